This design comes from an exercise in tuning for small area on the open sky130 flow, not from production work. RTL that was checked went through simulation tests only; none was proved equivalent to the original. Runs are listed by start time; runs that overlapped did not see each other's results, and the first one shown may already differ from the original design. Some runs may be left out. An edit can pass the tests and still lose a function that they never use. Only the layout flow was run in run 10; the RTL was not checked for function there.

File: config.mk
export PLATFORM = sky130hd
export DESIGN_NAME = fft16_top
export DESIGN_NICKNAME = fft16_top
export VERILOG_FILES = /design/flow/design.v
export SDC_FILE = /design/flow/constraint.sdc
export NUM_CORES = 4
export LEC_CHECK = 0
export CAP_MARGIN = 20
export CORE_MARGIN = 2
export CORE_UTILIZATION = 40
export SLEW_MARGIN = 20
File: constraint.sdc
create_clock -name core_clock -period 10.0 [get_ports {clk}]
set_input_delay 2.0000 -clock core_clock [delete_from_list [all_inputs] [get_ports {clk}]]
set_output_delay 2.0000 -clock core_clock [all_outputs]
set_load 0.01 [all_outputs]
File: design.v
`timescale 1ns / 1ps
module fft16_top(
    input clk,
    input rst,
    input [15:0] data_in,
    input [3:0] write_addr,
    input we,
    input [3:0] read_addr,
    input re,
    output [15:0] data_r,
    output [15:0] data_i
    );
    function [15:0] tr17; input [16:0] s; tr17 = {s[16], s[14:0]}; endfunction
    function [15:0] tr18; input [17:0] s; tr18 = {s[17], s[14:0]}; endfunction
    function [15:0] addsub;
        input [15:0] a, b; input sub;
        reg [16:0] s;
        begin
            s = {a[15], a} + ({b[15], b} ^ {17{sub}}) + {16'd0, sub};
            addsub = tr17(s);
        end
    endfunction
    function [15:0] add3;
        input [15:0] a, o1, o2; input c0, c1;
        reg [17:0] s;
        begin
            s = {{2{a[15]}}, a} + {{2{o1[15]}}, o1} + {{2{o2[15]}}, o2} + {17'd0, c0} + {17'd0, c1};
            add3 = tr18(s);
        end
    endfunction
    function [15:0] f180;
        input [15:0] v;
        reg [21:0] e, p;
        begin
            e = {{6{v[15]}}, v};
            p = (e << 5) + (e << 3) + (e << 2) + e;
            f180 = p[21:6];
        end
    endfunction
    reg [15:0] x [0:15];
    genvar g;
    generate for (g = 0; g < 16; g = g + 1) begin : smem
        always @(posedge clk)
            if (we && write_addr == g) x[g] <= data_in;
    end endgenerate
    wire k0 = read_addr[0], k1 = read_addr[1], k2 = read_addr[2];
    wire [15:0] A [0:7];
    generate for (g = 0; g < 8; g = g + 1) begin : st1
        assign A[g] = addsub(x[g], x[g+8], k0);
    end endgenerate
    wire [15:0] B [0:3];
    generate for (g = 0; g < 4; g = g + 1) begin : st2
        assign B[g] = addsub(A[g], A[g+4], k1);
    end endgenerate
    wire [15:0] Cr [0:1];
    wire [15:0] Ci [0:1];
    generate for (g = 0; g < 2; g = g + 1) begin : st3
        wire [15:0] a0 = A[g], a4 = A[g+4], a2 = A[g+2], a6 = A[g+6];
        wire min6 = (a6 == 16'h8000) & ~k1;
        wire min4 = (a4 == 16'h8000) & ~k1;
        wire [15:0] fb = f180(a2);
        wire [15:0] f6 = min6 ? 16'd0 : f180(a6);
        wire nb = |a2[5:0], n6 = |a6[5:0];
        reg [15:0] pr, o1, o2, pi, o3, o4;
        reg c1, c2, c3, c4;
        always @* begin
            if (!k0) begin
                pr = B[g];
                o1 = k1 ? 16'd0 : (B[g+2] ^ {16{k2}}); c1 = ~k1 & k2;
                o2 = 16'd0; c2 = 1'b0;
                pi = 16'd0;
                o3 = k1 ? (B[g+2] ^ {16{~k2}}) : 16'd0; c3 = k1 & ~k2;
                o4 = 16'd0; c4 = 1'b0;
            end else begin
                pr = a0;
                o1 = fb ^ {16{k1 ^ k2}};  c1 = k1 ? (k2 ? nb : ~nb) : k2;
                o2 = f6 ^ {16{~(k1 ^ k2)}}; c2 = k1 ? (k2 ? ~n6 : n6) : ~k2;
                pi = k1 ? a4 : (min4 ? 16'd0 : ~a4);
                o3 = f6 ^ {16{~k2}};  c3 = k2 ? n6 : ~n6;
                o4 = fb ^ {16{~k2}};  c4 = k2 ? nb : ~nb;
            end
        end
        wire ci_extra = k0 & ~k1 & ~min4;
        assign Cr[g] = add3(pr, o1, o2, c1, c2);
        wire [17:0] si = {{2{pi[15]}}, pi} + {{2{o3[15]}}, o3} + {{2{o4[15]}}, o4}
                       + {17'd0, c3} + {17'd0, c4} + {17'd0, ci_extra};
        assign Ci[g] = tr18(si);
    end endgenerate
    reg [15:0] ar4, ai4, br4, bi4;
    reg [3:0]  k4;
    always @(posedge clk)
        if (re) begin
            ar4 <= Cr[0]; ai4 <= Ci[0]; br4 <= Cr[1]; bi4 <= Ci[1];
            k4 <= read_addr;
        end
    function [47:0] prods;    
        input [15:0] v;
        reg [22:0] e, p45, p59, p49;
        begin
            e = {{7{v[15]}}, v};
            p45 = (e << 5) + (e << 3) + (e << 2) + e;
            p59 = (e << 6) - (e << 2) - e;
            p49 = (e << 5) + (e << 4) + e;
            prods = {p49[22:7], p59[21:6], p45[21:6]};
        end
    endfunction
    wire [47:0] pr_ = prods(br4), pi_ = prods(bi4);
    wire [15:0] h180r = pr_[15:0], h236r = pr_[31:16], h98r = pr_[47:32];
    wire [15:0] h180i = pi_[15:0], h236i = pi_[31:16], h98i = pi_[47:32];
    wire n6r = |br4[5:0], n7r = |br4[6:0], n6i = |bi4[5:0], n7i = |bi4[6:0];
    function [16:0] hsel;    
        input [2:0] cls; input [15:0] v, h180, h236, h98; input n6, n7;
        case (cls)
        3'd1: hsel = {1'b0, v};
        3'd2: hsel = {n6, h180};
        3'd3: hsel = {n6, h236};
        3'd4: hsel = {n7, h98};
        default: hsel = 17'd0;
        endcase
    endfunction
    reg [2:0] cr, ci;    
    reg swr, swi;        
    always @* begin
        case (k4[2:0])
        3'd0: begin cr = 1; ci = 0; swr = 0; swi = 0; end
        3'd1: begin cr = 3; ci = 4; swr = 0; swi = 1; end
        3'd2: begin cr = 2; ci = 2; swr = 0; swi = 1; end
        3'd3: begin cr = 4; ci = 3; swr = 0; swi = 1; end
        3'd4: begin cr = 0; ci = 1; swr = 0; swi = 1; end
        3'd5: begin cr = 4; ci = 3; swr = 1; swi = 1; end
        3'd6: begin cr = 2; ci = 2; swr = 1; swi = 1; end
        default: begin cr = 3; ci = 4; swr = 1; swi = 1; end
        endcase
    end
    wire q4 = k4[3];
    wire [16:0] t1 = hsel(cr, br4, h180r, h236r, h98r, n6r, n7r);   
    wire [16:0] t2 = hsel(ci, bi4, h180i, h236i, h98i, n6i, n7i);   
    wire [16:0] t3 = hsel(cr, bi4, h180i, h236i, h98i, n6i, n7i);   
    wire [16:0] t4 = hsel(ci, br4, h180r, h236r, h98r, n6r, n7r);   
    wire s1 = swr ^ q4, s2 = swi ^ ~q4, s3 = swr ^ q4, s4 = swi ^ q4;
    wire [15:0] o1 = t1[15:0] ^ {16{s1}}, o2 = t2[15:0] ^ {16{s2}};
    wire [15:0] o3 = t3[15:0] ^ {16{s3}}, o4 = t4[15:0] ^ {16{s4}};
    wire c1 = s1 ^ (swr & t1[16]), c2 = s2 ^ (swi & t2[16]);
    wire c3 = s3 ^ (swr & t3[16]), c4 = s4 ^ (swi & t4[16]);
    assign data_r = add3(ar4, o1, o2, c1, c2);
    assign data_i = add3(ai4, o3, o4, c3, c4);
endmodule
File: run.sh
#!/bin/bash
# synth_recipe.tcl (not shown) runs the flow's synth.tcl, then flattens the netlist and writes it again
# the make line also repeats each setting of config.mk as NAME=value (left out here)
make -C /OpenROAD-flow-scripts/flow DESIGN_CONFIG=/design/flow/config.mk WORK_HOME=/design/flow/orfs CLKGATE_MAP_FILE= SYNTH_SCRIPT=/design/flow/synth_recipe.tcl finish
==> summary.txt, run 1 <==
status -> complete, no violations
arrival time worst endpoint -> 7.62 ns
CP required -> 8.00 ns
crit path time final -> 9.62 ns
Area contributors post-synth -> edfxtp_1, ha_1, fa_1
# hold bufs at CTS -> 0
CP Capture Type -> output pin
warnings from Yosys -> 2
Worst Setup Start Kind -> flip-flop
worst-path cell chain -> inv_1 -> fa_1 -> ha_1 -> a21o_1 -> a2111oi_0 -> a211oi_1 -> a31o_2 -> a21o_1 -> xor2_1 -> mux2i_1 -> mux2i_1 -> a21oi_1 -> xor2_1 -> fa_1 -> ha_1 -> or4_1 -> nand2b_1 -> o211a_1 -> o21ai_0 -> a22o_1 -> clkdlybuf4s50_1
layout cells sized above 1 -> 0.0942
vias in the first global route -> 32.9k
final setup vio count -> 0
fillcell total -> 10.2k
GRT Overall Usage -> 0.216
CTS tree -> done
most common cell in the netlist -> ha_1
Post-synth top cells -> ha_1, inv_1, xnor2_1
# port buffers -> 58
share of the synthesized area in the top cell type -> 0.225
Synth Register Bits -> 324
clk_skew -> 0.0173 ns
1st-pass router iterations -> 6
IO Pins -> 60
Die Width -> 333 um
DRT Wirelength -> 121000 um
vias -> 33.9k
syn_area_per_cell -> 9.53 um2
min-delay worst type -> flip-flop to flip-flop
Mapped Cells -> 4541
Post-synth EDFFs -> 324
largest net degree at the start of global routing -> 73
critical path class -> flip-flop to output pin
RSZ-0062 raised after global routing -> false
Mapped Area -> 43300 um2
post-synthesis sequential area ratio -> 0.225
Crit Path Max Fanout -> 7
max_cap viols -> 0
prevailing post-synth register cell -> edfxtp_1
drt via density -> 5.41
# DRC -> 0
f_max -> 0.104 GHz
fin. max-slew vios -> 0
actual slew at the worst max-slew pin -> 1.10 ns
Fin. Hold Viols -> 0
die area -> 111000 um2
Clock Tree Root -> clkbuf_16
CTS Buf Count -> 39
CTS Sinks -> 324
initial antenna violation count -> 0
core area -> 107000 um2
GPL Wtd Cong -> 0.949
effective utilization at floorplan -> 0.404
first-pass GRT wire length -> 189000 um
chip height -> 333 um
1st-iter DRT viols -> 2535
Worst-Skew Late Latency -> 0.59 ns
nets -> 5713
fin worst setup slack -> 0.382 ns
fraction of registers with async set/reset -> 0
final worst-path cycle share -> 0.962
# diodes -> 0
H-tree depth -> 2
area delta synth->final -> 13.1%
post-synth net total -> 5422
Max clock buf depth -> 3
Slew HR -> 0.263
WL per Instance -> 19.3 um
DP HPWL -> 97800 um
Final ANT Viol Nets -> 0
fin util -> 0.457
clock slew at reported path FFs -> 0.06 ns
Placement Rows -> 120
worst slack, placed -> -0.0389 ns
leading area contributor after synthesis -> edfxtp_1
grt ovf -> 0
Cell variety after synth -> 95
max incr delay on CP -> 0.66 ns
Slowest cell on crit path -> edfxtp_1
## critical path: cells and delay by family (launching register included)
family	cells	cell delay, ns
AO/OA/AOI/OAI	9	2.48
XOR/XNOR	2	0.60
adder cells (fa/ha/maj)	4	1.48
buffers and inverters	2	0.72
flip-flops	1	0.66
multiplexers	2	0.33
AND/OR/NAND/NOR	2	0.76
## per-stage QoR
stage,hold slack [ns],instance area (um2),TNS (ns),instances
after floorplan,1.10,43300,0,4541
after global placement,1.31,47400,0,6165
after detailed placement,1.30,47400,-0.0617,6165
after CTS,1.33,48700,0,6239
after global routing,1.38,49000,0,6264
final,1.32,49000,0,6264
## metal layers
metal,wire [um],GRT usage,share of wire
met1,57400,0.309,0.47
met2,54800,0.354,0.45
met3,5600,0.0184,0.046
met4,3260,0.0529,0.027
met5,0,0,0
## area by class of cell
cell class / count / area, um2 / area share
multi-input cells: 3697 / 31700 / 0.648
clock inverters: 29 / 360 / 0.00736
repair buffers: 367 / 2910 / 0.0594
flip-flops and latches: 324 / 9730 / 0.199
inverters: 403 / 1510 / 0.0309
clock buffers: 41 / 983 / 0.0201
well taps: 1403 / 1760 / 0.0359
## what timing repair did
| item | 4_1_cts | 5_1_grt |
|---|---|---|
| endpoints found under the setup margin | 1 | 10 |
| endpoints found under the hold margin | 0 | 0 |
| resized for setup | 0 | 5 |
| pin swaps | 0 | 0 |
| buffers inserted | 4 | 25 |
## cell usage in the layout, fill, tap and decap left out, types with 22 or more instances in the layout
master and instances:
fa_1 318, or3_1 34, o21a_1 58, clkdlybuf4s50_1 52, o211ai_1 40, a21o_1 84, ha_1 534, mux2i_1 25
inv_1 401, buf_4 308, o21ai_0 226, a21oi_1 244, nand3_1 66, a31oi_1 35, xnor2_1 395, xor2_1 311
nor3_1 98, edfxtp_1 324, a221oi_1 40, clkbuf_16 39, o21bai_1 48, nor2_1 348, o221ai_1 22, a211oi_1 25
and3_1 32, o22ai_1 23, nand2_1 272, nand2b_1 46, nor2b_1 48
## registers in the layout (all words and copies together), names as in the netlist
signal,cells
bi4,16
k4,4
ai4,16
ar4,16
br4,16
x,256
## worst paths after layout
path | startpoint | endpoint | slack, ns | cells after the start
max | bi4[6] | data_i[15] | 0.38 | 21
min | x[0][0] | ar4[0] | 1.32 | 4
max reg2reg | x[10][0] | ai4[15] | 1.80 | 35
min reg2reg | x[0][0] | ar4[0] | 1.32 | 4
## cells by family (layout without fill, tap and decap cells)
group | count (synthesis) | in the layout | share of synthesized area
xor gates and xnor gates | 711 | 711 | 0.144
AOI/OAI and AO/OA | 1028 | 1028 | 0.157
muxes | 39 | 39 | 0.00977
buffers and inverters | 520 | 840 | 0.0453
DFF | 324 | 324 | 0.225
and+or+nand+nor | 1065 | 1065 | 0.117
adders and majority gates | 854 | 854 | 0.302
Power of run 1 is not shown: default switching activity piles up to over one toggle a cycle in this logic, so the estimate is an artifact.
==> run 2: changes to the inputs <==
--- a/config.mk
+++ b/config.mk
@@ -5,6 +5,7 @@
 export SDC_FILE = /design/flow/constraint.sdc
 export NUM_CORES = 4
 export LEC_CHECK = 0
+export ABC_AREA = 1
 export CAP_MARGIN = 20
 export CORE_MARGIN = 2
 export CORE_UTILIZATION = 40
==> summary.txt, run 2 <==
clk_skew -> 0.0183 ns (+0.00104 ns)
Crit path top cell by count -> o21ai_0
Synth Register Bits -> 324 (unchanged)
Mapped Area -> 48400 um2 (+12%)
Fin. Hold Viols -> 0 (unchanged)
commonest non-fill, non-tap cell in the layout -> nand2_1
most frequent cells in the layout -> nand2_1, inv_1, ha_1, nand3_1, a21oi_1
actual slew at the worst max-slew pin -> 1.12 ns (+0.0163 ns)
crit path time final -> 9.31 ns (-0.307 ns)
first-pass GRT wire length -> 233000 um (+23%)
IO Pins -> 60 (unchanged)
min-delay worst type -> flip-flop to flip-flop
number of flip-flops in the largest register -> 256 (unchanged)
Final ANT Viol Nets -> 0 (unchanged)
setup TNS -> 0 ns (unchanged)
CTS tree -> done
Die Width -> 352 um (+5.7%)
core area -> 120000 um2 (+12%)
Cell variety after synth -> 63 (-34%)
worst slack, placed -> 0.525 ns (+0.564 ns)
prevailing post-synth register cell -> edfxtp_1
post_cts resized -> 0 (unchanged)
Worst-Skew Late Latency -> 0.60 ns (about the same)
postcts setup bufs -> 0 (-4)
max incr delay on CP -> 0.84 ns (+0.18 ns)
CP required -> 8.00 ns (about the same)
effective utilization at floorplan -> 0.404 (about the same)
RSZ-0062 raised after global routing -> false
warnings from Yosys -> 2 (unchanged)
share of the synthesized area in the top cell type -> 0.201 (-0.0239)
worst-path cell chain -> fa_1 -> fa_1 -> ha_1 -> a21oi_1 -> a21boi_0 -> o21ai_0 -> o21ai_0 -> o21ai_0 -> nor3_1 -> nand2_1 -> nand2_1 -> nand2_1 -> fa_1 -> inv_1 -> ha_1 -> a21oi_1 -> o21ai_0 -> nand2_1 -> o211ai_1 -> a31oi_1 -> o21ai_0 -> xor2_1 -> clkdlybuf4s50_1
Buffers & Inverters on Critical Path -> 2 (unchanged)
f_max -> 0.107 GHz (+3.3%)
Post-synth EDFFs -> 324 (unchanged)
chip height -> 352 um (+5.7%)
Crit Path Max Fanout -> 10 (+3)
Clock Tree Root -> clkbuf_16
initial antenna violation count -> 3 (+3)
vias -> 43.0k (+27%)
clock slew at reported path FFs -> 0.06 ns (about the same)
DP HPWL -> 122000 um (+25%)
arrival time worst endpoint -> 7.31 ns (-0.31 ns)
CP Capture Type -> output pin
CTS Buf Count -> 38 (-2.6%)
DRT Wirelength -> 149000 um (+23%)
final setup vio count -> 0 (unchanged)
# port buffers -> 58 (unchanged)
critical path class -> flip-flop to output pin
GRT Overall Usage -> 0.236 (+0.0200)
vias in the first global route -> 41.0k (+25%)
worst hold slack -> 1.33 ns (+0.0111 ns)
fin. max-slew vios -> 0 (unchanged)
die area -> 124000 um2 (+12%)
Post-synth top cells -> nand2_1, inv_1, ha_1
GPL Wtd Cong -> 0.984 (+3.7%)
Mapped Cells -> 6433 (+42%)
status -> complete, no violations
Worst Setup Start Kind -> flip-flop
layout cells sized above 1 -> 0.0407 (-0.0535)
final worst-path cycle share -> 0.931 (-0.0307)
Slew HR -> 0.252 (-0.0109)
largest net degree at the start of global routing -> 82 (+12%)
fraction of registers with async set/reset -> 0 (unchanged)
Placement Rows -> 127 (+5.8%)
post-synth net total -> 7314 (+35%)
leading area contributor after synthesis -> edfxtp_1
post-synthesis sequential area ratio -> 0.201 (-0.0239)
1st-pass router iterations -> 7 (+1)
1st-iter DRT viols -> 3326 (+31%)
# hold bufs at CTS -> 0 (unchanged)
Slowest cell on crit path -> edfxtp_1
CTS Sinks -> 324 (unchanged)
WL per Instance -> 18.3 um (-5.3%)
largest register by flop count -> x
drt via density -> 5.30 (-2.1%)
Area contributors post-synth -> edfxtp_1, ha_1, fa_1
nets -> 7364 (+29%)
Max clock buf depth -> 3 (unchanged)
most common cell in the netlist -> nand2_1
H-tree depth -> 2 (unchanged)
critical path's top delay family -> compound AO/OA/AOI/OAI gates
area delta synth->final -> 8.23%
max_cap viols -> 0 (unchanged)
grt ovf -> 0 (unchanged)
syn_area_per_cell -> 7.53 um2 (-21%)
# DRC -> 0 (unchanged)
fin worst setup slack -> 0.689 ns (+0.307 ns)
==> run 2: path summary, 6_finish.rpt <==
kind	from	to	slack, ns	cells after the start
worst min register to register	x[0][0]	ar4[0]	1.33	4
worst max-delay path	bi4[5]	data_r[11]	0.69	23
worst max register to register	x[11][0]	bi4[11]	2.30	30
worst min-delay path	x[0][0]	ar4[0]	1.33	4
==> run 2: metal layers <==
layer	wire, um	up-vias	track usage
li1	-	21500	-
met1	69300	20300	0.328
met2	67800	1077	0.392
met3	7020	205	0.0212
met4	4530	0	0.0656
met5	0	-	0
==> run 2: layout make-up <==
type,count,area (um2)
diodes,3,7.51
clock buffers,48,988
repair buffers,136,1170
multi-input cells,5154,35000
clock inverters,21,349
fillers,12200,67600
inverters,829,3110
flip-flops and latches,324,9730
well taps,1612,2020
==> run 2: worst register-to-register path, delay by kind of cell (launching register included) <==
family | cells | cell delay [ns]
compound gates | 8 | 1.59
xor+xnor | 3 | 0.84
fa+ha+maj | 7 | 2.98
buf+inv | 3 | 0.34
flops | 1 | 0.42
simple gates | 9 | 1.28
==> run 2: logic make-up (layout without fill, tap and decap cells) <==
family,after synthesis,count (layout),synth area share
AND/OR/NAND/NOR,2768,2768,0.246
XOR/XNOR,484,484,0.0877
buffers and inverters,955,1034,0.0758
AO/OA/AOI/OAI,1049,1049,0.120
flip-flops,324,324,0.201
other,0,3,0
adder cells (fa/ha/maj),853,853,0.270
==> run 2: through the flow <==
step            util  std cells  instance area [um2]
4_1_cts        0.437       8124                52400
6_report       0.437       8127                52400
5_1_grt        0.437       8124                52400
3_3_place_gp   0.426       8055                51100
3_5_place_dp   0.426       8055                51100
2_1_floorplan      -       6433                48400
Power of run 2 is left out for the same reason.
==> run 3: changes to the inputs <==
==> design.v (replaced) <==
`timescale 1ns / 1ps
module fft16_top(
    input clk,
    input rst,
    input [15:0] data_in,
    input [3:0] write_addr,
    input we,
    input [3:0] read_addr,
    input re,
    output [15:0] data_r,
    output [15:0] data_i
    );
    function [15:0] tr17; input [16:0] s; tr17 = {s[16], s[14:0]}; endfunction
    function [15:0] tr18; input [17:0] s; tr18 = {s[17], s[14:0]}; endfunction
    function [15:0] addsub;
        input [15:0] a, b; input sub;
        reg [16:0] s;
        begin
            s = {a[15], a} + ({b[15], b} ^ {17{sub}}) + {16'd0, sub};
            addsub = tr17(s);
        end
    endfunction
    function [15:0] add3;
        input [15:0] a, o1, o2; input c0, c1;
        reg [17:0] s;
        begin
            s = {{2{a[15]}}, a} + {{2{o1[15]}}, o1} + {{2{o2[15]}}, o2} + {17'd0, c0} + {17'd0, c1};
            add3 = tr18(s);
        end
    endfunction
    reg [15:0] x [0:15];
    genvar g;
    generate for (g = 0; g < 16; g = g + 1) begin : smem
        always @(posedge clk)
            if (we && write_addr == g) x[g] <= data_in;
    end endgenerate
    wire k0 = read_addr[0], k1 = read_addr[1], k2 = read_addr[2];
    wire [15:0] A [0:7];
    generate for (g = 0; g < 8; g = g + 1) begin : st1
        assign A[g] = addsub(x[g], x[g+8], k0);
    end endgenerate
    wire [15:0] Cr [0:1];
    wire [15:0] Ci [0:1];
    generate for (g = 0; g < 2; g = g + 1) begin : st3
        wire [15:0] a0 = A[g], a4 = A[g+4], a2 = A[g+2], a6 = A[g+6];
        wire min6 = (a6 == 16'h8000) & k0 & ~k1;
        wire min4 = (a4 == 16'h8000) & k0 & ~k1;
        wire [22:0] xs, xc, ys, yc;
        wire [22:0] xsum, ysum;
        wire [22:0] xss, xcc, yss, ycc;
        csa4x45 ux(a2, xss, xcc);
        csa4x45 uy(a6, yss, ycc);
        assign xs = k0 ? xss : {a2[15], a2, 6'b111111};
        assign xc = k0 ? xcc : {{a6[15], a6} ^ {17{k1}}, 5'b0, k1};
        assign ys = k0 ? yss : {a0[15], a0, 6'b111111};
        assign yc = k0 ? ycc : {{a4[15], a4} ^ {17{k1}}, 5'b0, k1};
        assign xsum = xs + xc;
        assign ysum = ys + yc;
        wire [15:0] xo = {k0 ? xsum[21] : xsum[22], xsum[20:6]};
        wire [15:0] yo = {k0 ? ysum[21] : ysum[22], ysum[20:6]} & {16{~min6}};
        wire nb = |a2[5:0], n6 = |a6[5:0] & ~min6;
        reg [15:0] pr, o1, o2, pi, o3, o4;
        reg c1, c2, c3, c4;
        always @* begin
            if (!k0) begin
                pr = yo;
                o1 = k1 ? 16'd0 : (xo ^ {16{k2}}); c1 = ~k1 & k2;
                o2 = 16'd0; c2 = 1'b0;
                pi = 16'd0;
                o3 = 16'd0; c3 = 1'b0;
                o4 = k1 ? (xo ^ {16{~k2}}) : 16'd0; c4 = k1 & ~k2;
            end else begin
                pr = a0;
                o1 = xo ^ {16{k1 ^ k2}};  c1 = k1 ? (k2 ? nb : ~nb) : k2;
                o2 = yo ^ {16{~(k1 ^ k2)}}; c2 = k1 ? (k2 ? ~n6 : n6) : ~k2;
                pi = k1 ? a4 : (min4 ? 16'd0 : ~a4);
                o3 = yo ^ {16{~k2}};  c3 = k2 ? n6 : ~n6;
                o4 = xo ^ {16{~k2}};  c4 = k2 ? nb : ~nb;
            end
        end
        wire ci_extra = k0 & ~k1 & ~min4;
        assign Cr[g] = add3(pr, o1, o2, c1, c2);
        wire [17:0] si = {{2{pi[15]}}, pi} + {{2{o3[15]}}, o3} + {{2{o4[15]}}, o4}
                       + {17'd0, c3} + {17'd0, c4} + {17'd0, ci_extra};
        assign Ci[g] = tr18(si);
    end endgenerate
    reg [15:0] ar4, ai4, br4, bi4;
    reg [3:0]  k4;
    always @(posedge clk)
        if (re) begin
            ar4 <= Cr[0]; ai4 <= Ci[0]; br4 <= Cr[1]; bi4 <= Ci[1];
            k4 <= read_addr;
        end
    wire odd4 = k4[0];
    wire [24:0] uar_s, uar_c, ubr_s, ubr_c, uai_s, uai_c, ubi_s, ubi_c;
    prodA pa_r(br4, odd4, uar_s, uar_c);
    prodA pa_i(bi4, odd4, uai_s, uai_c);
    prodB pb_r(br4, ubr_s, ubr_c);
    prodB pb_i(bi4, ubi_s, ubi_c);
    wire [24:0] uar = uar_s + uar_c, uai = uai_s + uai_c;
    wire [24:0] ubr = ubr_s + ubr_c, ubi = ubi_s + ubi_c;
    wire [15:0] har = uar[23:8], hai = uai[23:8], hbr = ubr[23:8], hbi = ubi[23:8];
    wire n6r = |br4[5:0], n7r = |br4[6:0], n6i = |bi4[5:0], n7i = |bi4[6:0];
    function [16:0] hsel;    
        input [1:0] cls; input [15:0] v, ha, hb; input n6, n7;
        case (cls)
        2'd1: hsel = {1'b0, v};
        2'd2: hsel = {n6, ha};
        2'd3: hsel = {n7, hb};
        default: hsel = 17'd0;
        endcase
    endfunction
    reg [1:0] cr, ci;    
    reg swr, swi;        
    always @* begin
        case (k4[2:0])
        3'd0: begin cr = 1; ci = 0; swr = 0; swi = 0; end
        3'd1: begin cr = 2; ci = 3; swr = 0; swi = 1; end
        3'd2: begin cr = 2; ci = 2; swr = 0; swi = 1; end
        3'd3: begin cr = 3; ci = 2; swr = 0; swi = 1; end
        3'd4: begin cr = 0; ci = 1; swr = 0; swi = 1; end
        3'd5: begin cr = 3; ci = 2; swr = 1; swi = 1; end
        3'd6: begin cr = 2; ci = 2; swr = 1; swi = 1; end
        default: begin cr = 2; ci = 3; swr = 1; swi = 1; end
        endcase
    end
    wire q4 = k4[3];
    wire [16:0] t1 = hsel(cr, br4, har, hbr, n6r, n7r);   
    wire [16:0] t2 = hsel(ci, bi4, hai, hbi, n6i, n7i);   
    wire [16:0] t3 = hsel(cr, bi4, hai, hbi, n6i, n7i);   
    wire [16:0] t4 = hsel(ci, br4, har, hbr, n6r, n7r);   
    wire s1 = swr ^ q4, s2 = swi ^ ~q4, s3 = swr ^ q4, s4 = swi ^ q4;
    wire [15:0] o1 = t1[15:0] ^ {16{s1}}, o2 = t2[15:0] ^ {16{s2}};
    wire [15:0] o3 = t3[15:0] ^ {16{s3}}, o4 = t4[15:0] ^ {16{s4}};
    wire c1 = s1 ^ (swr & t1[16]), c2 = s2 ^ (swi & t2[16]);
    wire c3 = s3 ^ (swr & t3[16]), c4 = s4 ^ (swi & t4[16]);
    assign data_r = add3(ar4, o1, o2, c1, c2);
    assign data_i = add3(ai4, o3, o4, c3, c4);
endmodule
module csa32 #(parameter W = 25) (input [W-1:0] x, y, z, output [W-1:0] s, c);
    assign s = x ^ y ^ z;
    assign c = {(x[W-2:0] & y[W-2:0]) | (z[W-2:0] & (x[W-2:0] | y[W-2:0])), 1'b0};
endmodule
module csa4x45 (input [15:0] v, output [22:0] s, output [22:0] c);
    wire [22:0] e = {{7{v[15]}}, v};
    wire [22:0] s1, c1;
    csa32 #(23) l1 (e << 5, e << 3, e << 2, s1, c1);
    csa32 #(23) l2 (s1, c1, e, s, c);
endmodule
module prodA (input [15:0] v, input odd, output [24:0] s, output [24:0] c);
    wire [24:0] e = {{9{v[15]}}, v};
    wire [24:0] ne = ~e;
    wire [24:0] r1 = {e[16:0], odd ? 8'd20 : 8'd80};
    wire [24:0] r3 = odd ? (ne << 2) : (e << 2);
    wire [24:0] r4 = odd ? 25'd0 : (ne << 6);
    wire [24:0] s1, c1;
    csa32 #(25) l1 (r1, ne << 4, r3, s1, c1);
    csa32 #(25) l2 (s1, c1, r4, s, c);
endmodule
module prodB (input [15:0] v, output [24:0] s, output [24:0] c);
    wire [24:0] e = {{9{v[15]}}, v};
    wire [24:0] ne = ~e;
    csa32 #(25) l1 ({e[17:0], 7'd32}, ne << 5, e << 1, s, c);
endmodule
--- a/config.mk
+++ b/config.mk
@@ -5,7 +5,6 @@
 export SDC_FILE = /design/flow/constraint.sdc
 export NUM_CORES = 4
 export LEC_CHECK = 0
-export ABC_AREA = 1
 export CAP_MARGIN = 20
 export CORE_MARGIN = 2
 export CORE_UTILIZATION = 40
==> summary.txt, run 3 <==
status -> complete, no violations
Hold Path End -> br4[0]
most common cell in the netlist -> ha_1
critical register-to-register path startpoint -> x[11][1]
initial antenna violation count -> 0 (-3)
DRT Wirelength -> 116000 um (-22%)
clock slew at reported path FFs -> 0.06 ns (about the same)
final setup vio count -> 0 (unchanged)
worst hold path depth -> 4 (unchanged)
RSZ-0062 raised after global routing -> true
chip height -> 331 um (-6.0%)
max_cap viols -> 0 (unchanged)
Fin. Hold Viols -> 0 (unchanged)
cell count of the worst reg-to-reg path -> 31 (+3.3%)
reg2reg setup slack -> 1.79 ns (-0.51 ns)
Mapped Area -> 42700 um2 (-12%)
fin. max-slew vios -> 0 (unchanged)
share of the synthesized area in the top cell type -> 0.228 (+0.0267)
CP Capture Type -> output pin
actual slew at the worst max-slew pin -> 1.10 ns (-0.0221 ns)
flip-flop and latch area -> 9730 um2 (unchanged)
core area -> 106000 um2 (-12%)
largest net degree at the start of global routing -> 97 (+18%)
post-synth net total -> 5398 (-26%)
layout cells sized above 1 -> 0.0927 (+0.0520)
WL per Instance -> 18.8 um (+2.6%)
syn_area_per_cell -> 9.30 um2 (+24%)
area of the multi-input gates -> 31200 um2 (-11%)
drt via density -> 5.38 (+1.6%)
# port buffers -> 58 (unchanged)
GPL Wtd Cong -> 0.923 (-6.2%)
IO Pins -> 60 (unchanged)
fin worst setup slack -> 0.341 ns (-0.348 ns)
# hold bufs at CTS -> 0 (unchanged)
Cell variety after synth -> 98 (+56%)
Post-synth EDFFs -> 324 (unchanged)
# DRC -> 0 (unchanged)
vias in the first global route -> 32.4k (-21%)
DP Cell Count -> 6112 (-24%)
final worst-path cycle share -> 0.966 (+0.0348)
clk_skew -> 0.0245 ns (+0.00614 ns)
grt ovf -> 0 (unchanged)
fillcell total -> 10.2k (-17%)
Clock Tree Root -> clkbuf_16
1st-iter DRT viols -> 2228 (-33%)
Slew HR -> 0.264 (+0.0118)
effective utilization at floorplan -> 0.404 (+0.000699)
die area -> 110000 um2 (-12%)
f_max -> 0.104 GHz (-3.6%)
commonest non-fill, non-tap cell in the layout -> ha_1
H-tree depth -> 2 (unchanged)
CTS Sinks -> 324 (unchanged)
Final ANT Viol Nets -> 0 (unchanged)
RR Endpoint -> bi4[15]
GRT Overall Usage -> 0.211 (-0.0256)
worst slack, placed -> -0.0851 ns (-0.610 ns)
number of flip-flops in the largest register -> 256 (unchanged)
nets -> 5573 (-24%)
CTS tree -> done
Final Non-Filler Cells -> 6190 (-24%)
max incr delay on CP -> 0.58 ns (-0.26 ns)
first-pass GRT wire length -> 182000 um (-22%)
Max clock buf depth -> 3 (unchanged)
fraction of registers with async set/reset -> 0 (unchanged)
Placement Rows -> 119 (-6.3%)
Crit Path Max Fanout -> 6 (-4)
area delta synth->final -> 12.2%
Worst Setup Start Kind -> flip-flop
Worst-Skew Late Latency -> 0.59 ns (about the same)
min-delay worst type -> flip-flop to flip-flop
CTS Buf Count -> 40 (+5.3%)
1st-pass router iterations -> 5 (-2)
Post-synth top cells -> ha_1, xnor2_1, inv_1
Slowest cell on crit path -> clkdlybuf4s50_1
largest register by flop count -> x
hold_sp -> x[1][0]
Area contributors post-synth -> edfxtp_1, ha_1, fa_1
prevailing post-synth register cell -> edfxtp_1
vias -> 33.3k (-23%)
# diodes -> 0 (-3)
Synth Register Bits -> 324 (unchanged)
critical path class -> flip-flop to output pin
leading area contributor after synthesis -> edfxtp_1
DP HPWL -> 93100 um (-23%)
arrival time worst endpoint -> 7.66 ns (+0.35 ns)
crit path time final -> 9.66 ns (+0.348 ns)
CP required -> 8.00 ns (about the same)
Die Width -> 331 um (-6.0%)
warnings from Yosys -> 2 (unchanged)
post-synthesis sequential area ratio -> 0.228 (+0.0267)
most frequent cells in the layout -> ha_1, xnor2_1, inv_1, nor2_1, edfxtp_1
Mapped Cells -> 4596 (-29%)
-- run 3: changes by cell type after synthesis, sizes merged, moves of 111 or more --
cell and delta:
a21oi -209, xor2 -111, xnor2 +326, inv -435, nand2 -1247, nand3 -430
-- run 3: worst max path at each step --
stage | cells past startpoint | start | endpoint | slack (ns)
floorplan | 34 | read_addr[0] | bi4[15] | -0.06
global placement | 31 | read_addr[0] | ai4[15] | -0.05
detailed placement | 33 | read_addr[0] | ai4[15] | -0.09
CTS | 30 | k4[0] | data_r[14] | 0.01
global route | 27 | k4[0] | data_i[11] | -0.05
finish | 27 | k4[0] | data_r[11] | 0.34
-- run 3: critical path: cells and delay by family (launching register included) --
kind | cells | cell delay, ns
xor+xnor | 3 | 0.93
simple gates | 4 | 0.54
flops | 1 | 0.44
buf+inv | 6 | 1.22
fa+ha+maj | 6 | 2.33
mux | 1 | 0.14
compound gates | 7 | 1.48
-- run 3: repair_timing --
action,in CTS,in global routing
pin swaps,1,8
endpoints found under the setup margin,12,14
gates resized for setup,13,35
cloned,0,0
setup buffers,1,7
-- run 3: cell type report --
| class | count | share of cell area |
|---|---|---|
| clock buffers | 45 | 0.0217 |
| multi-input cells | 3717 | 0.651 |
| repair buffers | 293 | 0.0507 |
| inverters | 395 | 0.0310 |
| flip-flops and latches | 324 | 0.203 |
| well taps | 1391 | 0.0363 |
| clock inverters | 25 | 0.00639 |
-- run 3: stage by stage --
step	utilization	hold slack (ns)	area [um2]	setup TNS, ns
detailed placement	0.438	1.37	46300	-0.0855
global placement	0.438	1.39	46300	-0.0520
finish	0.454	1.37	48000	0
global route	0.454	1.45	48000	-0.0618
floorplan	-	1.02	42800	-0.0622
CTS	0.451	1.40	47700	0
-- run 3: kinds of logic after synthesis --
family	Yosys count	share of synthesized area
simple gates	1078	0.115
compound gates	1056	0.161
fa+ha+maj	781	0.276
xor+xnor	704	0.146
buf+inv	555	0.0491
flops	324	0.228
mux	98	0.0241
-- run 3: per-layer routing --
metal | vias to the layer above | wire length [um] | track usage
met5 | - | 0 | 0
li1 | 16400 | - | -
met2 | 710 | 53000 | 0.348
met3 | 134 | 4670 | 0.0165
met1 | 16000 | 55700 | 0.299
met4 | 0 | 2800 | 0.0509
Power of run 3 is left out for the same reason.
==> run 4: changes to the inputs <==
--- a/config.mk
+++ b/config.mk
@@ -7,5 +7,6 @@
 export LEC_CHECK = 0
 export CAP_MARGIN = 20
 export CORE_MARGIN = 2
-export CORE_UTILIZATION = 40
+export CORE_UTILIZATION = 60
+export CTS_BUF_LIST = sky130_fd_sc_hd__clkbuf_4 sky130_fd_sc_hd__clkbuf_8
 export SLEW_MARGIN = 20
==> summary.txt, run 4 <==
status -> complete, no violations
CTS tree -> done
prevailing post-synth register cell -> edfxtp_1
area delta synth->final -> 11.2%
1st-iter DRT viols -> 2250 (+0.99%)
min-delay worst type -> flip-flop to flip-flop
critical path class -> flip-flop to output pin
clock slew at reported path FFs -> 0.07 ns (about the same)
DP Cell Count -> 5687 (-7.0%)
# port buffers -> 58 (unchanged)
grt met3 use -> 0.0241 (+0.00761)
share of the synthesized area in the top cell type -> 0.228 (unchanged)
hold_sp -> x[1][0]
Mapped Area -> 42700 um2 (unchanged)
syn_area_per_cell -> 9.30 um2 (unchanged)
layout cells sized above 1 -> 0.109 (+0.0161)
fraction of registers with async set/reset -> 0 (unchanged)
fillcell total -> 5789 (-43%)
DRT Wirelength -> 116000 um (-0.26%)
Crit Path Max Fanout -> 20 (+14)
nets -> 5614 (+0.74%)
largest net degree at the start of global routing -> 88 (-9.3%)
Post-synth top cells -> ha_1, xnor2_1, inv_1
met1 Use GR -> 0.420 (+0.121)
number of flip-flops in the largest register -> 256 (unchanged)
CP Capture Type -> output pin
Worst-Skew Late Latency -> 0.67 ns (+0.08 ns)
chip height -> 271 um (-18%)
arrival time worst endpoint -> 7.74 ns (+0.08 ns)
post-synthesis sequential area ratio -> 0.228 (unchanged)
final setup vio count -> 0 (unchanged)
Hold Path End -> br4[0]
leading area contributor after synthesis -> edfxtp_1
final worst-path cycle share -> 0.974 (+0.00813)
clk_skew -> 0.0518 ns (+0.0274 ns)
fin. max-slew vios -> 0 (unchanged)
# DRC -> 0 (unchanged)
H-tree depth -> 2 (unchanged)
first-pass GRT wire length -> 180000 um (-0.88%)
Slew HR -> 0.307 (+0.0432)
Final ANT Viol Nets -> 0 (unchanged)
initial antenna violation count -> 1 (+1)
grt ovf -> 0 (unchanged)
max_cap viols -> 0 (unchanged)
Slowest cell on crit path -> clkdlybuf4s50_1
Synth Register Bits -> 324 (unchanged)
Cell variety after synth -> 98 (unchanged)
effective utilization at floorplan -> 0.608 (+0.204)
IO Pins -> 60 (unchanged)
Final Non-Filler Cells -> 5794 (-6.4%)
most frequent cells in the layout -> ha_1, xnor2_1, inv_1, nor2_1, edfxtp_1
vias -> 33.7k (+1.2%)
post-synth net total -> 5398 (unchanged)
most common cell in the netlist -> ha_1
crit path time final -> 9.74 ns (+0.0813 ns)
worst hold slack -> 1.25 ns (-0.114 ns)
Post-synth EDFFs -> 324 (unchanged)
critical path's top delay family -> adder cells
vias in the first global route -> 32.5k (+0.13%)
CTS Sinks -> 324 (unchanged)
Mapped Cells -> 4596 (unchanged)
actual slew at the worst max-slew pin -> 1.03 ns (-0.0677 ns)
Fin. Hold Viols -> 0 (unchanged)
CTS Buf Count -> 52 (+30%)
DP HPWL -> 92300 um (-0.91%)
Buffers & Inverters on Critical Path -> 8 (+2)
commonest non-fill, non-tap cell in the layout -> ha_1
largest register by flop count -> x
GRT Overall Usage -> 0.313 (+0.103)
# hold bufs at CTS -> 0 (unchanged)
reg2reg setup slack -> 1.74 ns (-0.05 ns)
cell count of the worst reg-to-reg path -> 33 (+6.5%)
most used routing layer -> met2
Area contributors post-synth -> edfxtp_1, ha_1, fa_1
worst hold path depth -> 4 (unchanged)
Worst Setup Start Kind -> flip-flop
Placement Rows -> 97 (-18%)
RR Endpoint -> bi4[14]
Max clock buf depth -> 3 (unchanged)
max incr delay on CP -> 0.57 ns (about the same)
critical register-to-register path startpoint -> x[15][0]
f_max -> 0.103 GHz (-0.83%)
Die Width -> 271 um (-18%)
met2 global-route usage -> 0.522 (+0.173)
CP required -> 8.00 ns (about the same)
core area -> 70300 um2 (-34%)
Crit path top cell by count -> fa_1
die area -> 73400 um2 (-33%)
Clock Tree Root -> clkbuf_8
WL per Instance -> 20.0 um (+6.6%)
GPL Wtd Cong -> 0.989 (+7.2%)
warnings from Yosys -> 2 (unchanged)
1st-pass router iterations -> 5 (unchanged)
drt via density -> 5.82 (+8.2%)
-- run 4: cell counts after synthesis --
No cell type changed its count.
-- run 4: timing repair --
action	in CTS	in global routing
gates resized for setup	34	56
pin swaps	4	14
buffers inserted	1	9
gates cloned	0	1
setup endpoints to repair	10	18
-- run 4: logic make-up after synthesis --
kind of cell    count (synthesis)  share of synthesized area
xor+xnor                      704                      0.146
mux                            98                     0.0241
simple gates                 1078                      0.115
fa+ha+maj                     781                      0.276
compound gates               1056                      0.161
buf+inv                       555                     0.0491
flops                         324                      0.228
-- run 4: worst max path at each step --
stage	start	end	slack, ns	depth (start not counted)
after global routing	k4[0]	data_i[15]	-0.05	25
after floorplan	read_addr[0]	bi4[15]	-0.06	34
final	k4[0]	data_i[10]	0.26	31
after global placement	read_addr[0]	ai4[15]	-0.25	33
after detailed placement	read_addr[0]	ai4[15]	-0.33	33
after CTS	k4[0]	data_r[14]	0.003	27
-- run 4: through the flow --
step	instance area (um2)	setup WS [ns]	util	setup TNS (ns)
finish	47500	0.260	0.677	0
global route	47500	-0.0546	0.677	-0.0704
CTS	47200	0.00258	0.671	0
detailed placement	45900	-0.325	0.653	-0.638
global placement	45900	-0.254	0.653	-0.280
floorplan	42800	-0.0622	-	-0.0622
-- run 4: layout make-up --
cell class | instances | area (um2) | share of cell area
Multi-Input combinational cell | 3717 | 31400 | 0.661
Sequential cell | 324 | 9730 | 0.205
Timing Repair Buffer | 322 | 2630 | 0.0552
Inverter | 395 | 1490 | 0.0313
Tap cell | 940 | 1180 | 0.0247
Clock buffer | 67 | 828 | 0.0174
Clock inverter | 28 | 272 | 0.00571
Antenna cell | 1 | 2.50 | 0.0000526
-- run 4: worst min-delay path, delay by kind of cell (launching register included) --
family,cells,cell delay [ns]
XOR/XNOR,1,0.16
AO/OA/AOI/OAI,1,0.22
flip-flops,1,0.36
adder cells (fa/ha/maj),2,0.39
-- run 4: layer usage --
metal / wire length [um] / vias to the layer above
met3: 5250 / 208
met5: 0 / -
met1: 51300 / 16100
met2: 53500 / 915
met4: 5770 / 0
li1: - / 16500
Power of run 4 is left out for the same reason.
==> run 5: changes to the inputs <==
--- a/config.mk
+++ b/config.mk
@@ -7,6 +7,7 @@
 export LEC_CHECK = 0
 export CAP_MARGIN = 20
 export CORE_MARGIN = 2
-export CORE_UTILIZATION = 60
-export CTS_BUF_LIST = sky130_fd_sc_hd__clkbuf_4 sky130_fd_sc_hd__clkbuf_8
+export CORE_UTILIZATION = 40
+export GPL_ROUTABILITY_DRIVEN = 0
+export GPL_TIMING_DRIVEN = 0
 export SLEW_MARGIN = 20
==> summary.txt, run 5 <==
status -> finished with violations
failed layout checks -> negative setup slack
RR Endpoint -> ai4[15]
min-delay worst type -> flip-flop to flip-flop
drt via density -> 5.66 (-2.8%)
reg2reg setup slack -> 2.01 ns (+0.27 ns)
most common cell in the netlist -> ha_1
worst hold path depth -> 4 (unchanged)
Synth Register Bits -> 324 (unchanged)
max_cap viols -> 0 (unchanged)
met1 Use GR -> 0.323 (-0.0970)
Buffers & Inverters on Critical Path -> 6 (-2)
largest net degree at the start of global routing -> 62 (-30%)
RSZ-0062 raised after global routing -> true
initial antenna violation count -> 0 (-1)
arrival time worst endpoint -> 8.07 ns (+0.33 ns)
Post-synth EDFFs -> 324 (unchanged)
Slew HR -> 0.198 (-0.109)
IO Pins -> 60 (unchanged)
chip height -> 331 um (+22%)
prevailing post-synth register cell -> edfxtp_1
CP Capture Type -> output pin
Die Width -> 331 um (+22%)
Synth Area in XOR/XNOR -> 0.146 (unchanged)
Crit path depth -> 28 (-9.7%)
commonest non-fill, non-tap cell in the layout -> ha_1
simple-gate share of the synthesized area -> 0.115 (unchanged)
DRT Wirelength -> 139000 um (+20%)
effective utilization at floorplan -> 0.404 (-0.204)
fillcell total -> 10.1k (+74%)
clk_skew -> 0.0335 ns (-0.0183 ns)
cell count of the worst reg-to-reg path -> 29 (-12%)
cell area after layout -> 49100 um2 (+3.3%)
Final ANT Viol Nets -> 0 (unchanged)
most frequent cells in the layout -> ha_1, inv_1, xnor2_1, nor2_1, edfxtp_1
Compound-Gate Fraction of Synth Area -> 0.161 (unchanged)
post-synth net total -> 5398 (unchanged)
max incr delay on CP -> 0.59 ns (+0.02 ns)
# hold bufs at CTS -> 0 (unchanged)
Area contributors post-synth -> edfxtp_1, ha_1, fa_1
DP HPWL -> 111000 um (+20%)
Mapped Area -> 42700 um2 (unchanged)
Clock Tree Root -> clkbuf_16
nets -> 5591 (-0.41%)
warnings from Yosys -> 2 (unchanged)
largest register by flop count -> x
GRT Overall Usage -> 0.249 (-0.0639)
CP Capture Point -> data_i[12]
Crit Path Max Fanout -> 21 (+5.0%)
Post-synth top cells -> ha_1, xnor2_1, inv_1
placed cell area -> 45400 um2 (-1.1%)
core area -> 106000 um2 (+50%)
fin worst setup slack -> -0.0658 ns (-0.326 ns)
Synth Area in Adders -> 0.276 (unchanged)
Placement Rows -> 119 (+23%)
critical register-to-register path startpoint -> x[14][0]
layout cells sized above 1 -> 0.110 (+0.000859)
Mapped Cells -> 4596 (unchanged)
crit path time final -> 10.07 ns (+0.326 ns)
actual slew at the worst max-slew pin -> 1.20 ns (+0.174 ns)
1st-iter DRT viols -> 3085 (+37%)
share of the synthesized area in the top cell type -> 0.228 (unchanged)
syn_area_per_cell -> 9.30 um2 (unchanged)
# diodes -> 0 (-1)
critical path's top delay family -> adder cells
Fin. Hold Viols -> 0 (unchanged)
# port buffers -> 58 (unchanged)
most used routing layer -> met2
die area -> 110000 um2 (+49%)
met2 global-route usage -> 0.410 (-0.112)
f_max -> 0.0993 GHz (-3.2%)
CTS Buf Count -> 35 (-33%)
Crit. Startpoint -> k4[0]
mux contribution to synthesized area -> 0.0241 (unchanged)
# DRC -> 0 (unchanged)
final worst-path cycle share -> 1.01 (+0.0326)
largest family of logic cells by synthesized area -> adder cells
number of flip-flops in the largest register -> 256 (unchanged)
area delta synth->final -> 14.9%
final setup vio count -> 1 (+1)
critical path class -> flip-flop to output pin
clock slew at reported path FFs -> 0.06 ns (about the same)
Slowest cell on crit path -> clkdlybuf4s50_1
WL per Instance -> 22.4 um (+12%)
fin. max-slew vios -> 0 (unchanged)
first-pass GRT wire length -> 207000 um (+15%)
post-synthesis sequential area ratio -> 0.228 (unchanged)
Cell variety after synth -> 98 (unchanged)
vias -> 35.1k (+4.1%)
Worst Setup Start Kind -> flip-flop
1st-pass router iterations -> 8 (+3)
fraction of registers with async set/reset -> 0 (unchanged)
grt ovf -> 0 (unchanged)
H-tree depth -> 2 (unchanged)
grt met3 use -> 0.0311 (+0.00694)
CTS Sinks -> 324 (unchanged)
Worst-Skew Late Latency -> 0.59 ns (-0.08 ns)
CTS tree -> done
CP required -> 8.00 ns (about the same)
vias in the first global route -> 34.0k (+4.7%)
Max clock buf depth -> 3 (unchanged)
leading area contributor after synthesis -> edfxtp_1
[run 5: final cells by class]
cell class                 instances  area [um2]  share of cell area
multi-input combinational       3717       32700               0.666
sequential                       324        9730               0.198
tap                             1391        1740              0.0354
inverter                         395        1500              0.0305
timing repair buffer             160        1460              0.0297
clock buffer                      38         908              0.0185
buffer                           156         816              0.0166
clock inverter                    25         239             0.00487
[run 5: how the worst min path moves through the flow]
stage | to | slack (ns) | startpoint
after floorplan | br4[0] | 1.02 | x[1][0]
after global placement | br4[0] | 1.27 | x[1][0]
after detailed placement | br4[0] | 1.29 | x[1][0]
after CTS | br4[0] | 1.29 | x[1][0]
after global routing | br4[0] | 1.38 | x[1][0]
final | br4[0] | 1.33 | x[1][0]
[run 5: timing repair]
item | in CTS | in global routing
pin swaps | 34 | 75
resized for setup | 200 | 216
setup buffers | 33 | 51
endpoints found under the setup margin | 91 | 43
[run 5: per-layer routing]
metal	part of all wire	wire length, um	up-vias
met4	0.060	8270	0
met1	0.42	58000	16900
met2	0.45	63000	1405
met3	0.068	9440	357
li1	-	-	16500
met5	0	0	-
[run 5: metrics by stage]
stage | setup TNS [ns] | hold WS, ns | utilization | worst slack, ns | cells
after floorplan | -0.0622 | 1.02 | - | -0.0622 | 4596
after global placement | -196.92 | 1.27 | 0.427 | -3.64 | 6045
after detailed placement | -178.75 | 1.29 | 0.429 | -3.75 | 6062
after CTS | -0.261 | 1.29 | 0.451 | -0.0901 | 6154
after global routing | -0.549 | 1.38 | 0.465 | -0.195 | 6206
final | -0.0658 | 1.33 | 0.465 | -0.0658 | 6206
[run 5: cell families after synthesis]
| kind of cell | after synthesis |
|---|---|
| AO/OA/AOI/OAI | 1056 |
| multiplexers | 98 |
| buffers and inverters | 555 |
| adder cells (fa/ha/maj) | 781 |
| XOR/XNOR | 704 |
| flip-flops | 324 |
| AND/OR/NAND/NOR | 1078 |
[run 5: tightest hold or removal path: cells and delay by family (launching register included)]
family                     cells  cell delay (ns)
adders and majority gates      2             0.43
xor gates and xnor gates       1             0.17
AOI/OAI and AO/OA              1             0.25
DFF                            1             0.35
Power of run 5 is left out for the same reason.
==> run 6: changes to the inputs <==
==> config.mk (replaced) <==
export PLATFORM = sky130hd
export DESIGN_NAME = fft16_top
export DESIGN_NICKNAME = fft16_top
export VERILOG_FILES = /design/flow/design.v
export SDC_FILE = /design/flow/constraint.sdc
export NUM_CORES = 4
export LEC_CHECK = 0
export CAP_MARGIN = 5
export CORE_MARGIN = 2
export CORE_UTILIZATION = 40
export SLEW_MARGIN = 5
==> summary.txt, run 6 <==
reg2reg setup slack -> 1.79 ns (-0.22 ns)
Die Width -> 331 um (unchanged)
GPL Wtd Cong -> 0.923
area delta synth->final -> 12.2%
grt ovf -> 0 (unchanged)
max_cap viols -> 0 (unchanged)
core area -> 106000 um2 (unchanged)
worst slack, placed -> -0.0851 ns (+3.67 ns)
CTS Sinks -> 324 (unchanged)
first-pass GRT wire length -> 182000 um (-12%)
fin worst setup slack -> 0.341 ns (+0.407 ns)
Cell variety after synth -> 98 (unchanged)
Final ANT Viol Nets -> 0 (unchanged)
CTS tree -> done
CTS Buf Count -> 40 (+14%)
Fin. Hold Viols -> 0 (unchanged)
vias in the first global route -> 32.4k (-4.6%)
clk_skew -> 0.0245 ns (-0.00902 ns)
syn_area_per_cell -> 9.30 um2 (unchanged)
# DRC -> 0 (unchanged)
cell count of the worst reg-to-reg path -> 31 (+6.9%)
DRT Wirelength -> 116000 um (-16%)
Crit Path Max Fanout -> 6 (-71%)
most common cell in the netlist -> ha_1
# diodes -> 0 (unchanged)
1st-pass router iterations -> 5 (-3)
IO Pins -> 60 (unchanged)
final setup vio count -> 0 (-1)
max incr delay on CP -> 0.58 ns (about the same)
final worst-path cycle share -> 0.966 (-0.0407)
Slowest cell on crit path -> clkdlybuf4s50_1
Post-synth EDFFs -> 324 (unchanged)
largest register by flop count -> x
warnings from Yosys -> 2 (unchanged)
min-delay worst type -> flip-flop to flip-flop
Post-synth top cells -> ha_1, xnor2_1, inv_1
arrival time worst endpoint -> 7.66 ns (-0.41 ns)
RSZ-0062 raised after global routing -> true
Placement Rows -> 119 (unchanged)
placed cell area -> 46300 um2 (+2.0%)
fillcell total -> 10.2k (+0.88%)
fin. max-slew vios -> 0 (unchanged)
Worst-Skew Late Latency -> 0.59 ns (about the same)
# port buffers -> 58 (unchanged)
cell area after layout -> 48000 um2 (-2.3%)
post-synth net total -> 5398 (unchanged)
prevailing post-synth register cell -> edfxtp_1
leading area contributor after synthesis -> edfxtp_1
area of the multi-input gates -> 31200 um2 (-4.6%)
number of flip-flops in the largest register -> 256 (unchanged)
drt via density -> 5.38 (-4.9%)
critical register-to-register path startpoint -> x[11][1]
Mapped Area -> 42700 um2 (unchanged)
post-synthesis sequential area ratio -> 0.228 (unchanged)
Mapped Cells -> 4596 (unchanged)
layout cells sized above 1 -> 0.0927 (-0.0169)
Synth Register Bits -> 324 (unchanged)
actual slew at the worst max-slew pin -> 1.10 ns (-0.106 ns)
status -> complete, no violations
chip height -> 331 um (unchanged)
die area -> 110000 um2 (unchanged)
largest net degree at the start of global routing -> 97 (+56%)
most frequent cells in the layout -> ha_1, xnor2_1, inv_1, nor2_1, edfxtp_1
initial antenna violation count -> 0 (unchanged)
f_max -> 0.104 GHz (+4.2%)
share of the synthesized area in the top cell type -> 0.228 (unchanged)
CP required -> 8.00 ns (about the same)
vias -> 33.3k (-5.2%)
Worst Setup Start Kind -> flip-flop
CP Capture Point -> data_r[11]
fraction of registers with async set/reset -> 0 (unchanged)
commonest non-fill, non-tap cell in the layout -> ha_1
flip-flop and latch area -> 9730 um2 (unchanged)
Max clock buf depth -> 3 (unchanged)
critical path class -> flip-flop to output pin
Clock Tree Root -> clkbuf_16
GRT Overall Usage -> 0.211 (-0.0386)
H-tree depth -> 2 (unchanged)
Slew HR -> 0.264 (+0.0656)
Final Non-Filler Cells -> 6190 (-0.26%)
DP HPWL -> 93100 um (-16%)
effective utilization at floorplan -> 0.404 (unchanged)
RR Endpoint -> bi4[15]
Area contributors post-synth -> edfxtp_1, ha_1, fa_1
DP Cell Count -> 6112 (+0.82%)
crit path time final -> 9.66 ns (-0.407 ns)
nets -> 5573 (-0.32%)
WL per Instance -> 18.8 um (-16%)
Crit. Startpoint -> k4[0]
CP Capture Type -> output pin
1st-iter DRT viols -> 2228 (-28%)
clock slew at reported path FFs -> 0.06 ns (about the same)
-- run 6: timing repair --
action / CTS / global route
endpoints found under the hold margin: 0 / 0
pin swaps: 1 / 8
buffers inserted: 1 / 7
resized for setup: 13 / 35
setup endpoints to repair: 12 / 14
hold buffers: 0 / 0
-- run 6: through the flow --
stage	TNS [ns]	utilization	hold WS, ns
6_report	0	0.454	1.37
5_1_grt	-0.0618	0.454	1.45
3_5_place_dp	-0.0855	0.438	1.37
3_3_place_gp	-0.0520	0.438	1.39
2_1_floorplan	-0.0622	-	1.02
4_1_cts	0	0.451	1.40
-- run 6: final cells by class --
class / count / area share
Clock buffer: 45 / 0.0217
Multi-Input combinational cell: 3717 / 0.651
Timing Repair Buffer: 293 / 0.0507
Tap cell: 1391 / 0.0363
Inverter: 395 / 0.0310
Sequential cell: 324 / 0.203
Clock inverter: 25 / 0.00639
-- run 6: cell families (layout without fill, tap and decap cells) --
kind of cell             count (synthesis)  in the layout  share of synthesized area
AO/OA/AOI/OAI                         1056           1056                      0.161
XOR/XNOR                               704            704                      0.146
adder cells (fa/ha/maj)                781            781                      0.276
buffers and inverters                  555            758                     0.0491
flip-flops                             324            324                      0.228
multiplexers                            98             98                     0.0241
AND/OR/NAND/NOR                       1078           1078                      0.115
-- run 6: critical path, delay by kind of cell, from the launching register on --
| family | cells | cell delay, ns |
|---|---|---|
| adders and majority gates | 6 | 2.33 |
| AOI/OAI and AO/OA | 7 | 1.48 |
| buffers and inverters | 6 | 1.22 |
| xor gates and xnor gates | 3 | 0.93 |
| and+or+nand+nor | 4 | 0.54 |
| DFF | 1 | 0.44 |
| muxes | 1 | 0.14 |
-- run 6: routing by layer --
layer	share of wire	global-route usage	vias to the layer above
li1	-	-	16400
met1	0.48	0.299	16000
met2	0.46	0.348	710
met3	0.040	0.0165	134
met4	0.024	0.0509	0
met5	0	0	-
-- run 6: worst min path at each step --
stage | from | endpoint | slack, ns | cells past startpoint
2_1_floorplan | x[1][0] | br4[0] | 1.02 | 4
3_3_place_gp | x[1][0] | br4[0] | 1.39 | 4
3_5_place_dp | x[1][0] | br4[0] | 1.37 | 4
4_1_cts | x[1][0] | br4[0] | 1.40 | 4
5_1_grt | x[1][0] | br4[0] | 1.45 | 4
6_report | x[1][0] | br4[0] | 1.37 | 4
Power of run 6 is left out for the same reason.
==> run 7: changes to the inputs <==
--- a/design.v
+++ b/design.v
@@ -45,15 +45,13 @@
         wire [15:0] a0 = A[g], a4 = A[g+4], a2 = A[g+2], a6 = A[g+6];
         wire min6 = (a6 == 16'h8000) & k0 & ~k1;
         wire min4 = (a4 == 16'h8000) & k0 & ~k1;
-        wire [22:0] xs, xc, ys, yc;
-        wire [22:0] xsum, ysum;
-        wire [22:0] xss, xcc, yss, ycc;
-        csa4x45 ux(a2, xss, xcc);
-        csa4x45 uy(a6, yss, ycc);
-        assign xs = k0 ? xss : {a2[15], a2, 6'b111111};
-        assign xc = k0 ? xcc : {{a6[15], a6} ^ {17{k1}}, 5'b0, k1};
-        assign ys = k0 ? yss : {a0[15], a0, 6'b111111};
-        assign yc = k0 ? ycc : {{a4[15], a4} ^ {17{k1}}, 5'b0, k1};
+        wire [17:0] x3 = {a2[15], a2, 1'b0} + {{2{a2[15]}}, a2};
+        wire [17:0] y3 = {a6[15], a6, 1'b0} + {{2{a6[15]}}, a6};
+        wire [22:0] xs, xc, ys, yc, xsum, ysum;
+        assign xs = k0 ? {{1{x3[17]}}, x3, 4'b0001} : {a2[15], a2, 6'b111111};
+        assign xc = k0 ? ~{{5{x3[17]}}, x3} : {{a6[15], a6} ^ {17{k1}}, 5'b0, k1};
+        assign ys = k0 ? {{1{y3[17]}}, y3, 4'b0001} : {a0[15], a0, 6'b111111};
+        assign yc = k0 ? ~{{5{y3[17]}}, y3} : {{a4[15], a4} ^ {17{k1}}, 5'b0, k1};
         assign xsum = xs + xc;
         assign ysum = ys + yc;
         wire [15:0] xo = {k0 ? xsum[21] : xsum[22], xsum[20:6]};
@@ -92,13 +90,9 @@
             k4 <= read_addr;
         end
     wire odd4 = k4[0];
-    wire [24:0] uar_s, uar_c, ubr_s, ubr_c, uai_s, uai_c, ubi_s, ubi_c;
-    prodA pa_r(br4, odd4, uar_s, uar_c);
-    prodA pa_i(bi4, odd4, uai_s, uai_c);
-    prodB pb_r(br4, ubr_s, ubr_c);
-    prodB pb_i(bi4, ubi_s, ubi_c);
-    wire [24:0] uar = uar_s + uar_c, uai = uai_s + uai_c;
-    wire [24:0] ubr = ubr_s + ubr_c, ubi = ubi_s + ubi_c;
+    wire [24:0] uar, uai, ubr, ubi;
+    prods pr4(br4, odd4, uar, ubr);
+    prods pi4(bi4, odd4, uai, ubi);
     wire [15:0] har = uar[23:8], hai = uai[23:8], hbr = ubr[23:8], hbi = ubi[23:8];
     wire n6r = |br4[5:0], n7r = |br4[6:0], n6i = |bi4[5:0], n7i = |bi4[6:0];
     function [16:0] hsel;    
@@ -141,24 +135,12 @@
     assign s = x ^ y ^ z;
     assign c = {(x[W-2:0] & y[W-2:0]) | (z[W-2:0] & (x[W-2:0] | y[W-2:0])), 1'b0};
 endmodule
-module csa4x45 (input [15:0] v, output [22:0] s, output [22:0] c);
-    wire [22:0] e = {{7{v[15]}}, v};
-    wire [22:0] s1, c1;
-    csa32 #(23) l1 (e << 5, e << 3, e << 2, s1, c1);
-    csa32 #(23) l2 (s1, c1, e, s, c);
+module prods (input [15:0] v, input odd, output [24:0] ua, output [24:0] ub);
+    wire [24:0] e = {{9{v[15]}}, v};
+    wire [24:0] v3 = (e << 1) + e;
+    wire [24:0] s, c;
+    csa32 #(25) l1 ({v3[20:0], 4'b0000} | {24'd0, ~odd}, odd ? (e << 3) : 25'd0,
+                    v3 ^ {25{~odd}}, s, c);
+    assign ua = (s + c) << 2;
+    assign ub = ({v3[20:0], 4'b0000} + e) << 1;
 endmodule
-module prodA (input [15:0] v, input odd, output [24:0] s, output [24:0] c);
-    wire [24:0] e = {{9{v[15]}}, v};
-    wire [24:0] ne = ~e;
-    wire [24:0] r1 = {e[16:0], odd ? 8'd20 : 8'd80};
-    wire [24:0] r3 = odd ? (ne << 2) : (e << 2);
-    wire [24:0] r4 = odd ? 25'd0 : (ne << 6);
-    wire [24:0] s1, c1;
-    csa32 #(25) l1 (r1, ne << 4, r3, s1, c1);
-    csa32 #(25) l2 (s1, c1, r4, s, c);
-endmodule
-module prodB (input [15:0] v, output [24:0] s, output [24:0] c);
-    wire [24:0] e = {{9{v[15]}}, v};
-    wire [24:0] ne = ~e;
-    csa32 #(25) l1 ({e[17:0], 7'd32}, ne << 5, e << 1, s, c);
-endmodule
--- a/config.mk
+++ b/config.mk
@@ -5,7 +5,7 @@
 export SDC_FILE = /design/flow/constraint.sdc
 export NUM_CORES = 4
 export LEC_CHECK = 0
-export CAP_MARGIN = 5
+export CAP_MARGIN = 20
 export CORE_MARGIN = 2
 export CORE_UTILIZATION = 40
-export SLEW_MARGIN = 5
+export SLEW_MARGIN = 20
==> summary.txt, run 7 <==
post-synth net total -> 5422 (+0.44%)
Buffers & Inverters on Critical Path -> 9 (+3)
DP HPWL -> 95400 um (+2.4%)
syn_area_per_cell -> 8.90 um2 (-4.3%)
final setup vio count -> 1 (+1)
Crit path top cell by count -> a21oi_2
Post-synth EDFFs -> 324 (unchanged)
most common cell in the netlist -> ha_1
crit path time final -> 10.06 ns (+0.397 ns)
Synth Register Bits -> 324 (unchanged)
GPL Wtd Cong -> 0.935 (+1.3%)
max incr delay on CP -> 0.54 ns (-0.04 ns)
nets -> 6082 (+9.1%)
# hold bufs at CTS -> 0 (unchanged)
CTS tree -> done
vias -> 36.1k (+8.5%)
warnings from Yosys -> 2 (unchanged)
Mapped Area -> 42000 um2 (-1.7%)
setup TNS -> -0.0562 ns (-0.0562 ns)
GRT Overall Usage -> 0.218 (+0.00700)
clk_skew -> 0.00943 ns (-0.0150 ns)
cell area after layout -> 52200 um2 (+8.7%)
1st-iter DRT viols -> 2454 (+10%)
Placement Rows -> 118 (-0.84%)
prevailing post-synth register cell -> edfxtp_1
f_max -> 0.0994 GHz (-4.0%)
grt ovf -> 0 (unchanged)
CP required -> 8.00 ns (about the same)
Die Width -> 328 um (-0.87%)
Cell variety after synth -> 96 (-2.0%)
die area -> 108000 um2 (-1.7%)
Worst-Skew Late Latency -> 0.60 ns (about the same)
Slowest cell on crit path -> fa_1
CTS Buf Count -> 31 (-23%)
Fin. Hold Viols -> 0 (unchanged)
most frequent cells in the layout -> buf_4, ha_1, xnor2_1, inv_1, nor2_1
largest register by flop count -> x
Area contributors post-synth -> edfxtp_1, ha_1, xnor2_1
# DRC -> 0 (unchanged)
fin. max-slew vios -> 0 (unchanged)
initial antenna violation count -> 0 (unchanged)
number of flip-flops in the largest register -> 256 (unchanged)
Mapped Cells -> 4721 (+2.7%)
H-tree depth -> 1 (-1)
CTS Sinks -> 324 (unchanged)
WL per Instance -> 17.9 um (-4.8%)
worst slack, placed -> -0.670 ns (-0.585 ns)
fillcell total -> 9763 (-4.0%)
Final ANT Viol Nets -> 0 (unchanged)
Clock Tree Root -> clkbuf_16
critical path class -> flip-flop to output pin
arrival time worst endpoint -> 8.06 ns (+0.40 ns)
Max clock buf depth -> 3 (unchanged)
first-pass GRT wire length -> 188000 um (+3.2%)
RSZ-0062 raised after global routing -> true
actual slew at the worst max-slew pin -> 1.18 ns (+0.0790 ns)
leading area contributor after synthesis -> edfxtp_1
failed layout checks -> negative setup slack
IO Pins -> 60 (unchanged)
layout cells sized above 1 -> 0.215 (+0.122)
Post-synth top cells -> ha_1, xnor2_1, inv_1
max_cap viols -> 0 (unchanged)
final worst-path cycle share -> 1.01 (+0.0397)
Crit Path Max Fanout -> 3 (-3)
1st-pass router iterations -> 6 (+1)
DRT Wirelength -> 121000 um (+4.4%)
chip height -> 328 um (-0.87%)
effective utilization at floorplan -> 0.405 (about the same)
largest net degree at the start of global routing -> 123 (+27%)
core area -> 104000 um2 (-1.8%)
drt via density -> 5.33 (-0.98%)
Slew HR -> 0.214 (-0.0499)
clock slew at reported path FFs -> 0.06 ns (about the same)
status -> finished with violations
area delta synth->final -> 24.2%
vias in the first global route -> 34.6k (+6.7%)
share of the synthesized area in the top cell type -> 0.232 (+0.00404)
placed cell area -> 48900 um2 (+5.7%)
# diodes -> 0 (unchanged)
fraction of registers with async set/reset -> 0 (unchanged)
critical path's top delay family -> compound AO/OA/AOI/OAI gates
Worst Setup Start Kind -> flip-flop
CP Capture Type -> output pin
commonest non-fill, non-tap cell in the layout -> buf_4
# port buffers -> 58 (unchanged)
fin worst setup slack -> -0.0562 ns (-0.397 ns)
min-delay worst type -> flip-flop to flip-flop
post-synthesis sequential area ratio -> 0.232 (+0.00404)
run 7: worst min-delay path: stages (launching register included):
cell	delay, ns
edfxtp_1	0.36
xor2_1	0.17
nand2_1	0.12
o21ai_0	0.12
fa_1	0.19
fa_1	0.23
run 7: cell type report:
cell class,instances,area (um2),area share
clock buffer,36,795,0.0152
timing repair buffer,786,6100,0.117
inverter,439,1650,0.0316
clock inverter,21,256,0.00492
sequential,324,9730,0.187
multi-input combinational,3799,31900,0.612
tap,1380,1730,0.0331
run 7: metrics by stage:
step / hold WS [ns] / utilization / instances
finish: 1.32 / 0.503 / 6785
global route: 1.40 / 0.503 / 6785
CTS: 1.30 / 0.490 / 6761
detailed placement: 1.30 / 0.471 / 6669
global placement: 1.26 / 0.471 / 6669
floorplan: 1.06 / - / 4721
run 7: logic make-up (layout without fill, tap and decap cells):
logic type                 count (synthesis)  after routing  synth area share
AOI/OAI and AO/OA                       1154           1154             0.182
and+or+nand+nor                         1130           1130             0.124
xor gates and xnor gates                 773            773             0.162
adders and majority gates                673            673             0.228
buffers and inverters                    598           1282            0.0541
DFF                                      324            324             0.232
muxes                                     69             69            0.0173
run 7: worst paths after layout:
| path | startpoint | to | slack, ns | cells past startpoint |
|---|---|---|---|---|
| setup / recovery | bi4[1] | data_r[14] | -0.06 | 38 |
| hold / removal | x[1][0] | br4[0] | 1.32 | 5 |
| setup reg to reg | x[10][0] | ai4[15] | 1.55 | 34 |
| hold reg to reg | x[1][0] | br4[0] | 1.32 | 5 |
run 7: what timing repair did:
| item | 4_1_cts | 5_1_grt |
|---|---|---|
| pin swaps | 101 | 128 |
| buffers inserted | 36 | 29 |
| gates resized for setup | 160 | 242 |
| endpoints found under the setup margin | 18 | 34 |
run 7: layer usage:
metal  wire, um  track usage  vias up  part of all wire
li1           -            -    17900                 -
met1      56400        0.303    17300              0.47
met2      56300        0.363      771              0.46
met3       4810       0.0136      171             0.040
met4       3740       0.0649        0             0.031
met5          0            0        -                 0
Power of run 7 is left out for the same reason.
==> run 8: changes to the inputs <==
--- a/design.v
+++ b/design.v
@@ -28,30 +28,52 @@
             add3 = tr18(s);
         end
     endfunction
-    reg [15:0] x [0:15];
+    reg [16:0] S [0:7];
+    reg [16:1] Dh [0:7];
+    wire [16:0] D [0:7];
     genvar g;
-    generate for (g = 0; g < 16; g = g + 1) begin : smem
+    wire [2:0] wp = write_addr[2:0];
+    wire whi = write_addr[3];
+    reg [16:0] s_old, d_old;
+    integer q;
+    always @* begin
+        s_old = S[0]; d_old = D[0];
+        for (q = 1; q < 8; q = q + 1)
+            if (wp == q) begin s_old = S[q]; d_old = D[q]; end
+    end
+    wire [17:0] osum = {s_old[16], s_old} + ({d_old[16], d_old} ^ {18{~whi}}) + {17'd0, ~whi};
+    wire [15:0] o = osum[16:1];
+    wire [16:0] s_new = {data_in[15], data_in} + {o[15], o};
+    wire [15:0] dpos = whi ? o : data_in, dneg = whi ? data_in : o;
+    wire [16:0] d_new = {dpos[15], dpos} + ~{dneg[15], dneg} + 17'd1;
+    generate for (g = 0; g < 8; g = g + 1) begin : smem
         always @(posedge clk)
-            if (we && write_addr == g) x[g] <= data_in;
+            if (we && wp == g) begin S[g] <= s_new; Dh[g] <= d_new[16:1]; end
+        assign D[g] = {Dh[g], S[g][0]};
     end endgenerate
     wire k0 = read_addr[0], k1 = read_addr[1], k2 = read_addr[2];
-    wire [15:0] A [0:7];
+    wire [15:0] AS [0:7];
+    wire [15:0] AD [0:7];
     generate for (g = 0; g < 8; g = g + 1) begin : st1
-        assign A[g] = addsub(x[g], x[g+8], k0);
+        assign AS[g] = tr17(S[g]);
+        assign AD[g] = tr17(D[g]);
     end endgenerate
     wire [15:0] Cr [0:1];
     wire [15:0] Ci [0:1];
     generate for (g = 0; g < 2; g = g + 1) begin : st3
-        wire [15:0] a0 = A[g], a4 = A[g+4], a2 = A[g+2], a6 = A[g+6];
+        wire [15:0] a0 = AD[g], a4 = AD[g+4], a2 = AD[g+2], a6 = AD[g+6];
+        wire [15:0] e0 = AS[g], e4 = AS[g+4], e2 = AS[g+2], e6 = AS[g+6];
         wire min6 = (a6 == 16'h8000) & k0 & ~k1;
         wire min4 = (a4 == 16'h8000) & k0 & ~k1;
-        wire [17:0] x3 = {a2[15], a2, 1'b0} + {{2{a2[15]}}, a2};
-        wire [17:0] y3 = {a6[15], a6, 1'b0} + {{2{a6[15]}}, a6};
-        wire [22:0] xs, xc, ys, yc, xsum, ysum;
-        assign xs = k0 ? {{1{x3[17]}}, x3, 4'b0001} : {a2[15], a2, 6'b111111};
-        assign xc = k0 ? ~{{5{x3[17]}}, x3} : {{a6[15], a6} ^ {17{k1}}, 5'b0, k1};
-        assign ys = k0 ? {{1{y3[17]}}, y3, 4'b0001} : {a0[15], a0, 6'b111111};
-        assign yc = k0 ? ~{{5{y3[17]}}, y3} : {{a4[15], a4} ^ {17{k1}}, 5'b0, k1};
+        wire [22:0] xs, xc, ys, yc;
+        wire [22:0] xsum, ysum;
+        wire [22:0] xss, xcc, yss, ycc;
+        csa4x45 ux(a2, xss, xcc);
+        csa4x45 uy(a6, yss, ycc);
+        assign xs = k0 ? xss : {e2[15], e2, 6'b111111};
+        assign xc = k0 ? xcc : {{e6[15], e6} ^ {17{k1}}, 5'b0, k1};
+        assign ys = k0 ? yss : {e0[15], e0, 6'b111111};
+        assign yc = k0 ? ycc : {{e4[15], e4} ^ {17{k1}}, 5'b0, k1};
         assign xsum = xs + xc;
         assign ysum = ys + yc;
         wire [15:0] xo = {k0 ? xsum[21] : xsum[22], xsum[20:6]};
@@ -90,9 +112,13 @@
             k4 <= read_addr;
         end
     wire odd4 = k4[0];
-    wire [24:0] uar, uai, ubr, ubi;
-    prods pr4(br4, odd4, uar, ubr);
-    prods pi4(bi4, odd4, uai, ubi);
+    wire [24:0] uar_s, uar_c, ubr_s, ubr_c, uai_s, uai_c, ubi_s, ubi_c;
+    prodA pa_r(br4, odd4, uar_s, uar_c);
+    prodA pa_i(bi4, odd4, uai_s, uai_c);
+    prodB pb_r(br4, ubr_s, ubr_c);
+    prodB pb_i(bi4, ubi_s, ubi_c);
+    wire [24:0] uar = uar_s + uar_c, uai = uai_s + uai_c;
+    wire [24:0] ubr = ubr_s + ubr_c, ubi = ubi_s + ubi_c;
     wire [15:0] har = uar[23:8], hai = uai[23:8], hbr = ubr[23:8], hbi = ubi[23:8];
     wire n6r = |br4[5:0], n7r = |br4[6:0], n6i = |bi4[5:0], n7i = |bi4[6:0];
     function [16:0] hsel;    
@@ -135,12 +161,24 @@
     assign s = x ^ y ^ z;
     assign c = {(x[W-2:0] & y[W-2:0]) | (z[W-2:0] & (x[W-2:0] | y[W-2:0])), 1'b0};
 endmodule
-module prods (input [15:0] v, input odd, output [24:0] ua, output [24:0] ub);
+module csa4x45 (input [15:0] v, output [22:0] s, output [22:0] c);
+    wire [22:0] e = {{7{v[15]}}, v};
+    wire [22:0] s1, c1;
+    csa32 #(23) l1 (e << 5, e << 3, e << 2, s1, c1);
+    csa32 #(23) l2 (s1, c1, e, s, c);
+endmodule
+module prodA (input [15:0] v, input odd, output [24:0] s, output [24:0] c);
     wire [24:0] e = {{9{v[15]}}, v};
-    wire [24:0] v3 = (e << 1) + e;
-    wire [24:0] s, c;
-    csa32 #(25) l1 ({v3[20:0], 4'b0000} | {24'd0, ~odd}, odd ? (e << 3) : 25'd0,
-                    v3 ^ {25{~odd}}, s, c);
-    assign ua = (s + c) << 2;
-    assign ub = ({v3[20:0], 4'b0000} + e) << 1;
+    wire [24:0] ne = ~e;
+    wire [24:0] r1 = {e[16:0], odd ? 8'd20 : 8'd80};
+    wire [24:0] r3 = odd ? (ne << 2) : (e << 2);
+    wire [24:0] r4 = odd ? 25'd0 : (ne << 6);
+    wire [24:0] s1, c1;
+    csa32 #(25) l1 (r1, ne << 4, r3, s1, c1);
+    csa32 #(25) l2 (s1, c1, r4, s, c);
 endmodule
+module prodB (input [15:0] v, output [24:0] s, output [24:0] c);
+    wire [24:0] e = {{9{v[15]}}, v};
+    wire [24:0] ne = ~e;
+    csa32 #(25) l1 ({e[17:0], 7'd32}, ne << 5, e << 1, s, c);
+endmodule
==> summary.txt, run 8 <==
status -> complete, no violations
fin util -> 0.443 (-0.0594)
clock slew at reported path FFs -> 0.06 ns (about the same)
placed cell area -> 42700 um2 (-13%)
Max clock buf depth -> 3 (unchanged)
largest net degree at the start of global routing -> 84 (-32%)
H-tree depth -> 2 (+1)
Area contributors post-synth -> edfxtp_1, fa_1, ha_1
Hold Path End -> br4[1]
CTS Sinks -> 332 (+2.5%)
fraction of registers with async set/reset -> 0 (unchanged)
actual slew at the worst max-slew pin -> 1.14 ns (-0.0370 ns)
most common cell in the netlist -> inv_1
WL per Instance -> 23.0 um (+29%)
warnings from Yosys -> 3 (+1)
# hold bufs at CTS -> 0 (unchanged)
Fin. Hold Viols -> 0 (unchanged)
die area -> 103000 um2 (-4.0%)
Worst-Skew Late Latency -> 0.61 ns (about the same)
crit path time final -> 9.91 ns (-0.150 ns)
fin. max-slew vios -> 0 (unchanged)
Worst Setup Start Kind -> flip-flop
worst hold path depth -> 4 (-1)
min-delay worst type -> flip-flop to flip-flop
flip-flop and latch area -> 9970 um2 (+2.5%)
CP Capture Type -> output pin
# diodes -> 0 (unchanged)
area of the multi-input gates -> 28000 um2 (-12%)
clk_skew -> 0.0456 ns (+0.0362 ns)
reg2reg setup slack -> 2.36 ns (+0.81 ns)
f_max -> 0.101 GHz (+1.5%)
layout cells sized above 1 -> 0.0718 (-0.143)
Slowest cell on crit path -> or4b_2
most frequent cells in the layout -> inv_1, ha_1, nor2_1, xnor2_1, edfxtp_1
share of the synthesized area in the top cell type -> 0.247 (+0.0157)
grt ovf -> 0 (unchanged)
RSZ-0062 raised after global routing -> true
Cell variety after synth -> 94 (-2.1%)
Final ANT Viol Nets -> 0 (unchanged)
DRT Wirelength -> 131000 um (+8.4%)
post-synth net total -> 5073 (-6.4%)
drt via density -> 5.63 (+5.7%)
CTS tree -> done
Mapped Cells -> 4340 (-8.1%)
core area -> 100000 um2 (-3.7%)
nets -> 5108 (-16%)
GPL Wtd Cong -> 0.959 (+2.5%)
1st-iter DRT viols -> 3307 (+35%)
vias in the first global route -> 31.9k (-7.8%)
hold_sp -> Dh[1][1]
# DRC -> 0 (unchanged)
Final Non-Filler Cells -> 5701 (-16%)
max incr delay on CP -> 0.59 ns (+0.05 ns)
largest register by flop count -> S
prevailing post-synth register cell -> edfxtp_1
Slew HR -> 0.236 (+0.0217)
cell count of the worst reg-to-reg path -> 31 (-8.8%)
largest registers -> S (136), Dh (128)
post-synthesis sequential area ratio -> 0.247 (+0.0157)
CTS Buf Count -> 39 (+26%)
Clock Tree Root -> clkbuf_16
area delta synth->final -> 9.94%
DP Cell Count -> 5625 (-16%)
Die Width -> 321 um (-2.0%)
number of flip-flops in the largest register -> 136 (-47%)
leading area contributor after synthesis -> edfxtp_1
# port buffers -> 58 (unchanged)
GRT Overall Usage -> 0.253 (+0.0355)
critical register-to-register path startpoint -> S[6][0]
final worst-path cycle share -> 0.991 (-0.0150)
fillcell total -> 9695 (-0.70%)
Placement Rows -> 116 (-1.7%)
first-pass GRT wire length -> 197000 um (+5.1%)
critical path class -> flip-flop to output pin
arrival time worst endpoint -> 7.91 ns (-0.15 ns)
Mapped Area -> 40300 um2 (-4.0%)
setup TNS -> 0 ns (+0.0562 ns)
commonest non-fill, non-tap cell in the layout -> inv_1
cell area after layout -> 44300 um2 (-15%)
Post-synth top cells -> inv_1, ha_1, nor2_1
final setup vio count -> 0 (-1)
syn_area_per_cell -> 9.29 um2 (+4.4%)
RR Endpoint -> ai4[14]
initial antenna violation count -> 0 (unchanged)
CP required -> 8.00 ns (about the same)
vias -> 32.1k (-11%)
DP HPWL -> 104000 um (+9.4%)
IO Pins -> 60 (unchanged)
Synth Register Bits -> 332 (+2.5%)
chip height -> 321 um (-2.0%)
effective utilization at floorplan -> 0.403 (-0.00162)
Post-synth EDFFs -> 332 (+2.5%)
max_cap viols -> 0 (unchanged)
Crit Path Max Fanout -> 7 (+4)
1st-pass router iterations -> 6 (unchanged)
run 8: worst max-delay path: cells and delay by family (launching register included):
| kind | cells | cell delay (ns) |
|---|---|---|
| AOI/OAI and AO/OA | 9 | 2.21 |
| xor gates and xnor gates | 2 | 0.37 |
| adders and majority gates | 6 | 2.39 |
| buffers and inverters | 5 | 1.00 |
| DFF | 1 | 0.47 |
| and+or+nand+nor | 3 | 0.90 |
run 8: what timing repair did:
action	4_1_cts	5_1_grt
endpoints found under the setup margin	11	8
setup buffers	2	5
pin swaps	5	5
cloned	0	0
resized for setup	17	27
run 8: per-layer routing:
layer	track usage	up-vias	routed length (um)
li1	-	15100	-
met2	0.427	1175	61900
met1	0.329	15600	54600
met5	0	-	0
met3	0.0340	232	9240
met4	0.0983	0	5740
run 8: logic make-up after synthesis:
| family | Yosys count | synth area share |
|---|---|---|
| AO/OA/AOI/OAI | 1012 | 0.161 |
| AND/OR/NAND/NOR | 942 | 0.105 |
| buffers and inverters | 710 | 0.0665 |
| adder cells (fa/ha/maj) | 705 | 0.274 |
| XOR/XNOR | 514 | 0.112 |
| flip-flops | 332 | 0.247 |
| multiplexers | 125 | 0.0339 |
run 8: through the flow:
stage,setup WS (ns),hold WS (ns)
CTS,0.0220,1.11
finish,0.0939,1.12
detailed placement,-0.0628,1.09
floorplan,0.192,0.877
global route,-0.170,1.18
global placement,-0.00162,1.06
run 8: worst max-delay path by stage:
stage,start,endpoint,cells past startpoint
after floorplan,k4[0],data_i[14],29
after global routing,k4[0],data_i[15],30
after CTS,k4[0],data_i[15],30
after global placement,k4[0],data_r[15],25
after detailed placement,k4[0],data_i[14],31
final,k4[0],data_r[15],25
run 8: cell type report:
class                      count  area share
sequential                   332       0.225
clock inverter                20     0.00669
timing repair buffer         170      0.0320
inverter                     534      0.0454
clock buffer                  49      0.0229
tap                         1298      0.0367
multi-input combinational   3298       0.631
Power of run 8 is left out for the same reason.
==> run 9: changes to the inputs <==
==> flow/run.sh (new file) <==
#!/bin/bash
set -euo pipefail
here="$(pwd)"
rm -rf "$here/orfs_scripts"
cp -r "$FLOW_HOME/scripts" "$here/orfs_scripts"
cp "$here/flow/abc.script" "$here/orfs_scripts/abc_speed.script"
export SCRIPTS_DIR="$here/orfs_scripts"
bash standard.sh > "$here/standard.log" 2>&1
==> flow/abc.script (new file) <==
strash
dc2
dch -f
amap
topo
stime -c
buffer -c
upsize -c
dnsize -c
==> standard.sh (new file) <==
#!/bin/bash
# synth_recipe.tcl (not shown) runs the flow's synth.tcl, then flattens the netlist and writes it again
# the make line also repeats each setting of config.mk as NAME=value (left out here)
make -C /OpenROAD-flow-scripts/flow DESIGN_CONFIG=/design/flow/config.mk WORK_HOME=/design/flow/orfs CLKGATE_MAP_FILE= SYNTH_SCRIPT=/design/flow/synth_recipe.tcl "${@:-finish}"
removed: run.sh
==> summary.txt, run 9 <==
largest net degree at the start of global routing -> 121 (+44%)
nets -> 5086 (-0.43%)
Mapped Area -> 37400 um2 (-7.3%)
cell count of the worst reg-to-reg path -> 39 (+26%)
min-delay worst type -> flip-flop to flip-flop
# hold bufs at CTS -> 0 (unchanged)
worst hold path depth -> 4 (unchanged)
most frequent cells in the layout -> inv_1, nor2_1, ha_1, edfxtp_1, a21oi_1
core area -> 92900 um2 (-7.1%)
crit path time final -> 9.70 ns (-0.209 ns)
1st-iter DRT viols -> 2246 (-32%)
Worst-Skew Late Latency -> 0.58 ns (-0.03 ns)
CP required -> 8.00 ns (about the same)
initial antenna violation count -> 0 (unchanged)
vias in the first global route -> 30.8k (-3.4%)
RSZ-0062 raised after global routing -> true
Cell variety after synth -> 56 (-40%)
final worst-path cycle share -> 0.970 (-0.0209)
Area contributors post-synth -> edfxtp_1, fa_1, ha_1
CTS Buf Count -> 39 (unchanged)
clk_skew -> 0.0338 ns (-0.0119 ns)
area delta synth->final -> 13.4%
Slew HR -> 0.302 (+0.0665)
grt ovf -> 0 (unchanged)
post-synthesis sequential area ratio -> 0.267 (+0.0194)
leading area contributor after synthesis -> edfxtp_1
clock slew at reported path FFs -> 0.06 ns (about the same)
GPL Wtd Cong -> 0.950 (-0.91%)
CTS Sinks -> 332 (unchanged)
status -> complete, no violations
final setup vio count -> 0 (unchanged)
CTS tree -> done
prevailing post-synth register cell -> edfxtp_1
number of flip-flops in the largest register -> 136 (unchanged)
reg2reg setup slack -> 1.21 ns (-1.15 ns)
Die Width -> 310 um (-3.7%)
Max clock buf depth -> 3 (unchanged)
actual slew at the worst max-slew pin -> 1.05 ns (-0.0915 ns)
Final Non-Filler Cells -> 5634 (-1.2%)
f_max -> 0.103 GHz (+2.2%)
RR Endpoint -> ai4[15]
GRT Overall Usage -> 0.248 (-0.00531)
Slowest cell on crit path -> fa_1
syn_area_per_cell -> 8.80 um2 (-5.3%)
DP HPWL -> 91800 um (-12%)
Clock Tree Root -> clkbuf_16
die area -> 95900 um2 (-7.2%)
# DRC -> 0 (unchanged)
CP Capture Type -> output pin
critical path class -> flip-flop to output pin
Hold Path End -> br4[1]
fraction of registers with async set/reset -> 0 (unchanged)
post-synth net total -> 4982 (-1.8%)
max incr delay on CP -> 0.51 ns (-0.08 ns)
Mapped Cells -> 4249 (-2.1%)
Worst Setup Start Kind -> flip-flop
setup TNS -> 0 ns (unchanged)
max_cap viols -> 0 (unchanged)
DP Cell Count -> 5547 (-1.4%)
IO Pins -> 60 (unchanged)
layout cells sized above 1 -> 0.106 (+0.0344)
first-pass GRT wire length -> 180000 um (-8.7%)
fin. max-slew vios -> 0 (unchanged)
DRT Wirelength -> 120000 um (-8.9%)
Post-synth top cells -> inv_1, nor2_1, ha_1
most common cell in the netlist -> inv_1
hold_sp -> Dh[1][1]
warnings from Yosys -> 3 (unchanged)
commonest non-fill, non-tap cell in the layout -> inv_1
# port buffers -> 58 (unchanged)
chip height -> 310 um (-3.7%)
largest registers -> S (136), Dh (128)
largest register by flop count -> S
worst hold slack -> 1.10 ns (-0.0246 ns)
Crit path top cell by count -> nor2_1
arrival time worst endpoint -> 7.70 ns (-0.21 ns)
share of the synthesized area in the top cell type -> 0.267 (+0.0194)
Crit Path Max Fanout -> 4 (-3)
WL per Instance -> 21.3 um (-7.8%)
effective utilization at floorplan -> 0.402 (-0.000786)
fin util -> 0.456 (+0.0131)
Final ANT Viol Nets -> 0 (unchanged)
Placement Rows -> 112 (-3.4%)
H-tree depth -> 2 (unchanged)
Synth Register Bits -> 332 (unchanged)
1st-pass router iterations -> 9 (+3)
drt via density -> 5.59 (-0.68%)
Fin. Hold Viols -> 0 (unchanged)
Post-synth EDFFs -> 332 (unchanged)
vias -> 31.5k (-1.8%)
# diodes -> 0 (unchanged)
critical register-to-register path startpoint -> S[6][0]
-- run 9: cell types whose count changed after synthesis, sizes merged, moves of 38 or more --
cell	delta
xnor2	-371
mux2i	-78
inv	+145
buf	-40
mux2	-42
o21a	+79
nor2	+92
o21ai	+41
xor2	-143
o22ai	+138
a221oi	+38
clkbuf	+53
-- run 9: area by class of cell --
class / instances / area [um2]
flip-flops and latches: 332 / 9970
multi-input cells: 3042 / 24900
well taps: 1254 / 1570
inverters: 686 / 2580
fillers: 8992 / 50500
repair buffers: 252 / 2140
clock buffers: 46 / 1020
clock inverters: 22 / 238
-- run 9: metrics by stage --
stage	worst slack, ns	cell area [um2]
floorplan	0.390	37400
global placement	-0.122	40300
detailed placement	-0.0879	40300
CTS	-0.0449	41700
global route	-0.0687	42400
finish	0.303	42400
-- run 9: critical path, delay by kind of cell, from the launching register on --
family,cells,cell delay (ns)
AO/OA/AOI/OAI,12,1.91
flip-flops,1,0.43
buffers and inverters,7,1.04
AND/OR/NAND/NOR,19,1.85
adder cells (fa/ha/maj),6,1.91
-- run 9: logic make-up after synthesis --
family / after synthesis / synth area share
compound gates: 1332 / 0.234
fa+ha+maj: 705 / 0.296
buf+inv: 875 / 0.0880
flops: 332 / 0.267
simple gates: 1005 / 0.116
-- run 9: worst max path at each step --
| stage | endpoint | slack (ns) | from |
|---|---|---|---|
| after global routing | data_i[15] | -0.07 | k4[0] |
| after detailed placement | data_i[15] | -0.09 | k4[0] |
| after floorplan | data_i[15] | 0.39 | k4[0] |
| after CTS | data_i[15] | -0.04 | k4[0] |
| final | data_r[14] | 0.30 | k4[0] |
| after global placement | data_i[15] | -0.12 | k4[0] |
-- run 9: per-layer routing --
metal  routed length, um  track usage  vias up  part of all wire
met5                   0            0        -                 0
met4                3630       0.0717        0             0.030
met3                8100       0.0299      195             0.068
met2               58200        0.434     1102              0.49
met1               49900        0.321    15000              0.42
li1                    -            -    15200                 -
-- run 9: repair_timing --
action                                  CTS  global route
setup buffers                             1            18
hold endpoints to repair                  0             0
gates resized for setup                  42           147
endpoints found under the setup margin    8            12
pin swaps                                 5            69
gates cloned                              0             1
Power of run 9 is left out for the same reason.
==> run 10: changes to the inputs <==
--- a/design.v
+++ b/design.v
@@ -65,15 +65,13 @@
         wire [15:0] e0 = AS[g], e4 = AS[g+4], e2 = AS[g+2], e6 = AS[g+6];
         wire min6 = (a6 == 16'h8000) & k0 & ~k1;
         wire min4 = (a4 == 16'h8000) & k0 & ~k1;
-        wire [22:0] xs, xc, ys, yc;
-        wire [22:0] xsum, ysum;
-        wire [22:0] xss, xcc, yss, ycc;
-        csa4x45 ux(a2, xss, xcc);
-        csa4x45 uy(a6, yss, ycc);
-        assign xs = k0 ? xss : {e2[15], e2, 6'b111111};
-        assign xc = k0 ? xcc : {{e6[15], e6} ^ {17{k1}}, 5'b0, k1};
-        assign ys = k0 ? yss : {e0[15], e0, 6'b111111};
-        assign yc = k0 ? ycc : {{e4[15], e4} ^ {17{k1}}, 5'b0, k1};
+        wire [17:0] x3 = {a2[15], a2, 1'b0} + {{2{a2[15]}}, a2};
+        wire [17:0] y3 = {a6[15], a6, 1'b0} + {{2{a6[15]}}, a6};
+        wire [22:0] xs, xc, ys, yc, xsum, ysum;
+        assign xs = k0 ? {{1{x3[17]}}, x3, 4'b0001} : {e2[15], e2, 6'b111111};
+        assign xc = k0 ? ~{{5{x3[17]}}, x3} : {{e6[15], e6} ^ {17{k1}}, 5'b0, k1};
+        assign ys = k0 ? {{1{y3[17]}}, y3, 4'b0001} : {e0[15], e0, 6'b111111};
+        assign yc = k0 ? ~{{5{y3[17]}}, y3} : {{e4[15], e4} ^ {17{k1}}, 5'b0, k1};
         assign xsum = xs + xc;
         assign ysum = ys + yc;
         wire [15:0] xo = {k0 ? xsum[21] : xsum[22], xsum[20:6]};
@@ -112,13 +110,9 @@
             k4 <= read_addr;
         end
     wire odd4 = k4[0];
-    wire [24:0] uar_s, uar_c, ubr_s, ubr_c, uai_s, uai_c, ubi_s, ubi_c;
-    prodA pa_r(br4, odd4, uar_s, uar_c);
-    prodA pa_i(bi4, odd4, uai_s, uai_c);
-    prodB pb_r(br4, ubr_s, ubr_c);
-    prodB pb_i(bi4, ubi_s, ubi_c);
-    wire [24:0] uar = uar_s + uar_c, uai = uai_s + uai_c;
-    wire [24:0] ubr = ubr_s + ubr_c, ubi = ubi_s + ubi_c;
+    wire [24:0] uar, uai, ubr, ubi;
+    prods pr4(br4, odd4, uar, ubr);
+    prods pi4(bi4, odd4, uai, ubi);
     wire [15:0] har = uar[23:8], hai = uai[23:8], hbr = ubr[23:8], hbi = ubi[23:8];
     wire n6r = |br4[5:0], n7r = |br4[6:0], n6i = |bi4[5:0], n7i = |bi4[6:0];
     function [16:0] hsel;    
@@ -161,24 +155,12 @@
     assign s = x ^ y ^ z;
     assign c = {(x[W-2:0] & y[W-2:0]) | (z[W-2:0] & (x[W-2:0] | y[W-2:0])), 1'b0};
 endmodule
-module csa4x45 (input [15:0] v, output [22:0] s, output [22:0] c);
-    wire [22:0] e = {{7{v[15]}}, v};
-    wire [22:0] s1, c1;
-    csa32 #(23) l1 (e << 5, e << 3, e << 2, s1, c1);
-    csa32 #(23) l2 (s1, c1, e, s, c);
+module prods (input [15:0] v, input odd, output [24:0] ua, output [24:0] ub);
+    wire [24:0] e = {{9{v[15]}}, v};
+    wire [24:0] v3 = (e << 1) + e;
+    wire [24:0] s, c;
+    csa32 #(25) l1 ({v3[20:0], 4'b0000} | {24'd0, ~odd}, odd ? (e << 3) : 25'd0,
+                    v3 ^ {25{~odd}}, s, c);
+    assign ua = (s + c) << 2;
+    assign ub = ({v3[20:0], 4'b0000} + e) << 1;
 endmodule
-module prodA (input [15:0] v, input odd, output [24:0] s, output [24:0] c);
-    wire [24:0] e = {{9{v[15]}}, v};
-    wire [24:0] ne = ~e;
-    wire [24:0] r1 = {e[16:0], odd ? 8'd20 : 8'd80};
-    wire [24:0] r3 = odd ? (ne << 2) : (e << 2);
-    wire [24:0] r4 = odd ? 25'd0 : (ne << 6);
-    wire [24:0] s1, c1;
-    csa32 #(25) l1 (r1, ne << 4, r3, s1, c1);
-    csa32 #(25) l2 (s1, c1, r4, s, c);
-endmodule
-module prodB (input [15:0] v, output [24:0] s, output [24:0] c);
-    wire [24:0] e = {{9{v[15]}}, v};
-    wire [24:0] ne = ~e;
-    csa32 #(25) l1 ({e[17:0], 7'd32}, ne << 5, e << 1, s, c);
-endmodule
==> summary.txt, run 10 <==
most frequent cells in the layout -> inv_1, nor2_1, ha_1, buf_4, edfxtp_1
Cell variety after synth -> 58 (+3.6%)
# port buffers -> 58 (unchanged)
Clock Tree Root -> clkbuf_16
most used routing layer -> met2
fin util -> 0.484 (+0.0275)
f_max -> 0.0913 GHz (-11%)
Worst Setup Start Kind -> flip-flop
met1 Use GR -> 0.321 (+0.000500)
actual slew at the worst max-slew pin -> 1.15 ns (+0.105 ns)
IO Pins -> 60 (unchanged)
Max clock buf depth -> 3 (unchanged)
fin. max-slew vios -> 0 (unchanged)
chip height -> 304 um (-1.9%)
failed layout checks -> negative setup slack
1st-pass router iterations -> 6 (-3)
CTS Buf Count -> 38 (-2.6%)
max incr delay on CP -> 0.60 ns (+0.09 ns)
met2 global-route usage -> 0.438 (+0.00390)
min-delay worst type -> flip-flop to flip-flop
Area contributors post-synth -> edfxtp_1, ha_1, fa_1
nets -> 5249 (+3.2%)
vias -> 32.9k (+4.5%)
Slowest cell on crit path -> fa_1
commonest non-fill, non-tap cell in the layout -> inv_1
status -> finished with violations
Fin. Hold Viols -> 0 (unchanged)
Mapped Cells -> 4286 (+0.87%)
post-synthesis sequential area ratio -> 0.277 (+0.0104)
max_cap viols -> 0 (unchanged)
CP required -> 8.00 ns (about the same)
DP HPWL -> 93100 um (+1.4%)
Mapped Area -> 36000 um2 (-3.8%)
RSZ-0062 raised after global routing -> true
largest net degree at the start of global routing -> 69 (-43%)
share of the synthesized area in the top cell type -> 0.277 (+0.0104)
CTS tree -> done
# DRC -> 0 (unchanged)
setup TNS -> -6.51 ns (-6.51 ns)
Placement Rows -> 109 (-2.7%)
Final ANT Viol Nets -> 0 (unchanged)
DRT Wirelength -> 119000 um (-0.84%)
grt met3 use -> 0.0259 (-0.00401)
Post-synth top cells -> inv_1, nor2_1, ha_1
initial antenna violation count -> 2 (+2)
core area -> 88800 um2 (-4.4%)
grt ovf -> 0 (unchanged)
CTS Sinks -> 332 (unchanged)
Die Width -> 304 um (-1.9%)
leading area contributor after synthesis -> edfxtp_1
CP Capture Type -> output pin
Post-synth EDFFs -> 332 (unchanged)
clock slew at reported path FFs -> 0.06 ns (about the same)
most common cell in the netlist -> inv_1
post-synth net total -> 4905 (-1.5%)
syn_area_per_cell -> 8.39 um2 (-4.6%)
first-pass GRT wire length -> 180000 um (-0.13%)
number of flip-flops in the largest register -> 136 (unchanged)
crit path time final -> 10.95 ns (+1.26 ns)
critical path class -> flip-flop to output pin
die area -> 92300 um2 (-3.7%)
prevailing post-synth register cell -> edfxtp_1
DP Cell Count -> 5706 (+2.9%)
placed cell area -> 40400 um2 (+0.29%)
final worst-path cycle share -> 1.10 (+0.126)
drt via density -> 5.66 (+1.1%)
GPL Wtd Cong -> 0.919 (-3.2%)
cell area after layout -> 42900 um2 (+1.3%)
fillcell total -> 8423 (-6.3%)
fin worst setup slack -> -0.954 ns (-1.26 ns)
Final Non-Filler Cells -> 5822 (+3.3%)
Crit Path Max Fanout -> 3 (-1)
layout cells sized above 1 -> 0.182 (+0.0760)
final setup vio count -> 13 (+13)
area delta synth->final -> 19.4%
WL per Instance -> 20.4 um (-4.0%)
H-tree depth -> 2 (unchanged)
largest register by flop count -> S
Synth Register Bits -> 332 (unchanged)
Crit path top cell by count -> inv_2
fraction of registers with async set/reset -> 0 (unchanged)
1st-iter DRT viols -> 2640 (+18%)
GRT Overall Usage -> 0.250 (+0.00184)
Worst-Skew Late Latency -> 0.58 ns (about the same)
effective utilization at floorplan -> 0.405 (+0.00289)
# hold bufs at CTS -> 0 (unchanged)
Slew HR -> 0.232 (-0.0697)
largest registers -> S (136), Dh (128)
vias in the first global route -> 31.6k (+2.7%)
clk_skew -> 0.0374 ns (+0.00363 ns)
arrival time worst endpoint -> 8.95 ns (+1.25 ns)
warnings from Yosys -> 3 (unchanged)
==> run 10: critical path: cells and delay by family (launching register included) <==
kind / cells / cell delay (ns)
AO/OA/AOI/OAI: 16 / 2.57
adder cells (fa/ha/maj): 6 / 2.03
buffers and inverters: 12 / 0.85
flip-flops: 1 / 0.41
AND/OR/NAND/NOR: 20 / 2.53
==> run 10: per-layer routing <==
layer  up-vias  share of wire
li1      16000              -
met1     15600           0.42
met2      1134           0.48
met3       204          0.063
met4         0          0.035
met5         -              0
==> run 10: area by class of cell <==
cell class              count  area (um2)  area share
multi-input cells        3076       23800       0.555
flip-flops and latches    332        9970       0.232
repair buffers            488        3880      0.0905
inverters                 694        2610      0.0607
well taps                1165        1460      0.0339
clock buffers              44         995      0.0232
clock inverters            22         200     0.00466
diodes                      1        2.50   0.0000583
==> run 10: per-stage QoR <==
stage	hold slack (ns)	setup WS, ns
finish	1.21	-0.954
global placement	1.14	-1.34
CTS	1.17	-0.879
global route	1.26	-1.37
detailed placement	1.14	-1.35
floorplan	0.895	0.0568
==> run 10: logic make-up after synthesis <==
logic type / Yosys count / share of synthesized area
simple gates: 1096 / 0.131
fa+ha+maj: 591 / 0.237
buf+inv: 878 / 0.0918
flops: 332 / 0.277
compound gates: 1389 / 0.263
==> run 10: final timing paths <==
kind	cells after the start	startpoint	slack [ns]	endpoint
max	54	br4[1]	-0.95	data_i[15]
min	6	Dh[0][16]	1.21	ar4[15]
max reg2reg	40	S[6][0]	1.03	ai4[15]
min reg2reg	6	Dh[0][16]	1.21	ar4[15]
==> run 10: repair_timing <==
action | 4_1_cts | 5_1_grt
setup endpoints to repair | 18 | 19
gates cloned | 0 | 0
pin swaps | 76 | 81
resized for setup | 174 | 148
setup buffers | 38 | 14
Power of run 10 is left out for the same reason.
==> run 11: changes to the inputs <==
--- a/design.v
+++ b/design.v
@@ -110,9 +110,13 @@
             k4 <= read_addr;
         end
     wire odd4 = k4[0];
-    wire [24:0] uar, uai, ubr, ubi;
-    prods pr4(br4, odd4, uar, ubr);
-    prods pi4(bi4, odd4, uai, ubi);
+    wire [24:0] uar_s, uar_c, ubr_s, ubr_c, uai_s, uai_c, ubi_s, ubi_c;
+    prodA pa_r(br4, odd4, uar_s, uar_c);
+    prodA pa_i(bi4, odd4, uai_s, uai_c);
+    prodB pb_r(br4, ubr_s, ubr_c);
+    prodB pb_i(bi4, ubi_s, ubi_c);
+    wire [24:0] uar = uar_s + uar_c, uai = uai_s + uai_c;
+    wire [24:0] ubr = ubr_s + ubr_c, ubi = ubi_s + ubi_c;
     wire [15:0] har = uar[23:8], hai = uai[23:8], hbr = ubr[23:8], hbi = ubi[23:8];
     wire n6r = |br4[5:0], n7r = |br4[6:0], n6i = |bi4[5:0], n7i = |bi4[6:0];
     function [16:0] hsel;    
@@ -155,12 +159,18 @@
     assign s = x ^ y ^ z;
     assign c = {(x[W-2:0] & y[W-2:0]) | (z[W-2:0] & (x[W-2:0] | y[W-2:0])), 1'b0};
 endmodule
-module prods (input [15:0] v, input odd, output [24:0] ua, output [24:0] ub);
+module prodA (input [15:0] v, input odd, output [24:0] s, output [24:0] c);
     wire [24:0] e = {{9{v[15]}}, v};
-    wire [24:0] v3 = (e << 1) + e;
-    wire [24:0] s, c;
-    csa32 #(25) l1 ({v3[20:0], 4'b0000} | {24'd0, ~odd}, odd ? (e << 3) : 25'd0,
-                    v3 ^ {25{~odd}}, s, c);
-    assign ua = (s + c) << 2;
-    assign ub = ({v3[20:0], 4'b0000} + e) << 1;
+    wire [24:0] ne = ~e;
+    wire [24:0] r1 = {e[16:0], odd ? 8'd20 : 8'd80};
+    wire [24:0] r3 = odd ? (ne << 2) : (e << 2);
+    wire [24:0] r4 = odd ? 25'd0 : (ne << 6);
+    wire [24:0] s1, c1;
+    csa32 #(25) l1 (r1, ne << 4, r3, s1, c1);
+    csa32 #(25) l2 (s1, c1, r4, s, c);
 endmodule
+module prodB (input [15:0] v, output [24:0] s, output [24:0] c);
+    wire [24:0] e = {{9{v[15]}}, v};
+    wire [24:0] ne = ~e;
+    csa32 #(25) l1 ({e[17:0], 7'd32}, ne << 5, e << 1, s, c);
+endmodule
==> summary.txt, run 11 <==
Max clock buf depth -> 3 (unchanged)
final worst-path cycle share -> 0.967 (-0.128)
most common cell in the netlist -> inv_1
min-delay worst type -> flip-flop to flip-flop
Clock Tree Root -> clkbuf_16
Worst Setup Start Kind -> flip-flop
share of the synthesized area in the top cell type -> 0.272 (-0.00526)
first-pass GRT wire length -> 178000 um (-1.2%)
leading area contributor after synthesis -> edfxtp_1
CTS Buf Count -> 38 (unchanged)
grt ovf -> 0 (unchanged)
CTS tree -> done
Worst-Skew Late Latency -> 0.58 ns (about the same)
core area -> 91200 um2 (+2.8%)
Post-synth EDFFs -> 332 (unchanged)
DP Cell Count -> 5535 (-3.0%)
DRT Wirelength -> 117000 um (-1.2%)
f_max -> 0.103 GHz (+13%)
arrival time worst endpoint -> 7.67 ns (-1.28 ns)
actual slew at the worst max-slew pin -> 1.19 ns (+0.0362 ns)
CTS Sinks -> 332 (unchanged)
Cell variety after synth -> 66 (+14%)
Slowest cell on crit path -> fa_1
1st-iter DRT viols -> 2418 (-8.4%)
post-synthesis sequential area ratio -> 0.272 (-0.00526)
fin util -> 0.452 (-0.0321)
Final Non-Filler Cells -> 5614 (-3.6%)
final setup vio count -> 0 (-13)
number of flip-flops in the largest register -> 136 (unchanged)
cell count of the worst reg-to-reg path -> 45 (+13%)
# port buffers -> 58 (unchanged)
largest register by flop count -> S
GPL Wtd Cong -> 0.916 (-0.37%)
drt via density -> 5.66 (about the same)
fraction of registers with async set/reset -> 0 (unchanged)
warnings from Yosys -> 3 (unchanged)
area delta synth->final -> 12.4%
setup TNS -> 0 ns (+6.51 ns)
initial antenna violation count -> 2 (unchanged)
die area -> 94100 um2 (+1.9%)
clock slew at reported path FFs -> 0.06 ns (about the same)
CP Capture Type -> output pin
Synth Register Bits -> 332 (unchanged)
Slew HR -> 0.205 (-0.0271)
clk_skew -> 0.0330 ns (-0.00443 ns)
Crit Path Max Fanout -> 3 (unchanged)
GRT Overall Usage -> 0.245 (-0.00444)
critical register-to-register path startpoint -> Dh[7][1]
max_cap viols -> 0 (unchanged)
max incr delay on CP -> 0.58 ns (-0.02 ns)
# DRC -> 0 (unchanged)
most frequent cells in the layout -> inv_1, nor2_1, ha_1, edfxtp_1, a21oi_1
vias -> 31.7k (-3.6%)
RSZ-0062 raised after global routing -> true
vias in the first global route -> 31.0k (-1.9%)
largest registers -> S (136), Dh (128)
CP required -> 8.00 ns (about the same)
WL per Instance -> 20.9 um (+2.5%)
reg2reg setup slack -> 0.70 ns (-0.33 ns)
# diodes -> 0 (-1)
IO Pins -> 60 (unchanged)
1st-pass router iterations -> 6 (unchanged)
post-synth net total -> 4983 (+1.6%)
chip height -> 307 um (+0.95%)
Post-synth top cells -> inv_1, nor2_1, ha_1
prevailing post-synth register cell -> edfxtp_1
Die Width -> 307 um (+0.95%)
H-tree depth -> 2 (unchanged)
layout cells sized above 1 -> 0.100 (-0.0821)
Final ANT Viol Nets -> 0 (unchanged)
DP HPWL -> 91000 um (-2.2%)
nets -> 5072 (-3.4%)
worst hold path depth -> 5 (-1)
Area contributors post-synth -> edfxtp_1, ha_1, fa_1
status -> complete, no violations
Mapped Area -> 36700 um2 (+1.9%)
critical path class -> flip-flop to output pin
commonest non-fill, non-tap cell in the layout -> inv_1
crit path time final -> 9.67 ns (-1.28 ns)
effective utilization at floorplan -> 0.402 (-0.00331)
hold_sp -> Dh[0][16]
Mapped Cells -> 4314 (+0.65%)
Placement Rows -> 111 (+1.8%)
largest net degree at the start of global routing -> 86 (+25%)
syn_area_per_cell -> 8.50 um2 (+1.3%)
RR Endpoint -> bi4[15]
fin. max-slew vios -> 0 (unchanged)
Hold Path End -> ar4[15]
Fin. Hold Viols -> 0 (unchanged)
run 11: what timing repair did:
item | CTS | global route
buffers inserted | 0 | 13
setup endpoints to repair | 8 | 11
pin swaps | 7 | 66
hold buffers | 0 | 0
resized for setup | 47 | 126
run 11: how the worst max path moves through the flow:
stage | startpoint | end | slack, ns | cells past startpoint
3_5_place_dp | k4[0] | data_r[15] | -0.05 | 41
2_1_floorplan | k4[0] | data_i[15] | 0.32 | 45
5_1_grt | k4[0] | data_i[15] | -0.05 | 41
6_report | bi4[3] | data_r[15] | 0.33 | 44
4_1_cts | k4[0] | data_r[12] | 0.03 | 35
3_3_place_gp | k4[0] | data_r[15] | 0.03 | 41
run 11: kinds of logic after synthesis:
family,Yosys count,synth area share
AO/OA/AOI/OAI,1389,0.253
XOR/XNOR,1,0.000239
adder cells (fa/ha/maj),641,0.259
AND/OR/NAND/NOR,1102,0.129
flip-flops,332,0.272
buffers and inverters,849,0.0870
run 11: per-layer routing:
metal,part of all wire,up-vias,global-route usage
li1,-,15500,-
met1,0.43,15000,0.326
met2,0.48,1025,0.421
met3,0.059,189,0.0241
met4,0.032,2,0.0740
met5,0.00011,-,0
run 11: worst max-delay path: cells and delay by family, from the launching register on:
family                   cells  cell delay [ns]
adder cells (fa/ha/maj)      6             1.97
AO/OA/AOI/OAI               11             2.07
AND/OR/NAND/NOR             23             2.13
buffers and inverters        4             0.48
flip-flops                   1             0.44
run 11: per-stage QoR:
stage               hold WS [ns]  cell area (um2)  worst slack, ns
floorplan                  0.970            36700            0.318
global placement            1.14            39400           0.0347
detailed placement          1.16            39400          -0.0474
CTS                         1.16            40600           0.0279
global route                1.24            41200          -0.0547
finish                      1.17            41200            0.326
run 11: layout make-up:
cell class	count	area (um2)
clock inverter	18	173
clock buffer	47	985
fill	8927	50000
timing repair buffer	238	1950
multi-input combinational	3133	24200
inverter	660	2480
tap	1186	1480
sequential	332	9970
Power of run 11 is left out for the same reason.
==> run 12: changes to the inputs <==
--- a/design.v
+++ b/design.v
@@ -28,50 +28,30 @@
             add3 = tr18(s);
         end
     endfunction
-    reg [16:0] S [0:7];
-    reg [16:1] Dh [0:7];
-    wire [16:0] D [0:7];
+    reg [15:0] x [0:15];
     genvar g;
-    wire [2:0] wp = write_addr[2:0];
-    wire whi = write_addr[3];
-    reg [16:0] s_old, d_old;
-    integer q;
-    always @* begin
-        s_old = S[0]; d_old = D[0];
-        for (q = 1; q < 8; q = q + 1)
-            if (wp == q) begin s_old = S[q]; d_old = D[q]; end
-    end
-    wire [17:0] osum = {s_old[16], s_old} + ({d_old[16], d_old} ^ {18{~whi}}) + {17'd0, ~whi};
-    wire [15:0] o = osum[16:1];
-    wire [16:0] s_new = {data_in[15], data_in} + {o[15], o};
-    wire [15:0] dpos = whi ? o : data_in, dneg = whi ? data_in : o;
-    wire [16:0] d_new = {dpos[15], dpos} + ~{dneg[15], dneg} + 17'd1;
-    generate for (g = 0; g < 8; g = g + 1) begin : smem
+    generate for (g = 0; g < 16; g = g + 1) begin : smem
         always @(posedge clk)
-            if (we && wp == g) begin S[g] <= s_new; Dh[g] <= d_new[16:1]; end
-        assign D[g] = {Dh[g], S[g][0]};
+            if (we && write_addr == g) x[g] <= data_in;
     end endgenerate
     wire k0 = read_addr[0], k1 = read_addr[1], k2 = read_addr[2];
-    wire [15:0] AS [0:7];
-    wire [15:0] AD [0:7];
+    wire [15:0] A [0:7];
     generate for (g = 0; g < 8; g = g + 1) begin : st1
-        assign AS[g] = tr17(S[g]);
-        assign AD[g] = tr17(D[g]);
+        assign A[g] = addsub(x[g], x[g+8], k0);
     end endgenerate
     wire [15:0] Cr [0:1];
     wire [15:0] Ci [0:1];
     generate for (g = 0; g < 2; g = g + 1) begin : st3
-        wire [15:0] a0 = AD[g], a4 = AD[g+4], a2 = AD[g+2], a6 = AD[g+6];
-        wire [15:0] e0 = AS[g], e4 = AS[g+4], e2 = AS[g+2], e6 = AS[g+6];
+        wire [15:0] a0 = A[g], a4 = A[g+4], a2 = A[g+2], a6 = A[g+6];
         wire min6 = (a6 == 16'h8000) & k0 & ~k1;
         wire min4 = (a4 == 16'h8000) & k0 & ~k1;
         wire [17:0] x3 = {a2[15], a2, 1'b0} + {{2{a2[15]}}, a2};
         wire [17:0] y3 = {a6[15], a6, 1'b0} + {{2{a6[15]}}, a6};
         wire [22:0] xs, xc, ys, yc, xsum, ysum;
-        assign xs = k0 ? {{1{x3[17]}}, x3, 4'b0001} : {e2[15], e2, 6'b111111};
-        assign xc = k0 ? ~{{5{x3[17]}}, x3} : {{e6[15], e6} ^ {17{k1}}, 5'b0, k1};
-        assign ys = k0 ? {{1{y3[17]}}, y3, 4'b0001} : {e0[15], e0, 6'b111111};
-        assign yc = k0 ? ~{{5{y3[17]}}, y3} : {{e4[15], e4} ^ {17{k1}}, 5'b0, k1};
+        assign xs = k0 ? {{1{x3[17]}}, x3, 4'b0001} : {a2[15], a2, 6'b111111};
+        assign xc = k0 ? ~{{5{x3[17]}}, x3} : {{a6[15], a6} ^ {17{k1}}, 5'b0, k1};
+        assign ys = k0 ? {{1{y3[17]}}, y3, 4'b0001} : {a0[15], a0, 6'b111111};
+        assign yc = k0 ? ~{{5{y3[17]}}, y3} : {{a4[15], a4} ^ {17{k1}}, 5'b0, k1};
         assign xsum = xs + xc;
         assign ysum = ys + yc;
         wire [15:0] xo = {k0 ? xsum[21] : xsum[22], xsum[20:6]};
==> summary.txt, run 12 <==
Worst Setup Start Kind -> primary input
max_cap viols -> 0 (unchanged)
CTS Sinks -> 324 (-2.4%)
fin. max-slew vios -> 0 (unchanged)
chip height -> 311 um (+1.5%)
Placement Rows -> 112 (+0.90%)
DRT Wirelength -> 111000 um (-5.4%)
f_max -> 0.0981 GHz (-5.1%)
Area contributors post-synth -> edfxtp_1, ha_1, fa_1
Post-synth top cells -> nor2_1, inv_1, ha_1
nets -> 6088 (+20%)
GPL Wtd Cong -> 0.918 (+0.20%)
share of the synthesized area in the top cell type -> 0.257 (-0.0146)
failed layout checks -> negative setup slack
number of flip-flops in the largest register -> 256 (+88%)
# DRC -> 0 (unchanged)
Mapped Area -> 37800 um2 (+3.1%)
Worst-Skew Late Latency -> 0.59 ns (about the same)
1st-pass router iterations -> 8 (+2)
Die Width -> 311 um (+1.5%)
prevailing post-synth register cell -> edfxtp_1
critical path class -> primary input to flip-flop
CP Capture Type -> flip-flop
fillcell total -> 8591 (-3.8%)
actual slew at the worst max-slew pin -> 1.11 ns (-0.0821 ns)
Fin. Hold Viols -> 0 (unchanged)
Mapped Cells -> 4539 (+5.2%)
first-pass GRT wire length -> 174000 um (-2.3%)
DP HPWL -> 87400 um (-4.0%)
Clock Tree Root -> clkbuf_16
Crit Path Max Fanout -> 7 (+4)
layout cells sized above 1 -> 0.249 (+0.148)
final setup vio count -> 2 (+2)
mux contribution to synthesized area -> 0 (unchanged)
min-delay worst type -> flip-flop to flip-flop
largest family of logic cells by synthesized area -> adder cells
fraction of registers with async set/reset -> 0 (unchanged)
Cell variety after synth -> 67 (+1.5%)
warnings from Yosys -> 2 (-1)
Max clock buf depth -> 3 (unchanged)
IO Pins -> 60 (unchanged)
core area -> 93500 um2 (+2.4%)
most frequent cells in the layout -> buf_4, nor2_1, inv_1, ha_1, a21oi_1
area delta synth->final -> 29.7%
largest register by flop count -> x
grt ovf -> 0 (unchanged)
Synth Area in Adders -> 0.280 (+0.0210)
GRT Overall Usage -> 0.224 (-0.0216)
Compound-Gate Fraction of Synth Area -> 0.244 (-0.00879)
largest net degree at the start of global routing -> 75 (-13%)
Synth Register Bits -> 324 (-2.4%)
H-tree depth -> 2 (unchanged)
CP required -> 10.41 ns (+2.41 ns)
simple-gate share of the synthesized area -> 0.141 (+0.0117)
syn_area_per_cell -> 8.33 um2 (-2.0%)
status -> finished with violations
effective utilization at floorplan -> 0.405 (+0.00266)
Slowest cell on crit path -> fa_1
post-synth net total -> 5292 (+6.2%)
Synth Area in XOR/XNOR -> 0.000232 (-0.00000722)
1st-iter DRT viols -> 1944 (-20%)
initial antenna violation count -> 4 (+2)
leading area contributor after synthesis -> edfxtp_1
CTS tree -> done
Final ANT Viol Nets -> 0 (unchanged)
post-synthesis sequential area ratio -> 0.257 (-0.0146)
WL per Instance -> 16.8 um (-20%)
clk_skew -> 0.0384 ns (+0.00544 ns)
vias in the first global route -> 33.1k (+6.6%)
die area -> 97000 um2 (+3.1%)
Buffers & Inverters on Critical Path -> 9 (+5)
crit path time final -> 10.20 ns (+0.523 ns)
commonest non-fill, non-tap cell in the layout -> buf_4
max incr delay on CP -> 0.59 ns (about the same)
CTS Buf Count -> 37 (-2.6%)
final worst-path cycle share -> 1.02 (+0.0523)
most common cell in the netlist -> nor2_1
arrival time worst endpoint -> 10.61 ns (+2.94 ns)
critical path's top delay family -> simple AND/OR/NAND/NOR gates
Slew HR -> 0.261 (+0.0554)
Post-synth EDFFs -> 324 (-2.4%)
worst slack, placed -> -0.991 ns (-0.944 ns)
vias -> 34.6k (+9.1%)
fin worst setup slack -> -0.197 ns (-0.523 ns)
clock slew at reported path FFs -> 0.06 ns (about the same)
RSZ-0062 raised after global routing -> true
# port buffers -> 58 (unchanged)
drt via density -> 5.23 (-7.4%)
Crit path top cell by count -> nand2_1
-- run 12: logic make-up (layout without fill, tap and decap cells) --
family / after synthesis / in the layout
AND/OR/NAND/NOR: 1255 / 1255
flip-flops: 324 / 324
buffers and inverters: 780 / 1601
XOR/XNOR: 1 / 1
AO/OA/AOI/OAI: 1454 / 1454
adder cells (fa/ha/maj): 725 / 725
other: 0 / 1
-- run 12: layout make-up --
class / count / area, um2 / share of cell area
tap: 1254 / 1570 / 0.0320
antenna: 1 / 2.50 / 0.0000510
clock inverter: 20 / 145 / 0.00296
timing repair buffer: 917 / 7160 / 0.146
sequential: 324 / 9730 / 0.198
inverter: 620 / 2340 / 0.0477
clock buffer: 44 / 952 / 0.0194
multi-input combinational: 3435 / 27100 / 0.553
-- run 12: tightest hold or removal path: stages, from the launching register on --
cell,delay [ns]
edfxtp_1,0.34
a21oi_1,0.14
o22ai_2,0.15
fa_1,0.22
fa_2,0.20
-- run 12: through the flow --
stage	TNS (ns)	cells	util	hold slack (ns)	area (um2)
2_1_floorplan	-1.37	4539	-	0.961	38400
3_5_place_dp	-8.06	6487	0.491	1.13	45900
4_1_cts	-0.397	6568	0.508	1.14	47400
5_1_grt	-4.19	6615	0.525	1.22	49000
3_3_place_gp	-7.06	6487	0.491	1.12	45900
6_report	-0.340	6615	0.525	1.15	49000
-- run 12: final timing paths --
path                                   start  endpoint  slack, ns  cells after the start
worst max-delay path            read_addr[0]   bi4[15]      -0.20                     58
worst min-delay path                 x[0][0]    ar4[0]       1.15                      4
worst max register to register      x[11][0]   bi4[15]       1.09                     56
worst min register to register       x[0][0]    ar4[0]       1.15                      4
-- run 12: timing repair --
action,in CTS,in global routing
setup endpoints to repair,12,29
pin swaps,29,128
hold buffers,0,0
setup buffers,17,48
resized for setup,96,317
hold endpoints to repair,0,0
-- run 12: routing by layer --
layer,GRT usage,wire length [um],part of all wire
met5,0,20,0.00018
met4,0.0670,3570,0.032
met3,0.0210,4220,0.038
met2,0.378,51800,0.47
met1,0.303,51400,0.46
Power of run 12 is left out for the same reason.
==> run 13: changes to the inputs <==
==> design.v: back to that of run 11 <==
--- a/config.mk
+++ b/config.mk
@@ -8,4 +8,6 @@
 export CAP_MARGIN = 20
 export CORE_MARGIN = 2
 export CORE_UTILIZATION = 40
+export CTS_CLUSTER_DIAMETER = 80
+export CTS_CLUSTER_SIZE = 30
 export SLEW_MARGIN = 20
==> summary.txt, run 13 <==
most used routing layer -> met2
# DRC -> 0 (unchanged)
share of the synthesized area in the top cell type -> 0.272 (+0.0146)
CTS tree -> done
Slowest cell on crit path -> fa_1
1st-iter DRT viols -> 2226 (+15%)
clk_skew -> 0.0299 ns (-0.00845 ns)
RR Endpoint -> bi4[15]
Mapped Cells -> 4314 (-5.0%)
hold_sp -> Dh[0][16]
syn_area_per_cell -> 8.50 um2 (+2.0%)
CTS Buf Count -> 25 (-32%)
1st-pass router iterations -> 6 (-2)
critical path class -> flip-flop to output pin
vias in the first global route -> 30.9k (-6.6%)
Clock Tree Root -> clkbuf_16
Area contributors post-synth -> edfxtp_1, ha_1, fa_1
Final ANT Viol Nets -> 0 (unchanged)
setup TNS -> 0 ns (+0.340 ns)
Max clock buf depth -> 3 (unchanged)
Crit Path Max Fanout -> 12 (+5)
Worst Setup Start Kind -> flip-flop
post-synthesis sequential area ratio -> 0.272 (+0.0146)
vias -> 31.7k (-8.6%)
reg2reg setup slack -> 0.80 ns (-0.29 ns)
WL per Instance -> 20.9 um (+24%)
grt met3 use -> 0.0224 (+0.00143)
die area -> 94100 um2 (-3.0%)
Synth Register Bits -> 332 (+2.5%)
cell count of the worst reg-to-reg path -> 45 (-20%)
CP Capture Type -> output pin
cell area after layout -> 41000 um2 (-16%)
worst slack, placed -> -0.0474 ns (+0.944 ns)
final worst-path cycle share -> 0.975 (-0.0451)
CP Capture Point -> data_r[15]
drt via density -> 5.66 (+8.1%)
Worst-Skew Late Latency -> 0.60 ns (about the same)
DP HPWL -> 91000 um (+4.1%)
GPL Wtd Cong -> 0.916 (-0.20%)
# port buffers -> 58 (unchanged)
fin. max-slew vios -> 0 (unchanged)
Crit. Startpoint -> k4[0]
IO Pins -> 60 (unchanged)
largest net degree at the start of global routing -> 86 (+15%)
most frequent cells in the layout -> inv_1, nor2_1, ha_1, edfxtp_1, a21oi_1
fraction of registers with async set/reset -> 0 (unchanged)
CTS Sinks -> 332 (+2.5%)
Buffers & Inverters on Critical Path -> 7 (-2)
leading area contributor after synthesis -> edfxtp_1
most common cell in the netlist -> inv_1
layout cells sized above 1 -> 0.100 (-0.149)
arrival time worst endpoint -> 7.75 ns (-2.86 ns)
max_cap viols -> 0 (unchanged)
number of flip-flops in the largest register -> 136 (-47%)
prevailing post-synth register cell -> edfxtp_1
Post-synth top cells -> inv_1, nor2_1, ha_1
met2 global-route usage -> 0.418 (+0.0399)
fin worst setup slack -> 0.254 ns (+0.451 ns)
effective utilization at floorplan -> 0.402 (-0.00266)
Crit path depth -> 40 (-31%)
f_max -> 0.103 GHz (+4.6%)
actual slew at the worst max-slew pin -> 1.21 ns (+0.109 ns)
max incr delay on CP -> 0.51 ns (-0.08 ns)
# diodes -> 0 (-1)
placed cell area -> 39400 um2 (-14%)
area delta synth->final -> 11.7%
DRT Wirelength -> 117000 um (+5.2%)
critical path's top delay family -> compound AO/OA/AOI/OAI gates
min-delay worst type -> flip-flop to flip-flop
Cell variety after synth -> 66 (-1.5%)
Fin. Hold Viols -> 0 (unchanged)
final setup vio count -> 0 (-2)
Mapped Area -> 36700 um2 (-3.0%)
chip height -> 307 um (-1.5%)
Crit path top cell by count -> nand2b_1
RSZ-0062 raised after global routing -> true
Placement Rows -> 111 (-0.89%)
Slew HR -> 0.187 (-0.0732)
status -> complete, no violations
# hold bufs at CTS -> 0 (unchanged)
core area -> 91200 um2 (-2.4%)
Post-synth EDFFs -> 332 (+2.5%)
CP required -> 8.00 ns (-2.41 ns)
nets -> 5061 (-17%)
grt ovf -> 0 (unchanged)
post-synth net total -> 4983 (-5.8%)
first-pass GRT wire length -> 177000 um (+1.9%)
largest registers -> S (136), Dh (128)
commonest non-fill, non-tap cell in the layout -> inv_1
largest register by flop count -> S
met1 Use GR -> 0.324 (+0.0215)
Die Width -> 307 um (-1.5%)
initial antenna violation count -> 2 (-2)
critical register-to-register path startpoint -> Dh[7][1]
crit path time final -> 9.75 ns (-0.451 ns)
GRT Overall Usage -> 0.244 (+0.0199)
clock slew at reported path FFs -> 0.09 ns (+0.03 ns)
warnings from Yosys -> 3 (+1)
H-tree depth -> 1 (-1)
[run 13: layout make-up]
type / instances / area (um2)
Fill cell: 8943 / 50300
Clock buffer: 26 / 629
Multi-Input combinational cell: 3133 / 24200
Inverter: 660 / 2480
Timing Repair Buffer: 240 / 1960
Clock inverter: 19 / 278
Tap cell: 1186 / 1480
Sequential cell: 332 / 9970
[run 13: worst min path at each step]
stage	endpoint	slack, ns	cells after the start
after floorplan	ar4[0]	0.97	4
after global routing	br4[0]	1.25	4
after CTS	br4[0]	1.18	4
final	ar4[15]	1.19	5
after global placement	br4[0]	1.14	4
after detailed placement	br4[0]	1.16	4
[run 13: metrics by stage]
stage	util	instances	hold slack [ns]
after floorplan	-	4314	0.970
after global placement	0.432	5535	1.14
after detailed placement	0.432	5535	1.16
after CTS	0.443	5581	1.18
after global routing	0.449	5596	1.25
final	0.449	5596	1.19
[run 13: worst reg2reg max path, delay by kind of cell, from the launching register on]
kind	cells	cell delay, ns
compound gates	19	4.04
simple gates	19	2.55
fa+ha+maj	5	1.72
flops	1	0.49
buf+inv	2	0.22
[run 13: timing repair]
action / 4_1_cts / 5_1_grt
endpoints found under the setup margin: 8 / 11
gates cloned: 0 / 0
pin swaps: 7 / 69
gates resized for setup: 49 / 123
buffers inserted: 1 / 14
[run 13: kinds of logic (layout without fill, tap and decap cells)]
kind of cell               Yosys count  after routing  share of synthesized area
buffers and inverters              849            945                     0.0870
xor gates and xnor gates             1              1                   0.000239
and+or+nand+nor                   1102           1102                      0.129
DFF                                332            332                      0.272
AOI/OAI and AO/OA                 1389           1389                      0.253
adders and majority gates          641            641                      0.259
[run 13: routing by layer]
layer  vias up  wire [um]
met5         -         13
met1     15100      50300
met4         2       3870
met2       943      55700
met3       187       6990
li1      15500          -
Power of run 13 is left out for the same reason.
==> run 14: changes to the inputs <==
==> flow/abc.script (replaced) <==
strash
dc2
dc2
dch -f
amap
topo
stime -c
buffer -c
upsize -c
dnsize -c
==> summary.txt, run 14 <==
clock slew at reported path FFs -> 0.09 ns (about the same)
commonest non-fill, non-tap cell in the layout -> inv_1
DP HPWL -> 87900 um (-3.5%)
1st-pass router iterations -> 5 (-1)
leading area contributor after synthesis -> edfxtp_1
Final ANT Viol Nets -> 0 (unchanged)
Slowest cell on crit path -> fa_1
largest net degree at the start of global routing -> 72 (-16%)
CP Capture Type -> output pin
CP required -> 8.00 ns (about the same)
grt ovf -> 0 (unchanged)
vias -> 31.1k (-1.6%)
max incr delay on CP -> 0.51 ns (about the same)
initial antenna violation count -> 2 (unchanged)
effective utilization at floorplan -> 0.402 (about the same)
syn_area_per_cell -> 8.53 um2 (+0.40%)
hold_sp -> S[1][0]
RSZ-0062 raised after global routing -> true
actual slew at the worst max-slew pin -> 1.20 ns (-0.0172 ns)
1st-iter DRT viols -> 2355 (+5.8%)
CTS Sinks -> 332 (unchanged)
nets -> 5036 (-0.49%)
area delta synth->final -> 12.2%
largest registers -> S (136), Dh (128)
reg2reg setup slack -> 0.98 ns (+0.18 ns)
DRT Wirelength -> 112000 um (-4.5%)
CTS tree -> done
most used routing layer -> met2
clk_skew -> 0.0372 ns (+0.00725 ns)
setup TNS -> 0 ns (unchanged)
share of the synthesized area in the top cell type -> 0.272 (about the same)
WL per Instance -> 20.0 um (-4.2%)
met1 Use GR -> 0.312 (-0.0128)
final setup vio count -> 0 (unchanged)
vias in the first global route -> 30.7k (-0.74%)
met2 global-route usage -> 0.412 (-0.00652)
Post-synth EDFFs -> 332 (unchanged)
RR Endpoint -> ai4[15]
Post-synth top cells -> inv_1, nor2_1, ha_1
Slew HR -> 0.202 (+0.0145)
Die Width -> 307 um (about the same)
placed cell area -> 39300 um2 (-0.24%)
max_cap viols -> 0 (unchanged)
min-delay worst type -> flip-flop to flip-flop
most common cell in the netlist -> inv_1
Mapped Area -> 36700 um2 (about the same)
drt via density -> 5.59 (-1.3%)
GPL Wtd Cong -> 0.893 (-2.5%)
Area contributors post-synth -> edfxtp_1, ha_1, fa_1
Max clock buf depth -> 3 (unchanged)
cell area after layout -> 41100 um2 (+0.39%)
Crit Path Max Fanout -> 5 (-7)
Final Non-Filler Cells -> 5577 (-0.34%)
final worst-path cycle share -> 0.991 (+0.0159)
Worst Setup Start Kind -> flip-flop
warnings from Yosys -> 3 (unchanged)
fin. max-slew vios -> 0 (unchanged)
cell count of the worst reg-to-reg path -> 40 (-11%)
core area -> 91200 um2 (unchanged)
GRT Overall Usage -> 0.235 (-0.00894)
die area -> 94100 um2 (about the same)
Hold Path End -> br4[0]
Worst-Skew Late Latency -> 0.62 ns (+0.02 ns)
post-synthesis sequential area ratio -> 0.272 (about the same)
DP Cell Count -> 5508 (-0.49%)
# port buffers -> 58 (unchanged)
layout cells sized above 1 -> 0.106 (+0.00638)
f_max -> 0.101 GHz (-1.6%)
chip height -> 307 um (about the same)
fin util -> 0.451 (+0.00176)
arrival time worst endpoint -> 7.91 ns (+0.16 ns)
critical register-to-register path startpoint -> Dh[6][1]
IO Pins -> 60 (unchanged)
most frequent cells in the layout -> inv_1, nor2_1, ha_1, edfxtp_1, nand2_1
prevailing post-synth register cell -> edfxtp_1
Cell variety after synth -> 58 (-12%)
Placement Rows -> 111 (unchanged)
fraction of registers with async set/reset -> 0 (unchanged)
grt met3 use -> 0.0174 (-0.00496)
largest register by flop count -> S
worst hold path depth -> 4 (-1)
CTS Buf Count -> 29 (+16%)
number of flip-flops in the largest register -> 136 (unchanged)
Synth Register Bits -> 332 (unchanged)
post-synth net total -> 4964 (-0.38%)
first-pass GRT wire length -> 172000 um (-2.8%)
critical path class -> flip-flop to output pin
# DRC -> 0 (unchanged)
status -> complete, no violations
Fin. Hold Viols -> 0 (unchanged)
H-tree depth -> 1 (unchanged)
crit path time final -> 9.91 ns (+0.159 ns)
Mapped Cells -> 4295 (-0.44%)
Clock Tree Root -> clkbuf_16
# hold bufs at CTS -> 0 (unchanged)
-- run 14: what timing repair did --
item | 4_1_cts | 5_1_grt
pin swaps | 12 | 68
buffers inserted | 1 | 15
resized for setup | 60 | 117
setup endpoints to repair | 9 | 11
-- run 14: final cells by class --
cell class	instances	area, um2
fill	8945	50100
multi-input combinational	3131	24300
sequential	332	9970
inverter	639	2410
timing repair buffer	234	1900
tap	1186	1480
clock buffer	29	726
clock inverter	25	367
antenna	1	2.50
-- run 14: kinds of logic after synthesis --
kind of cell	synth area share
flops	0.272
simple gates	0.139
buf+inv	0.0858
compound gates	0.244
fa+ha+maj	0.259
-- run 14: worst max-delay path by stage --
stage               slack (ns)         end   from  cells after the start
floorplan                 0.12  data_i[15]  k4[0]                     43
global placement         -0.42  data_i[15]  k4[0]                     44
detailed placement       -0.44  data_i[15]  k4[0]                     44
CTS                      -0.16  data_r[13]  k4[0]                     43
global route             -0.47  data_i[15]  k4[0]                     41
finish                    0.09  data_i[15]  k4[0]                     40
-- run 14: routing by layer --
metal  vias up  share of wire
met5         -              0
met2       919           0.48
met1     14700           0.44
met4         0          0.028
met3       174          0.055
li1      15300              -
-- run 14: worst max-delay path: cells and delay by family (launching register included) --
kind	cells	cell delay (ns)
AOI/OAI and AO/OA	10	1.62
adders and majority gates	6	2.32
buffers and inverters	5	0.72
DFF	1	0.41
and+or+nand+nor	19	2.16
-- run 14: through the flow --
stage | hold slack (ns) | setup WS [ns]
floorplan | 0.957 | 0.119
global placement | 1.15 | -0.419
detailed placement | 1.16 | -0.439
CTS | 1.18 | -0.160
global route | 1.25 | -0.470
finish | 1.21 | 0.0945
Power of run 14 is left out for the same reason.
==> run 15: changes to the inputs <==
==> design.v: back to that of run 3 <==
==> flow/abc.script (replaced) <==
strash
dch
map -a
topo
stime -c
buffer -c
upsize -c
dnsize -c
--- a/config.mk
+++ b/config.mk
@@ -8,6 +8,4 @@
 export CAP_MARGIN = 20
 export CORE_MARGIN = 2
 export CORE_UTILIZATION = 40
-export CTS_CLUSTER_DIAMETER = 80
-export CTS_CLUSTER_SIZE = 30
 export SLEW_MARGIN = 20
==> summary.txt, run 15 <==
status -> complete, no violations
largest register by flop count -> x
CTS Sinks -> 324 (-2.4%)
max_cap viols -> 0 (unchanged)
RSZ-0062 raised after global routing -> true
leading area contributor after synthesis -> edfxtp_1
Synth Register Bits -> 324 (-2.4%)
number of flip-flops in the largest register -> 256 (+88%)
Max clock buf depth -> 3 (unchanged)
DP HPWL -> 92300 um (+5.1%)
DP Cell Count -> 6319 (+15%)
initial antenna violation count -> 0 (-2)
min-delay worst type -> flip-flop to flip-flop
# port buffers -> 58 (unchanged)
setup TNS -> 0 ns (unchanged)
area of the multi-input gates -> 29000 um2 (+19%)
Clock Tree Root -> clkbuf_16
clk_skew -> 0.0282 ns (-0.00898 ns)
1st-pass router iterations -> 5 (unchanged)
# hold bufs at CTS -> 0 (unchanged)
CTS tree -> done
critical path class -> flip-flop to output pin
vias in the first global route -> 32.3k (+5.3%)
fillcell total -> 10.2k (+14%)
drt via density -> 5.18 (-7.3%)
CP required -> 8.00 ns (about the same)
1st-iter DRT viols -> 2304 (-2.2%)
largest net degree at the start of global routing -> 182 (+150%)
final setup vio count -> 0 (unchanged)
die area -> 107000 um2 (+13%)
CP Capture Type -> output pin
fraction of registers with async set/reset -> 0 (unchanged)
Slew HR -> 0.353 (+0.152)
# DRC -> 0 (unchanged)
area delta synth->final -> 11.3%
Final Non-Filler Cells -> 6397 (+15%)
f_max -> 0.105 GHz (+3.9%)
commonest non-fill, non-tap cell in the layout -> inv_1
actual slew at the worst max-slew pin -> 0.967 ns (-0.230 ns)
effective utilization at floorplan -> 0.403 (+0.00140)
Cell variety after synth -> 76 (+31%)
layout cells sized above 1 -> 0.0749 (-0.0314)
fin worst setup slack -> 0.467 ns (+0.372 ns)
vias -> 33.1k (+6.4%)
Buffers & Inverters on Critical Path -> 5 (unchanged)
max incr delay on CP -> 0.58 ns (+0.07 ns)
grt ovf -> 0 (unchanged)
CTS Buf Count -> 38 (+31%)
Die Width -> 327 um (+6.5%)
GPL Wtd Cong -> 0.946 (+6.0%)
Post-synth top cells -> inv_1, xor2_1, ha_1
most common cell in the netlist -> inv_1
chip height -> 327 um (+6.5%)
post-synth net total -> 5631 (+13%)
Post-synth EDFFs -> 324 (-2.4%)
GRT Overall Usage -> 0.213 (-0.0221)
crit path time final -> 9.53 ns (-0.372 ns)
# diodes -> 0 (-1)
Final ANT Viol Nets -> 0 (unchanged)
Crit path top cell by count -> fa_1
worst slack, placed -> 0.0106 ns (+0.449 ns)
IO Pins -> 60 (unchanged)
syn_area_per_cell -> 8.63 um2 (+1.1%)
worst hold slack -> 1.33 ns (+0.128 ns)
Mapped Cells -> 4829 (+12%)
arrival time worst endpoint -> 7.53 ns (-0.38 ns)
Worst Setup Start Kind -> flip-flop
flip-flop and latch area -> 9730 um2 (-2.4%)
first-pass GRT wire length -> 180000 um (+4.5%)
Fin. Hold Viols -> 0 (unchanged)
final worst-path cycle share -> 0.953 (-0.0372)
warnings from Yosys -> 2 (-1)
fin. max-slew vios -> 0 (unchanged)
core area -> 103000 um2 (+13%)
Area contributors post-synth -> edfxtp_1, ha_1, fa_1
most frequent cells in the layout -> inv_1, xor2_1, ha_1, nand2_1, a21oi_1
Slowest cell on crit path -> clkdlybuf4s50_1
nets -> 5792 (+15%)
critical path's top delay family -> adder cells
clock slew at reported path FFs -> 0.06 ns (-0.03 ns)
Mapped Area -> 41700 um2 (+14%)
Crit Path Max Fanout -> 12 (+7)
WL per Instance -> 17.8 um (-11%)
Placement Rows -> 118 (+6.3%)
post-synthesis sequential area ratio -> 0.234 (-0.0385)
H-tree depth -> 2 (+1)
share of the synthesized area in the top cell type -> 0.234 (-0.0385)
DRT Wirelength -> 114000 um (+2.1%)
Worst-Skew Late Latency -> 0.59 ns (-0.03 ns)
prevailing post-synth register cell -> edfxtp_1
## run 15: changes by cell type in the layout (fill, tap and decap cells not counted), moves of 71 or more
cell | previous run | this run
a21oi_1 | 231 | 490
fa_1 | 193 | 274
ha_1 | 429 | 500
nand2_1 | 249 | 492
nand2b_1 | 94 | 0
nand3_1 | 10 | 115
nor2_1 | 539 | 393
o21a_1 | 219 | 18
o21ai_0 | 213 | 306
o22ai_1 | 163 | 38
xnor2_1 | 0 | 93
xor2_1 | 0 | 524
## run 15: worst paths after layout
kind	depth (start not counted)	slack [ns]	to	from
worst min-delay path	6	1.33	bi4[0]	x[5][14]
worst max-delay path	28	0.47	data_i[14]	k4[0]
worst max register to register	38	1.96	ai4[15]	x[10][0]
worst min register to register	6	1.33	bi4[0]	x[5][14]
## run 15: per-stage QoR
step | instance area [um2] | utilization
3_3_place_gp | 45000 | 0.435
4_1_cts | 46200 | 0.447
5_1_grt | 46300 | 0.448
3_5_place_dp | 45000 | 0.435
6_report | 46300 | 0.448
2_1_floorplan | 41700 | -
## run 15: cell families after synthesis
family / after synthesis / synth area share
adder cells (fa/ha/maj): 774 / 0.282
multiplexers: 8 / 0.00192
AO/OA/AOI/OAI: 1128 / 0.158
AND/OR/NAND/NOR: 1176 / 0.119
XOR/XNOR: 625 / 0.132
buffers and inverters: 794 / 0.0729
flip-flops: 324 / 0.234
## run 15: layout make-up
cell class	instances	area share
Clock inverter	19	0.00602
Sequential cell	324	0.210
Clock buffer	48	0.0213
Tap cell	1380	0.0373
Multi-Input combinational cell	3711	0.625
Timing Repair Buffer	264	0.0470
Inverter	651	0.0530
## run 15: tightest hold or removal path: cells and delay by family (launching register included)
kind	cells	cell delay, ns
DFF	1	0.32
xor gates and xnor gates	1	0.10
and+or+nand+nor	2	0.28
adders and majority gates	3	0.49
## run 15: per-layer routing
layer  wire, um  global-route usage  part of all wire
met2      51800               0.348              0.45
met3       5080              0.0188             0.045
met5          0                   0                 0
met4       2820              0.0539             0.025
met1      54300               0.303              0.48
## run 15: what timing repair did
item	4_1_cts	5_1_grt
gates resized for setup	2	12
setup buffers	0	10
pin swaps	0	1
setup endpoints to repair	1	3
Power of run 15 is left out for the same reason.
==> run 16: changes to the inputs <==
==> flow/abc.script (replaced) <==
strash
dc2
dch -f
amap
topo
stime -c
buffer -c
upsize -c
dnsize -c
--- a/config.mk
+++ b/config.mk
@@ -8,4 +8,6 @@
 export CAP_MARGIN = 20
 export CORE_MARGIN = 2
 export CORE_UTILIZATION = 40
+export CTS_CLUSTER_DIAMETER = 80
+export CTS_CLUSTER_SIZE = 30
 export SLEW_MARGIN = 20
==> summary.txt, run 16 <==
GRT Overall Usage -> 0.233 (+0.0208)
Cell variety after synth -> 63 (-17%)
GPL Wtd Cong -> 0.905 (-4.4%)
min-delay worst type -> flip-flop to flip-flop
most frequent cells in the layout -> buf_4, nor2_1, inv_1, ha_1, a21oi_1
most common cell in the netlist -> nor2_1
failed layout checks -> negative setup slack
largest net degree at the start of global routing -> 136 (-25%)
Post-synth top cells -> nor2_1, inv_1, ha_1
grt ovf -> 0 (unchanged)
Placement Rows -> 113 (-4.2%)
clock slew at reported path FFs -> 0.10 ns (+0.04 ns)
flip-flop and latch area -> 9730 um2 (unchanged)
fin util -> 0.528 (+0.0800)
first-pass GRT wire length -> 180000 um (about the same)
commonest non-fill, non-tap cell in the layout -> buf_4
die area -> 97600 um2 (-8.5%)
RSZ-0062 raised after global routing -> true
Worst Setup Start Kind -> primary input
actual slew at the worst max-slew pin -> 1.11 ns (+0.141 ns)
CP required -> 10.34 ns (+2.34 ns)
Fin. Hold Viols -> 0 (unchanged)
setup TNS -> -0.402 ns (-0.402 ns)
fin. max-slew vios -> 0 (unchanged)
warnings from Yosys -> 2 (unchanged)
# port buffers -> 58 (unchanged)
1st-pass router iterations -> 8 (+3)
Final ANT Viol Nets -> 0 (unchanged)
core area -> 94600 um2 (-8.5%)
# diodes -> 0 (unchanged)
CTS Sinks -> 324 (unchanged)
area of the multi-input gates -> 27700 um2 (-4.6%)
critical path class -> primary input to flip-flop
f_max -> 0.0976 GHz (-6.9%)
Max clock buf depth -> 3 (unchanged)
Crit path top cell by count -> o21a_1
status -> finished with violations
crit path time final -> 10.24 ns (+0.708 ns)
DRT Wirelength -> 117000 um (+2.4%)
fin worst setup slack -> -0.241 ns (-0.708 ns)
DP Cell Count -> 6431 (+1.8%)
Mapped Cells -> 4396 (-9.0%)
Mapped Area -> 38100 um2 (-8.6%)
DP HPWL -> 92000 um (-0.38%)
Worst-Skew Late Latency -> 0.60 ns (about the same)
Met2 Wirelength -> 57700 um (+11%)
Crit Path Max Fanout -> 5 (-7)
post-synthesis sequential area ratio -> 0.256 (+0.0221)
Final Non-Filler Cells -> 6551 (+2.4%)
drt via density -> 5.28 (+1.8%)
max incr delay on CP -> 0.48 ns (-0.10 ns)
fraction of registers with async set/reset -> 0 (unchanged)
arrival time worst endpoint -> 10.58 ns (+3.05 ns)
# hold bufs at CTS -> 0 (unchanged)
M1 WL -> 50900 um (-6.2%)
nets -> 6072 (+4.8%)
Synth Register Bits -> 324 (unchanged)
Slew HR -> 0.259 (-0.0944)
H-tree depth -> 1 (-1)
Post-synth EDFFs -> 324 (unchanged)
fillcell total -> 8627 (-15%)
layout cells sized above 1 -> 0.273 (+0.198)
1st-iter DRT viols -> 2003 (-13%)
prevailing post-synth register cell -> edfxtp_1
# DRC -> 0 (unchanged)
area delta synth->final -> 31.3%
number of flip-flops in the largest register -> 256 (unchanged)
post-synth net total -> 5198 (-7.7%)
worst slack, placed -> -1.14 ns (-1.15 ns)
share of the synthesized area in the top cell type -> 0.256 (+0.0221)
final setup vio count -> 4 (+4)
max_cap viols -> 0 (unchanged)
chip height -> 312 um (-4.4%)
CTS Buf Count -> 22 (-42%)
IO Pins -> 60 (unchanged)
Die Width -> 312 um (-4.4%)
vias in the first global route -> 33.9k (+5.1%)
syn_area_per_cell -> 8.66 um2 (+0.37%)
effective utilization at floorplan -> 0.402 (-0.000663)
Slowest cell on crit path -> fa_1
leading area contributor after synthesis -> edfxtp_1
Area contributors post-synth -> edfxtp_1, ha_1, fa_1
Top Metal Used -> met4
largest register by flop count -> x
WL per Instance -> 17.8 um (about the same)
CP Capture Type -> flip-flop
Clock Tree Root -> clkbuf_16
Met3 Routed Length -> 4660 um (-8.3%)
CTS tree -> done
initial antenna violation count -> 4 (+4)
vias -> 34.6k (+4.3%)
final worst-path cycle share -> 1.02 (+0.0708)
clk_skew -> 0.0372 ns (+0.00901 ns)
run 16: cell count changes after synthesis, sizes merged, moves of 64 or more:
| cell | change |
|---|---|
| xnor2 | -92 |
| o22ai | +108 |
| nand3 | -104 |
| nand2 | -262 |
| a221oi | +70 |
| o21ai | -141 |
| xor2 | -531 |
| nand2b | +70 |
| inv | -64 |
| o21a | +105 |
| nor2 | +299 |
| a21o | +72 |
run 16: layout make-up:
type / count / share of cell area
inverters: 591 / 0.0445
multi-input cells: 3324 / 0.553
repair buffers: 1007 / 0.159
well taps: 1265 / 0.0317
clock inverters: 16 / 0.00581
flip-flops and latches: 324 / 0.195
clock buffers: 24 / 0.0116
run 16: kinds of logic after synthesis:
kind of cell / share of synthesized area
adder cells (fa/ha/maj): 0.308
XOR/XNOR: 0.000460
buffers and inverters: 0.0738
AND/OR/NAND/NOR: 0.131
flip-flops: 0.256
AO/OA/AOI/OAI: 0.231
run 16: per-stage QoR:
step           hold WS, ns  instance area [um2]
2_1_floorplan         1.07                38600
3_3_place_gp          1.24                46700
3_5_place_dp          1.27                46700
4_1_cts               1.30                48100
5_1_grt               1.50                50000
6_report              1.38                50000
run 16: timing repair:
item | in CTS | in global routing
pin swaps | 42 | 243
resized for setup | 92 | 372
gates cloned | 3 | 1
endpoints found under the setup margin | 19 | 30
buffers inserted | 14 | 67
run 16: final timing paths:
kind	from	end	slack (ns)	depth (start not counted)
max	read_addr[0]	bi4[15]	-0.24	47
min reg2reg	x[1][0]	br4[0]	1.38	6
min	x[1][0]	br4[0]	1.38	6
max reg2reg	x[15][1]	bi4[15]	0.91	45
run 16: worst max-delay path, delay by kind of cell:
family | cells | cell delay [ns]
AOI/OAI and AO/OA | 21 | 3.73
adders and majority gates | 7 | 2.47
buffers and inverters | 8 | 0.96
and+or+nand+nor | 11 | 1.42
run 16: routing by layer:
| metal | up-vias | GRT usage |
|---|---|---|
| li1 | 17300 | - |
| met1 | 16400 | 0.299 |
| met2 | 700 | 0.420 |
| met3 | 164 | 0.0175 |
| met4 | 0 | 0.0667 |
| met5 | - | 0 |
Power of run 16 is left out for the same reason.
==> run 17: changes to the inputs <==
==> design.v: back to that of run 11 <==
==> flow/abc.script (replaced) <==
strash
dch
map -a
topo
stime -c
buffer -c
upsize -c
dnsize -c
==> summary.txt, run 17 <==
most common cell in the netlist -> inv_1
1st-pass router iterations -> 5 (-3)
largest net degree at the start of global routing -> 76 (-44%)
H-tree depth -> 1 (unchanged)
fin. max-slew vios -> 0 (unchanged)
status -> complete, no violations
GRT Overall Usage -> 0.249 (+0.0158)
max_cap viols -> 0 (unchanged)
leading area contributor after synthesis -> edfxtp_1
Area contributors post-synth -> edfxtp_1, ha_1, fa_1
clk_skew -> 0.0266 ns (-0.0106 ns)
Final Non-Filler Cells -> 5962 (-9.0%)
CTS tree -> done
Slowest cell on crit path -> clkdlybuf4s50_1
Cell variety after synth -> 59 (-6.3%)
actual slew at the worst max-slew pin -> 1.15 ns (+0.0417 ns)
prevailing post-synth register cell -> edfxtp_1
die area -> 98800 um2 (+1.1%)
core area -> 95200 um2 (+0.60%)
final worst-path cycle share -> 0.945 (-0.0794)
post-synth net total -> 5352 (+3.0%)
Worst Setup Start Kind -> flip-flop
Max clock buf depth -> 3 (unchanged)
Die Width -> 314 um (+0.57%)
layout cells sized above 1 -> 0.0449 (-0.228)
min-delay worst type -> flip-flop to flip-flop
met2 global-route usage -> 0.434 (+0.0131)
grt ovf -> 0 (unchanged)
CP Capture Type -> output pin
post-synthesis sequential area ratio -> 0.259 (+0.00332)
area delta synth->final -> 8.42%
RSZ-0062 raised after global routing -> false
DP Cell Count -> 5907 (-8.1%)
IO Pins -> 60 (unchanged)
first-pass GRT wire length -> 189000 um (+5.2%)
largest registers -> S (136), Dh (128)
DRT Wirelength -> 125000 um (+7.0%)
cell count of the worst reg-to-reg path -> 37 (-18%)
Final ANT Viol Nets -> 0 (unchanged)
share of the synthesized area in the top cell type -> 0.259 (+0.00332)
DP HPWL -> 98100 um (+6.7%)
1st-iter DRT viols -> 2412 (+20%)
initial antenna violation count -> 1 (-3)
Worst-Skew Late Latency -> 0.60 ns (about the same)
most frequent cells in the layout -> inv_1, nand2_1, a21oi_1, ha_1, o21ai_0
Mapped Cells -> 4683 (+6.5%)
GPL Wtd Cong -> 0.978 (+8.0%)
Slew HR -> 0.228 (-0.0310)
effective utilization at floorplan -> 0.405 (+0.00222)
final setup vio count -> 0 (-4)
nets -> 5345 (-12%)
arrival time worst endpoint -> 7.45 ns (-3.13 ns)
met1 Use GR -> 0.325 (+0.0253)
grt met3 use -> 0.0230 (+0.00547)
Placement Rows -> 113 (unchanged)
Synth Register Bits -> 332 (+2.5%)
most used routing layer -> met2
warnings from Yosys -> 3 (+1)
# DRC -> 0 (unchanged)
Crit path top cell by count -> nor2_1
chip height -> 314 um (+0.57%)
Fin. Hold Viols -> 0 (unchanged)
f_max -> 0.106 GHz (+8.4%)
vias in the first global route -> 32.5k (-4.1%)
setup TNS -> 0 ns (+0.402 ns)
clock slew at reported path FFs -> 0.09 ns (about the same)
worst hold path depth -> 4 (-2)
# port buffers -> 58 (unchanged)
CTS Buf Count -> 26 (+18%)
vias -> 33.0k (-4.6%)
syn_area_per_cell -> 8.22 um2 (-5.0%)
Clock Tree Root -> clkbuf_16
Post-synth top cells -> inv_1, nand2_1, a21oi_1
Post-synth EDFFs -> 332 (+2.5%)
largest register by flop count -> S
CP required -> 8.00 ns (-2.34 ns)
number of flip-flops in the largest register -> 136 (-47%)
crit path time final -> 9.45 ns (-0.794 ns)
CTS Sinks -> 332 (+2.5%)
max incr delay on CP -> 0.56 ns (+0.08 ns)
fraction of registers with async set/reset -> 0 (unchanged)
WL per Instance -> 20.9 um (+18%)
Crit Path Max Fanout -> 15 (+10)
# hold bufs at CTS -> 0 (unchanged)
critical path class -> flip-flop to output pin
drt via density -> 5.53 (+4.8%)
Mapped Area -> 38500 um2 (+1.2%)
commonest non-fill, non-tap cell in the layout -> inv_1
==> run 17: layout make-up <==
type	count	area (um2)
multi-input cells	3493	25500
clock buffers	28	679
well taps	1265	1580
flip-flops and latches	332	9970
clock inverters	20	290
inverters	686	2590
repair buffers	137	1170
fillers	9438	53400
diodes	1	2.50
==> run 17: metrics by stage <==
step / util / setup slack (ns) / instance area (um2) / hold slack, ns
after floorplan: - / 1.21 / 38500 / 0.871
after global placement: 0.428 / 0.698 / 40700 / 1.03
after detailed placement: 0.428 / 0.652 / 40700 / 1.06
after CTS: 0.438 / 0.0400 / 41700 / 1.08
after global routing: 0.439 / 0.0178 / 41700 / 1.15
final: 0.439 / 0.553 / 41700 / 1.11
==> run 17: worst max-delay path: cells and delay by family, from the launching register on <==
| family | cells | cell delay, ns |
|---|---|---|
| adder cells (fa/ha/maj) | 6 | 2.33 |
| AO/OA/AOI/OAI | 10 | 1.72 |
| XOR/XNOR | 2 | 0.51 |
| buffers and inverters | 3 | 0.98 |
| AND/OR/NAND/NOR | 7 | 0.86 |
| flip-flops | 1 | 0.43 |
==> run 17: path summary, 6_finish.rpt <==
path / startpoint / end / slack, ns
hold reg to reg: S[1][0] / br4[0] / 1.11
setup / recovery: k4[0] / data_i[13] / 0.55
hold / removal: S[1][0] / br4[0] / 1.11
setup reg to reg: S[6][0] / ai4[15] / 1.76
==> run 17: logic make-up (layout without fill, tap and decap cells) <==
kind of cell / after synthesis / in the layout / share of synthesized area
adders and majority gates: 641 / 641 / 0.247
buffers and inverters: 858 / 871 / 0.0838
AOI/OAI and AO/OA: 1307 / 1307 / 0.194
muxes: 1 / 1 / 0.000260
other: 0 / 1 / 0
xor gates and xnor gates: 421 / 421 / 0.0960
DFF: 332 / 332 / 0.259
and+or+nand+nor: 1123 / 1123 / 0.121
==> run 17: what timing repair did <==
| item | CTS | global route |
|---|---|---|
| setup endpoints to repair | 1 | 8 |
| pin swaps | 0 | 1 |
| buffers inserted | 0 | 6 |
| resized for setup | 1 | 15 |
| endpoints found under the hold margin | 0 | 0 |
==> run 17: layer usage <==
layer / wire length [um] / vias up
met3: 8370 / 229
met2: 60000 / 1141
li1: - / 15900
met4: 4610 / 0
met1: 51800 / 15700
met5: 0 / -
Power of run 17 is left out for the same reason.
==> run 18: changes to the inputs <==
--- a/design.v
+++ b/design.v
@@ -44,8 +44,7 @@
     wire [17:0] osum = {s_old[16], s_old} + ({d_old[16], d_old} ^ {18{~whi}}) + {17'd0, ~whi};
     wire [15:0] o = osum[16:1];
     wire [16:0] s_new = {data_in[15], data_in} + {o[15], o};
-    wire [15:0] dpos = whi ? o : data_in, dneg = whi ? data_in : o;
-    wire [16:0] d_new = {dpos[15], dpos} + ~{dneg[15], dneg} + 17'd1;
+    wire [16:0] d_new = ({o[15], o} ^ {17{~whi}}) + ({data_in[15], data_in} ^ {17{whi}}) + 17'd1;
     generate for (g = 0; g < 8; g = g + 1) begin : smem
         always @(posedge clk)
             if (we && wp == g) begin S[g] <= s_new; Dh[g] <= d_new[16:1]; end
==> flow/abc.script (replaced) <==
strash
dc2
dch -f
amap
topo
stime -c
buffer -c
upsize -c
dnsize -c
==> summary.txt, run 18 <==
Max clock buf depth -> 3 (unchanged)
# DRC -> 0 (unchanged)
Slew HR -> 0.209 (-0.0187)
Clock Tree Root -> clkbuf_16
fillcell total -> 8875 (-6.0%)
warnings from Yosys -> 3 (unchanged)
die area -> 93800 um2 (-5.0%)
1st-pass router iterations -> 6 (+1)
Die Width -> 306 um (-2.5%)
Placement Rows -> 110 (-2.7%)
clk_skew -> 0.0612 ns (+0.0346 ns)
Post-synth EDFFs -> 332 (unchanged)
initial antenna violation count -> 3 (+2)
syn_area_per_cell -> 8.53 um2 (+3.7%)
Worst Setup Start Kind -> flip-flop
Synth Area in XOR/XNOR -> 0 (-0.0960)
chip height -> 306 um (-2.5%)
fraction of registers with async set/reset -> 0 (unchanged)
min-delay worst type -> flip-flop to flip-flop
largest net degree at the start of global routing -> 100 (+32%)
Crit Path Max Fanout -> 11 (-4)
final worst-path cycle share -> 0.976 (+0.0317)
post-synth net total -> 4954 (-7.4%)
Cell variety after synth -> 68 (+15%)
1st-iter DRT viols -> 2121 (-12%)
number of flip-flops in the largest register -> 136 (unchanged)
CTS Buf Count -> 24 (-7.7%)
H-tree depth -> 1 (unchanged)
Mapped Area -> 36600 um2 (-5.1%)
CP Capture Type -> output pin
CP required -> 8.00 ns (about the same)
DRT Wirelength -> 114000 um (-8.8%)
most frequent cells in the layout -> inv_1, nor2_1, ha_1, edfxtp_1, a21oi_1
grt ovf -> 0 (unchanged)
Synth Area in Adders -> 0.260 (+0.0132)
first-pass GRT wire length -> 175000 um (-7.6%)
Slowest cell on crit path -> fa_1
largest register by flop count -> S
vias -> 31.2k (-5.2%)
commonest non-fill, non-tap cell in the layout -> inv_1
drt via density -> 5.65 (+2.3%)
final setup vio count -> 0 (unchanged)
max incr delay on CP -> 0.45 ns (-0.11 ns)
largest registers -> S (136), Dh (128)
worst hold slack -> 1.18 ns (+0.0661 ns)
status -> complete, no violations
vias in the first global route -> 30.2k (-7.1%)
nets -> 4999 (-6.5%)
GRT Overall Usage -> 0.240 (-0.00875)
Mapped Cells -> 4285 (-8.5%)
largest family of logic cells by synthesized area -> adder cells
f_max -> 0.102 GHz (-3.2%)
arrival time worst endpoint -> 7.76 ns (+0.31 ns)
# port buffers -> 58 (unchanged)
leading area contributor after synthesis -> edfxtp_1
CTS Sinks -> 332 (unchanged)
critical path class -> flip-flop to output pin
share of the synthesized area in the top cell type -> 0.273 (+0.0138)
max_cap viols -> 0 (unchanged)
mux contribution to synthesized area -> 0 (-0.000260)
Worst-Skew Late Latency -> 0.61 ns (about the same)
WL per Instance -> 20.6 um (-1.5%)
Final ANT Viol Nets -> 0 (unchanged)
post-synthesis sequential area ratio -> 0.273 (+0.0138)
effective utilization at floorplan -> 0.405 (about the same)
Final Non-Filler Cells -> 5525 (-7.3%)
fin util -> 0.446 (+0.00711)
core area -> 90300 um2 (-5.1%)
Area contributors post-synth -> edfxtp_1, ha_1, fa_1
clock slew at reported path FFs -> 0.09 ns (about the same)
setup TNS -> 0 ns (unchanged)
simple-gate share of the synthesized area -> 0.125 (+0.00443)
GPL Wtd Cong -> 0.903 (-7.6%)
prevailing post-synth register cell -> edfxtp_1
layout cells sized above 1 -> 0.0764 (+0.0314)
RSZ-0062 raised after global routing -> true
Synth Register Bits -> 332 (unchanged)
Fin. Hold Viols -> 0 (unchanged)
most common cell in the netlist -> inv_1
Post-synth top cells -> inv_1, nor2_1, ha_1
DP HPWL -> 89600 um (-8.7%)
fin. max-slew vios -> 0 (unchanged)
crit path time final -> 9.76 ns (+0.317 ns)
actual slew at the worst max-slew pin -> 1.19 ns (+0.0363 ns)
CTS tree -> done
area delta synth->final -> 10.1%
IO Pins -> 60 (unchanged)
Compound-Gate Fraction of Synth Area -> 0.256 (+0.0623)
DP Cell Count -> 5473 (-7.3%)
[run 18: final timing paths]
path | slack, ns | depth (start not counted) | startpoint | to
worst max-delay path | 0.24 | 41 | k4[0] | data_i[15]
worst min-delay path | 1.18 | 5 | Dh[0][16] | ar4[15]
worst max register to register | 0.92 | 44 | Dh[6][2] | ai4[15]
worst min register to register | 1.18 | 5 | Dh[0][16] | ar4[15]
[run 18: metrics by stage]
step                      setup WS [ns]  area, um2
final                             0.236      40300
after global routing             -0.366      40300
after CTS                        0.0294      40000
after detailed placement          0.255      39100
after global placement            0.299      39100
after floorplan                   0.524      36600
[run 18: area by class of cell]
cell class                      count  area (um2)  share of cell area
Inverter                          652        2450              0.0610
Multi-Input combinational cell   3118       23800               0.591
Sequential cell                   332        9970               0.248
Clock buffer                       26         629              0.0156
Clock inverter                     17         246             0.00612
Tap cell                         1176        1470              0.0366
Timing Repair Buffer              202        1700              0.0421
Antenna cell                        2        5.00            0.000124
[run 18: worst max-delay path: cells and delay by family, from the launching register on]
kind / cells / cell delay (ns)
compound gates: 14 / 2.62
simple gates: 16 / 1.42
buf+inv: 5 / 0.69
fa+ha+maj: 6 / 1.99
flops: 1 / 0.40
[run 18: kinds of logic after synthesis]
family / after synthesis
AND/OR/NAND/NOR: 1075
buffers and inverters: 835
AO/OA/AOI/OAI: 1402
adder cells (fa/ha/maj): 641
flip-flops: 332
[run 18: metal layers]
metal | global-route usage | routed length, um | up-vias
li1 | - | - | 15400
met1 | 0.320 | 48900 | 14700
met2 | 0.421 | 55000 | 1018
met3 | 0.0204 | 7100 | 131
met4 | 0.0589 | 2890 | 0
met5 | 0 | 0 | -
[run 18: timing repair]
item | in CTS | in global routing
buffers inserted | 1 | 5
setup endpoints to repair | 5 | 10
resized for setup | 12 | 79
pin swaps | 1 | 13
hold buffers | 0 | 0
gates cloned | 0 | 1
Power of run 18 is left out for the same reason.

## separate check: timing with driven ports
The flow's constraints put no driver on any port. The routed layouts listed below were extracted and timed again, unchanged, in two steps. Step 1 sets driving cells, clkbuf_16 on the clock port and buf_2 on the other inputs (assumed; they add their load-dependent delay and slew). Step 2 also shifts input and output timing later by t, the mid clock arrival at the registers, as if the neighbouring blocks saw the same clock. a / b / c = ideal ports / drivers / drivers and shift; a / b = the first two.
| run | t (ns) | setup slack, ns | hold WS [ns] |
|---|---|---|---|
| run 1 | 0.654 | 0.382 / 0.311 / -0.039 | 1.322 / 1.322 / 1.322 |
| run 2 | 0.665 | 0.689 / 0.620 / 0.444 | 1.333 / 1.333 / 1.333 |
| run 3 | 0.641 | 0.341 / 0.276 / -0.137 | 1.369 / 1.369 / 1.369 |
| run 4 | 0.697 | 0.260 / 0.200 / -0.147 | 1.255 / 1.255 / 1.255 |
| run 5 | 0.633 | -0.066 / -0.130 / -0.513 | 1.326 / 1.326 / 1.326 |
| run 6 | 0.641 | 0.341 / 0.276 / -0.137 | 1.369 / 1.369 / 1.369 |
| run 7 | 0.652 | -0.056 / -0.116 / -0.202 | 1.319 / 1.319 / 1.319 |
| run 8 | 0.655 | 0.094 / 0.029 / 0.683 | 1.120 / 1.120 / 1.120 |
| run 9 | 0.636 | 0.303 / 0.235 / 0.100 | 1.096 / 1.096 / 1.096 |
| run 10 | 0.620 | -0.954 / -1.018 / -0.398 | 1.211 / 1.211 / 1.211 |
| run 11 | 0.627 | 0.326 / 0.263 / 0.294 | 1.169 / 1.169 / 1.169 |
| run 12 | 0.636 | -0.197 / -0.191 / -0.827 | 1.152 / 1.152 / 1.152 |
| run 13 | 0.648 | 0.254 / 0.191 / 0.398 | 1.186 / 1.186 / 1.186 |
| run 14 | 0.671 | 0.095 / 0.026 / 0.372 | 1.206 / 1.206 / 1.206 |
| run 15 | 0.645 | 0.467 / 0.397 / 0.076 | 1.335 / 1.335 / 1.335 |
| run 16 | 0.643 | -0.241 / -0.423 / -1.065 | 1.376 / 1.376 / 1.376 |
| run 17 | 0.663 | 0.553 / 0.484 / 0.859 | 1.111 / 1.111 / 1.111 |
| run 18 | 0.642 | 0.236 / 0.173 / 0.233 | 1.177 / 1.177 / 1.177 |
With both steps, setup timing fails in run 1, run 3, run 4 and run 6, where it was met with ideal ports. The setup slack of run 16, which loses most, moves by -0.182 ns with the drivers and by -0.824 ns with both steps.
